From an optimization exercise on the open Yosys and OpenROAD flow, aimed at small area; shortcuts taken in it are not production practice. Only simulation tests tie the RTL to the original design; equivalence was not proved. Runs are listed by start time; runs that overlapped did not see each other's results, and the first one shown may already differ from the original design. The series may have gaps, and a smaller design here may also do less where the tests do not look. The clock port is modelled as an ideal driver, which makes a skipped or thinned clock tree look cheaper than it is; a real chip needs a root buffer or a tree. Power figures rest on the tool's default switching activity, not on a simulated workload.

==> design.v <==
`timescale 1ns / 1ps 
module lab3_2(
			input[3:0] command,
			input CLK, 
			input mode,
			output total_time1,
			output [3:0] total_time0,
			output total_cost1,
			output [3:0] total_cost0,
			output reg [3:2] coord_x,
			output reg [1:0] coord_y,
			output reg warning
    );
reg [7:0] r_time1, r_time0, r_cost1, r_cost0;
assign total_time1 = r_time1[0];
assign total_time0 = r_time0[3:0];
assign total_cost1 = r_cost1[0];
assign total_cost0 = r_cost0[3:0];
always@(posedge CLK)
	if(mode == 0)
	begin
		warning = 0;
		r_time0 = r_time0 + 1;
		if(r_time1 == 1 && r_time0 == 10)
		begin
			r_time1 = 0;
			r_time0 = 0;
		end
		if(r_time1 == 0 && r_time0 == 10)
		begin
			r_time1 = 1;
			r_time0 = 0;
		end
		if(command == 0)
		begin
			r_cost0 = r_cost0 + 1;
			if(r_cost1 == 1 && r_cost0 > 9)
			begin
				r_cost1 = 0;
				r_cost0 = (r_cost0  - 10);
			end
			if(r_cost1 == 0 && r_cost0 > 9)
			begin
				r_cost1 = 1;
				r_cost0 = (r_cost0 - 10);
			end
		end
		if(command == 1)
		begin
			if((coord_x == 1 && coord_y == 0) || (coord_x == 1 && coord_y == 1) || (coord_x == 2 && coord_y == 0) || (coord_x == 2 && coord_y == 1))
			begin
				coord_x = coord_x - 1;
				coord_y = coord_y + 1;
				r_cost0 = r_cost0 + 3;
				if(r_cost1 == 1 && r_cost0 > 9)
				begin
					r_cost1 = 0;
					r_cost0 = (r_cost0  - 10);
				end
				if(r_cost1 == 0 && r_cost0 > 9)
				begin
					r_cost1 = 1;
					r_cost0 = (r_cost0 - 10);
				end
 			end
			else
			begin
				r_cost0 = r_cost0 + 1;
				if(r_cost1 == 1 && r_cost0 > 9)
				begin
					r_cost1 = 0;
					r_cost0 = (r_cost0  - 10);
				end
				if(r_cost1 == 0 && r_cost0 > 9)
				begin
					r_cost1 = 1;
					r_cost0 = (r_cost0 - 10);
				end
			end
		end
		if(command == 2)
		begin
			r_cost0 = r_cost0 + 2;
			if(r_cost1 == 1 && r_cost0 > 9)
			begin
				r_cost1 = 0;
				r_cost0 = (r_cost0  - 10);
			end
			if(r_cost1 == 0 && r_cost0 > 9)
			begin
				r_cost1 = 1;
				r_cost0 = (r_cost0 - 10);
			end
			if(coord_y == 2)
			begin
				coord_y = 0;
			end
			else
			begin
				coord_y = coord_y + 1;
			end
		end
		if(command == 3)
		begin
			if((coord_x == 0 && coord_y == 0) || (coord_x == 0 && coord_y == 1) || (coord_x == 1 && coord_y == 0) || (coord_x == 1 && coord_y == 1))
			begin
				coord_x = coord_x + 1;
				coord_y = coord_y +1;
				r_cost0 = r_cost0 + 3;
				if(r_cost1 == 1 && r_cost0 > 9)
				begin
					r_cost1 = 0;
					r_cost0 = (r_cost0  - 10);
				end
				if(r_cost1 == 0 && r_cost0 > 9)
				begin
					r_cost1 = 1;
					r_cost0 = (r_cost0 - 10);
				end
			end
			else
			begin
				r_cost0 = r_cost0 + 1;
				if(r_cost1 == 1 && r_cost0 > 9)
				begin
					r_cost1 = 0;
					r_cost0 = (r_cost0  - 10);
				end
				if(r_cost1 == 0 && r_cost0 > 9)
				begin
					r_cost1 = 1;
					r_cost0 = (r_cost0 - 10);
				end
			end
		end
		if(command == 4)
		begin
			r_cost0 = r_cost0 + 2;
			if(r_cost1 == 1 && r_cost0 > 9)
			begin
				r_cost1 = 0;
				r_cost0 = (r_cost0  - 10);
			end
			if(r_cost1 == 0 && r_cost0 > 9)
			begin
				r_cost1 = 1;
				r_cost0 = (r_cost0 - 10);
			end
			if(coord_x == 2)
			begin
				coord_x = 0;
			end
			else
			begin
				coord_x = coord_x +1;
			end
		end
		if(command == 5)
		begin
			if((coord_x == 0 && coord_y == 1) || (coord_x == 0 && coord_y == 2) || (coord_x == 1 && coord_y == 1) || (coord_x == 1 && coord_y == 2))
			begin
				coord_x = coord_x + 1;
				coord_y = coord_y - 1;
				r_cost0 = r_cost0 + 3;
				if(r_cost1 == 1 && r_cost0 > 9)
				begin
					r_cost1 = 0;
					r_cost0 = (r_cost0  - 10);
				end
				if(r_cost1 == 0 && r_cost0 > 9)
				begin
					r_cost1 = 1;
					r_cost0 = (r_cost0 - 10);
				end
			end
			else
			begin
				r_cost0 = r_cost0 + 1;
				if(r_cost1 == 1 && r_cost0 > 9)
				begin
					r_cost1 = 0;
					r_cost0 = (r_cost0  - 10);
				end
				if(r_cost1 == 0 && r_cost0 > 9)
				begin
					r_cost1 = 1;
					r_cost0 = (r_cost0 - 10);
				end
			end
		end
		if(command == 6)
		begin
		r_cost0 = r_cost0 + 2;
			if(r_cost1 == 1 && r_cost0 > 9)
			begin
				r_cost1 = 0;
				r_cost0 = (r_cost0  - 10);
			end
			if(r_cost1 == 0 && r_cost0 > 9)
			begin
				r_cost1 = 1;
				r_cost0 = (r_cost0 - 10);
			end
			if(coord_y == 0)
			begin
				coord_y = 2;
			end
			else
			begin
				coord_y = coord_y - 1;
			end
		end
		if(command == 7)
		begin
			if((coord_x == 1 && coord_y == 1) || (coord_x == 1 && coord_y == 2) || (coord_x == 2 && coord_y == 1) || (coord_x == 2 && coord_y == 2))
			begin
				r_cost0 = r_cost0 + 3;
				if(r_cost1 == 1 && r_cost0 > 9)
				begin
					r_cost1 = 0;
					r_cost0 = (r_cost0  - 10);
				end
				if(r_cost1 == 0 && r_cost0 > 9)
				begin
					r_cost1 = 1;
					r_cost0 = (r_cost0 - 10);
				end
				coord_x = coord_x - 1;
				coord_y = coord_y - 1;
			end
			else
			begin
				r_cost0 = r_cost0 + 1;
				if(r_cost1 == 1 && r_cost0 > 9)
				begin
					r_cost1 = 0;
					r_cost0 = (r_cost0  - 10);
				end
				if(r_cost1 == 0 && r_cost0 > 9)
				begin
					r_cost1 = 1;
					r_cost0 = (r_cost0 - 10);
				end
			end
		end
		if(command == 8)
		begin
			r_cost0 = r_cost0 + 2;
			if(r_cost1 == 1 && r_cost0 > 9)
			begin
				r_cost1 = 0;
				r_cost0 = (r_cost0  - 10);
			end
			if(r_cost1 == 0 && r_cost0 > 9)
			begin
				r_cost1 = 1;
				r_cost0 = (r_cost0 - 10);
			end
			if(coord_x == 0)
			begin
				coord_x = 2;
			end
			else
			begin
				coord_x = coord_x - 1;
			end
		end
	end
	else
		begin
			warning = 1;
			coord_x = 0;
			coord_y = 0;
			r_time1 = 0;
			r_time0 = 0;
			r_cost1 = 0;
			r_cost0 = 0;		
		end
endmodule
==> run.sh <==
#!/bin/bash
# synth_recipe.tcl (not shown) runs the flow's synth.tcl, then flattens the netlist and writes it again
# the make line also repeats each setting of config.mk as NAME=value (left out here)
make -C /OpenROAD-flow-scripts/flow DESIGN_CONFIG=/design/flow/config.mk WORK_HOME=/design/flow/orfs CLKGATE_MAP_FILE= SYNTH_SCRIPT=/design/flow/synth_recipe.tcl finish
==> config.mk <==
export PLATFORM = sky130hd
export DESIGN_NAME = lab3_2
export DESIGN_NICKNAME = lab3_2
export VERILOG_FILES = /design/flow/design.v
export SDC_FILE = /design/flow/constraint.sdc
export NUM_CORES = 4
export LEC_CHECK = 0
export CAP_MARGIN = 20
export CORE_MARGIN = 2
export CORE_UTILIZATION = 40
export SLEW_MARGIN = 20
==> constraint.sdc <==
create_clock -name core_clock -period 30.0 [get_ports {CLK}]
set_input_delay 6.0000 -clock core_clock [delete_from_list [all_inputs] [get_ports {CLK}]]
set_output_delay 6.0000 -clock core_clock [all_outputs]
set_load 0.01 [all_outputs]
==> metrics.yaml, run 1 <==
outcome: "no timing/DRC/antenna violations"
grtUsageTotal: 0.258
period_minus_slack_ps: 28820
ys_async_sr_fraction: 0
worst_slew_pin_slew_ps: 991
stdcell_area_um2: 17600
grt_max_degree: 43
dr.first_iter.drc_count: 1634
root_buffer: "clkbuf_16"
grt_pass1_wl_um: 85000
wl_per_cell_um: 19.3
ys_seq_area_frac: 0.0488
vias: 18300
synth_compound_area_frac: 0.399
post-route-period-util: 0.961
hp-start: "r_time1[4]"
crit_family: "compound AO/OA/AOI/OAI gates"
worstHoldPathCells: 1
end_kind: "flop"
port_buffers: 20
ys_warn_count: 1
drt_wl_total_um: 53600
synth.area.mux_share: 0.0497
cts-hold-fix-buffers: 0
yosys.area.top_type_share: 0.0635
cts_tree: "yes"
worstPathArrival_ps: 28990
synthCells: 2185
start_util: 0.405
die_width_um: 199
finalSetupViolCount: 0
r2r-start: "r_cost1[4]"
cp-start-kind: "primary input"
r2r_cells: 101
cp_slowest_stage_delay_ps: 640
synth_flop_cell: "dfxtp_1"
path_max_fanout: 12
cts-htree-levels: 2
yosysUniqueCellTypes: 137
hold_viol: 0
clk_latency_ps: 280
design.core.area_um2: 37500
cts_buffer_depth: 2
hpwl_um: 41600
viasPerCell: 6.59
overflow: 0
drc: 0
fin_nets: 2348
fp.dieArea_um2: 39500
synth_seq_cells: 37
path_class: "primary input to flop"
drt_pass1_iterations: 6
synth_common_cells: "214 x nand2_1, 194 x nor2_1, 119 x a21oi_1"
rrSetupSlack_ps: 3910
drive_gt1_frac: 0.184
min_to: "r_time1[4]"
drtAntennaViolNets: 0
synth_edf_count: 0
synth.most_common_cell: "nand2_1"
clk_pin_slew_ps: 50
gp_congestion: 1.01
fin_worst_skew_ps: 2.75
die_h_um: 199
report.final.slew_viol_count: 0
cts_buffers: 5
antenna_found_initial: 1
cts_sinks: 37
syn_area_um2: 15200
timing.fmax_ghz: 0.0347
synth_top_area_cell: "ha_1"
relSlewSlack: 0.340
cap_viol_max_count: 0
path_buf_inv: 10
synth_fa_ha_area_frac: 0.0643
hold_path.class: "flop to flop"
placed_cell_area_um2: 16500
synth_area_leaders: "ha_1 6.4%, xnor2_1 5.4%, nand2_1 5.3%"
r2r_end: "r_cost0[1]"
crit_path_top_delay_cell: "or4_1"
synth_top_family_by_area: "compound AO/OA/AOI/OAI gates"
pin_count: 21
synth_xor_area_frac: 0.0747
rows: 71
first_global_vias: 16300
avgSynthCellArea_um2: 6.94
synth_fp_nets: 2268
required_ps: 30170
areaGrowthSynthToFinish_pct: 15.8
timing.hold.ws_ps: 457
synthSimpleGateAreaFrac: 0.312
-- stage by stage --
| stage | instances | setup TNS (ps) | utilization | worst slack (ps) |
|---|---|---|---|---|
| detailed placement | 2743 | -6020 | 0.441 | -786 |
| global placement | 2743 | -1840 | 0.441 | -404 |
| floorplan | 2185 | 0 | - | 596 |
| global route | 2777 | -385 | 0.468 | -118 |
| finish | 2778 | 0 | 0.469 | 1180 |
| CTS | 2752 | 0 | 0.447 | 31.3 |
-- routing by layer --
metal | part of all wire | track usage | up-vias
li1 | - | - | 8692
met1 | 0.46 | 0.357 | 8733
met2 | 0.45 | 0.428 | 757
met3 | 0.061 | 0.0185 | 116
met4 | 0.026 | 0.0727 | 0
met5 | 0 | 0 | -
-- what timing repair did --
item | 4_1_cts | 5_1_grt
buffers inserted | 1 | 23
setup endpoints to repair | 11 | 15
gates resized for setup | 11 | 124
pin swaps | 2 | 16
gates cloned | 0 | 2
-- cell usage in the layout (no fill, tap or decap), types with 11 or more instances in the layout --
master / instances
o21a_1: 21
o31a_1: 15
or4_1: 18
mux2i_1: 38
o31ai_1: 22
clkdlybuf4s50_1: 20
or2_2: 13
nor2b_1: 16
a31oi_1: 37
and3_1: 30
nor3_1: 78
xnor2_1: 85
nor2_1: 187
xor2_1: 24
a211o_1: 23
o2111ai_1: 13
a2111oi_0: 12
a211oi_1: 34
nand4_1: 33
nand3_1: 100
o22ai_1: 19
o211ai_1: 40
o21ai_1: 35
or3_1: 31
nand2_1: 211
o21ai_0: 84
dfxtp_1: 37
ha_1: 68
mux2_2: 18
and2_1: 48
a211oi_2: 18
a21o_1: 22
nor4_1: 18
buf_4: 150
a311oi_1: 11
inv_1: 69
a21oi_1: 112
o211a_1: 20
a22oi_1: 12
nand2b_1: 20
-- how the worst max path moves through the flow --
stage | endpoint | startpoint | depth (start not counted)
final | r_cost0[1] | command[1] | 92
after global routing | r_cost0[3] | command[1] | 104
after CTS | r_cost0[5] | command[0] | 105
after detailed placement | r_cost0[5] | command[2] | 101
after global placement | r_cost0[5] | command[3] | 100
after floorplan | r_cost0[5] | command[0] | 106
-- state kept, by name (all words and copies together), names as in the netlist --
name and flops:
warning 1, coord_x 2, r_time0 8, coord_y 2, r_cost0 8, r_cost1 8, r_time1 8
-- final cells by class --
type / instances / area [um^2]
sequential: 37 / 741
timing repair buffer: 172 / 1350
multi-input combinational: 1965 / 14300
clock buffer: 7 / 143
inverter: 84 / 328
clock inverter: 1 / 30.0
tap: 511 / 639
antenna: 1 / 2.50
fill: 3860 / 19900
-- logic make-up after synthesis --
| group | after synthesis |
|---|---|
| fa+ha+maj | 78 |
| simple gates | 910 |
| flops | 37 |
| compound gates | 783 |
| xor+xnor | 123 |
| buf+inv | 184 |
| mux | 70 |
-- worst reg2reg max path, delay by kind of cell, from the launching register on --
family                   cells  cell delay, ps
flip-flops                   1             310
AND/OR/NAND/NOR             31            8370
multiplexers                 5            1720
AO/OA/AOI/OAI               42           11250
buffers and inverters       11            1880
adder cells (fa/ha/maj)      9            2000
XOR/XNOR                     3             430
Power of run 1 is left out: the tool's default activity adds up to more than one toggle a clock period on the data nets, which glitch-free logic cannot reach.
==> run 2: changes to the inputs <==
==> design.v (replaced) <==
`timescale 1ns / 1ps
module lab3_2(
			input[3:0] command,
			input CLK,
			input mode,
			output reg total_time1,
			output reg [3:0] total_time0,
			output reg total_cost1,
			output reg [3:0] total_cost0,
			output reg [3:2] coord_x,
			output reg [1:0] coord_y,
			output reg warning
    );
wire x1 = coord_x[3], x0 = coord_x[2];
wire y1 = coord_y[1], y0 = coord_y[0];
wire [3:0] c = command;
wire odd  = ~c[3] & c[0];
wire dxp  = c[1] ^ c[2];           
wire dyp  = ~c[2];                 
wire okx  = dxp ? ~x1 : (x1 | x0);
wire oky  = dyp ? ~y1 : (y1 | y0);
wire diag = odd & okx & oky;
wire incx = (diag & dxp)  | (c == 4'd4);
wire decx = (diag & ~dxp) | (c == 4'd8);
wire incy = (diag & dyp)  | (c == 4'd2);
wire decy = (diag & ~dyp) | (c == 4'd6);
wire xz = ~x1 & ~x0;
wire yz = ~y1 & ~y0;
wire [1:0] nx = incx ? {x0, xz} : decx ? {xz, x1} : {x1, x0};
wire [1:0] ny = incy ? {y0, yz} : decy ? {yz, y1} : {y1, y0};
wire k0 = ~c[3] & (c[0] | (~c[2] & ~c[1]));
wire k1 = diag | (~c[0] & (c[3] ? (~c[2] & ~c[1]) : (c[2] | c[1])));
wire [3:0] d = total_cost0;
wire cy1 = d[0] & k0;
wire s0 = d[0] ^ k0;
wire s1 = d[1] ^ k1 ^ cy1;
wire cy2 = (d[1] & k1) | (cy1 & (d[1] | k1));
wire s2 = d[2] ^ cy2;
wire cy3 = d[2] & cy2;
wire s3 = d[3] ^ cy3;
wire cwrap = d[3] & (k1 | (d[0] & k0)) | (d[2] & d[1] & d[0] & k1 & k0);
wire [3:0] t = total_time0;
wire twrap = t[3] & t[0];
always @(posedge CLK)
	if (mode) begin
		warning <= 1'b1;
		coord_x <= 2'd0;
		coord_y <= 2'd0;
		total_time1 <= 1'b0;
		total_time0 <= 4'd0;
		total_cost1 <= 1'b0;
		total_cost0 <= 4'd0;
	end else begin
		warning <= 1'b0;
		coord_x <= nx;
		coord_y <= ny;
		total_time1 <= total_time1 ^ twrap;
		total_time0 <= {t[3] ? ~t[0] : (t[2] & t[1] & t[0]),
		                t[2] ^ (t[1] & t[0]),
		                ~t[3] & (t[1] ^ t[0]),
		                ~t[0]};
		total_cost1 <= total_cost1 ^ cwrap;
		total_cost0 <= {~cwrap & s3, ~cwrap & s2, cwrap ? s2 : s1, s0};
	end
endmodule
--- a/config.mk
+++ b/config.mk
@@ -6,6 +6,7 @@
 export NUM_CORES = 4
 export LEC_CHECK = 0
+export ABC_AREA = 1
 export CAP_MARGIN = 20
-export CORE_MARGIN = 2
-export CORE_UTILIZATION = 40
+export CORE_AREA = 5 5 65 65
+export DIE_AREA = 0 0 70 70
 export SLEW_MARGIN = 20
==> metrics.yaml, run 2 <==
synth_edf_count: 0
cts-htree-levels: 1
antenna_found_initial: 0
drt_wl_total_um: 1790
yosysUniqueCellTypes: 21
dp_cells: 173
hpwl_um: 1420
start_util: 0.237
cts_tree: "yes"
path_class: "primary input to flop"
top_regs: "total_cost0: 4 flops, total_time0: 4 flops"
clk_pin_slew_ps: 90
fin_worst_skew_ps: 1.17
p_leak_nw: 0.499
dr.first_iter.drc_count: 10
finalSetupViolCount: 0
overflow: 0
hold_path.class: "flop to flop"
ys_async_sr_fraction: 0
yosys.area.top_type_share: 0.370
mostFrequentLayoutCells: "20 x clkdlybuf4s50_1, 17 x inv_1, 16 x nand2_1"
grt_pass1_wl_um: 3230
ir_drop_mv: 0.0177
rows: 21
post-route-period-util: 0.270
grtUsageTotal: 0.0806
synth_flop_cell: "dfxtp_1"
pin_count: 21
placed_cell_area_um2: 1040
cts_resized: 0
cp-start-kind: "primary input"
cap_viol_max_count: 0
rrSetupSlack_ps: 28120
fin_cells: 177
grt_max_degree: 9
final_common_cell: "clkdlybuf4s50_1"
synth.most_common_cell: "inv_1"
outcome: "no timing/DRC/antenna violations"
rsz0062_at_grt: "false"
drc: 0
period_minus_slack_ps: 8100
synth_fp_nets: 122
gp_congestion: 0.819
fp.dieArea_um2: 4900
hold_viol: 0
syn_area_um2: 811
worstPathArrival_ps: 8290
stdcell_area_um2: 1060
synth_common_cells: "17 x inv_1, 16 x nand2_1, 15 x dfxtp_1"
cts_buffers: 3
avgSynthCellArea_um2: 7.30
ys_seq_area_frac: 0.370
port_buffers: 20
die_width_um: 70
p_per_area_nw_per_um2: 44.5
worst_slew_pin_slew_ps: 252
fillers: 391
drive_gt1_frac: 0.0763
path_max_fanout: 6
fin_nets: 143
power.total_mw: 0.0474
n_antenna_cell: 0
tns_ps: 0
design.core.area_um2: 3420
drt_pass1_iterations: 4
synthCells: 111
cts_buffer_depth: 2
first_global_vias: 785
synth_top_area_cell: "dfxtp_1"
synth_seq_cells: 15
root_buffer: "clkbuf_4"
end_kind: "flop"
drtAntennaViolNets: 0
required_ps: 30190
ys_warn_count: 1
timing.fmax_ghz: 0.123
viasPerCell: 4.25
vias: 753
cts_sinks: 15
clk_latency_ps: 280
cts-hold-fix-buffers: 0
relSlewSlack: 0.831
areaGrowthSynthToFinish_pct: 31.3
wl_per_cell_um: 10.1
die_h_um: 70
synth_area_leaders: "dfxtp_1 37%, nand3_1 8.0%, inv_1 7.9%"
report.final.slew_viol_count: 0
cts_setup_buffers: 0
## run 2: cell types whose count changed after synthesis, sizes merged, moves of 46 or more
cell    before  now
nor3        88    0
nand3      102   14
mux2i       46    0
inv         78   18
nand2      216   19
xnor2       94    2
o21ai      129    5
clkbuf      57    0
and2        51    0
a21oi      123    8
ha          77    4
nor2       196   16
a211oi      57    0
## run 2: logic make-up (layout without fill, tap and decap cells)
group / after synthesis / count (layout) / share of synthesized area
xor+xnor: 3 / 3 / 0.0324
compound gates: 15 / 15 / 0.0988
buf+inv: 22 / 42 / 0.120
flops: 15 / 15 / 0.370
fa+ha+maj: 5 / 5 / 0.0864
simple gates: 51 / 51 / 0.292
## run 2: stage by stage
stage / hold slack [ps] / util / setup WS [ps]
4_1_cts: 497 / 0.312 / 21890
3_5_place_dp: 474 / 0.304 / 21590
2_1_floorplan: 480 / - / 22360
6_report: 487 / 0.312 / 21900
5_1_grt: 536 / 0.312 / 21740
3_3_place_gp: 465 / 0.304 / 21670
## run 2: layout make-up
class	count	area (um^2)	share of cell area
multi-input combinational	74	413	0.388
sequential	15	300	0.282
timing repair buffer	20	200	0.188
inverter	18	67.6	0.0635
tap	46	57.6	0.0541
clock buffer	4	26.3	0.0247
## run 2: metal layers
layer | track usage | share of wire
met4 | 0.0532 | 0.029
met3 | 0.0201 | 0.048
met1 | 0.0843 | 0.45
met2 | 0.142 | 0.47
met5 | 0 | 0
## run 2: worst max-delay path, stage by stage
cell and delay, ps:
clkdlybuf4s50_1 590, inv_1 90, ha_1 320, inv_1 60
nand2_1 40, nand2_1 60, inv_1 40, nand2_2 90
nand2_2 90, fa_1 420, ha_1 300, a21oi_1 120
nor2_1 60
## run 2: final timing paths
check,start,cells past startpoint,to
setup / recovery,command[2],13,total_cost0[1]
hold / removal,total_time0[0],1,total_time0[0]
setup reg to reg,coord_x[3],10,total_cost0[1]
hold reg to reg,total_time0[0],1,total_time0[0]
## run 2: power breakdown
part | switching (mW) | total (mW) | internal [mW]
sequential | 0.00155 | 0.0231 | 0.0216
clock | 0.00647 | 0.0116 | 0.00517
combinational | 0.00640 | 0.0126 | 0.00622
==> run 3: changes to the inputs <==
==> flow/run.sh (new file) <==
#!/bin/bash
# The standard layout, with the port buffers made from the smallest buffer
# cell and power recovery (downsizing of non-critical cells) after routing.
set -euo pipefail
bash standard.sh \
  'BUFFER_PORTS_ARGS=-buffer_cell sky130_fd_sc_hd__buf_1' \
  RECOVER_POWER=100 \
  finish > standard.log 2>&1
==> standard.sh (new file) <==
#!/bin/bash
# synth_recipe.tcl (not shown) runs the flow's synth.tcl, then flattens the netlist and writes it again
# the make line also repeats each setting of config.mk as NAME=value (left out here)
make -C /OpenROAD-flow-scripts/flow DESIGN_CONFIG=/design/flow/config.mk WORK_HOME=/design/flow/orfs CLKGATE_MAP_FILE= SYNTH_SCRIPT=/design/flow/synth_recipe.tcl "${@:-finish}"
removed: run.sh
==> metrics.yaml, run 3 <==
multi_input_area_um2: 405
crit_path_start: "command[2]"
mostFrequentLayoutCells: "18 x nand2_1, 18 x buf_1, 17 x inv_1"
drive_gt1_frac: 0.0534
cts-hold-fix-buffers: 0
tns_ps: 0
first_global_vias: 716
n_antenna_cell: 0
drt_pass1_iterations: 5
hold_path.class: "flop to flop"
ys_async_sr_fraction: 0
ys_seq_area_frac: 0.370
synth_flop_cell: "dfxtp_1"
fillers: 398
cts_buffer_depth: 2
r2r_end: "total_cost0[1]"
report.final.slew_viol_count: 0
synthCells: 111
regArea_um2: 300
synth_edf_count: 0
grt_pass1_wl_um: 3000
ir_drop_mv: 0.0217
hpwl_um: 1310
p_leak_nw: 0.450
port_buffers: 20
cts_buffers: 3
post-route-period-util: 0.260
outcome: "no timing/DRC/antenna violations"
synth_top_area_cell: "dfxtp_1"
dr.first_iter.drc_count: 15
finalSetupViolCount: 0
synth_area_leaders: "dfxtp_1 37%, nand3_1 8.0%, inv_1 7.9%"
fin_worst_skew_ps: 1.86
p_per_area_nw_per_um2: 47.5
period_minus_slack_ps: 7800
areaGrowthSynthToFinish_pct: 15.0
r2r_cells: 10
syn_area_um2: 811
design.core.area_um2: 3420
cts_tree: "yes"
worst_slew_pin_slew_ps: 292
end_kind: "flop"
drtAntennaViolNets: 0
clk_latency_ps: 280
relSlewSlack: 0.805
cts_setup_buffers: 0
yosys.area.top_type_share: 0.370
synth.most_common_cell: "inv_1"
start_util: 0.237
synth_fp_nets: 122
synth_seq_cells: 15
drc: 0
clk_pin_slew_ps: 90
hold_viol: 0
rows: 21
grtUsageTotal: 0.0743
place_ws_ps: 21980
antenna_found_initial: 0
cts-htree-levels: 1
synth_common_cells: "17 x inv_1, 16 x nand2_1, 15 x dfxtp_1"
worstPathArrival_ps: 7980
worst_slack_ps: 22200
avgSynthCellArea_um2: 7.30
rsz0062_at_grt: "false"
cp-start-kind: "primary input"
timing.fmax_ghz: 0.128
pin_count: 21
overflow: 0
required_ps: 30180
top_regs: "total_cost0: 4 flops, total_time0: 4 flops"
wl_per_cell_um: 9.11
path_class: "primary input to flop"
r2r-start: "coord_x[3]"
cts_resized: 0
vias: 729
fp.dieArea_um2: 4900
die_width_um: 70
gp_congestion: 0.805
fin_nets: 143
cap_viol_max_count: 0
cts_sinks: 15
viasPerCell: 4.12
root_buffer: "clkbuf_4"
endpoint: "total_cost0[1]"
die_h_um: 70
rrSetupSlack_ps: 28070
grt_max_degree: 9
path_max_fanout: 6
yosysUniqueCellTypes: 21
drt_wl_total_um: 1610
ys_warn_count: 1
run 3: cell counts after synthesis:
No cell type changed its count.
run 3: worst max-delay path, stage by stage:
cell,delay [ps]
clkbuf_1,210
inv_1,100
ha_1,320
nand2_1,80
nand3_2,60
nor2_1,50
nand2_1,120
nand2_1,140
fa_1,430
ha_1,300
a21oi_1,120
nor2_1,60
run 3: layer usage:
| layer | GRT usage | wire [um] |
|---|---|---|
| met1 | 0.0934 | 808 |
| met5 | 0 | 0 |
| met3 | 0.0215 | 87 |
| met4 | 0.0489 | 38 |
| met2 | 0.109 | 678 |
run 3: through the flow:
stage / cell area, um^2 / power [mW] / utilization / instances / hold slack, ps
final: 932 / 0.0443 / 0.273 / 177 / 495
after global routing: 932 / 0.0486 / 0.273 / 177 / 541
after CTS: 940 / 0.0452 / 0.275 / 177 / 495
after detailed placement: 913 / 0.0337 / 0.267 / 173 / 473
after global placement: 913 / 0.0337 / 0.267 / 173 / 471
after floorplan: 811 / 0.0313 / - / 111 / 480
run 3: cells by family after synthesis:
group / Yosys count / synth area share
buffers and inverters: 22 / 0.120
adders and majority gates: 5 / 0.0864
AOI/OAI and AO/OA: 15 / 0.0988
xor gates and xnor gates: 3 / 0.0324
and+or+nand+nor: 51 / 0.292
DFF: 15 / 0.370
run 3: power breakdown:
part / switching, mW / internal [mW] / total (mW)
Sequential: 0.00152 / 0.0216 / 0.0231
Combinational: 0.00609 / 0.00376 / 0.00985
Clock: 0.00621 / 0.00516 / 0.0114
run 3: layout make-up:
type,count,area share
clock buffer,4,0.0282
inverter,18,0.0725
multi-input combinational,74,0.435
sequential,15,0.322
tap,46,0.0617
timing repair buffer,20,0.0805
run 3: worst min-delay path by stage:
stage / from / end / depth (start not counted)
final: total_time0[0] / total_time0[0] / 1
after global routing: total_time0[0] / total_time0[0] / 1
after CTS: total_time0[0] / total_time0[0] / 1
after detailed placement: total_time0[0] / total_time0[0] / 1
after global placement: total_time0[0] / total_time0[0] / 1
after floorplan: total_time0[0] / total_time0[0] / 1
==> run 4: changes to the inputs <==
==> flow/run.sh (replaced) <==
#!/bin/bash
# The standard layout (standard.sh) with these changes:
# - synthesis maps with an area-oriented ABC script (flow/area.abc) and
#   without the separate full/half-adder extraction;
# - the port buffers use the smallest buffer cell;
# - CTS drives all flip-flops from one cluster without a dummy load;
# - power recovery (downsizing non-critical cells) after global routing.
set -euo pipefail
here=$(pwd)
export FLOW_ABC_SCRIPT=$here/flow/area.abc
bash standard.sh \
  SYNTH_SCRIPT=$here/flow/synth.tcl \
  ADDER_MAP_FILE= \
  'BUFFER_PORTS_ARGS=-buffer_cell sky130_fd_sc_hd__buf_1' \
  'CTS_ARGS=-sink_clustering_enable -sink_clustering_size 20 -sink_clustering_max_diameter 500 -root_buf sky130_fd_sc_hd__clkbuf_4 -buf_list sky130_fd_sc_hd__clkbuf_4 -dont_use_dummy_load -repair_clock_nets' \
  RECOVER_POWER=100 \
  finish > standard.log 2>&1
==> flow/area.abc (new file) <==
strash
&get -n
&deepsyn -T 10 -S 1
&put
dch -f
amap
topo
==> flow/synth.tcl (new file) <==
# The standard flow's synthesis script (synth_recipe.tcl), with ABC's technology mapping
# run from an area-oriented script instead of ORFS's speed script.
proc synth {args} { yosys synth -nofsm -noshare {*}$args }
proc abc {args} {
  set i [lsearch $args -script]
  if { $i >= 0 } {
    set args [lreplace $args $i [expr {$i + 1}] -script $::env(FLOW_ABC_SCRIPT)]
  }
  yosys abc {*}$args
}
source $::env(SCRIPTS_DIR)/synth.tcl
# left out here: clear keep_hierarchy, flatten, clean up, hide names made inside functions, write 1_2_yosys.v
--- a/config.mk
+++ b/config.mk
@@ -6,5 +6,4 @@
 export NUM_CORES = 4
 export LEC_CHECK = 0
-export ABC_AREA = 1
 export CAP_MARGIN = 20
 export CORE_AREA = 5 5 65 65
==> metrics.yaml, run 4 <==
synthSimpleGateAreaFrac: 0.269
synth.area.mux_share: 0
r2r_cells: 14
r2r-start: "coord_y[1]"
ys_async_sr_fraction: 0
grt_pass1_wl_um: 2330
worst_slew_pin_slew_ps: 626
tns_ps: 0
hold_path.class: "flop to flop"
hold_viol: 0
yosys.area.top_type_share: 0.444
synth_edf_count: 0
start_util: 0.198
syn_area_um2: 676
design.core.area_um2: 3420
cts_buffer_depth: 2
synth_area_leaders: "dfxtp_1 44%, nor2_1 11%, clkinv_1 6.1%"
cts_setup_buffers: 0
utilization: 0.234
antenna_found_initial: 0
period_minus_slack_ps: 8360
drt_pass1_iterations: 6
die_h_um: 70
fin_worst_skew_ps: 8.70
drt_wl_total_um: 1430
root_buffer: "clkbuf_4"
fp.dieArea_um2: 4900
areaGrowthSynthToFinish_pct: 18.5
clk_latency_ps: 280
port_buffers: 20
cts_buffers: 3
yosysUniqueCellTypes: 20
hpwl_um: 1090
cts_resized: 0
synthCells: 88
synth_xor_area_frac: 0
rsz0062_at_grt: "false"
vias: 610
outcome: "no timing/DRC/antenna violations"
synth.most_common_cell: "nor2_1"
dr.first_iter.drc_count: 36
rrSetupSlack_ps: 27370
synth_flop_cell: "dfxtp_1"
cts_sinks: 15
mostFrequentLayoutCells: "19 x nor2_1, 19 x buf_1, 15 x dfxtp_1"
relSlewSlack: 0.579
fillers: 402
avgSynthCellArea_um2: 7.68
clk_pin_slew_ps: 90
first_global_vias: 498
synth_common_cells: "19 x nor2_1, 15 x dfxtp_1, 11 x clkinv_1"
wl_per_cell_um: 9.33
post-route-period-util: 0.279
rows: 21
path_class: "primary input to flop"
viasPerCell: 3.99
grt_max_degree: 15
required_ps: 30210
synth_fp_nets: 94
cts-hold-fix-buffers: 0
cp-start-kind: "primary input"
end_kind: "flop"
ir_drop_mv: 0.0174
ys_seq_area_frac: 0.444
timing.fmax_ghz: 0.120
pin_count: 21
drive_gt1_frac: 0.0280
drtAntennaViolNets: 0
n_antenna_cell: 0
synth_top_family_by_area: "simple AND/OR/NAND/NOR gates"
ys_warn_count: 1
top_regs: "total_cost0: 4 flops, total_time0: 4 flops"
die_width_um: 70
gp_congestion: 0.773
fin_nets: 115
p_leak_nw: 0.267
cts_tree: "yes"
cap_viol_max_count: 0
report.final.slew_viol_count: 0
r2r_end: "total_cost1"
path_max_fanout: 6
grtUsageTotal: 0.0605
worstPathArrival_ps: 8570
overflow: 0
crit_path_start: "command[2]"
finalSetupViolCount: 0
synth_compound_area_frac: 0.181
synth_fa_ha_area_frac: 0
p_per_area_nw_per_um2: 50.5
synth_seq_cells: 15
cts-htree-levels: 1
drc: 0
synth_top_area_cell: "dfxtp_1"
endpoint: "total_cost0[2]"
## run 4: cell count changes after synthesis, sizes merged, moves of 7 or more
cell and delta:
clkinv +11, inv -18, nand2 -16, nand3 -14, nor3 +7
## run 4: report_power, final
group / leakage (nW) / internal, mW / switching [mW]
clock: 0.0138 / 0.00465 / 0.00613
combinational: 0.130 / 0.00279 / 0.00451
sequential: 0.123 / 0.0212 / 0.00116
total: 0.267 / 0.0287 / 0.0118
## run 4: kinds of logic (layout without fill, tap and decap cells)
family                 count (synthesis)  after routing
AND/OR/NAND/NOR                       39             39
AO/OA/AOI/OAI                         19             19
flip-flops                            15             15
buffers and inverters                 15             34
## run 4: layout make-up
cell class	instances	area [um^2]	share of cell area
well taps	46	57.6	0.0719
clock buffers	3	22.5	0.0281
inverters	11	41.3	0.0516
multi-input cells	58	304	0.380
repair buffers	20	75.1	0.0938
flip-flops and latches	15	300	0.375
## run 4: critical path: stages
cell and delay [ps]:
buf_1 140, clkinv_1 180, o22ai_1 210, clkinv_1 120
nor3_1 240, nor4_1 130, a31oi_1 330, clkinv_1 150
a21oi_1 250, nor2_1 100, clkinv_1 70, nor2b_1 50
nor2_1 120, nor3_1 80, or2_0 240, nor3_1 170
## run 4: worst min path at each step
stage / slack [ps] / cells after the start / from / end
2_1_floorplan: 460 / 2 / coord_y[1] / coord_y[1]
3_3_place_gp: 450 / 1 / total_time1 / total_time1
3_5_place_dp: 470 / 1 / total_cost1 / total_cost1
4_1_cts: 480 / 1 / total_time1 / total_time1
5_1_grt: 490 / 1 / total_cost1 / total_cost1
6_report: 470 / 1 / total_time1 / total_time1
## run 4: stage by stage
step           std cells  instance area, um^2  hold WS, ps  power [mW]  setup slack [ps]
2_1_floorplan         88                  676          464      0.0283             21870
3_3_place_gp         150                  778          451      0.0303             21320
3_5_place_dp         150                  778          465      0.0302             21340
4_1_cts              153                  801          479      0.0417             21640
5_1_grt              153                  801          494      0.0436             21210
6_report             153                  801          472      0.0405             21640
## run 4: per-layer routing
metal  up-vias  GRT usage  share of wire
met4         0     0.0319         0.0098
met1       251     0.0783           0.52
met2        19     0.0776           0.38
li1        338          -              -
met5         -          0              0
met3         2     0.0344          0.083
==> run 5: changes to the inputs <==
==> flow/run.sh (replaced) <==
#!/bin/bash
# The standard layout (standard.sh) with these changes:
# - synthesis maps with an area-oriented ABC script (flow/area.abc) and
#   without the separate full/half-adder extraction;
# - the port buffers use the smallest buffer cell;
# - the clock tree is one clock buffer driving every flip-flop
#   (flow/cts_collapse.tcl, run after CTS);
# - power recovery (downsizing non-critical cells) after global routing.
set -euo pipefail
here=$(pwd)
export FLOW_ABC_SCRIPT=$here/flow/area.abc
bash standard.sh \
  SYNTH_SCRIPT=$here/flow/synth.tcl \
  ADDER_MAP_FILE= \
  'BUFFER_PORTS_ARGS=-buffer_cell sky130_fd_sc_hd__buf_1' \
  'CTS_ARGS=-sink_clustering_enable -sink_clustering_size 20 -sink_clustering_max_diameter 500 -root_buf sky130_fd_sc_hd__clkbuf_4 -buf_list sky130_fd_sc_hd__clkbuf_4 -dont_use_dummy_load' \
  POST_CTS_TCL=$here/flow/cts_collapse.tcl \
  RECOVER_POWER=100 \
  finish > standard.log 2>&1
==> flow/cts_collapse.tcl (new file) <==
# POST_CTS hook: drive every clock sink from the root clock buffer. The leaf
# clock buffers CTS made under the root are removed and their loads moved onto
# the root's net; the root is then sized up until the flip-flop clock pins'
# slew is within 110 ps.
set block [ord::get_db_block]
set root [$block findInst clkbuf_0_CLK]
set rootnet [[$root findITerm X] getNet]
foreach it [$rootnet getITerms] {
  set inst [$it getInst]
  if { $inst == $root || [$it isOutputSignal] } { continue }
  set master [[$inst getMaster] getName]
  if { ![string match "sky130_fd_sc_hd__clkbuf_*" $master] } { continue }
  set outnet [[$inst findITerm X] getNet]
  foreach load [$outnet getITerms] {
    if { [$load getInst] == $inst } { continue }
    $load disconnect
    $load connect $rootnet
  }
  puts "cts_collapse: removed [$inst getName]"
  odb::dbInst_destroy $inst
  odb::dbNet_destroy $outnet
}
proc clk_pin_slew { } {
  estimate_parasitics -placement
  set mx 0
  foreach p [get_pins -hierarchical */CLK] {
    set s [get_property $p slew_max]
    if { $s > $mx } { set mx $s }
  }
  return $mx
}
set db [ord::get_db]
foreach size {4 8 16} {
  $root swapMaster [$db findMaster sky130_fd_sc_hd__clkbuf_$size]
  set s [clk_pin_slew]
  puts "cts_collapse: root clkbuf_$size, flip-flop clock slew $s"
  if { $s <= 0.110 } { break }
}
detailed_placement
check_placement -verbose
--- a/config.mk
+++ b/config.mk
@@ -9,3 +9,4 @@
 export CORE_AREA = 5 5 65 65
 export DIE_AREA = 0 0 70 70
+export PLACE_DENSITY = 0.9
 export SLEW_MARGIN = 20
==> metrics.yaml, run 5 <==
drt_pass1_iterations: 5
drt_wl_total_um: 1570
wl_per_cell_um: 10.4
placed_cell_area_um2: 778
path_class: "primary input to flop"
hp-start: "total_time1"
timing.hold.ws_ps: 474
syn_area_um2: 676
cts_sinks: 15
timing.fmax_ghz: 0.115
worstHoldPathCells: 1
min_to: "total_time1"
yosys.area.top_type_share: 0.444
drtAntennaViolNets: 0
worst_slew_pin_slew_ps: 691
top_regs: "total_cost0: 4 flops, total_time0: 4 flops"
first_global_vias: 617
r2r_cells: 14
fin_worst_skew_ps: 1.12
design.core.area_um2: 3420
rrSetupSlack_ps: 27230
r2r-start: "coord_y[1]"
place_ws_ps: 21230
rows: 21
hold_viol: 0
cap_viol_max_count: 0
synth.most_common_cell: "nor2_1"
die_h_um: 70
tns_ps: 0
fillers: 404
outcome: "no timing/DRC/antenna violations"
finalSetupViolCount: 0
areaGrowthSynthToFinish_pct: 17.2
ys_async_sr_fraction: 0
synth_common_cells: "19 x nor2_1, 15 x dfxtp_1, 11 x clkinv_1"
synth_top_area_cell: "dfxtp_1"
fp.dieArea_um2: 4900
period_minus_slack_ps: 8670
stdcell_area_um2: 792
viasPerCell: 4.28
worst_slack_ps: 21330
worstPathArrival_ps: 8750
synth_fp_nets: 94
end_kind: "flop"
drc: 0
required_ps: 30080
dr.first_iter.drc_count: 26
ys_warn_count: 1
rsz0062_at_grt: "false"
path_max_fanout: 6
post-route-period-util: 0.289
antenna_found_initial: 0
r2r_end: "total_cost1"
fin_nets: 113
overflow: 0
synth_flop_cell: "dfxtp_1"
grt_max_degree: 16
avgSynthCellArea_um2: 7.68
vias: 646
grtUsageTotal: 0.0753
synth_seq_cells: 15
grt_pass1_wl_um: 2660
hpwl_um: 1230
report.final.slew_viol_count: 0
drive_gt1_frac: 0.00952
p_per_area_nw_per_um2: 47.8
synth_edf_count: 0
start_util: 0.198
synth_area_leaders: "dfxtp_1 44%, nor2_1 11%, clkinv_1 6.1%"
clk_latency_ps: 150
port_buffers: 20
relSlewSlack: 0.535
clk_pin_slew_ps: 90
synthCells: 88
n_antenna_cell: 0
mostFrequentLayoutCells: "19 x nor2_1, 19 x buf_1, 15 x dfxtp_1"
p_leak_nw: 0.260
hold_path.class: "flop to flop"
gp_congestion: 0.788
ys_seq_area_frac: 0.444
cp-start-kind: "primary input"
pin_count: 21
ir_drop_mv: 0.0239
die_width_um: 70
yosysUniqueCellTypes: 20
run 5: worst max-delay path by stage:
stage	slack [ps]	from	to	depth (start not counted)
after global routing	20990	command[2]	total_cost1	15
after global placement	21390	command[2]	total_cost0[2]	16
after detailed placement	21230	command[2]	total_cost0[2]	16
final	21330	command[2]	total_cost0[2]	16
after floorplan	21870	command[2]	total_cost0[2]	15
run 5: report_power, final:
part / total, mW / internal [mW] / switching, mW
Combinational: 0.00749 / 0.00279 / 0.00470
Sequential: 0.0224 / 0.0212 / 0.00114
Clock: 0.00797 / 0.00308 / 0.00489
run 5: metal layers:
layer,part of all wire,vias up,GRT usage
li1,-,334,-
met1,0.51,285,0.107
met2,0.44,25,0.121
met3,0.045,2,0.0129
met4,0.0064,0,0.0128
met5,0,-,0
run 5: cell families after synthesis:
group,share of synthesized area
simple gates,0.269
buf+inv,0.106
compound gates,0.181
flops,0.444
run 5: layout make-up:
| cell class | count | area (um^2) | share of cell area |
|---|---|---|---|
| Multi-Input combinational cell | 58 | 304 | 0.384 |
| Sequential cell | 15 | 300 | 0.379 |
| Timing Repair Buffer | 20 | 75.1 | 0.0948 |
| Tap cell | 46 | 57.6 | 0.0727 |
| Inverter | 11 | 41.3 | 0.0521 |
| Clock buffer | 1 | 13.8 | 0.0174 |
run 5: critical path, stage by stage:
cell	delay [ps]
buf_1	160
clkinv_1	180
o22ai_1	250
clkinv_1	140
nor3_1	240
nor4_1	140
a31oi_1	310
clkinv_1	150
a21oi_1	290
nor2_1	110
clkinv_1	70
nor2b_1	50
nor2_1	130
nor3_1	90
or2_0	240
nor3_1	190
run 5: stage by stage:
stage	power, mW	cells	util
floorplan	0.0283	88	-
global placement	0.0300	150	0.228
detailed placement	0.0303	150	0.228
global route	0.0404	151	0.232
finish	0.0378	151	0.232
==> run 6: changes to the inputs <==
--- a/flow/run.sh
+++ b/flow/run.sh
@@ -4,6 +4,6 @@
 #   without the separate full/half-adder extraction;
 # - the port buffers use the smallest buffer cell;
-# - the clock tree is one clock buffer driving every flip-flop
-#   (flow/cts_collapse.tcl, run after CTS);
+# - the clock port drives the leaf clock buffers directly, each sized
+#   to its load (flow/cts_leaves.tcl, run after CTS);
 # - power recovery (downsizing non-critical cells) after global routing.
 set -euo pipefail
@@ -15,5 +15,5 @@
   'BUFFER_PORTS_ARGS=-buffer_cell sky130_fd_sc_hd__buf_1' \
   'CTS_ARGS=-sink_clustering_enable -sink_clustering_size 20 -sink_clustering_max_diameter 500 -root_buf sky130_fd_sc_hd__clkbuf_4 -buf_list sky130_fd_sc_hd__clkbuf_4 -dont_use_dummy_load' \
-  POST_CTS_TCL=$here/flow/cts_collapse.tcl \
+  POST_CTS_TCL=$here/flow/cts_leaves.tcl \
   RECOVER_POWER=100 \
   finish > standard.log 2>&1
==> flow/cts_leaves.tcl (new file) <==
# POST_CTS hook: the clock port drives the leaf clock buffers directly. The
# root clock buffer CTS made is removed and the leaves' inputs moved onto the
# clock port's net (the port then feeds only the leaves); each leaf is then
# given the smallest clock buffer that keeps its flip-flops' clock-pin slew
# within 110 ps.
set block [ord::get_db_block]
set db [ord::get_db]
set root [$block findInst clkbuf_0_CLK]
set clknet [[$root findITerm A] getNet]
set rootnet [[$root findITerm X] getNet]
set leaves {}
foreach it [$rootnet getITerms] {
  set inst [$it getInst]
  if { $inst == $root } { continue }
  $it disconnect
  $it connect $clknet
  lappend leaves $inst
}
puts "cts_leaves: removed [$root getName], [llength $leaves] leaves on the clock port"
odb::dbInst_destroy $root
odb::dbNet_destroy $rootnet
proc leaf_slew { leaf } {
  estimate_parasitics -placement
  set mx 0
  foreach it [[[$leaf findITerm X] getNet] getITerms] {
    if { [$it getInst] == $leaf } { continue }
    set p [get_pins [[$it getInst] getName]/[[$it getMTerm] getName]]
    set s [get_property $p slew_max]
    if { $s > $mx } { set mx $s }
  }
  return $mx
}
foreach leaf $leaves {
  foreach size {1 2 4 8 16} {
    $leaf swapMaster [$db findMaster sky130_fd_sc_hd__clkbuf_$size]
    set s [leaf_slew $leaf]
    puts "cts_leaves: [$leaf getName] clkbuf_$size, clock-pin slew $s"
    if { $s <= 0.110 } { break }
  }
}
detailed_placement
check_placement -verbose
removed: flow/cts_collapse.tcl
==> metrics.yaml, run 6 <==
ys_seq_area_frac: 0.444
rsz0062_at_grt: "false"
ir_drop_mv: 0.0273
vias: 641
cap_viol_max_count: 0
use_met3: 0.0215
port_buffers: 20
grt_use_met1: 0.0843
dr.first_iter.drc_count: 5
worstHoldPathCells: 1
hold_path.class: "flop to flop"
worst_slew_pin_slew_ps: 659
r2r-start: "coord_y[1]"
areaGrowthSynthToFinish_pct: 17.4
overflow: 0
r2r_end: "total_cost1"
viasPerCell: 4.22
path_max_fanout: 6
synth_common_cells: "19 x nor2_1, 15 x dfxtp_1, 11 x clkinv_1"
path_class: "primary input to flop"
clk_pin_slew_ps: 100
synth_top_area_cell: "dfxtp_1"
synth_edf_count: 0
start_util: 0.198
min_to: "total_time1"
mostFrequentLayoutCells: "19 x nor2_1, 19 x buf_1, 15 x dfxtp_1"
wl_per_cell_um: 10.3
end_kind: "flop"
die_h_um: 70
period_minus_slack_ps: 8620
gp_congestion: 0.788
antenna_found_initial: 0
grtUsageTotal: 0.0670
synth_area_leaders: "dfxtp_1 44%, nor2_1 11%, clkinv_1 6.1%"
worstPathArrival_ps: 8710
outcome: "no timing/DRC/antenna violations"
clk_latency_ps: 160
fin_nets: 114
synth.most_common_cell: "nor2_1"
n_antenna_cell: 0
fillers: 406
post-route-period-util: 0.287
design.core.area_um2: 3420
r2r_cells: 14
fin_worst_skew_ps: 18.2
fin_cells: 152
drt_wl_total_um: 1570
rows: 21
synth_fp_nets: 94
ys_warn_count: 1
drc: 0
pin_count: 21
avgSynthCellArea_um2: 7.68
met2_usage: 0.112
fp.dieArea_um2: 4900
cp-start-kind: "primary input"
tns_ps: 0
report.final.slew_viol_count: 0
p_leak_nw: 0.262
top_usage_layer: "met2"
hold_viol: 0
rrSetupSlack_ps: 27290
synth_flop_cell: "dfxtp_1"
drt_pass1_iterations: 4
first_global_vias: 622
die_width_um: 70
hpwl_um: 1230
drtAntennaViolNets: 0
yosys.area.top_type_share: 0.444
relSlewSlack: 0.557
finalSetupViolCount: 0
cts_sinks: 15
yosysUniqueCellTypes: 20
ys_async_sr_fraction: 0
top_regs: "total_cost0: 4 flops, total_time0: 4 flops"
timing.fmax_ghz: 0.116
grt_max_degree: 15
grt_pass1_wl_um: 2700
drive_gt1_frac: 0.0189
required_ps: 30090
syn_area_um2: 676
dp_cells: 150
p_per_area_nw_per_um2: 48.3
hp-start: "total_time1"
synth_seq_cells: 15
synthCells: 88
-- run 6: cell counts after synthesis --
No cell type changed its count.
-- run 6: area by class of cell --
cell class	count	area, um^2	area share
clock buffers	2	15.0	0.0189
well taps	46	57.6	0.0726
multi-input cells	58	304	0.383
flip-flops and latches	15	300	0.379
repair buffers	20	75.1	0.0946
inverters	11	41.3	0.0521
-- run 6: worst max path at each step --
stage                     startpoint  cells past startpoint              to
after detailed placement  command[2]                     16  total_cost0[2]
after global placement    command[2]                     16  total_cost0[2]
after global routing      command[2]                     15     total_cost1
final                     command[2]                     16  total_cost0[2]
after floorplan           command[2]                     15  total_cost0[2]
-- run 6: cell families after synthesis --
logic type	after synthesis	synth area share
compound gates	19	0.181
buf+inv	15	0.106
flops	15	0.444
simple gates	39	0.269
-- run 6: stage by stage --
| stage | worst slack (ps) | util | total power, mW | hold slack (ps) | area (um^2) |
|---|---|---|---|---|---|
| detailed placement | 21230 | 0.228 | 0.0303 | 458 | 778 |
| finish | 21380 | 0.232 | 0.0383 | 471 | 793 |
| global route | 20990 | 0.232 | 0.0406 | 511 | 793 |
| floorplan | 21870 | - | 0.0283 | 464 | 676 |
| global placement | 21390 | 0.228 | 0.0300 | 450 | 778 |
-- run 6: layer usage --
| metal | part of all wire | wire length, um | vias to the layer above |
|---|---|---|---|
| met5 | 0 | 0 | - |
| met4 | 0.0051 | 8 | 0 |
| met3 | 0.048 | 76 | 2 |
| met2 | 0.44 | 685 | 20 |
| met1 | 0.51 | 798 | 280 |
| li1 | - | - | 339 |
-- run 6: report_power, final --
group          leakage [nW]  internal [mW]  switching (mW)
Clock               0.00920        0.00319         0.00527
Sequential            0.123         0.0212         0.00117
Combinational         0.130        0.00279         0.00464
-- run 6: worst max-delay path, cell delays in order --
cell and delay [ps]:
buf_1 160, clkinv_1 180, o22ai_1 250, clkinv_1 140
nor3_1 240, nor4_1 130, a31oi_1 310, clkinv_1 150
a21oi_1 280, nor2_1 110, clkinv_1 70, nor2b_1 50
nor2_1 130, nor3_1 90, or2_0 240, nor3_1 170
==> run 7: changes to the inputs <==
==> design.v (replaced) <==
`timescale 1ns / 1ps
module lab3_2(
			input[3:0] command,
			input CLK,
			input mode,
			output reg total_time1,
			output reg [3:0] total_time0,
			output reg total_cost1,
			output reg [3:0] total_cost0,
			output reg [3:2] coord_x,
			output reg [1:0] coord_y,
			output reg warning
    );
wire n_tt1, n_t0, n_t1, n_t2, n_t3, n_tc1, n_d0, n_d1, n_d2, n_d3, n_x0, n_x1, n_y0, n_y1, n_w;
wire c0 = command[0], c1 = command[1], c2 = command[2], c3 = command[3];
wire m = mode;
wire T1 = total_time1, t0 = total_time0[0], t1 = total_time0[1], t2 = total_time0[2], t3 = total_time0[3];
wire C1 = total_cost1, d0 = total_cost0[0], d1 = total_cost0[1], d2 = total_cost0[2], d3 = total_cost0[3];
wire x0 = coord_x[2], x1 = coord_x[3], y0 = coord_y[0], y1 = coord_y[1];
wire g20 = t3 & t0;
wire g21 = g20 & T1;
wire g22 = ~g20 & ~T1;
wire g23 = ~g22 & ~m;
wire g24 = g23 & ~g21;
wire g25 = ~t0 & ~m;
wire g26 = ~g20 & ~m;
wire g27 = t1 & t0;
wire g28 = ~t1 & ~t0;
wire g29 = ~g28 & ~g27;
wire g30 = g29 & g26;
wire g31 = g27 & ~t2;
wire g32 = ~g27 & ~t3;
wire g33 = g32 & t2;
wire g34 = ~g33 & ~g31;
wire g35 = ~g34 & g26;
wire g36 = ~g31 & g26;
wire g37 = g36 & ~g32;
wire g38 = ~c2 & ~c1;
wire g39 = ~g38 & ~c0;
wire g40 = ~g39 & ~c3;
wire g41 = c2 & c1;
wire g42 = ~g41 & ~g38;
wire g43 = g42 & x1;
wire g44 = ~x1 & ~x0;
wire g45 = g44 & ~g42;
wire g46 = ~g45 & ~g43;
wire g47 = ~y1 & ~y0;
wire g48 = g47 & ~c2;
wire g49 = y1 & c2;
wire g50 = ~g49 & ~g48;
wire g51 = g50 & ~y0;
wire g52 = ~g51 & g46;
wire g53 = ~g52 & g40;
wire g54 = g38 & ~c0;
wire g55 = ~g54 & ~c3;
wire g56 = g54 & c3;
wire g57 = ~g56 & ~g55;
wire g58 = ~g57 & ~m;
wire g59 = g58 & ~g53;
wire g60 = ~g59 & ~d1;
wire g61 = g40 & d0;
wire g62 = g59 & d1;
wire g63 = ~g62 & ~g60;
wire g64 = g63 & ~g61;
wire g65 = ~g64 & ~g60;
wire g66 = g65 & d2;
wire g67 = ~g66 & ~m;
wire g68 = g67 & ~d3;
wire g69 = ~g65 & d3;
wire g70 = ~g69 & g67;
wire g71 = ~g63 & g61;
wire g72 = ~g71 & ~g64;
wire g73 = g72 & ~m;
wire g74 = g73 & ~g70;
wire g75 = ~g74 & ~g68;
wire g76 = ~g75 & ~C1;
wire g77 = g75 & C1;
wire g78 = ~g77 & ~m;
wire g79 = g78 & ~g76;
wire g80 = ~g40 & ~d0;
wire g81 = ~g61 & ~m;
wire g82 = g81 & ~g80;
wire g83 = g72 & ~d3;
wire g84 = ~g83 & g70;
wire g85 = ~g65 & ~d2;
wire g86 = ~g85 & g68;
wire g87 = c1 & ~c0;
wire g88 = ~g87 & g59;
wire g89 = ~g88 & ~m;
wire g90 = g89 & x0;
wire g91 = g46 & ~x0;
wire g92 = g91 & g88;
wire g93 = ~g92 & ~g90;
wire g94 = g42 & x0;
wire g95 = ~g94 & ~g45;
wire g96 = ~g95 & g88;
wire g97 = g89 & x1;
wire g98 = ~g97 & ~g96;
wire g99 = ~c1 & ~c0;
wire g100 = ~g99 & g59;
wire g101 = g100 & ~g50;
wire g102 = ~g100 & ~m;
wire g103 = g102 & y0;
wire g104 = ~g103 & ~g101;
wire g105 = g102 & y1;
wire g106 = ~y0 & ~c2;
wire g107 = ~g47 & c2;
wire g108 = ~g107 & ~g106;
wire g109 = g108 & g100;
wire g110 = ~g109 & ~g105;
assign n_tt1 = g24;
assign n_t0 = g25;
assign n_t1 = g30;
assign n_t2 = g35;
assign n_t3 = g37;
assign n_tc1 = g79;
assign n_d0 = g82;
assign n_d1 = g84;
assign n_d2 = g86;
assign n_d3 = g74;
assign n_x0 = ~g93;
assign n_x1 = ~g98;
assign n_y0 = ~g104;
assign n_y1 = ~g110;
assign n_w = m;
always @(posedge CLK) begin
	warning <= n_w;
	total_time1 <= n_tt1;
	total_time0 <= {n_t3, n_t2, n_t1, n_t0};
	total_cost1 <= n_tc1;
	total_cost0 <= {n_d3, n_d2, n_d1, n_d0};
	coord_x <= {n_x1, n_x0};
	coord_y <= {n_y1, n_y0};
end
endmodule
--- a/flow/run.sh
+++ b/flow/run.sh
@@ -4,6 +4,6 @@
 #   without the separate full/half-adder extraction;
 # - the port buffers use the smallest buffer cell;
-# - the clock port drives the leaf clock buffers directly, each sized
-#   to its load (flow/cts_leaves.tcl, run after CTS);
+# - the clock tree is one clock buffer driving every flip-flop
+#   (flow/cts_collapse.tcl, run after CTS);
 # - power recovery (downsizing non-critical cells) after global routing.
 set -euo pipefail
@@ -15,5 +15,5 @@
   'BUFFER_PORTS_ARGS=-buffer_cell sky130_fd_sc_hd__buf_1' \
   'CTS_ARGS=-sink_clustering_enable -sink_clustering_size 20 -sink_clustering_max_diameter 500 -root_buf sky130_fd_sc_hd__clkbuf_4 -buf_list sky130_fd_sc_hd__clkbuf_4 -dont_use_dummy_load' \
-  POST_CTS_TCL=$here/flow/cts_leaves.tcl \
+  POST_CTS_TCL=$here/flow/cts_collapse.tcl \
   RECOVER_POWER=100 \
   finish > standard.log 2>&1
==> flow/area.abc (replaced) <==
strash
dch -f
amap
topo
==> flow/cts_collapse.tcl (new file) <==
# POST_CTS hook: drive every clock sink from the root clock buffer. The leaf
# clock buffers CTS made under the root are removed and their loads moved onto
# the root's net; the root is then sized up until the flip-flop clock pins'
# slew is within 110 ps.
set block [ord::get_db_block]
set root [$block findInst clkbuf_0_CLK]
set rootnet [[$root findITerm X] getNet]
foreach it [$rootnet getITerms] {
  set inst [$it getInst]
  if { $inst == $root || [$it isOutputSignal] } { continue }
  set master [[$inst getMaster] getName]
  if { ![string match "sky130_fd_sc_hd__clkbuf_*" $master] } { continue }
  set outnet [[$inst findITerm X] getNet]
  foreach load [$outnet getITerms] {
    if { [$load getInst] == $inst } { continue }
    $load disconnect
    $load connect $rootnet
  }
  puts "cts_collapse: removed [$inst getName]"
  odb::dbInst_destroy $inst
  odb::dbNet_destroy $outnet
}
proc clk_pin_slew { } {
  estimate_parasitics -placement
  set mx 0
  foreach p [get_pins -hierarchical */CLK] {
    set s [get_property $p slew_max]
    if { $s > $mx } { set mx $s }
  }
  return $mx
}
set db [ord::get_db]
foreach size {4 8 16} {
  $root swapMaster [$db findMaster sky130_fd_sc_hd__clkbuf_$size]
  set s [clk_pin_slew]
  puts "cts_collapse: root clkbuf_$size, flip-flop clock slew $s"
  if { $s <= 0.110 } { break }
}
detailed_placement
check_placement -verbose
removed: flow/cts_leaves.tcl
==> metrics.yaml, run 7 <==
r2r_end: "total_cost1"
placed_cell_area_um2: 741
yosys.area.top_type_share: 0.430
p_leak_nw: 0.258
final_common_cell: "buf_1"
clockPowerShare: 0.202
r2r-start: "coord_x[2]"
drc: 0
fp.dieArea_um2: 4900
fillers: 394
overflow: 0
p_comb_frac: 0.231
synth_common_cells: "15 x dfxtp_1, 12 x buf_4, 12 x nor2_1"
ys_seq_area_frac: 0.430
synth_area_leaders: "dfxtp_1 43%, buf_4 13%, o21ai_0 6.5%"
fin_nets: 106
required_ps: 30080
synth_flop_cell: "dfxtp_1"
cp-start-kind: "primary input"
port_buffers: 20
gp_congestion: 0.771
outcome: "no timing/DRC/antenna violations"
design.core.area_um2: 3420
power.total_mw: 0.0415
timing.fmax_ghz: 0.119
first_global_vias: 530
path_class: "primary input to flop"
drt_wl_total_um: 1450
cap_viol_max_count: 0
rsz0062_at_grt: "false"
synth_compound_area_frac: 0.238
crit_family: "compound AO/OA/AOI/OAI gates"
min_to: "total_time1"
synth_xor_area_frac: 0
clk_latency_ps: 150
rows: 21
synth.area.mux_share: 0
drt_pass1_iterations: 4
synth_seq_cells: 15
intPower_mw: 0.0286
dr.first_iter.drc_count: 30
yosysUniqueCellTypes: 18
drive_gt1_frac: 0.0102
cts_sinks: 15
areaGrowthSynthToFinish_pct: 8.06
report.final.slew_viol_count: 0
end_kind: "flop"
grtUsageTotal: 0.0679
path_max_fanout: 5
hpwl_um: 1150
antenna_found_initial: 0
stdcell_area_um2: 754
viasPerCell: 4.21
ir_drop_mv: 0.0207
synth.most_common_cell: "dfxtp_1"
fin_worst_skew_ps: 2.06
synth_fp_nets: 95
synth_top_area_cell: "dfxtp_1"
p_switching_mw: 0.0129
grt_pass1_wl_um: 2300
synthSimpleGateAreaFrac: 0.149
ys_warn_count: 1
drtAntennaViolNets: 0
hold_viol: 0
syn_area_um2: 698
vias: 606
period_minus_slack_ps: 8410
path_cells: "buf_1 -> clkinv_1 -> o21ai_0 -> o21ai_0 -> a21o_1 -> a21oi_1 -> nor2_1 -> a21oi_1 -> nand2_1 -> o21ai_0 -> clkinv_1 -> nand2_1 -> nand2_1 -> a21oi_1 -> nor3_1 -> nor2_1 -> nor2_1 -> a211oi_1"
top_regs: "total_cost0: 4 flops, total_time0: 4 flops"
wl_per_cell_um: 10.0
p_per_area_nw_per_um2: 55.0
worst_slew_pin_slew_ps: 338
tns_ps: 0
relSlewSlack: 0.772
swShare: 0.310
start_util: 0.204
crit_path_top_delay_cell: "a21oi_1"
synthCells: 89
clk_pin_slew_ps: 100
die_width_um: 70
hp-start: "total_time1"
die_h_um: 70
synth_edf_count: 0
n_antenna_cell: 0
post-route-period-util: 0.280
path_buf_inv: 3
pwr-share-seq: 0.567
synth_fa_ha_area_frac: 0
synth_top_family_by_area: "compound AO/OA/AOI/OAI gates"
mostFrequentLayoutCells: "19 x buf_1, 15 x dfxtp_1, 12 x nor2_1"
worstHoldPathCells: 1
ys_async_sr_fraction: 0
finalSetupViolCount: 0
hold_path.class: "flop to flop"
pin_count: 21
r2r_cells: 17
cp_slowest_stage_delay_ps: 280
worstPathArrival_ps: 8480
avgSynthCellArea_um2: 7.84
grt_max_degree: 16
rrSetupSlack_ps: 27480
-- run 7: cell count changes after synthesis, moves of 2 or more --
cell | before | now
a31oi_1 | 2 | 0
o21ai_0 | 1 | 9
o211ai_1 | 2 | 0
nor2_1 | 19 | 12
nand2_1 | 3 | 7
nor3_1 | 7 | 3
buf_4 | 4 | 12
nor4_1 | 2 | 0
a211oi_1 | 4 | 1
a32oi_1 | 0 | 2
nor2b_1 | 3 | 0
-- run 7: layer usage --
metal,wire (um),track usage,up-vias
met5,0,0,-
met4,0,0.00638,0
met3,121,0.0187,0
met2,679,0.110,22
met1,645,0.0930,267
li1,-,-,317
-- run 7: worst max path at each step --
stage	from	end	slack (ps)	cells past startpoint
6_report	command[2]	total_cost1	21590	18
3_5_place_dp	command[2]	total_cost1	21400	18
2_1_floorplan	command[1]	total_cost1	21940	18
3_3_place_gp	command[2]	total_cost1	21490	18
5_1_grt	command[2]	total_cost1	21120	18
-- run 7: logic make-up (layout without fill, tap and decap cells) --
| logic type | after synthesis | count (layout) |
|---|---|---|
| AOI/OAI and AO/OA | 27 | 27 |
| buffers and inverters | 22 | 31 |
| and+or+nand+nor | 25 | 25 |
| DFF | 15 | 15 |
-- run 7: layout make-up --
cell class | instances | area, um^2 | share of cell area
Sequential cell | 15 | 300 | 0.398
Multi-Input combinational cell | 52 | 270 | 0.358
Timing Repair Buffer | 20 | 75.1 | 0.0995
Tap cell | 46 | 57.6 | 0.0763
Inverter | 10 | 37.5 | 0.0498
Clock buffer | 1 | 13.8 | 0.0182
-- run 7: power groups by stage --
stage	Clock [mW]	Combinational, mW	Sequential [mW]
floorplan	0	0.00875	0.0239
global placement	0	0.00934	0.0240
detailed placement	0	0.00967	0.0240
global route	0.00955	0.0110	0.0239
finish	0.00836	0.00960	0.0235
-- run 7: stage by stage --
stage,worst slack (ps),util,std cells,hold WS (ps)
after detailed placement,21400,0.217,143,446
final,21590,0.221,144,462
after floorplan,21940,-,89,419
after global placement,21490,0.217,143,432
after global routing,21120,0.221,144,495
==> run 8: changes to the inputs <==
--- a/flow/run.sh
+++ b/flow/run.sh
@@ -6,4 +6,5 @@
 # - the clock tree is one clock buffer driving every flip-flop
 #   (flow/cts_collapse.tcl, run after CTS);
+# - all pins on the middle of the bottom edge (flow/io_pins.tcl);
 # - power recovery (downsizing non-critical cells) after global routing.
 set -euo pipefail
@@ -15,4 +16,5 @@
   'BUFFER_PORTS_ARGS=-buffer_cell sky130_fd_sc_hd__buf_1' \
   'CTS_ARGS=-sink_clustering_enable -sink_clustering_size 20 -sink_clustering_max_diameter 500 -root_buf sky130_fd_sc_hd__clkbuf_4 -buf_list sky130_fd_sc_hd__clkbuf_4 -dont_use_dummy_load' \
+  PRE_IO_PLACEMENT_TCL=$here/flow/io_pins.tcl \
   POST_CTS_TCL=$here/flow/cts_collapse.tcl \
   RECOVER_POWER=100 \
--- a/flow/cts_collapse.tcl
+++ b/flow/cts_collapse.tcl
@@ -31,5 +31,5 @@
 }
 set db [ord::get_db]
-foreach size {4 8 16} {
+foreach size {2 4 8 16} {
   $root swapMaster [$db findMaster sky130_fd_sc_hd__clkbuf_$size]
   set s [clk_pin_slew]
==> flow/io_pins.tcl (new file) <==
# PRE_IO_PLACEMENT hook: put every pin on the bottom edge, near its middle,
# so the design's cells (and its flip-flops) sit close together.
set die [[ord::get_db_block] getDieArea]
set w [expr {[$die dx] / 1000.0}]
set lo [expr {$w / 2 - 15}]
set hi [expr {$w / 2 + 15}]
set_io_pin_constraint -pin_names [get_ports *] -region bottom:$lo-$hi
==> metrics.yaml, run 8 <==
p_leak_nw: 0.258
viasPerCell: 4.17
synth_xor_area_frac: 0
synth_top_family_by_area: "compound AO/OA/AOI/OAI gates"
r2r-start: "coord_x[2]"
areaGrowthSynthToFinish_pct: 8.06
vias: 600
n_antenna_cell: 0
synth_fa_ha_area_frac: 0
yosys.area.top_type_share: 0.430
grtUsageTotal: 0.0581
die_width_um: 70
crit_path_top_delay_cell: "o21ai_0"
endpoint: "total_cost1"
synth_edf_count: 0
hold_path.class: "flop to flop"
first_global_vias: 533
path_buf_inv: 3
drt_wl_total_um: 1280
grt_max_degree: 16
period_minus_slack_ps: 8470
end_kind: "flop"
mostFrequentLayoutCells: "19 x buf_1, 15 x dfxtp_1, 12 x nor2_1"
path_class: "primary input to flop"
cap_viol_max_count: 0
drive_gt1_frac: 0.0102
fin_worst_skew_ps: 1.56
die_h_um: 70
hpwl_um: 1070
rsz0062_at_grt: "false"
final_common_cell: "buf_1"
fillers: 399
relSlewSlack: 0.780
synth_compound_area_frac: 0.238
yosysUniqueCellTypes: 18
p_per_area_nw_per_um2: 54.2
tns_ps: 0
drt_pass1_iterations: 5
synth_common_cells: "15 x dfxtp_1, 12 x buf_4, 12 x nor2_1"
cp-start-kind: "primary input"
path_cells: "buf_1 -> clkinv_1 -> o21ai_0 -> o21ai_0 -> a21o_1 -> a21oi_1 -> nor2_1 -> a21oi_1 -> nand2_1 -> o21ai_0 -> clkinv_1 -> nand2_1 -> nand2_1 -> a21oi_1 -> nor3_1 -> nor2_1 -> nor2_1 -> a211oi_1"
ys_async_sr_fraction: 0
grt_pass1_wl_um: 2150
path_max_fanout: 5
crit_path_start: "command[2]"
placed_cell_area_um2: 741
fin_nets: 106
crit_family: "compound AO/OA/AOI/OAI gates"
dr.first_iter.drc_count: 26
drc: 0
synth_seq_cells: 15
r2r_end: "total_cost1"
cp_slowest_stage_delay_ps: 300
drtAntennaViolNets: 0
top_regs: "total_cost0: 4 flops, total_time0: 4 flops"
hold_viol: 0
finalSetupViolCount: 0
worstPathArrival_ps: 8530
report.final.slew_viol_count: 0
rrSetupSlack_ps: 27430
outcome: "no timing/DRC/antenna violations"
worst_slew_pin_slew_ps: 327
cp_num_cells: 18
overflow: 0
synth_flop_cell: "dfxtp_1"
synth.area.mux_share: 0
synth_area_leaders: "dfxtp_1 43%, buf_4 13%, o21ai_0 6.5%"
ys_seq_area_frac: 0.430
post-route-period-util: 0.282
timing.fmax_ghz: 0.118
synthSimpleGateAreaFrac: 0.149
clk_latency_ps: 150
design.core.area_um2: 3420
antenna_found_initial: 0
synthCells: 89
clk_pin_slew_ps: 90
start_util: 0.204
fp.dieArea_um2: 4900
stdcell_area_um2: 754
r2r_cells: 17
rows: 21
ys_warn_count: 1
synth_fp_nets: 95
synth_top_area_cell: "dfxtp_1"
place_ws_ps: 21460
avgSynthCellArea_um2: 7.84
pin_count: 21
worst_slack_ps: 21530
cts_sinks: 15
required_ps: 30060
port_buffers: 20
syn_area_um2: 698
gp_congestion: 0.763
wl_per_cell_um: 8.91
synth.most_common_cell: "dfxtp_1"
ir_drop_mv: 0.0266
[run 8: cell families (layout without fill, tap and decap cells)]
group | Yosys count | after routing
compound gates | 27 | 27
buf+inv | 22 | 31
flops | 15 | 15
simple gates | 25 | 25
[run 8: area by class of cell]
| class | instances | area (um^2) | area share |
|---|---|---|---|
| clock buffer | 1 | 13.8 | 0.0182 |
| inverter | 10 | 37.5 | 0.0498 |
| multi-input combinational | 52 | 270 | 0.358 |
| sequential | 15 | 300 | 0.398 |
| tap | 46 | 57.6 | 0.0763 |
| timing repair buffer | 20 | 75.1 | 0.0995 |
[run 8: worst min path at each step]
stage              startpoint             end  slack, ps  depth (start not counted)
3_3_place_gp      total_time1     total_time1        430                          1
3_5_place_dp   total_time0[0]  total_time0[0]        450                          1
6_report       total_time0[0]  total_time0[0]        470                          1
5_1_grt        total_time0[0]  total_time0[0]        500                          1
2_1_floorplan  total_time0[0]  total_time0[0]        420                          1
[run 8: stage by stage]
stage | power [mW] | utilization | hold WS (ps) | std cells
6_report | 0.0409 | 0.221 | 470 | 144
5_1_grt | 0.0434 | 0.221 | 501 | 144
3_3_place_gp | 0.0332 | 0.217 | 432 | 143
2_1_floorplan | 0.0326 | - | 419 | 89
3_5_place_dp | 0.0336 | 0.217 | 448 | 143
[run 8: worst register-to-register path, stage by stage, from the launching register on]
cell      delay (ps)
dfxtp_1          380
clkinv_1         110
nand3_1          100
o21ai_0          120
a21o_1           170
a21oi_1          280
nor2_1            70
a21oi_1          150
nand2_1           80
o21ai_0          110
clkinv_1         120
nand2_1           80
nand2_1           60
a21oi_1          170
nor3_1            80
nor2_1           170
nor2_1            60
a211oi_1         180
[run 8: metal layers]
layer	track usage	up-vias	part of all wire
met5	0	-	0
met4	0.0128	0	0
met3	0	0	0.019
met2	0.124	8	0.57
met1	0.0620	281	0.41
li1	-	311	-
[run 8: where the power goes]
part	internal, mW	switching [mW]
registers	0.0220	0.00169
clock network	0.00308	0.00475
logic	0.00355	0.00587
==> run 9: changes to the inputs <==
--- a/flow/run.sh
+++ b/flow/run.sh
@@ -4,6 +4,6 @@
 #   without the separate full/half-adder extraction;
 # - the port buffers use the smallest buffer cell;
-# - the clock tree is one clock buffer driving every flip-flop
-#   (flow/cts_collapse.tcl, run after CTS);
+# - the clock port drives the leaf clock buffers directly, each sized
+#   to its load (flow/cts_leaves.tcl, run after CTS);
 # - all pins on the middle of the bottom edge (flow/io_pins.tcl);
 # - power recovery (downsizing non-critical cells) after global routing.
@@ -17,5 +17,5 @@
   'CTS_ARGS=-sink_clustering_enable -sink_clustering_size 20 -sink_clustering_max_diameter 500 -root_buf sky130_fd_sc_hd__clkbuf_4 -buf_list sky130_fd_sc_hd__clkbuf_4 -dont_use_dummy_load' \
   PRE_IO_PLACEMENT_TCL=$here/flow/io_pins.tcl \
-  POST_CTS_TCL=$here/flow/cts_collapse.tcl \
+  POST_CTS_TCL=$here/flow/cts_leaves.tcl \
   RECOVER_POWER=100 \
   finish > standard.log 2>&1
==> flow/cts_leaves.tcl (new file) <==
# POST_CTS hook: the clock port drives the leaf clock buffers directly. The
# root clock buffer CTS made is removed and the leaves' inputs moved onto the
# clock port's net (the port then feeds only the leaves); each leaf is then
# given the smallest clock buffer that keeps its flip-flops' clock-pin slew
# within 115 ps.
set block [ord::get_db_block]
set db [ord::get_db]
set root [$block findInst clkbuf_0_CLK]
set clknet [[$root findITerm A] getNet]
set rootnet [[$root findITerm X] getNet]
set leaves {}
foreach it [$rootnet getITerms] {
  set inst [$it getInst]
  if { $inst == $root } { continue }
  $it disconnect
  $it connect $clknet
  lappend leaves $inst
}
puts "cts_leaves: removed [$root getName], [llength $leaves] leaves on the clock port"
odb::dbInst_destroy $root
odb::dbNet_destroy $rootnet
proc leaf_slew { leaf } {
  estimate_parasitics -placement
  set mx 0
  foreach it [[[$leaf findITerm X] getNet] getITerms] {
    if { [$it getInst] == $leaf } { continue }
    set p [get_pins [[$it getInst] getName]/[[$it getMTerm] getName]]
    set s [get_property $p slew_max]
    if { $s > $mx } { set mx $s }
  }
  return $mx
}
foreach leaf $leaves {
  foreach size {1 2 4 8 16} {
    $leaf swapMaster [$db findMaster sky130_fd_sc_hd__clkbuf_$size]
    set s [leaf_slew $leaf]
    puts "cts_leaves: [$leaf getName] clkbuf_$size, clock-pin slew $s"
    if { $s <= 0.115 } { break }
  }
}
detailed_placement
check_placement -verbose
removed: flow/cts_collapse.tcl
==> metrics.yaml, run 9 <==
outcome: "no timing/DRC/antenna violations"
gp_congestion: 0.763
synth_seq_cells: 15
clk_pin_slew_ps: 90
port_buffers: 20
synth_top_family_by_area: "compound AO/OA/AOI/OAI gates"
overflow: 0
path_buf_inv: 3
path_cells: "buf_1 -> clkinv_1 -> o21ai_0 -> o21ai_0 -> a21o_1 -> a21oi_1 -> nor2_1 -> a21oi_1 -> nand2_1 -> o21ai_0 -> clkinv_1 -> nand2_1 -> nand2_1 -> a21oi_1 -> nor3_1 -> nor2_1 -> nor2_1 -> a211oi_1"
design.core.area_um2: 3420
die_width_um: 70
hpwl_um: 1070
use_met3: 0.0129
syn_area_um2: 698
dr.first_iter.drc_count: 15
ir_drop_mv: 0.0269
grt_use_met1: 0.0482
synth_fa_ha_area_frac: 0
required_ps: 30070
cts_sinks: 15
drt_pass1_iterations: 4
cp_slowest_stage_delay_ps: 310
pin_count: 21
cp-start-kind: "primary input"
grt_pass1_wl_um: 2180
crit_path_top_delay_cell: "o21ai_0"
synth_fp_nets: 95
utilization: 0.221
drc: 0
avgSynthCellArea_um2: 7.84
rows: 21
p_per_area_nw_per_um2: 53.5
hold_viol: 0
fin_nets: 107
intPower_mw: 0.0281
multi_input_area_um2: 270
synth_xor_area_frac: 0
yosys.area.top_type_share: 0.430
top_regs: "total_cost0: 4 flops, total_time0: 4 flops"
fp.dieArea_um2: 4900
worst_slew_pin_slew_ps: 331
tns_ps: 0
mostFrequentLayoutCells: "19 x buf_1, 15 x dfxtp_1, 12 x nor2_1"
synth_edf_count: 0
synth_area_leaders: "dfxtp_1 43%, buf_4 13%, o21ai_0 6.5%"
hold_path.class: "flop to flop"
synth.most_common_cell: "dfxtp_1"
ys_seq_area_frac: 0.430
areaGrowthSynthToFinish_pct: 7.89
clockPowerShare: 0.180
regArea_um2: 300
antenna_found_initial: 0
report.final.slew_viol_count: 0
fillers: 401
grt_max_degree: 11
clk_latency_ps: 150
synth_common_cells: "15 x dfxtp_1, 12 x buf_4, 12 x nor2_1"
final_common_cell: "buf_1"
pwr-share-seq: 0.587
synth_flop_cell: "dfxtp_1"
timing.fmax_ghz: 0.118
grtUsageTotal: 0.0537
viasPerCell: 4.12
period_minus_slack_ps: 8450
synth_top_area_cell: "dfxtp_1"
p_comb_frac: 0.233
ys_warn_count: 1
dp_cells: 143
p_switching_mw: 0.0122
relSlewSlack: 0.777
path_class: "primary input to flop"
rsz0062_at_grt: "false"
vias: 598
cap_viol_max_count: 0
synth_compound_area_frac: 0.238
place_ws_ps: 21460
first_global_vias: 532
crit_family: "compound AO/OA/AOI/OAI gates"
post-route-period-util: 0.282
p_leak_nw: 0.260
wl_per_cell_um: 8.86
synth.area.mux_share: 0
finalSetupViolCount: 0
synthSimpleGateAreaFrac: 0.149
drtAntennaViolNets: 0
n_antenna_cell: 0
path_max_fanout: 5
worstPathArrival_ps: 8530
start_util: 0.204
timing.hold.ws_ps: 469
fin_worst_skew_ps: 27.9
ys_async_sr_fraction: 0
worst_slack_ps: 21550
swShare: 0.303
yosysUniqueCellTypes: 18
drive_gt1_frac: 0.0202
drt_wl_total_um: 1290
fin_cells: 145
end_kind: "flop"
met2_usage: 0.109
die_h_um: 70
synthCells: 89
top_usage_layer: "met2"
run 9: routing by layer:
layer / vias to the layer above / wire (um)
met2: 10 / 706
met1: 273 / 512
met4: 0 / 27
met5: - / 0
met3: 2 / 38
li1: 313 / -
run 9: metrics by stage:
stage               power [mW]  instance area (um^2)
floorplan               0.0326                   698
global placement        0.0332                   741
detailed placement      0.0336                   741
global route            0.0426                   753
finish                  0.0403                   753
run 9: worst paths after layout:
check                           slack, ps  cells after the start           start             end
worst max-delay path                21550                     18      command[2]     total_cost1
worst min-delay path                  470                      1  total_time0[0]  total_time0[0]
worst max register to register      27470                     17      coord_x[2]     total_cost1
worst min register to register        470                      1  total_time0[0]  total_time0[0]
run 9: worst register-to-register path: cells and delay by family (launching register included):
kind	cells	cell delay, ps
AO/OA/AOI/OAI	7	1170
flip-flops	1	380
buffers and inverters	2	230
AND/OR/NAND/NOR	8	700
run 9: cells by family after synthesis:
family	after synthesis
compound gates	27
buf+inv	22
flops	15
simple gates	25
run 9: cell type report:
cell class / count / share of cell area
sequential: 15 / 0.399
multi-input combinational: 52 / 0.359
timing repair buffer: 20 / 0.0997
tap: 46 / 0.0764
inverter: 10 / 0.0498
clock buffer: 2 / 0.0166
run 9: power groups by stage:
stage / clock network [mW] / logic [mW] / registers [mW]
2_1_floorplan: 0 / 0.00875 / 0.0239
3_3_place_gp: 0 / 0.00921 / 0.0240
5_1_grt: 0.00786 / 0.0108 / 0.0240
3_5_place_dp: 0 / 0.00945 / 0.0241
6_report: 0.00724 / 0.00940 / 0.0236
==> run 10: changes to the inputs <==
==> design.v (replaced) <==
`timescale 1ns / 1ps
module lab3_2(
			input[3:0] command,
			input CLK,
			input mode,
			output reg total_time1,
			output reg [3:0] total_time0,
			output reg total_cost1,
			output reg [3:0] total_cost0,
			output reg [3:2] coord_x,
			output reg [1:0] coord_y,
			output reg warning
    );
wire n_tt1, n_t0, n_t1, n_t2, n_t3, n_tc1, n_d0, n_d1, n_d2, n_d3, n_x0, n_x1, n_y0, n_y1;
wire c0 = command[0], c1 = command[1], c2 = command[2], c3 = command[3];
wire m = mode;
wire T1 = total_time1, t0 = total_time0[0], t1 = total_time0[1], t2 = total_time0[2], t3 = total_time0[3];
wire C1 = total_cost1, d0 = total_cost0[0], d1 = total_cost0[1], d2 = total_cost0[2], d3 = total_cost0[3];
wire x0 = coord_x[2], x1 = coord_x[3], y0 = coord_y[0], y1 = coord_y[1];
wire gt7 = ~t1 & ~t0;
wire gt8 = ~gt7 & t3;
wire gt9 = gt8 & T1;
wire gt10 = ~gt8 & ~T1;
wire gt11 = ~gt10 & ~m;
wire gt12 = gt11 & ~gt9;
wire gt13 = ~t0 & ~m;
wire gt14 = t1 & t0;
wire gt15 = ~t3 & ~m;
wire gt16 = gt15 & ~gt7;
wire gt17 = gt16 & ~gt14;
wire gt18 = ~gt14 & ~t2;
wire gt19 = gt14 & t2;
wire gt20 = ~gt19 & gt15;
wire gt21 = gt20 & ~gt18;
wire gt22 = ~gt8 & ~m;
wire gt23 = gt22 & ~gt20;
assign n_tt1 = gt12;
assign n_t0 = gt13;
assign n_t1 = gt17;
assign n_t2 = gt21;
assign n_t3 = gt23;
wire gp15 = ~c2 & ~c1;
wire gp16 = gp15 & ~c0;
wire gp17 = ~gp16 & c3;
wire gp18 = ~gp15 & ~c0;
wire gp19 = ~gp18 & ~c3;
wire gp20 = c1 & ~c0;
wire gp21 = c2 & c1;
wire gp22 = ~gp21 & ~gp15;
wire gp23 = ~gp22 & x1;
wire gp24 = ~gp22 & ~x0;
wire gp25 = ~gp24 & ~x1;
wire gp26 = ~gp25 & ~gp23;
wire gp27 = ~y0 & c2;
wire gp28 = gp27 & ~y1;
wire gp29 = y1 & ~c2;
wire gp30 = ~gp29 & ~gp28;
wire gp31 = gp30 & c0;
wire gp32 = gp31 & ~gp26;
wire gp33 = ~gp32 & ~gp20;
wire gp34 = gp33 & gp19;
wire gp35 = ~gp34 & ~gp17;
wire gp36 = gp35 & d1;
wire gp37 = gp19 & d0;
wire gp38 = ~gp35 & ~d1;
wire gp39 = ~gp38 & ~gp36;
wire gp40 = gp39 & gp37;
wire gp41 = ~gp40 & ~gp36;
wire gp42 = ~gp41 & d2;
wire gp43 = ~gp42 & ~d3;
wire gp44 = ~gp39 & ~gp37;
wire gp45 = gp40 & ~d3;
wire gp46 = ~gp45 & ~gp44;
wire gp47 = gp46 & ~gp43;
wire gp48 = gp47 & C1;
wire gp49 = ~gp47 & ~C1;
wire gp50 = ~gp49 & ~m;
wire gp51 = gp50 & ~gp48;
wire gp52 = ~gp19 & ~d0;
wire gp53 = ~gp37 & ~m;
wire gp54 = gp53 & ~gp52;
wire gp55 = ~gp43 & ~gp40;
wire gp56 = gp46 & ~m;
wire gp57 = gp56 & ~gp55;
wire gp58 = gp41 & ~d2;
wire gp59 = ~gp58 & ~m;
wire gp60 = gp59 & gp43;
wire gp61 = ~gp46 & ~m;
wire gp62 = gp61 & ~gp43;
wire gp63 = gp35 & ~gp20;
wire gp64 = gp63 & ~gp26;
wire gp65 = ~gp64 & ~x0;
wire gp66 = gp63 & x0;
wire gp67 = ~gp66 & ~m;
wire gp68 = gp67 & ~gp65;
wire gp69 = ~gp63 & x1;
wire gp70 = gp63 & ~x1;
wire gp71 = ~gp70 & ~gp69;
wire gp72 = gp22 & x0;
wire gp73 = ~gp72 & gp25;
wire gp74 = ~gp73 & ~m;
wire gp75 = gp74 & ~gp71;
wire gp76 = ~gp33 & ~c3;
wire gp77 = gp76 & gp30;
wire gp78 = ~gp77 & ~y0;
wire gp79 = gp76 & y0;
wire gp80 = ~gp79 & ~m;
wire gp81 = gp80 & ~gp78;
wire gp82 = y0 & ~c2;
wire gp83 = ~gp82 & ~gp28;
wire gp84 = gp83 & gp76;
wire gp85 = ~gp76 & ~y1;
wire gp86 = ~gp85 & ~m;
wire gp87 = gp86 & ~gp84;
assign n_tc1 = gp51;
assign n_d0 = gp54;
assign n_d1 = gp57;
assign n_d2 = gp60;
assign n_d3 = gp62;
assign n_x0 = gp68;
assign n_x1 = gp75;
assign n_y0 = gp81;
assign n_y1 = gp87;
always @(posedge CLK) begin
	warning <= m;
	total_time1 <= n_tt1;
	total_time0 <= {n_t3, n_t2, n_t1, n_t0};
	total_cost1 <= n_tc1;
	total_cost0 <= {n_d3, n_d2, n_d1, n_d0};
	coord_x <= {n_x1, n_x0};
	coord_y <= {n_y1, n_y0};
end
endmodule
--- a/flow/run.sh
+++ b/flow/run.sh
@@ -1,5 +1,6 @@
 #!/bin/bash
 # The standard layout (standard.sh) with these changes:
-# - synthesis maps with an area-oriented ABC script (flow/area.abc) and
+# - synthesis maps with area-oriented ABC scripts (flow/abc/), keeping the
+#   smallest result, and
 #   without the separate full/half-adder extraction;
 # - the port buffers use the smallest buffer cell;
@@ -10,5 +11,5 @@
 set -euo pipefail
 here=$(pwd)
-export FLOW_ABC_SCRIPT=$here/flow/area.abc
+export FLOW_ABC_SCRIPTS="$(ls $here/flow/abc/m* | tr "\n" " ")"
 bash standard.sh \
   SYNTH_SCRIPT=$here/flow/synth.tcl \
==> flow/abc/m1 (new file) <==
strash
dch -f
amap
topo
==> flow/abc/m2 (new file) <==
strash
dch
amap
topo
==> flow/abc/m3 (new file) <==
strash
amap
topo
==> flow/abc/m4 (new file) <==
strash
dc2
dch
amap
topo
==> flow/abc/m5 (new file) <==
strash
dch -f
map -a
topo
==> flow/abc/m6 (new file) <==
strash
&get -n
&dch
&nf -a
&put
topo
==> flow/synth.tcl (replaced) <==
# The standard flow's synthesis script (synth_recipe.tcl), with ABC's technology mapping
# run from area-oriented scripts instead of ORFS's speed script: each script
# in FLOW_ABC_SCRIPTS maps the same logic and the smallest result is kept.
proc synth {args} { yosys synth -nofsm -noshare {*}$args }
proc my_area { } {
  set r [tee -q -s result.string stat {*}$::lib_args]
  if { [regexp {Chip area for module[^:]*:\s*([0-9.]+)} $r -> a] } { return $a }
  return 1e18
}
proc abc {args} {
  set i [lsearch $args -script]
  set best ""
  set best_area 1e18
  yosys design -save my_pre_abc
  foreach s $::env(FLOW_ABC_SCRIPTS) {
    yosys design -load my_pre_abc
    yosys abc {*}[lreplace $args $i [expr {$i + 1}] -script $s]
    set a [my_area]
    puts "bench abc: $s gives $a"
    if { $a < $best_area } {
      set best_area $a
      set best $s
      yosys design -save my_best_abc
    }
  }
  yosys design -load my_best_abc
  puts "bench abc: kept $best ($best_area)"
}
source $::env(SCRIPTS_DIR)/synth.tcl
# left out here: clear keep_hierarchy, flatten, clean up, hide names made inside functions, write 1_2_yosys.v
removed: flow/area.abc
==> metrics.yaml, run 10 <==
outcome: "no timing/DRC/antenna violations"
cap_viol_max_count: 0
clk_pin_slew_ps: 110
worst_slew_pin_slew_ps: 636
rrSetupSlack_ps: 27680
first_global_vias: 462
worstPathArrival_ps: 8130
endpoint: "total_cost1"
synth_top_area_cell: "dfxtp_1"
p_leak_nw: 0.240
top_layer_used: "met4"
drt_pass1_iterations: 4
required_ps: 30000
synth.most_common_cell: "dfxtp_1"
wl_per_cell_um: 8.89
synth_seq_cells: 15
viasPerCell: 3.95
power.total_mw: 0.0373
vias: 541
final_common_cell: "buf_1"
synth_area_leaders: "dfxtp_1 44%, buf_4 13%, a21oi_1 6.7%"
place_ws_ps: 21770
gp_congestion: 0.770
cp_num_cells: 14
drtAntennaViolNets: 0
timing.hold.ws_ps: 468
crit_path_top_delay_cell: "a31oi_1"
finalSetupViolCount: 0
die_width_um: 70
rows: 21
cts_sinks: 15
ir_drop_mv: 0.0218
synth_edf_count: 0
utilization: 0.214
ys_warn_count: 1
r2r_cells: 12
rsz0062_at_grt: "false"
ys_seq_area_frac: 0.444
fin_cells: 137
report.final.slew_viol_count: 0
areaGrowthSynthToFinish_pct: 8.13
hold_path.class: "flop to flop"
stdcell_area_um2: 732
grt_pass1_wl_um: 2090
mostFrequentLayoutCells: "19 x buf_1, 15 x dfxtp_1, 12 x nor2_1"
yosys.area.top_type_share: 0.444
timing.fmax_ghz: 0.123
avgSynthCellArea_um2: 8.36
period_minus_slack_ps: 8130
cp_slowest_stage_delay_ps: 230
fin_nets: 99
grt_max_degree: 16
syn_area_um2: 677
n_antenna_cell: 0
port_buffers: 20
overflow: 0
end_kind: "flop"
antenna_found_initial: 0
path_max_fanout: 4
clk_latency_ps: 150
hpwl_um: 962
crit_path_start: "command[1]"
cp-start-kind: "primary input"
dp_cells: 135
tns_ps: 0
worst_slack_ps: 21870
drt_wl_total_um: 1220
hold_viol: 0
r2r_end: "total_cost1"
path_buf_inv: 2
start_util: 0.198
relSlewSlack: 0.576
drc: 0
synth_fp_nets: 87
top_regs: "total_cost0: 4 flops, total_time0: 4 flops"
post-route-period-util: 0.271
dr.first_iter.drc_count: 18
path_class: "primary input to flop"
design.core.area_um2: 3420
synth_flop_cell: "dfxtp_1"
dr_wl_met3_um: 22
synthCells: 81
fp.dieArea_um2: 4900
placed_cell_area_um2: 719
m1WireLength_um: 552
die_h_um: 70
drive_gt1_frac: 0.0220
grtUsageTotal: 0.0515
r2r-start: "coord_x[3]"
yosysUniqueCellTypes: 20
pin_count: 21
crit_family: "compound AO/OA/AOI/OAI gates"
path_cells: "buf_1 -> nor2_1 -> a21oi_1 -> o21ai_0 -> o21ai_0 -> a31oi_1 -> a22oi_1 -> o21ai_0 -> or2_0 -> nand2_1 -> a21oi_1 -> clkinv_1 -> a21oi_1 -> a311oi_1"
synth_common_cells: "15 x dfxtp_1, 12 x buf_4, 12 x nor2_1"
fin_worst_skew_ps: 21.1
ys_async_sr_fraction: 0
p_per_area_nw_per_um2: 51.0
wl_met2_um: 622
[run 10: cell families (layout without fill, tap and decap cells)]
group / count (synthesis) / after routing / synth area share
buffers and inverters: 16 / 26 / 0.155
DFF: 15 / 15 / 0.444
AOI/OAI and AO/OA: 23 / 23 / 0.213
and+or+nand+nor: 27 / 27 / 0.189
[run 10: how the worst min path moves through the flow]
stage                         from        endpoint  slack, ps  cells after the start
floorplan           total_time0[0]  total_time0[0]        420                      1
global placement    total_time0[0]  total_time0[0]        430                      1
detailed placement  total_time0[0]  total_time0[0]        440                      1
global route        total_time0[0]  total_time0[0]        480                      1
finish              total_time0[0]  total_time0[0]        470                      1
[run 10: layout make-up]
class / count / area (um^2)
clock buffers: 2 / 12.5
flip-flops and latches: 15 / 300
well taps: 46 / 57.6
multi-input cells: 50 / 272
inverters: 4 / 15.0
fillers: 389 / 2680
repair buffers: 20 / 75.1
[run 10: report_power, final]
part | internal, mW | total (mW) | leakage, nW | switching [mW]
Combinational | 0.00263 | 0.00718 | 0.108 | 0.00454
Clock | 0.00253 | 0.00743 | 0.00875 | 0.00490
Sequential | 0.0214 | 0.0227 | 0.124 | 0.00129
[run 10: worst reg2reg max path, delay by kind of cell (launching register included)]
kind,cells,cell delay (ps)
buf+inv,2,240
compound gates,8,1240
flops,1,410
simple gates,2,300
[run 10: metal layers]
metal  global-route usage  vias up
li1                     -      295
met2               0.0892        3
met3               0.0172        2
met1               0.0583      241
met5                    0        -
met4               0.0191        0
==> run 11: changes to the inputs <==
--- a/flow/io_pins.tcl
+++ b/flow/io_pins.tcl
@@ -3,5 +3,5 @@
 set die [[ord::get_db_block] getDieArea]
 set w [expr {[$die dx] / 1000.0}]
-set lo [expr {$w / 2 - 15}]
-set hi [expr {$w / 2 + 15}]
+set lo [expr {$w / 2 - 10}]
+set hi [expr {$w / 2 + 10}]
 set_io_pin_constraint -pin_names [get_ports *] -region bottom:$lo-$hi
--- a/config.mk
+++ b/config.mk
@@ -9,4 +9,4 @@
 export CORE_AREA = 5 5 65 65
 export DIE_AREA = 0 0 70 70
-export PLACE_DENSITY = 0.9
+export PLACE_DENSITY = 0.95
 export SLEW_MARGIN = 20
==> metrics.yaml, run 11 <==
die_h_um: 70
synth_top_area_cell: "dfxtp_1"
error: "[ERROR PPL-0111] 1 constraint(s) does not have available slots for the pins."
synth.most_common_cell: "dfxtp_1"
synth_seq_cells: 15
ys_warn_count: 1
yosys.area.top_type_share: 0.444
synthCells: 81
outcome: "stopped before the end"
ys_seq_area_frac: 0.444
start_util: 0.198
synth_edf_count: 0
failing_step: "I/O pin placement"
synth_area_leaders: "dfxtp_1 44%, buf_4 13%, a21oi_1 6.7%"
rows: 21
synth_flop_cell: "dfxtp_1"
die_width_um: 70
avgSynthCellArea_um2: 8.36
synth_fp_nets: 87
syn_area_um2: 677
ys_async_sr_fraction: 0
synth_common_cells: "15 x dfxtp_1, 12 x buf_4, 12 x nor2_1"
yosysUniqueCellTypes: 20
[run 11: cell counts after synthesis]
Identical to the previous run, type by type.
[run 11: logic make-up after synthesis]
family / synth area share
buffers and inverters: 0.155
and+or+nand+nor: 0.189
DFF: 0.444
AOI/OAI and AO/OA: 0.213
==> run 12: changes to the inputs <==
--- a/flow/io_pins.tcl
+++ b/flow/io_pins.tcl
@@ -3,5 +3,5 @@
 set die [[ord::get_db_block] getDieArea]
 set w [expr {[$die dx] / 1000.0}]
-set lo [expr {$w / 2 - 10}]
-set hi [expr {$w / 2 + 10}]
+set lo [expr {$w / 2 - 12}]
+set hi [expr {$w / 2 + 12}]
 set_io_pin_constraint -pin_names [get_ports *] -region bottom:$lo-$hi
==> metrics.yaml, run 12 <==
fin_worst_skew_ps: 7.54
synth.most_common_cell: "dfxtp_1"
n_antenna_cell: 0
design.core.area_um2: 3420
die_width_um: 70
fp.dieArea_um2: 4900
finalSetupViolCount: 0
report.final.slew_viol_count: 0
die_h_um: 70
worst_slew_pin_slew_ps: 653
path_buf_inv: 2
hpwl_um: 1010
synthCells: 81
period_minus_slack_ps: 8170
ir_drop_mv: 0.0158
yosys.area.top_type_share: 0.444
synth_top_area_cell: "dfxtp_1"
outcome: "no timing/DRC/antenna violations"
final_common_cell: "buf_1"
rrSetupSlack_ps: 27670
start_util: 0.198
dr.first_iter.drc_count: 24
port_buffers: 20
grt_max_degree: 16
crit_top_cell: "o21ai_0"
synth_flop_cell: "dfxtp_1"
antenna_found_initial: 0
stdcell_area_um2: 734
grt_pass1_wl_um: 2260
p_leak_nw: 0.240
timing.fmax_ghz: 0.122
vias: 582
cp-start-kind: "primary input"
yosysUniqueCellTypes: 20
worstPathArrival_ps: 8220
viasPerCell: 4.25
cap_viol_max_count: 0
synth_common_cells: "15 x dfxtp_1, 12 x buf_4, 12 x nor2_1"
required_ps: 30050
fin_nets: 99
placed_cell_area_um2: 719
areaGrowthSynthToFinish_pct: 8.50
ys_async_sr_fraction: 0
drt_wl_total_um: 1300
post-route-period-util: 0.272
relSlewSlack: 0.565
top_regs: "total_cost0: 4 flops, total_time0: 4 flops"
cp_slowest_stage_delay_ps: 300
r2r-start: "coord_x[2]"
pin_count: 21
clk_pin_slew_ps: 80
ys_seq_area_frac: 0.444
mostFrequentLayoutCells: "19 x buf_1, 15 x dfxtp_1, 12 x nor2_1"
hold_viol: 0
drc: 0
gp_congestion: 0.786
min_to: "total_time0[0]"
syn_area_um2: 677
rows: 21
multi_input_area_um2: 272
regArea_um2: 300
hp-start: "total_time0[0]"
fillers: 387
path_cells: "buf_1 -> nor2_1 -> a21oi_1 -> o21ai_0 -> o21ai_0 -> a31oi_1 -> a22oi_1 -> o21ai_0 -> or2_0 -> nor2_1 -> a21oi_1 -> clkinv_1 -> a211oi_1"
synth_edf_count: 0
cts_sinks: 15
rsz0062_at_grt: "false"
grtUsageTotal: 0.0566
overflow: 0
synth_seq_cells: 15
p_per_area_nw_per_um2: 51.7
synth_fp_nets: 87
drtAntennaViolNets: 0
path_class: "primary input to flop"
drive_gt1_frac: 0.0220
crit_family: "compound AO/OA/AOI/OAI gates"
cp_num_cells: 13
tns_ps: 0
synth_area_leaders: "dfxtp_1 44%, buf_4 13%, a21oi_1 6.7%"
end_kind: "flop"
wl_per_cell_um: 9.47
ys_warn_count: 1
r2r_cells: 10
path_max_fanout: 4
avgSynthCellArea_um2: 8.36
drt_pass1_iterations: 5
worstHoldPathCells: 1
clk_latency_ps: 150
first_global_vias: 498
hold_path.class: "flop to flop"
crit_path_top_delay_cell: "a21oi_1"
r2r_end: "total_cost0[1]"
==> run 12: worst max path at each step <==
stage	to	slack [ps]	from
floorplan	total_cost1	22150	command[1]
global placement	total_cost1	21870	command[2]
finish	total_cost0[1]	21830	command[2]
detailed placement	total_cost0[1]	21700	command[2]
global route	total_cost0[1]	21370	command[2]
==> run 12: area by class of cell <==
type	instances	share of cell area
clock buffers	2	0.0204
inverters	4	0.0204
multi-input cells	50	0.370
flip-flops and latches	15	0.409
well taps	46	0.0784
repair buffers	20	0.102
==> run 12: kinds of logic (layout without fill, tap and decap cells) <==
logic type,count (synthesis),after routing,share of synthesized area
AO/OA/AOI/OAI,23,23,0.213
buffers and inverters,16,26,0.155
flip-flops,15,15,0.444
AND/OR/NAND/NOR,27,27,0.189
==> run 12: power by group <==
group | internal (mW) | leakage (nW) | switching [mW] | total [mW]
Clock | 0.00318 | 0.00920 | 0.00469 | 0.00787
Combinational | 0.00263 | 0.108 | 0.00471 | 0.00735
Sequential | 0.0214 | 0.124 | 0.00131 | 0.0227
Total | 0.0273 | 0.240 | 0.0107 | 0.0380
==> run 12: stage by stage <==
stage	util	setup WS (ps)	hold WS [ps]	power (mW)	instances
after floorplan	-	22150	423	0.0295	81
final	0.215	21830	483	0.0380	137
after global placement	0.211	21870	431	0.0302	135
after detailed placement	0.211	21700	470	0.0306	135
after global routing	0.215	21370	513	0.0405	137
==> run 12: per-layer routing <==
layer,GRT usage,wire [um]
met4,0.0255,27
met5,0,0
met3,0.0172,22
met2,0.102,701
met1,0.0601,546
==> run 13: changes to the inputs <==
--- a/flow/cts_leaves.tcl
+++ b/flow/cts_leaves.tcl
@@ -3,5 +3,5 @@
 # clock port's net (the port then feeds only the leaves); each leaf is then
 # given the smallest clock buffer that keeps its flip-flops' clock-pin slew
-# within 115 ps.
+# within 120 ps.
 set block [ord::get_db_block]
 set db [ord::get_db]
@@ -36,5 +36,5 @@
     set s [leaf_slew $leaf]
     puts "cts_leaves: [$leaf getName] clkbuf_$size, clock-pin slew $s"
-    if { $s <= 0.115 } { break }
+    if { $s <= 0.120 } { break }
   }
 }
--- a/flow/io_pins.tcl
+++ b/flow/io_pins.tcl
@@ -3,5 +3,5 @@
 set die [[ord::get_db_block] getDieArea]
 set w [expr {[$die dx] / 1000.0}]
-set lo [expr {$w / 2 - 12}]
-set hi [expr {$w / 2 + 12}]
+set lo [expr {$w / 2 - 15}]
+set hi [expr {$w / 2 + 15}]
 set_io_pin_constraint -pin_names [get_ports *] -region bottom:$lo-$hi
--- a/config.mk
+++ b/config.mk
@@ -9,4 +9,4 @@
 export CORE_AREA = 5 5 65 65
 export DIE_AREA = 0 0 70 70
-export PLACE_DENSITY = 0.95
+export PLACE_DENSITY = 0.9
 export SLEW_MARGIN = 20
==> metrics.yaml, run 13 <==
endpoint: "total_cost1"
rows: 21
vias: 541
r2r_end: "total_cost1"
hold_viol: 0
port_buffers: 20
clk_pin_slew_ps: 110
post-route-period-util: 0.271
final_common_cell: "buf_1"
place_ws_ps: 21770
worst_slack_ps: 21870
path_buf_inv: 2
r2r-start: "coord_x[3]"
drive_gt1_frac: 0.0220
grt_pass1_wl_um: 2090
fin_nets: 99
cp_slowest_stage_delay_ps: 230
antenna_found_initial: 0
cp-start-kind: "primary input"
hpwl_um: 962
rsz0062_at_grt: "false"
overflow: 0
synth_top_family_by_area: "compound AO/OA/AOI/OAI gates"
outcome: "no timing/DRC/antenna violations"
r2r_cells: 12
viasPerCell: 3.95
worst_slew_pin_slew_ps: 636
p_per_area_nw_per_um2: 51.0
synth_flop_cell: "dfxtp_1"
timing.fmax_ghz: 0.123
tns_ps: 0
synth_xor_area_frac: 0
synthSimpleGateAreaFrac: 0.189
cp_num_cells: 14
synth_edf_count: 0
synth_fp_nets: 87
dr.first_iter.drc_count: 18
drt_wl_total_um: 1220
path_cells: "buf_1 -> nor2_1 -> a21oi_1 -> o21ai_0 -> o21ai_0 -> a31oi_1 -> a22oi_1 -> o21ai_0 -> or2_0 -> nand2_1 -> a21oi_1 -> clkinv_1 -> a21oi_1 -> a311oi_1"
wl_per_cell_um: 8.89
ys_async_sr_fraction: 0
synthCells: 81
period_minus_slack_ps: 8130
syn_area_um2: 677
utilization: 0.214
synth_compound_area_frac: 0.213
pin_count: 21
worstPathArrival_ps: 8130
grtUsageTotal: 0.0515
ir_drop_mv: 0.0218
fp.dieArea_um2: 4900
drc: 0
design.core.area_um2: 3420
synth_top_area_cell: "dfxtp_1"
finalSetupViolCount: 0
die_h_um: 70
die_width_um: 70
crit_family: "compound AO/OA/AOI/OAI gates"
synth.area.mux_share: 0
grt_max_degree: 16
start_util: 0.198
power.total_mw: 0.0373
areaGrowthSynthToFinish_pct: 8.13
ys_seq_area_frac: 0.444
cap_viol_max_count: 0
required_ps: 30000
synth_fa_ha_area_frac: 0
cts_sinks: 15
hold_path.class: "flop to flop"
rrSetupSlack_ps: 27680
path_class: "primary input to flop"
synth.most_common_cell: "dfxtp_1"
path_max_fanout: 4
gp_congestion: 0.770
fin_worst_skew_ps: 21.1
synth_area_leaders: "dfxtp_1 44%, buf_4 13%, a21oi_1 6.7%"
clk_latency_ps: 150
yosys.area.top_type_share: 0.444
mostFrequentLayoutCells: "19 x buf_1, 15 x dfxtp_1, 12 x nor2_1"
first_global_vias: 462
ys_warn_count: 1
synth_seq_cells: 15
yosysUniqueCellTypes: 20
top_regs: "total_cost0: 4 flops, total_time0: 4 flops"
n_antenna_cell: 0
drt_pass1_iterations: 4
relSlewSlack: 0.576
report.final.slew_viol_count: 0
p_leak_nw: 0.240
drtAntennaViolNets: 0
crit_path_start: "command[1]"
crit_path_top_delay_cell: "a31oi_1"
avgSynthCellArea_um2: 8.36
end_kind: "flop"
synth_common_cells: "15 x dfxtp_1, 12 x buf_4, 12 x nor2_1"
-- run 13: cell counts after synthesis --
No cell type changed its count.
-- run 13: how the worst min path moves through the flow --
stage	cells after the start	start	endpoint
after global placement	1	total_time0[0]	total_time0[0]
final	1	total_time0[0]	total_time0[0]
after floorplan	1	total_time0[0]	total_time0[0]
after global routing	1	total_time0[0]	total_time0[0]
after detailed placement	1	total_time0[0]	total_time0[0]
-- run 13: cells by family after synthesis --
group,Yosys count
AOI/OAI and AO/OA,23
and+or+nand+nor,27
buffers and inverters,16
DFF,15
-- run 13: stage by stage --
step	cells	area [um^2]	hold WS (ps)
after detailed placement	135	719	441
after floorplan	81	677	423
final	137	732	468
after global placement	135	719	432
after global routing	137	732	483
-- run 13: routing by layer --
metal	wire length, um	GRT usage	share of wire
met5	0	0	0
met4	20	0.0191	0.016
met3	22	0.0172	0.018
met2	622	0.0892	0.51
met1	552	0.0583	0.45
-- run 13: power by group --
group          internal (mW)  leakage [nW]  switching, mW  total (mW)
clock                0.00253       0.00875        0.00490     0.00743
combinational        0.00263         0.108        0.00454     0.00718
sequential            0.0214         0.124        0.00129      0.0227
total                 0.0266         0.240         0.0107      0.0373
-- run 13: final cells by class --
| cell class | instances | area (um^2) |
|---|---|---|
| Fill cell | 389 | 2680 |
| Sequential cell | 15 | 300 |
| Multi-Input combinational cell | 50 | 272 |
| Timing Repair Buffer | 20 | 75.1 |
| Tap cell | 46 | 57.6 |
| Inverter | 4 | 15.0 |
| Clock buffer | 2 | 12.5 |
==> run 14: changes to the inputs <==
==> design.v (replaced) <==
`timescale 1ns / 1ps
module lab3_2(
			input[3:0] command,
			input CLK,
			input mode,
			output reg total_time1,
			output reg [3:0] total_time0,
			output reg total_cost1,
			output reg [3:0] total_cost0,
			output reg [3:2] coord_x,
			output reg [1:0] coord_y,
			output reg warning
    );
wire n_tt1, n_t0, n_t1, n_t2, n_t3, n_tc1, n_d0, n_d1, n_d2, n_d3, n_x0, n_x1, n_y0, n_y1, n_w;
wire c0 = command[0], c1 = command[1], c2 = command[2], c3 = command[3];
wire m = mode;
wire T1 = total_time1, t0 = total_time0[0], t1 = total_time0[1], t2 = total_time0[2], t3 = total_time0[3];
wire C1 = total_cost1, d0 = total_cost0[0], d1 = total_cost0[1], d2 = total_cost0[2], d3 = total_cost0[3];
wire x0 = coord_x[2], x1 = coord_x[3], y0 = coord_y[0], y1 = coord_y[1];
wire g20 = ~t1 & ~t0;
wire g21 = ~g20 & t3;
wire g22 = ~g21 & ~T1;
wire g23 = g21 & T1;
wire g24 = ~g23 & ~m;
wire g25 = g24 & ~g22;
wire g26 = ~t0 & ~m;
wire g27 = ~t3 & ~m;
wire g28 = t1 & t0;
wire g29 = ~g28 & g27;
wire g30 = g29 & ~g20;
wire g31 = ~g28 & ~t2;
wire g32 = g27 & ~t2;
wire g33 = ~g32 & ~g29;
wire g34 = ~g33 & ~g31;
wire g35 = ~g21 & ~m;
wire g36 = g35 & g33;
wire g37 = ~c2 & ~c1;
wire g38 = c2 & c1;
wire g39 = ~g38 & ~g37;
wire g40 = ~g39 & ~x0;
wire g41 = ~g40 & ~x1;
wire g42 = ~g39 & x1;
wire g43 = ~g42 & ~g41;
wire g44 = ~y0 & c2;
wire g45 = g44 & ~y1;
wire g46 = y1 & ~c2;
wire g47 = ~g46 & ~g45;
wire g48 = g47 & c0;
wire g49 = g48 & ~g43;
wire g50 = c1 & ~c0;
wire g51 = ~g50 & ~g49;
wire g52 = ~g51 & ~c3;
wire g53 = g37 & ~c0;
wire g54 = ~g53 & c3;
wire g55 = ~g37 & ~c0;
wire g56 = ~g55 & ~c3;
wire g57 = ~g56 & ~g54;
wire g58 = ~g57 & ~g52;
wire g59 = ~g58 & d1;
wire g60 = g56 & d0;
wire g61 = g58 & ~d1;
wire g62 = ~g61 & ~g59;
wire g63 = g62 & g60;
wire g64 = ~g63 & ~g59;
wire g65 = ~g64 & d2;
wire g66 = ~g65 & ~d3;
wire g67 = g63 & ~d3;
wire g68 = ~g62 & ~g60;
wire g69 = ~g68 & ~g67;
wire g70 = g69 & ~g66;
wire g71 = ~g70 & ~C1;
wire g72 = g70 & C1;
wire g73 = ~g72 & ~m;
wire g74 = g73 & ~g71;
wire g75 = ~g56 & ~d0;
wire g76 = ~g60 & ~m;
wire g77 = g76 & ~g75;
wire g78 = ~g66 & ~g63;
wire g79 = g69 & ~m;
wire g80 = g79 & ~g78;
wire g81 = g64 & ~d2;
wire g82 = ~g81 & ~m;
wire g83 = g82 & g66;
wire g84 = ~g69 & ~m;
wire g85 = g84 & ~g66;
wire g86 = ~g58 & ~g50;
wire g87 = g86 & ~g43;
wire g88 = ~g87 & ~x0;
wire g89 = g86 & x0;
wire g90 = ~g89 & ~m;
wire g91 = g90 & ~g88;
wire g92 = g86 & ~x1;
wire g93 = ~g86 & x1;
wire g94 = ~g93 & ~g92;
wire g95 = g39 & x0;
wire g96 = ~g95 & g41;
wire g97 = ~g96 & ~m;
wire g98 = g97 & ~g94;
wire g99 = g52 & g47;
wire g100 = ~g99 & ~y0;
wire g101 = g52 & y0;
wire g102 = ~g101 & ~m;
wire g103 = g102 & ~g100;
wire g104 = ~g52 & ~y1;
wire g105 = y0 & ~c2;
wire g106 = ~g105 & ~g45;
wire g107 = g106 & g52;
wire g108 = ~g107 & ~m;
wire g109 = g108 & ~g104;
assign n_tt1 = g25;
assign n_t0 = g26;
assign n_t1 = g30;
assign n_t2 = g34;
assign n_t3 = g36;
assign n_tc1 = g74;
assign n_d0 = g77;
assign n_d1 = g80;
assign n_d2 = g83;
assign n_d3 = g85;
assign n_x0 = g91;
assign n_x1 = g98;
assign n_y0 = g103;
assign n_y1 = g109;
assign n_w = m;
always @(posedge CLK) begin
	warning <= n_w;
	total_time1 <= n_tt1;
	total_time0 <= {n_t3, n_t2, n_t1, n_t0};
	total_cost1 <= n_tc1;
	total_cost0 <= {n_d3, n_d2, n_d1, n_d0};
	coord_x <= {n_x1, n_x0};
	coord_y <= {n_y1, n_y0};
end
endmodule
==> metrics.yaml, run 14 <==
top_usage_layer: "met2"
hold_viol: 0
syn_area_um2: 698
mostFrequentLayoutCells: "19 x buf_1, 15 x dfxtp_1, 13 x nor2_1"
worst_slew_pin_slew_ps: 593
worstPathArrival_ps: 8330
antenna_found_initial: 0
hpwl_um: 1030
fin_worst_skew_ps: 22.6
overflow: 0
ys_seq_area_frac: 0.430
synth_flop_cell: "dfxtp_1"
synth_edf_count: 0
utilization: 0.221
drtAntennaViolNets: 0
viasPerCell: 4.14
outcome: "no timing/DRC/antenna violations"
grtUsageTotal: 0.0525
post-route-period-util: 0.278
synth_common_cells: "15 x dfxtp_1, 13 x nor2_1, 12 x buf_4"
hold_path.class: "flop to flop"
drt_pass1_iterations: 4
die_h_um: 70
crit_family: "compound AO/OA/AOI/OAI gates"
grt_pass1_wl_um: 2140
synth_top_area_cell: "dfxtp_1"
cts_sinks: 15
p_leak_nw: 0.251
worst_slack_ps: 21670
fin_nets: 108
period_minus_slack_ps: 8330
drt_wl_total_um: 1250
die_width_um: 70
power.total_mw: 0.0374
finalSetupViolCount: 0
n_antenna_cell: 0
first_global_vias: 510
drc: 0
synth.most_common_cell: "dfxtp_1"
place_ws_ps: 21530
drive_gt1_frac: 0.0200
design.core.area_um2: 3420
path_buf_inv: 4
start_util: 0.204
cp_slowest_stage_delay_ps: 260
cap_viol_max_count: 0
clk_latency_ps: 150
path_max_fanout: 4
rows: 21
synth_area_leaders: "dfxtp_1 43%, buf_4 13%, nor2_1 7.0%"
vias: 604
ys_async_sr_fraction: 0
path_class: "primary input to flop"
final_common_cell: "buf_1"
avgSynthCellArea_um2: 7.76
relSlewSlack: 0.604
synth_fp_nets: 96
fp.dieArea_um2: 4900
clk_pin_slew_ps: 100
timing.fmax_ghz: 0.120
top_regs: "total_cost0: 4 flops, total_time0: 4 flops"
synthCells: 90
grt_use_met1: 0.0584
yosysUniqueCellTypes: 17
report.final.slew_viol_count: 0
pin_count: 21
end_kind: "flop"
met2_usage: 0.0923
areaGrowthSynthToFinish_pct: 7.89
synth_seq_cells: 15
ys_warn_count: 1
use_met3: 0.0172
yosys.area.top_type_share: 0.430
p_per_area_nw_per_um2: 49.7
path_cells: "buf_1 -> clkinv_1 -> o21ai_0 -> clkinv_1 -> nor2_1 -> nor2_1 -> a21oi_1 -> o22ai_1 -> o22a_1 -> o21ai_0 -> o21ai_0 -> a21oi_1 -> clkinv_1 -> a21oi_1 -> a311oi_1"
dr.first_iter.drc_count: 33
required_ps: 30000
rsz0062_at_grt: "false"
cp-start-kind: "primary input"
port_buffers: 20
crit_path_top_delay_cell: "o21ai_0"
gp_congestion: 0.800
wl_per_cell_um: 8.53
tns_ps: 0
ir_drop_mv: 0.0180
grt_max_degree: 15
## run 14: changes by cell type after synthesis, sizes merged, moves of 2 or more
cell,previous run,this run
clkinv,4,11
o21ai,3,8
a211oi,6,4
nor2b,3,1
nor3,4,6
## run 14: power breakdown
group / leakage (nW) / internal [mW] / switching [mW]
Clock: 0.00875 / 0.00253 / 0.00456
Combinational: 0.119 / 0.00274 / 0.00474
Sequential: 0.124 / 0.0214 / 0.00140
Total: 0.251 / 0.0267 / 0.0107
## run 14: worst paths after layout
path,from,endpoint,slack (ps),cells past startpoint
worst max-delay path,command[2],total_cost1,21670,15
worst max register to register,coord_x[2],total_cost1,27760,11
worst min register to register,total_time0[0],total_time0[0],470,1
worst min-delay path,total_time0[0],total_time0[0],470,1
## run 14: worst reg2reg max path, stage by stage, from the launching register on
cell      delay [ps]
dfxtp_1          360
nor2_1           150
nor2_1            50
a21oi_1          160
o22ai_1          130
o22a_1           210
o21ai_0          260
o21ai_0          170
a21oi_1          260
clkinv_1         140
a21oi_1          160
a311oi_1          50
## run 14: cell type report
class | instances | area [um^2]
inverters | 11 | 41.3
fillers | 398 | 2660
flip-flops and latches | 15 | 300
multi-input cells | 52 | 267
well taps | 46 | 57.6
repair buffers | 20 | 75.1
clock buffers | 2 | 12.5
## run 14: metal layers
| layer | part of all wire | wire, um |
|---|---|---|
| met1 | 0.44 | 548 |
| met2 | 0.54 | 673 |
| met3 | 0.018 | 23 |
| met4 | 0 | 0 |
| met5 | 0 | 0 |
## run 14: cells by family (layout without fill, tap and decap cells)
logic type	Yosys count	count (layout)	synth area share
buffers and inverters	23	33	0.188
AO/OA/AOI/OAI	26	26	0.220
flip-flops	15	15	0.430
AND/OR/NAND/NOR	26	26	0.161
## run 14: metrics by stage
stage / hold slack, ps / std cells / instance area [um^2]
after global routing: 509 / 146 / 753
after detailed placement: 458 / 144 / 741
final: 469 / 146 / 753
after global placement: 445 / 144 / 741
after floorplan: 423 / 90 / 698
==> run 15: changes to the inputs <==
==> design.v: back to that of run 10 <==
--- a/flow/run.sh
+++ b/flow/run.sh
@@ -5,6 +5,7 @@
 #   without the separate full/half-adder extraction;
 # - the port buffers use the smallest buffer cell;
-# - the clock port drives the leaf clock buffers directly, each sized
-#   to its load (flow/cts_leaves.tcl, run after CTS);
+# - the flip-flops gathered together after global placement
+#   (flow/flops_together.tcl) and driven by one clock buffer sized to its
+#   load (flow/cts_collapse.tcl, run after CTS);
 # - all pins on the middle of the bottom edge (flow/io_pins.tcl);
 # - power recovery (downsizing non-critical cells) after global routing.
@@ -18,5 +19,6 @@
   'CTS_ARGS=-sink_clustering_enable -sink_clustering_size 20 -sink_clustering_max_diameter 500 -root_buf sky130_fd_sc_hd__clkbuf_4 -buf_list sky130_fd_sc_hd__clkbuf_4 -dont_use_dummy_load' \
   PRE_IO_PLACEMENT_TCL=$here/flow/io_pins.tcl \
-  POST_CTS_TCL=$here/flow/cts_leaves.tcl \
+  POST_GLOBAL_PLACE_TCL=$here/flow/flops_together.tcl \
+  POST_CTS_TCL=$here/flow/cts_collapse.tcl \
   RECOVER_POWER=100 \
   finish > standard.log 2>&1
==> flow/cts_collapse.tcl (new file) <==
# POST_CTS hook: drive every clock sink from the root clock buffer. The leaf
# clock buffers CTS made under the root are removed and their loads moved onto
# the root's net; the root is then sized up until the flip-flop clock pins'
# slew is within 120 ps.
set block [ord::get_db_block]
set root [$block findInst clkbuf_0_CLK]
set rootnet [[$root findITerm X] getNet]
foreach it [$rootnet getITerms] {
  set inst [$it getInst]
  if { $inst == $root || [$it isOutputSignal] } { continue }
  set master [[$inst getMaster] getName]
  if { ![string match "sky130_fd_sc_hd__clkbuf_*" $master] } { continue }
  set outnet [[$inst findITerm X] getNet]
  foreach load [$outnet getITerms] {
    if { [$load getInst] == $inst } { continue }
    $load disconnect
    $load connect $rootnet
  }
  puts "cts_collapse: removed [$inst getName]"
  odb::dbInst_destroy $inst
  odb::dbNet_destroy $outnet
}
proc clk_pin_slew { } {
  estimate_parasitics -placement
  set mx 0
  foreach p [get_pins -hierarchical */CLK] {
    set s [get_property $p slew_max]
    if { $s > $mx } { set mx $s }
  }
  return $mx
}
set db [ord::get_db]
foreach size {2 4 8 16} {
  $root swapMaster [$db findMaster sky130_fd_sc_hd__clkbuf_$size]
  set s [clk_pin_slew]
  puts "cts_collapse: root clkbuf_$size, flip-flop clock slew $s"
  if { $s <= 0.120 } { break }
}
detailed_placement
check_placement -verbose
==> flow/flops_together.tcl (new file) <==
# POST_GLOBAL_PLACE hook: gather the flip-flops into a block of rows around
# their centroid (ordered as global placement left them), so that one small
# clock buffer can drive them all. Detailed placement then legalises.
set block [ord::get_db_block]
set flops {}
foreach inst [$block getInsts] {
  if { [[$inst getMaster] isSequential] } { lappend flops $inst }
}
set n [llength $flops]
if { $n > 0 } {
  set sx 0
  set sy 0
  foreach f $flops {
    set b [$f getBBox]
    set sx [expr {$sx + ([$b xMin] + [$b xMax]) / 2.0}]
    set sy [expr {$sy + ([$b yMin] + [$b yMax]) / 2.0}]
  }
  set cx [expr {$sx / $n}]
  set cy [expr {$sy / $n}]
  set cols [expr {int(ceil(sqrt($n / 2.0)))}]
  set rows [expr {int(ceil(double($n) / $cols))}]
  set fw [[[lindex $flops 0] getMaster] getWidth]
  set rh 2720
  # rows by y, then columns by x, as global placement had them
  set byy [lsort -real -command {apply {{a b} {
    expr {[[$a getBBox] yMin] - [[$b getBBox] yMin]}
  }}} $flops]
  set i 0
  for {set r 0} {$r < $rows} {incr r} {
    set row [lrange $byy [expr {$r * $cols}] [expr {$r * $cols + $cols - 1}]]
    set row [lsort -command {apply {{a b} {
      expr {[[$a getBBox] xMin] - [[$b getBBox] xMin]}
    }}} $row]
    set c 0
    foreach f $row {
      set x [expr {int($cx + ($c - ($cols - 1) / 2.0) * ($fw + 460) - $fw / 2.0)}]
      set y [expr {int($cy + ($r - ($rows - 1) / 2.0) * $rh - $rh / 2.0)}]
      $f setLocation $x $y
      incr c
    }
  }
  puts "flops_together: $n flip-flops in $rows rows of $cols around ([expr {$cx / 1000.0}], [expr {$cy / 1000.0}])"
}
removed: flow/cts_leaves.tcl
==> metrics.yaml, run 15 <==
outcome: "no timing/DRC/antenna violations"
crit_top_cell: "o21ai_0"
drtAntennaViolNets: 0
drt_pass1_iterations: 8
wl_per_cell_um: 10.7
viasPerCell: 4.43
worst_slack_ps: 21820
n_antenna_cell: 0
cp_slowest_stage_delay_ps: 280
power.total_mw: 0.0381
worst_slew_pin_slew_ps: 642
required_ps: 30060
pin_count: 21
crit_path_top_delay_cell: "a211oi_1"
tns_ps: 0
cp-start-kind: "primary input"
timing.fmax_ghz: 0.122
top_regs: "total_cost0: 4 flops, total_time0: 4 flops"
ys_async_sr_fraction: 0
r2r-start: "coord_y[1]"
yosys.area.top_type_share: 0.444
place_ws_ps: 21730
fp.dieArea_um2: 4900
drt_wl_total_um: 1450
yosysUniqueCellTypes: 20
first_global_vias: 520
avgSynthCellArea_um2: 8.36
end_kind: "flop"
clk_pin_slew_ps: 90
ys_warn_count: 1
rsz0062_at_grt: "false"
antenna_found_initial: 0
synthCells: 81
worstPathArrival_ps: 8240
synth_fp_nets: 87
crit_path_start: "command[1]"
synth_flop_cell: "dfxtp_1"
path_class: "primary input to flop"
cts_sinks: 15
syn_area_um2: 677
dr.first_iter.drc_count: 63
fin_nets: 98
drc: 0
period_minus_slack_ps: 8180
cap_viol_max_count: 0
overflow: 0
worstHoldPathCells: 1
vias: 603
grt_pass1_wl_um: 2200
port_buffers: 20
hp-start: "total_time0[0]"
areaGrowthSynthToFinish_pct: 8.32
synth_edf_count: 0
post-route-period-util: 0.273
clk_latency_ps: 150
r2r_cells: 10
die_h_um: 70
fillers: 389
design.core.area_um2: 3420
p_per_area_nw_per_um2: 52.0
relSlewSlack: 0.572
synth_seq_cells: 15
ys_seq_area_frac: 0.444
synth.most_common_cell: "dfxtp_1"
synth_top_area_cell: "dfxtp_1"
final_common_cell: "buf_1"
report.final.slew_viol_count: 0
finalSetupViolCount: 0
hpwl_um: 1120
die_width_um: 70
rows: 21
hold_path.class: "flop to flop"
drive_gt1_frac: 0.0111
hold_viol: 0
utilization: 0.215
grtUsageTotal: 0.0605
synth_common_cells: "15 x dfxtp_1, 12 x buf_4, 12 x nor2_1"
ir_drop_mv: 0.0226
p_leak_nw: 0.238
mostFrequentLayoutCells: "19 x buf_1, 15 x dfxtp_1, 12 x nor2_1"
fin_worst_skew_ps: 0.722
path_cells: "buf_1 -> nor2_1 -> a21oi_1 -> o21ai_0 -> o21ai_0 -> a31oi_1 -> a22oi_1 -> o21ai_0 -> or2_0 -> nand2_1 -> a21oi_1 -> clkinv_1 -> a211oi_1"
path_max_fanout: 4
synth_area_leaders: "dfxtp_1 44%, buf_4 13%, a21oi_1 6.7%"
grt_max_degree: 16
start_util: 0.198
==> run 15: cell type report <==
type	count	area, um^2	share of cell area
Tap cell	46	57.6	0.0785
Inverter	4	15.0	0.0205
Sequential cell	15	300	0.410
Clock buffer	1	13.8	0.0188
Multi-Input combinational cell	50	272	0.370
Timing Repair Buffer	20	75.1	0.102
==> run 15: where the power goes <==
group | switching [mW] | internal (mW) | total, mW | leakage [nW]
clock | 0.00469 | 0.00307 | 0.00777 | 0.00719
sequential | 0.00142 | 0.0214 | 0.0229 | 0.124
combinational | 0.00487 | 0.00264 | 0.00751 | 0.108
==> run 15: worst paths after layout <==
| path | to | slack (ps) |
|---|---|---|
| setup / recovery | total_cost0[1] | 21820 |
| hold / removal | total_time0[0] | 470 |
| setup reg to reg | total_cost0[1] | 27640 |
| hold reg to reg | total_time0[0] | 470 |
==> run 15: metrics by stage <==
| stage | hold WS, ps | instance area, um^2 | instances |
|---|---|---|---|
| 6_report | 469 | 733 | 136 |
| 2_1_floorplan | 423 | 677 | 81 |
| 3_3_place_gp | 432 | 719 | 135 |
| 5_1_grt | 483 | 733 | 136 |
| 3_5_place_dp | 443 | 719 | 135 |
==> run 15: logic make-up (layout without fill, tap and decap cells) <==
group           after synthesis  in the layout  share of synthesized area
simple gates                 27             27                      0.189
compound gates               23             23                      0.213
buf+inv                      16             25                      0.155
flops                        15             15                      0.444
==> run 15: worst max-delay path, delay by kind of cell <==
family | cells | cell delay (ps)
buffers and inverters | 2 | 260
and+or+nand+nor | 3 | 470
AOI/OAI and AO/OA | 8 | 1500
==> run 15: routing by layer <==
metal	vias up	track usage	wire, um
met5	-	0	0
met4	0	0.0298	68
met3	12	0.00143	49
met2	23	0.113	759
met1	276	0.0697	572
li1	292	-	-
==> run 16: changes to the inputs <==
--- a/flow/cts_collapse.tcl
+++ b/flow/cts_collapse.tcl
@@ -1,5 +1,5 @@
 # POST_CTS hook: drive every clock sink from the root clock buffer. The leaf
 # clock buffers CTS made under the root are removed and their loads moved onto
-# the root's net; the root is then sized up until the flip-flop clock pins'
+# the root's net; the root is then moved to the centre of its loads and sized up until the flip-flop clock pins'
 # slew is within 120 ps.
 set block [ord::get_db_block]
@@ -30,4 +30,20 @@
   return $mx
 }
+# put the root at the centre of its flip-flops
+set sx 0
+set sy 0
+set n 0
+foreach it [$rootnet getITerms] {
+  set inst [$it getInst]
+  if { $inst == $root } { continue }
+  set b [$inst getBBox]
+  set sx [expr {$sx + ([$b xMin] + [$b xMax]) / 2.0}]
+  set sy [expr {$sy + ([$b yMin] + [$b yMax]) / 2.0}]
+  incr n
+}
+if { $n > 0 } {
+  $root setLocation [expr {int($sx / $n)}] [expr {int($sy / $n)}]
+  detailed_placement
+}
 set db [ord::get_db]
 foreach size {2 4 8 16} {
==> metrics.yaml, run 16 <==
outcome: "no timing/DRC/antenna violations"
drc: 0
hold_viol: 0
hpwl_um: 1120
areaGrowthSynthToFinish_pct: 8.32
design.core.area_um2: 3420
synth_fa_ha_area_frac: 0
hold_path.class: "flop to flop"
r2r_cells: 11
rrSetupSlack_ps: 27670
drtAntennaViolNets: 0
clk_pin_slew_ps: 90
start_util: 0.198
worstPathArrival_ps: 8200
p_leak_nw: 0.238
end_kind: "flop"
dr_wl_met3_um: 84
timing.hold.ws_ps: 469
min_to: "total_time0[0]"
avgSynthCellArea_um2: 8.36
pin_count: 21
syn_area_um2: 677
period_minus_slack_ps: 8150
yosys.area.top_type_share: 0.444
timing.fmax_ghz: 0.123
rsz0062_at_grt: "false"
n_antenna_cell: 0
worst_slack_ps: 21850
dr.first_iter.drc_count: 43
synthCells: 81
synth_top_area_cell: "dfxtp_1"
ys_seq_area_frac: 0.444
synth.most_common_cell: "dfxtp_1"
post-route-period-util: 0.272
vias: 621
synth_common_cells: "15 x dfxtp_1, 12 x buf_4, 12 x nor2_1"
wl_per_cell_um: 10.4
grtUsageTotal: 0.0602
final_common_cell: "buf_1"
drive_gt1_frac: 0.0111
synth_flop_cell: "dfxtp_1"
cts_sinks: 15
path_max_fanout: 4
antenna_found_initial: 0
place_ws_ps: 21730
wl_met2_um: 727
power.total_mw: 0.0380
drt_pass1_iterations: 6
worstHoldPathCells: 1
fin_worst_skew_ps: 0.977
ir_drop_mv: 0.0176
grt_max_degree: 16
synth_fp_nets: 87
cap_viol_max_count: 0
yosysUniqueCellTypes: 20
synth_compound_area_frac: 0.213
synth_top_family_by_area: "compound AO/OA/AOI/OAI gates"
path_class: "primary input to flop"
report.final.slew_viol_count: 0
synth_area_leaders: "dfxtp_1 44%, buf_4 13%, a21oi_1 6.7%"
utilization: 0.215
placed_cell_area_um2: 719
fillers: 389
tns_ps: 0
dp_cells: 135
synth_edf_count: 0
fin_cells: 136
m1WireLength_um: 536
synth_xor_area_frac: 0
overflow: 0
die_h_um: 70
stdcell_area_um2: 733
relSlewSlack: 0.585
synth.area.mux_share: 0
first_global_vias: 503
finalSetupViolCount: 0
rows: 21
ys_warn_count: 1
synth_seq_cells: 15
hp-start: "total_time0[0]"
r2r_end: "total_cost0[1]"
top_regs: "total_cost0: 4 flops, total_time0: 4 flops"
r2r-start: "coord_x[3]"
multi_input_area_um2: 272
required_ps: 30050
port_buffers: 20
cp-start-kind: "primary input"
top_layer_used: "met4"
worst_slew_pin_slew_ps: 622
fp.dieArea_um2: 4900
p_per_area_nw_per_um2: 51.8
clk_latency_ps: 150
regArea_um2: 300
ys_async_sr_fraction: 0
die_width_um: 70
mostFrequentLayoutCells: "19 x buf_1, 15 x dfxtp_1, 12 x nor2_1"
fin_nets: 98
drt_wl_total_um: 1420
grt_pass1_wl_um: 2150
synthSimpleGateAreaFrac: 0.189
viasPerCell: 4.57
run 16: worst max-delay path by stage:
stage                           to  cells after the start  startpoint
floorplan              total_cost1                     13  command[1]
global placement       total_cost1                     14  command[1]
detailed placement  total_cost0[1]                     13  command[1]
global route        total_cost0[2]                     13  command[1]
finish              total_cost0[1]                     13  command[1]
run 16: where the power goes:
group / total [mW] / internal (mW) / switching [mW]
clock: 0.00776 / 0.00307 / 0.00469
sequential: 0.0228 / 0.0214 / 0.00139
combinational: 0.00742 / 0.00264 / 0.00478
run 16: routing by layer:
metal,up-vias,track usage
met5,-,0
met4,0,0.0340
met3,10,0.00574
met2,29,0.112
met1,289,0.0654
li1,293,-
run 16: layout make-up:
class / count / area share
inverter: 4 / 0.0205
multi-input combinational: 50 / 0.370
clock buffer: 1 / 0.0188
timing repair buffer: 20 / 0.102
tap: 46 / 0.0785
sequential: 15 / 0.410
run 16: worst max-delay path, stage by stage:
cell and delay, ps:
buf_1 110, nor2_1 160, a21oi_1 80, o21ai_0 200, o21ai_0 140, a31oi_1 230, a22oi_1 120, o21ai_0 220
or2_0 210, nand2_1 100, a21oi_1 200, clkinv_1 150, a211oi_1 290
run 16: kinds of logic (layout without fill, tap and decap cells):
family,after synthesis,after routing
AOI/OAI and AO/OA,23,23
buffers and inverters,16,25
DFF,15,15
and+or+nand+nor,27,27
==> run 17: changes to the inputs <==
--- a/flow/run.sh
+++ b/flow/run.sh
@@ -6,6 +6,6 @@
 # - the port buffers use the smallest buffer cell;
 # - the flip-flops gathered together after global placement
-#   (flow/flops_together.tcl) and driven by one clock buffer sized to its
-#   load (flow/cts_collapse.tcl, run after CTS);
+#   (flow/flops_together.tcl); the clock port drives the leaf clock
+#   buffers directly, each sized to its load (flow/cts_leaves.tcl);
 # - all pins on the middle of the bottom edge (flow/io_pins.tcl);
 # - power recovery (downsizing non-critical cells) after global routing.
@@ -20,5 +20,5 @@
   PRE_IO_PLACEMENT_TCL=$here/flow/io_pins.tcl \
   POST_GLOBAL_PLACE_TCL=$here/flow/flops_together.tcl \
-  POST_CTS_TCL=$here/flow/cts_collapse.tcl \
+  POST_CTS_TCL=$here/flow/cts_leaves.tcl \
   RECOVER_POWER=100 \
   finish > standard.log 2>&1
==> flow/cts_leaves.tcl (new file) <==
# POST_CTS hook: the clock port drives the leaf clock buffers directly. The
# root clock buffer CTS made is removed and the leaves' inputs moved onto the
# clock port's net (the port then feeds only the leaves); each leaf is then
# given the smallest clock buffer that keeps its flip-flops' clock-pin slew
# within 120 ps.
set block [ord::get_db_block]
set db [ord::get_db]
set root [$block findInst clkbuf_0_CLK]
set clknet [[$root findITerm A] getNet]
set rootnet [[$root findITerm X] getNet]
set leaves {}
foreach it [$rootnet getITerms] {
  set inst [$it getInst]
  if { $inst == $root } { continue }
  $it disconnect
  $it connect $clknet
  lappend leaves $inst
}
puts "cts_leaves: removed [$root getName], [llength $leaves] leaves on the clock port"
odb::dbInst_destroy $root
odb::dbNet_destroy $rootnet
proc leaf_slew { leaf } {
  estimate_parasitics -placement
  set mx 0
  foreach it [[[$leaf findITerm X] getNet] getITerms] {
    if { [$it getInst] == $leaf } { continue }
    set p [get_pins [[$it getInst] getName]/[[$it getMTerm] getName]]
    set s [get_property $p slew_max]
    if { $s > $mx } { set mx $s }
  }
  return $mx
}
foreach leaf $leaves {
  foreach size {1 2 4 8 16} {
    $leaf swapMaster [$db findMaster sky130_fd_sc_hd__clkbuf_$size]
    set s [leaf_slew $leaf]
    puts "cts_leaves: [$leaf getName] clkbuf_$size, clock-pin slew $s"
    if { $s <= 0.120 } { break }
  }
}
detailed_placement
check_placement -verbose
removed: flow/cts_collapse.tcl
==> metrics.yaml, run 17 <==
hold_viol: 0
worstPathArrival_ps: 8180
fp.dieArea_um2: 4900
synth_seq_cells: 15
avgSynthCellArea_um2: 8.36
clk_latency_ps: 140
viasPerCell: 4.36
cts_sinks: 15
drc: 0
min_to: "total_time0[0]"
n_antenna_cell: 0
grt_max_degree: 16
hold_path.class: "flop to flop"
rows: 21
fin_worst_skew_ps: 2.39
ys_seq_area_frac: 0.444
mostFrequentLayoutCells: "19 x buf_1, 15 x dfxtp_1, 12 x nor2_1"
ys_warn_count: 1
top_regs: "total_cost0: 4 flops, total_time0: 4 flops"
report.final.slew_viol_count: 0
timing.hold.ws_ps: 463
dr.first_iter.drc_count: 27
die_width_um: 70
pin_count: 21
synth_flop_cell: "dfxtp_1"
cp-start-kind: "primary input"
final_common_cell: "buf_1"
p_per_area_nw_per_um2: 50.8
fillers: 392
first_global_vias: 507
synth_edf_count: 0
hpwl_um: 1120
vias: 597
synthCells: 81
wl_per_cell_um: 9.90
synth_area_leaders: "dfxtp_1 44%, buf_4 13%, a21oi_1 6.7%"
antenna_found_initial: 0
end_kind: "flop"
start_util: 0.198
required_ps: 30060
multi_input_area_um2: 272
tns_ps: 0
post-route-period-util: 0.271
r2r_end: "total_cost0[1]"
syn_area_um2: 677
synth_top_area_cell: "dfxtp_1"
grt_pass1_wl_um: 2140
drt_wl_total_um: 1360
relSlewSlack: 0.581
overflow: 0
path_class: "primary input to flop"
period_minus_slack_ps: 8120
grtUsageTotal: 0.0537
fin_nets: 99
die_h_um: 70
port_buffers: 20
worstHoldPathCells: 1
yosys.area.top_type_share: 0.444
clk_pin_slew_ps: 120
finalSetupViolCount: 0
p_leak_nw: 0.240
synth_common_cells: "15 x dfxtp_1, 12 x buf_4, 12 x nor2_1"
path_max_fanout: 4
hp-start: "total_time0[0]"
design.core.area_um2: 3420
r2r-start: "coord_x[3]"
rsz0062_at_grt: "false"
areaGrowthSynthToFinish_pct: 8.13
drt_pass1_iterations: 4
cap_viol_max_count: 0
synth.most_common_cell: "dfxtp_1"
r2r_cells: 11
ys_async_sr_fraction: 0
drive_gt1_frac: 0.0220
regArea_um2: 300
drtAntennaViolNets: 0
ir_drop_mv: 0.0224
timing.fmax_ghz: 0.123
outcome: "no timing/DRC/antenna violations"
synth_fp_nets: 87
worst_slew_pin_slew_ps: 629
yosysUniqueCellTypes: 20
rrSetupSlack_ps: 27690
==> run 17: cell types whose count changed in the layout (fill, tap and decap cells not counted), sizes merged <==
cell / delta
clkbuf: +1
==> run 17: area by class of cell <==
| class | count | area share |
|---|---|---|
| Clock buffer | 2 | 0.0171 |
| Inverter | 4 | 0.0205 |
| Sequential cell | 15 | 0.410 |
| Timing Repair Buffer | 20 | 0.103 |
| Tap cell | 46 | 0.0786 |
| Multi-Input combinational cell | 50 | 0.371 |
==> run 17: worst max path at each step <==
stage / start / end / slack (ps)
global placement: command[1] / total_cost1 / 21840
global route: command[1] / total_cost0[2] / 21580
finish: command[1] / total_cost0[1] / 21880
floorplan: command[1] / total_cost1 / 22150
detailed placement: command[1] / total_cost0[1] / 21730
==> run 17: critical path: stages <==
cell	delay, ps
buf_1	110
nor2_1	150
a21oi_1	80
o21ai_0	200
o21ai_0	140
a31oi_1	230
a22oi_1	120
o21ai_0	220
or2_0	210
nand2_1	100
a21oi_1	200
clkinv_1	150
a211oi_1	270
==> run 17: logic make-up after synthesis <==
logic type | Yosys count | synth area share
AOI/OAI and AO/OA | 23 | 0.213
buffers and inverters | 16 | 0.155
DFF | 15 | 0.444
and+or+nand+nor | 27 | 0.189
==> run 17: metal layers <==
metal,GRT usage,share of wire,vias up,routed length (um)
met3,0.0143,0.026,4,35
met1,0.0516,0.40,287,537
met4,0.0340,0.037,0,50
met2,0.0997,0.54,11,732
met5,0,0,-,0
li1,-,-,295,-
==> run 17: power breakdown <==
part | internal, mW | leakage [nW] | switching (mW)
combinational | 0.00264 | 0.108 | 0.00472
clock | 0.00252 | 0.00875 | 0.00449
sequential | 0.0214 | 0.124 | 0.00139
total | 0.0266 | 0.240 | 0.0106
==> run 17: per-stage QoR <==
step | std cells | power, mW | utilization | area [um^2] | setup WS, ps
2_1_floorplan | 81 | 0.0295 | - | 677 | 22150
3_3_place_gp | 135 | 0.0302 | 0.211 | 719 | 21840
3_5_place_dp | 135 | 0.0307 | 0.211 | 719 | 21730
5_1_grt | 137 | 0.0392 | 0.214 | 732 | 21580
6_report | 137 | 0.0372 | 0.214 | 732 | 21880
==> run 18: changes to the inputs <==
--- a/flow/cts_leaves.tcl
+++ b/flow/cts_leaves.tcl
@@ -3,5 +3,5 @@
 # clock port's net (the port then feeds only the leaves); each leaf is then
 # given the smallest clock buffer that keeps its flip-flops' clock-pin slew
-# within 120 ps.
+# within 125 ps.
 set block [ord::get_db_block]
 set db [ord::get_db]
@@ -36,5 +36,5 @@
     set s [leaf_slew $leaf]
     puts "cts_leaves: [$leaf getName] clkbuf_$size, clock-pin slew $s"
-    if { $s <= 0.120 } { break }
+    if { $s <= 0.125 } { break }
   }
 }
==> metrics.yaml, run 18 <==
antenna_found_initial: 0
fp.dieArea_um2: 4900
required_ps: 30060
synthSimpleGateAreaFrac: 0.189
ys_seq_area_frac: 0.444
drtAntennaViolNets: 0
path_class: "primary input to flop"
synth_compound_area_frac: 0.213
synth_fa_ha_area_frac: 0
cts_sinks: 15
placed_cell_area_um2: 719
path_max_fanout: 4
overflow: 0
hpwl_um: 1120
synth_xor_area_frac: 0
stdcell_area_um2: 729
grt_max_degree: 16
die_width_um: 70
tns_ps: 0
pin_count: 21
drc: 0
synth_edf_count: 0
fin_cells: 137
r2r_cells: 11
synth_common_cells: "15 x dfxtp_1, 12 x buf_4, 12 x nor2_1"
start_util: 0.198
hold_path.class: "flop to flop"
final_common_cell: "buf_1"
synth_top_area_cell: "dfxtp_1"
relSlewSlack: 0.581
p_per_area_nw_per_um2: 50.2
synthCells: 81
mostFrequentLayoutCells: "19 x buf_1, 15 x dfxtp_1, 12 x nor2_1"
first_global_vias: 507
grt_pass1_wl_um: 2140
hold_viol: 0
dp_cells: 135
synth_fp_nets: 87
synth_flop_cell: "dfxtp_1"
fillers: 393
ys_warn_count: 1
yosys.area.top_type_share: 0.444
synth.most_common_cell: "dfxtp_1"
p_leak_nw: 0.240
areaGrowthSynthToFinish_pct: 7.76
grtUsageTotal: 0.0537
finalSetupViolCount: 0
synth_top_family_by_area: "compound AO/OA/AOI/OAI gates"
period_minus_slack_ps: 8120
yosysUniqueCellTypes: 20
cp-start-kind: "primary input"
report.final.slew_viol_count: 0
dr.first_iter.drc_count: 27
outcome: "no timing/DRC/antenna violations"
end_kind: "flop"
rows: 21
viasPerCell: 4.36
timing.fmax_ghz: 0.123
clk_pin_slew_ps: 120
worst_slew_pin_slew_ps: 629
port_buffers: 20
syn_area_um2: 677
top_regs: "total_cost0: 4 flops, total_time0: 4 flops"
avgSynthCellArea_um2: 8.36
rsz0062_at_grt: "false"
post-route-period-util: 0.271
utilization: 0.214
n_antenna_cell: 0
synth.area.mux_share: 0
timing.hold.ws_ps: 473
synth_seq_cells: 15
drive_gt1_frac: 0.0220
fin_nets: 99
die_h_um: 70
design.core.area_um2: 3420
cap_viol_max_count: 0
ir_drop_mv: 0.0221
drt_pass1_iterations: 4
fin_worst_skew_ps: 1.24
vias: 597
worstHoldPathCells: 1
synth_area_leaders: "dfxtp_1 44%, buf_4 13%, a21oi_1 6.7%"
clk_latency_ps: 140
drt_wl_total_um: 1360
wl_per_cell_um: 9.91
rrSetupSlack_ps: 27690
ys_async_sr_fraction: 0
worstPathArrival_ps: 8180
[run 18: path summary, 6_finish.rpt]
| check | startpoint | end |
|---|---|---|
| setup reg to reg | coord_x[3] | total_cost0[1] |
| hold reg to reg | total_time0[0] | total_time0[0] |
| setup / recovery | command[1] | total_cost0[1] |
| hold / removal | total_time0[0] | total_time0[0] |
[run 18: layout make-up]
class	instances	area [um^2]	area share
clock buffer	2	10.0	0.0137
tap	46	57.6	0.0789
sequential	15	300	0.412
multi-input combinational	50	272	0.372
timing repair buffer	20	75.1	0.103
inverter	4	15.0	0.0206
[run 18: power breakdown]
group | leakage, nW | switching (mW) | total (mW) | internal [mW]
combinational | 0.108 | 0.00472 | 0.00736 | 0.00264
sequential | 0.124 | 0.00139 | 0.0228 | 0.0215
clock | 0.00831 | 0.00452 | 0.00639 | 0.00187
[run 18: cells by family after synthesis]
| family | after synthesis |
|---|---|
| buf+inv | 16 |
| simple gates | 27 |
| compound gates | 23 |
| flops | 15 |
[run 18: metal layers]
layer  vias to the layer above  GRT usage  part of all wire
met2                        11     0.0997              0.54
met3                         4     0.0143             0.027
met5                         -          0                 0
li1                        295          -                 -
met1                       287     0.0516              0.40
met4                         0     0.0340             0.037
[run 18: metrics by stage]
stage | setup WS, ps | power, mW
2_1_floorplan | 22150 | 0.0295
3_3_place_gp | 21840 | 0.0302
3_5_place_dp | 21730 | 0.0307
5_1_grt | 21580 | 0.0385
6_report | 21880 | 0.0366
[run 18: critical path, stage by stage]
cell	delay, ps
buf_1	110
nor2_1	150
a21oi_1	80
o21ai_0	200
o21ai_0	140
a31oi_1	230
a22oi_1	120
o21ai_0	220
or2_0	210
nand2_1	100
a21oi_1	200
clkinv_1	150
a211oi_1	270

==> afterwards: timing with drivers on the ports <==
No port has a modelled driver above. Below, the same layouts with a new extraction and two added sets of constraints. Step 1: set_driving_cell puts a clkbuf_16 on CLK and a buf_2 on each other input, an assumption about the parent block. Step 2 times the ports against the registers' clock, not the clock port: input delays grow and output delays shrink by t, the midpoint of the rising clock arrivals with the driver on. a / b / c = ideal ports / drivers / drivers and shift; a / b = the first two.
run | t (ns) | slack for setup (ns) | hold slack, ns | worst slew at a driven data input, ns | pins driven straight from the clock port
run 1 | 0.309 | 1.183 / 1.141 / 0.832 | 0.457 / 0.457 / 0.457 | 0.07 | 1
run 2 | 0.304 | 21.897 / 21.892 / 21.587 | 0.487 / 0.487 / 0.487 | 0.04 | 1
run 3 | 0.297 | 22.199 / 22.180 / 21.883 | 0.495 / 0.495 / 0.495 | 0.04 | 1
run 4 | 0.293 | 21.637 / 21.628 / 21.335 | 0.472 / 0.472 / 0.472 | 0.03 | 1
run 5 | 0.171 | 21.327 / 21.315 / 21.145 | 0.474 / 0.474 / 0.474 | 0.04 | 1
run 6 | 0.174 | 21.384 / 21.376 / 21.202 | 0.471 / 0.471 / 0.471 | 0.04 | 2
run 7 | 0.174 | 21.594 / 21.583 / 21.409 | 0.462 / 0.462 / 0.462 | 0.03 | 1
run 8 | 0.166 | 21.534 / 21.530 / 21.364 | 0.470 / 0.470 / 0.470 | 0.03 | 1
run 9 | 0.168 | 21.548 / 21.552 / 21.384 | 0.469 / 0.469 / 0.469 | 0.03 | 2
run 10 | 0.170 | 21.869 / 21.874 / 21.703 | 0.468 / 0.468 / 0.468 | 0.03 | 2
run 12 | 0.169 | 21.828 / 21.834 / 21.665 | 0.483 / 0.483 / 0.483 | 0.03 | 2
run 13 | 0.170 | 21.869 / 21.874 / 21.703 | 0.468 / 0.468 / 0.468 | 0.03 | 2
run 14 | 0.164 | 21.670 / 21.671 / 21.506 | 0.469 / 0.469 / 0.469 | 0.03 | 2
run 15 | 0.165 | 21.819 / 21.816 / 21.651 | 0.469 / 0.469 / 0.469 | 0.03 | 1
run 16 | 0.169 | 21.855 / 21.856 / 21.688 | 0.469 / 0.469 / 0.469 | 0.03 | 1
run 17 | 0.168 | 21.882 / 21.887 / 21.719 | 0.463 / 0.463 / 0.463 | 0.03 | 2
run 18 | 0.170 | 21.882 / 21.887 / 21.717 | 0.473 / 0.473 / 0.473 | 0.03 | 2
After both steps every run listed still meets setup and hold. For run 1, which loses most, drivers alone change the setup slack by -0.042 ns; drivers and shift together by -0.351 ns.
